Background: an optimization exercise with open tools, aiming at small area. Do not read the settings as production practice.
RTL that was checked went through simulation tests only; none was proved equivalent to the original.
Runs are listed by start time; runs that overlapped did not see each other's results, and the first one shown may already differ from the original design.
Some runs may be left out. An edit can pass the tests and still lose a function that they never use.
Only the layout flow was run in runs 7 to 9, 14 and 15; the RTL was not checked for function there.

$ cat flow/config.mk
export PLATFORM = sky130hd
export DESIGN_NAME = processing_element
export DESIGN_NICKNAME = processing_element
export VERILOG_FILES = /design/flow/design.v
export SDC_FILE = /design/flow/constraint.sdc
export NUM_CORES = 4
export LEC_CHECK = 0
export CAP_MARGIN = 20
export CORE_MARGIN = 2
export CORE_UTILIZATION = 40
export SLEW_MARGIN = 20
$ cat flow/constraint.sdc
create_clock -name core_clock -period 8.0 [get_ports {clk}]
set_input_delay 1.6000 -clock core_clock [delete_from_list [all_inputs] [get_ports {clk}]]
set_output_delay 1.6000 -clock core_clock [all_outputs]
set_load 0.01 [all_outputs]
$ cat flow/design.v
module processing_element (
    input clk, reset,
    input [15:0] in_a, in_b,
    output reg [15:0] out_a, out_b,
    output reg [31:0] acc
);
    always @(posedge clk or posedge reset) begin
        if (reset) begin
            acc <= 32'b0; out_a <= 16'b0; out_b <= 16'b0;
        end else begin
            acc <= acc + (in_a * in_b);
            out_a <= in_a; out_b <= in_b;
        end
    end
endmodule
$ cat flow/run.sh
#!/bin/bash
# synth_recipe.tcl (not shown) runs the flow's synth.tcl, then flattens the netlist and writes it again
# the make line also repeats each setting of config.mk as NAME=value (left out here)
make -C /OpenROAD-flow-scripts/flow DESIGN_CONFIG=/design/flow/config.mk WORK_HOME=/design/flow/orfs CLKGATE_MAP_FILE= SYNTH_SCRIPT=/design/flow/synth_recipe.tcl finish
==> summary.txt, run 1 <==
* Slew margin rel. at 0.387
* ANT cells at 0
* Period utilization at 0.931
* Synth Flop Type: dfrtp_1
* Slowest cell on the critical path: clkdlybuf4s50_1
* Clk pin slew, worst setup/hold paths at ~60 ps
* Min cycle time layout at between 7000 and 8000 ps
* Post-route clock skew at 9.56 ps
* Syn Std Cell Area at 0.0112 sq mm
* Status: finished clean
* CTS buffer count at 9
* Yosys cell types at 50
* Fin nets at 1671
* Total track usage at 0.204
* Std cell rows at 61
* Initial Utilization at 0.406
* Sum Neg Setup Slack at 0 ps
* WS Path Type: in2reg
* Register area share after synthesis at 0.143
* Proportion of layout cells with a drive suffix above 1 at 0.0509
* DR iter-0 viols at 478
* Setup crit end kind: flip-flop
* Mapped Cells at 1209
* Worst-margin pin slew at 920 ps
* CP cell instances: clkdlybuf4s50_1, buf_4, nand2_1, fa_1, fa_1, inv_1, fa_1, inv_1, fa_1, fa_1, fa_1, inv_1, ha_1, a21oi_1, o21ai_0, a221o_2, a2111oi_0, a311oi_1
* Cts hold-fix bufs at 0
* Drt first pass iters at 7
* Post-CTS Resized at 0
* Post-route ant nets at 0
* Crit-path most repeated cell: fa_1
* CP Launch Type: primary input
* F_max at 134 MHz
* Die Span X at 172 microns
* Count of pins over their slew limit at 0
* Worst-Skew Late Latency at 350 ps
* P&R area growth vs syn at 16.5%
* Max incr delay on CP at 860 ps
* Layout fillers at 2656
* Hold Path Depth at 1
* Asr flop ratio synth at 1.00
* Core area at 0.0277 sq mm
* First-pass GRT wire length at 46300 microns
* Routed wire length at 27500 microns
* Clk buf depth at 2
* H-Tree Depth at 3
* CTS tree: yes
* Final routed wire length divided by cell count at 16.2 microns
* Pin count of the biggest net entering global routing at 65
* Hold Vio Cnt, Final at 0
* DP Wirelength at 23200 microns
* CP arrival at 7660 ps
* Die area at between 0.02 and 0.03 sq mm
* Vias in the first global route at 8557
* Clk root buf: clkbuf_16
* Unrepaired setup endpoints after global routing: no
* Initial antenna violation count at 0
* Max Cap Violations at 0
* Port buffer count at between 90 and 100
* Worst Path Required at approximately 8200 ps
* Worst min path class: reg2reg
* Synthesized area per cell at roughly 9.3 sq um
* Remaining global-route overflow at 0
* DRC viols at 0
* Vias per cell at 4.71
* Post-CTS setup buffers at 0
* Setup-failing EPs final at 0
* GP Congestion at 0.847
* Worst Path Max Fanout at 15
* Clock sink total at 64
* Yosys reg bits at 64
* EDFF count, synth at 0
* FF-to-FF path depth at 15
* Yosys warnings at 1
* Routed vias at 7991
* Die H at 172 microns
* I/O pin count at 98
kinds of logic after synthesis:
| kind of cell | Yosys count | synth area share |
|---|---|---|
| xor+xnor | 27 | 0.0210 |
| buf+inv | 368 | 0.125 |
| fa+ha+maj | 324 | 0.511 |
| simple gates | 332 | 0.144 |
| flops | 64 | 0.143 |
| compound gates | 93 | 0.0558 |
| mux | 1 | 0.000891 |
cells in the mapped netlist, types with 2 or more instances:
master     instances  share of area
nand2b_1           2         0.0011
nor2b_1            2         0.0011
o211ai_2           2         0.0022
o21ai_1            4         0.0018
nand2_1          172          0.057
buf_2              3         0.0013
xnor2_1           14          0.011
nor3_1             5         0.0022
and2_1           117          0.065
dfrtp_1           64           0.14
a211oi_1           3         0.0020
a311oi_1           3         0.0023
fa_1             225           0.40
a21o_2             2         0.0016
a2111oi_0          2         0.0016
o21ai_0           17         0.0076
a21oi_2            2         0.0016
inv_1            326           0.11
nor4_1             2         0.0011
o31ai_1            2         0.0013
o22ai_1            2         0.0011
ha_1              99           0.11
nand4_1            5         0.0028
a21o_1             4         0.0027
and4_1             4         0.0031
a21oi_1           32          0.014
a2111oi_2          2         0.0027
nand3_1            5         0.0022
xor2_1            13          0.010
buf_6              2         0.0020
nor2_1            14         0.0047
a31oi_1            2         0.0011
o211ai_1           3         0.0020
clkbuf_1          37          0.012
layer usage:
layer / GRT usage / share of wire / wire [microns] / up-vias
met3: 0.0251 / 0.040 / 1110 / 22
met4: 0.0402 / 0.011 / 310 / 0
li1: - / - / - / 3757
met2: 0.321 / 0.46 / 12600 / 179
met5: 0 / 0 / 0 / -
met1: 0.304 / 0.49 / 13400 / 4033
final timing paths:
check,startpoint,end,slack [ps]
max in group asynchronous,reset,out_a[8]$_DFF_PP0_,5540
setup / recovery,in_b[6],acc[21]$_DFF_PP0_,550
min in group asynchronous,reset,acc[10]$_DFF_PP0_,1840
hold / removal,acc[0]$_DFF_PP0_,acc[0]$_DFF_PP0_,540
hold reg to reg,acc[0]$_DFF_PP0_,acc[0]$_DFF_PP0_,540
setup reg to reg,acc[9]$_DFF_PP0_,acc[28]$_DFF_PP0_,3460
worst max-delay path, delay by kind of cell:
family | cells | cell delay, ps
and+or+nand+nor | 1 | 70
buffers and inverters | 5 | 1230
adders and majority gates | 7 | 3340
AOI/OAI and AO/OA | 5 | 1400
state kept, by name (all words and copies together), names as in the netlist:
name   cells
acc       32
out_b     16
out_a     16
placed cells by master, fill, tap and decap left out, types with 17 or more instances in the layout:
| cell | Yosys | layout |
|---|---|---|
| inv_1 | 326 | 325 |
| fa_1 | 225 | 225 |
| nand2_1 | 172 | 172 |
| and2_1 | 117 | 117 |
| ha_1 | 99 | 99 |
| clkdlybuf4s50_1 | 0 | 97 |
| dfrtp_1 | 64 | 64 |
| buf_4 | 0 | 38 |
| a21oi_1 | 32 | 32 |
| o21ai_0 | 17 | 17 |
metrics by stage:
| stage | utilization | cells | cell area [sq um] | worst slack, ps | hold WS, ps |
|---|---|---|---|---|---|
| 2_1_floorplan | - | 1209 | 11200 | 1320 | 545 |
| 3_3_place_gp | 0.462 | 1680 | 12800 | 213 | 492 |
| 3_5_place_dp | 0.462 | 1680 | 12800 | 237 | 530 |
| 4_1_cts | 0.473 | 1695 | 13100 | 573 | 541 |
| 5_1_grt | 0.473 | 1695 | 13100 | 243 | 556 |
| 6_report | 0.473 | 1695 | 13100 | 552 | 537 |
area by class of cell:
| class | instances | area [sq um] | share of cell area |
|---|---|---|---|
| clock inverters | 4 | 70.1 | 0.00535 |
| flip-flops and latches | 64 | 1600 | 0.122 |
| clock buffers | 11 | 233 | 0.0178 |
| well taps | 378 | 473 | 0.0361 |
| inverters | 326 | 1220 | 0.0935 |
| multi-input cells | 777 | 8240 | 0.629 |
| repair buffers | 135 | 1260 | 0.0959 |
Power of run 1 is left out: the tool's default activity adds up to more than one toggle a clock period on the data nets, which glitch-free logic cannot reach.
==> run 2, diff against run 1 <==
==> flow/design.v (replaced) <==
module processing_element (
    input clk, reset,
    input [15:0] in_a, in_b,
    output reg [15:0] out_a, out_b,
    output reg [31:0] acc
);
  wire [15:0] na, nb;
  pe_inv16 u_ia (.a(in_a), .y(na));
  pe_inv16 u_ib (.a(in_b), .y(nb));
  wire pp_0_0 = ~(na[0] | nb[0]);
  wire pp_0_1 = ~(na[0] | nb[1]);
  wire pp_0_2 = ~(na[0] | nb[2]);
  wire pp_0_3 = ~(na[0] | nb[3]);
  wire pp_0_4 = ~(na[0] | nb[4]);
  wire pp_0_5 = ~(na[0] | nb[5]);
  wire pp_0_6 = ~(na[0] | nb[6]);
  wire pp_0_7 = ~(na[0] | nb[7]);
  wire pp_0_8 = ~(na[0] | nb[8]);
  wire pp_0_9 = ~(na[0] | nb[9]);
  wire pp_0_10 = ~(na[0] | nb[10]);
  wire pp_0_11 = ~(na[0] | nb[11]);
  wire pp_0_12 = ~(na[0] | nb[12]);
  wire pp_0_13 = ~(na[0] | nb[13]);
  wire pp_0_14 = ~(na[0] | nb[14]);
  wire pp_0_15 = ~(na[0] | nb[15]);
  wire pp_1_0 = ~(na[1] | nb[0]);
  wire pp_1_1 = ~(na[1] | nb[1]);
  wire pp_1_2 = ~(na[1] | nb[2]);
  wire pp_1_3 = ~(na[1] | nb[3]);
  wire pp_1_4 = ~(na[1] | nb[4]);
  wire pp_1_5 = ~(na[1] | nb[5]);
  wire pp_1_6 = ~(na[1] | nb[6]);
  wire pp_1_7 = ~(na[1] | nb[7]);
  wire pp_1_8 = ~(na[1] | nb[8]);
  wire pp_1_9 = ~(na[1] | nb[9]);
  wire pp_1_10 = ~(na[1] | nb[10]);
  wire pp_1_11 = ~(na[1] | nb[11]);
  wire pp_1_12 = ~(na[1] | nb[12]);
  wire pp_1_13 = ~(na[1] | nb[13]);
  wire pp_1_14 = ~(na[1] | nb[14]);
  wire pp_1_15 = ~(na[1] | nb[15]);
  wire pp_2_0 = ~(na[2] | nb[0]);
  wire pp_2_1 = ~(na[2] | nb[1]);
  wire pp_2_2 = ~(na[2] | nb[2]);
  wire pp_2_3 = ~(na[2] | nb[3]);
  wire pp_2_4 = ~(na[2] | nb[4]);
  wire pp_2_5 = ~(na[2] | nb[5]);
  wire pp_2_6 = ~(na[2] | nb[6]);
  wire pp_2_7 = ~(na[2] | nb[7]);
  wire pp_2_8 = ~(na[2] | nb[8]);
  wire pp_2_9 = ~(na[2] | nb[9]);
  wire pp_2_10 = ~(na[2] | nb[10]);
  wire pp_2_11 = ~(na[2] | nb[11]);
  wire pp_2_12 = ~(na[2] | nb[12]);
  wire pp_2_13 = ~(na[2] | nb[13]);
  wire pp_2_14 = ~(na[2] | nb[14]);
  wire pp_2_15 = ~(na[2] | nb[15]);
  wire pp_3_0 = ~(na[3] | nb[0]);
  wire pp_3_1 = ~(na[3] | nb[1]);
  wire pp_3_2 = ~(na[3] | nb[2]);
  wire pp_3_3 = ~(na[3] | nb[3]);
  wire pp_3_4 = ~(na[3] | nb[4]);
  wire pp_3_5 = ~(na[3] | nb[5]);
  wire pp_3_6 = ~(na[3] | nb[6]);
  wire pp_3_7 = ~(na[3] | nb[7]);
  wire pp_3_8 = ~(na[3] | nb[8]);
  wire pp_3_9 = ~(na[3] | nb[9]);
  wire pp_3_10 = ~(na[3] | nb[10]);
  wire pp_3_11 = ~(na[3] | nb[11]);
  wire pp_3_12 = ~(na[3] | nb[12]);
  wire pp_3_13 = ~(na[3] | nb[13]);
  wire pp_3_14 = ~(na[3] | nb[14]);
  wire pp_3_15 = ~(na[3] | nb[15]);
  wire pp_4_0 = ~(na[4] | nb[0]);
  wire pp_4_1 = ~(na[4] | nb[1]);
  wire pp_4_2 = ~(na[4] | nb[2]);
  wire pp_4_3 = ~(na[4] | nb[3]);
  wire pp_4_4 = ~(na[4] | nb[4]);
  wire pp_4_5 = ~(na[4] | nb[5]);
  wire pp_4_6 = ~(na[4] | nb[6]);
  wire pp_4_7 = ~(na[4] | nb[7]);
  wire pp_4_8 = ~(na[4] | nb[8]);
  wire pp_4_9 = ~(na[4] | nb[9]);
  wire pp_4_10 = ~(na[4] | nb[10]);
  wire pp_4_11 = ~(na[4] | nb[11]);
  wire pp_4_12 = ~(na[4] | nb[12]);
  wire pp_4_13 = ~(na[4] | nb[13]);
  wire pp_4_14 = ~(na[4] | nb[14]);
  wire pp_4_15 = ~(na[4] | nb[15]);
  wire pp_5_0 = ~(na[5] | nb[0]);
  wire pp_5_1 = ~(na[5] | nb[1]);
  wire pp_5_2 = ~(na[5] | nb[2]);
  wire pp_5_3 = ~(na[5] | nb[3]);
  wire pp_5_4 = ~(na[5] | nb[4]);
  wire pp_5_5 = ~(na[5] | nb[5]);
  wire pp_5_6 = ~(na[5] | nb[6]);
  wire pp_5_7 = ~(na[5] | nb[7]);
  wire pp_5_8 = ~(na[5] | nb[8]);
  wire pp_5_9 = ~(na[5] | nb[9]);
  wire pp_5_10 = ~(na[5] | nb[10]);
  wire pp_5_11 = ~(na[5] | nb[11]);
  wire pp_5_12 = ~(na[5] | nb[12]);
  wire pp_5_13 = ~(na[5] | nb[13]);
  wire pp_5_14 = ~(na[5] | nb[14]);
  wire pp_5_15 = ~(na[5] | nb[15]);
  wire pp_6_0 = ~(na[6] | nb[0]);
  wire pp_6_1 = ~(na[6] | nb[1]);
  wire pp_6_2 = ~(na[6] | nb[2]);
  wire pp_6_3 = ~(na[6] | nb[3]);
  wire pp_6_4 = ~(na[6] | nb[4]);
  wire pp_6_5 = ~(na[6] | nb[5]);
  wire pp_6_6 = ~(na[6] | nb[6]);
  wire pp_6_7 = ~(na[6] | nb[7]);
  wire pp_6_8 = ~(na[6] | nb[8]);
  wire pp_6_9 = ~(na[6] | nb[9]);
  wire pp_6_10 = ~(na[6] | nb[10]);
  wire pp_6_11 = ~(na[6] | nb[11]);
  wire pp_6_12 = ~(na[6] | nb[12]);
  wire pp_6_13 = ~(na[6] | nb[13]);
  wire pp_6_14 = ~(na[6] | nb[14]);
  wire pp_6_15 = ~(na[6] | nb[15]);
  wire pp_7_0 = ~(na[7] | nb[0]);
  wire pp_7_1 = ~(na[7] | nb[1]);
  wire pp_7_2 = ~(na[7] | nb[2]);
  wire pp_7_3 = ~(na[7] | nb[3]);
  wire pp_7_4 = ~(na[7] | nb[4]);
  wire pp_7_5 = ~(na[7] | nb[5]);
  wire pp_7_6 = ~(na[7] | nb[6]);
  wire pp_7_7 = ~(na[7] | nb[7]);
  wire pp_7_8 = ~(na[7] | nb[8]);
  wire pp_7_9 = ~(na[7] | nb[9]);
  wire pp_7_10 = ~(na[7] | nb[10]);
  wire pp_7_11 = ~(na[7] | nb[11]);
  wire pp_7_12 = ~(na[7] | nb[12]);
  wire pp_7_13 = ~(na[7] | nb[13]);
  wire pp_7_14 = ~(na[7] | nb[14]);
  wire pp_7_15 = ~(na[7] | nb[15]);
  wire pp_8_0 = ~(na[8] | nb[0]);
  wire pp_8_1 = ~(na[8] | nb[1]);
  wire pp_8_2 = ~(na[8] | nb[2]);
  wire pp_8_3 = ~(na[8] | nb[3]);
  wire pp_8_4 = ~(na[8] | nb[4]);
  wire pp_8_5 = ~(na[8] | nb[5]);
  wire pp_8_6 = ~(na[8] | nb[6]);
  wire pp_8_7 = ~(na[8] | nb[7]);
  wire pp_8_8 = ~(na[8] | nb[8]);
  wire pp_8_9 = ~(na[8] | nb[9]);
  wire pp_8_10 = ~(na[8] | nb[10]);
  wire pp_8_11 = ~(na[8] | nb[11]);
  wire pp_8_12 = ~(na[8] | nb[12]);
  wire pp_8_13 = ~(na[8] | nb[13]);
  wire pp_8_14 = ~(na[8] | nb[14]);
  wire pp_8_15 = ~(na[8] | nb[15]);
  wire pp_9_0 = ~(na[9] | nb[0]);
  wire pp_9_1 = ~(na[9] | nb[1]);
  wire pp_9_2 = ~(na[9] | nb[2]);
  wire pp_9_3 = ~(na[9] | nb[3]);
  wire pp_9_4 = ~(na[9] | nb[4]);
  wire pp_9_5 = ~(na[9] | nb[5]);
  wire pp_9_6 = ~(na[9] | nb[6]);
  wire pp_9_7 = ~(na[9] | nb[7]);
  wire pp_9_8 = ~(na[9] | nb[8]);
  wire pp_9_9 = ~(na[9] | nb[9]);
  wire pp_9_10 = ~(na[9] | nb[10]);
  wire pp_9_11 = ~(na[9] | nb[11]);
  wire pp_9_12 = ~(na[9] | nb[12]);
  wire pp_9_13 = ~(na[9] | nb[13]);
  wire pp_9_14 = ~(na[9] | nb[14]);
  wire pp_9_15 = ~(na[9] | nb[15]);
  wire pp_10_0 = ~(na[10] | nb[0]);
  wire pp_10_1 = ~(na[10] | nb[1]);
  wire pp_10_2 = ~(na[10] | nb[2]);
  wire pp_10_3 = ~(na[10] | nb[3]);
  wire pp_10_4 = ~(na[10] | nb[4]);
  wire pp_10_5 = ~(na[10] | nb[5]);
  wire pp_10_6 = ~(na[10] | nb[6]);
  wire pp_10_7 = ~(na[10] | nb[7]);
  wire pp_10_8 = ~(na[10] | nb[8]);
  wire pp_10_9 = ~(na[10] | nb[9]);
  wire pp_10_10 = ~(na[10] | nb[10]);
  wire pp_10_11 = ~(na[10] | nb[11]);
  wire pp_10_12 = ~(na[10] | nb[12]);
  wire pp_10_13 = ~(na[10] | nb[13]);
  wire pp_10_14 = ~(na[10] | nb[14]);
  wire pp_10_15 = ~(na[10] | nb[15]);
  wire pp_11_0 = ~(na[11] | nb[0]);
  wire pp_11_1 = ~(na[11] | nb[1]);
  wire pp_11_2 = ~(na[11] | nb[2]);
  wire pp_11_3 = ~(na[11] | nb[3]);
  wire pp_11_4 = ~(na[11] | nb[4]);
  wire pp_11_5 = ~(na[11] | nb[5]);
  wire pp_11_6 = ~(na[11] | nb[6]);
  wire pp_11_7 = ~(na[11] | nb[7]);
  wire pp_11_8 = ~(na[11] | nb[8]);
  wire pp_11_9 = ~(na[11] | nb[9]);
  wire pp_11_10 = ~(na[11] | nb[10]);
  wire pp_11_11 = ~(na[11] | nb[11]);
  wire pp_11_12 = ~(na[11] | nb[12]);
  wire pp_11_13 = ~(na[11] | nb[13]);
  wire pp_11_14 = ~(na[11] | nb[14]);
  wire pp_11_15 = ~(na[11] | nb[15]);
  wire pp_12_0 = ~(na[12] | nb[0]);
  wire pp_12_1 = ~(na[12] | nb[1]);
  wire pp_12_2 = ~(na[12] | nb[2]);
  wire pp_12_3 = ~(na[12] | nb[3]);
  wire pp_12_4 = ~(na[12] | nb[4]);
  wire pp_12_5 = ~(na[12] | nb[5]);
  wire pp_12_6 = ~(na[12] | nb[6]);
  wire pp_12_7 = ~(na[12] | nb[7]);
  wire pp_12_8 = ~(na[12] | nb[8]);
  wire pp_12_9 = ~(na[12] | nb[9]);
  wire pp_12_10 = ~(na[12] | nb[10]);
  wire pp_12_11 = ~(na[12] | nb[11]);
  wire pp_12_12 = ~(na[12] | nb[12]);
  wire pp_12_13 = ~(na[12] | nb[13]);
  wire pp_12_14 = ~(na[12] | nb[14]);
  wire pp_12_15 = ~(na[12] | nb[15]);
  wire pp_13_0 = ~(na[13] | nb[0]);
  wire pp_13_1 = ~(na[13] | nb[1]);
  wire pp_13_2 = ~(na[13] | nb[2]);
  wire pp_13_3 = ~(na[13] | nb[3]);
  wire pp_13_4 = ~(na[13] | nb[4]);
  wire pp_13_5 = ~(na[13] | nb[5]);
  wire pp_13_6 = ~(na[13] | nb[6]);
  wire pp_13_7 = ~(na[13] | nb[7]);
  wire pp_13_8 = ~(na[13] | nb[8]);
  wire pp_13_9 = ~(na[13] | nb[9]);
  wire pp_13_10 = ~(na[13] | nb[10]);
  wire pp_13_11 = ~(na[13] | nb[11]);
  wire pp_13_12 = ~(na[13] | nb[12]);
  wire pp_13_13 = ~(na[13] | nb[13]);
  wire pp_13_14 = ~(na[13] | nb[14]);
  wire pp_13_15 = ~(na[13] | nb[15]);
  wire pp_14_0 = ~(na[14] | nb[0]);
  wire pp_14_1 = ~(na[14] | nb[1]);
  wire pp_14_2 = ~(na[14] | nb[2]);
  wire pp_14_3 = ~(na[14] | nb[3]);
  wire pp_14_4 = ~(na[14] | nb[4]);
  wire pp_14_5 = ~(na[14] | nb[5]);
  wire pp_14_6 = ~(na[14] | nb[6]);
  wire pp_14_7 = ~(na[14] | nb[7]);
  wire pp_14_8 = ~(na[14] | nb[8]);
  wire pp_14_9 = ~(na[14] | nb[9]);
  wire pp_14_10 = ~(na[14] | nb[10]);
  wire pp_14_11 = ~(na[14] | nb[11]);
  wire pp_14_12 = ~(na[14] | nb[12]);
  wire pp_14_13 = ~(na[14] | nb[13]);
  wire pp_14_14 = ~(na[14] | nb[14]);
  wire pp_14_15 = ~(na[14] | nb[15]);
  wire pp_15_0 = ~(na[15] | nb[0]);
  wire pp_15_1 = ~(na[15] | nb[1]);
  wire pp_15_2 = ~(na[15] | nb[2]);
  wire pp_15_3 = ~(na[15] | nb[3]);
  wire pp_15_4 = ~(na[15] | nb[4]);
  wire pp_15_5 = ~(na[15] | nb[5]);
  wire pp_15_6 = ~(na[15] | nb[6]);
  wire pp_15_7 = ~(na[15] | nb[7]);
  wire pp_15_8 = ~(na[15] | nb[8]);
  wire pp_15_9 = ~(na[15] | nb[9]);
  wire pp_15_10 = ~(na[15] | nb[10]);
  wire pp_15_11 = ~(na[15] | nb[11]);
  wire pp_15_12 = ~(na[15] | nb[12]);
  wire pp_15_13 = ~(na[15] | nb[13]);
  wire pp_15_14 = ~(na[15] | nb[14]);
  wire pp_15_15 = ~(na[15] | nb[15]);
  wire s1, c2;
  pe_ha u_s1 (.a(acc[12]), .b(pp_0_12), .s(s1), .co(c2));
  wire s3, c4;
  pe_fa u_s3 (.a(acc[13]), .b(pp_0_13), .c(pp_1_12), .s(s3), .co(c4));
  wire s5, c6;
  pe_ha u_s5 (.a(pp_2_11), .b(pp_3_10), .s(s5), .co(c6));
  wire s7, c8;
  pe_fa u_s7 (.a(acc[14]), .b(pp_0_14), .c(pp_1_13), .s(s7), .co(c8));
  wire s9, c10;
  pe_fa u_s9 (.a(pp_2_12), .b(pp_3_11), .c(pp_4_10), .s(s9), .co(c10));
  wire s11, c12;
  pe_ha u_s11 (.a(pp_5_9), .b(pp_6_8), .s(s11), .co(c12));
  wire s13, c14;
  pe_fa u_s13 (.a(acc[15]), .b(pp_0_15), .c(pp_1_14), .s(s13), .co(c14));
  wire s15, c16;
  pe_fa u_s15 (.a(pp_2_13), .b(pp_3_12), .c(pp_4_11), .s(s15), .co(c16));
  wire s17, c18;
  pe_fa u_s17 (.a(pp_5_10), .b(pp_6_9), .c(pp_7_8), .s(s17), .co(c18));
  wire s19, c20;
  pe_ha u_s19 (.a(pp_8_7), .b(pp_9_6), .s(s19), .co(c20));
  wire s21, c22;
  pe_fa u_s21 (.a(acc[16]), .b(pp_1_15), .c(pp_2_14), .s(s21), .co(c22));
  wire s23, c24;
  pe_fa u_s23 (.a(pp_3_13), .b(pp_4_12), .c(pp_5_11), .s(s23), .co(c24));
  wire s25, c26;
  pe_fa u_s25 (.a(pp_6_10), .b(pp_7_9), .c(pp_8_8), .s(s25), .co(c26));
  wire s27, c28;
  pe_ha u_s27 (.a(pp_9_7), .b(pp_10_6), .s(s27), .co(c28));
  wire s29, c30;
  pe_fa u_s29 (.a(acc[17]), .b(pp_2_15), .c(pp_3_14), .s(s29), .co(c30));
  wire s31, c32;
  pe_fa u_s31 (.a(pp_4_13), .b(pp_5_12), .c(pp_6_11), .s(s31), .co(c32));
  wire s33, c34;
  pe_fa u_s33 (.a(pp_7_10), .b(pp_8_9), .c(pp_9_8), .s(s33), .co(c34));
  wire s35, c36;
  pe_fa u_s35 (.a(acc[18]), .b(pp_3_15), .c(pp_4_14), .s(s35), .co(c36));
  wire s37, c38;
  pe_fa u_s37 (.a(pp_5_13), .b(pp_6_12), .c(pp_7_11), .s(s37), .co(c38));
  wire s39, c40;
  pe_fa u_s39 (.a(acc[19]), .b(pp_4_15), .c(pp_5_14), .s(s39), .co(c40));
  wire s41, c42;
  pe_ha u_s41 (.a(acc[8]), .b(pp_0_8), .s(s41), .co(c42));
  wire s43, c44;
  pe_fa u_s43 (.a(acc[9]), .b(pp_0_9), .c(pp_1_8), .s(s43), .co(c44));
  wire s45, c46;
  pe_ha u_s45 (.a(pp_2_7), .b(pp_3_6), .s(s45), .co(c46));
  wire s47, c48;
  pe_fa u_s47 (.a(acc[10]), .b(pp_0_10), .c(pp_1_9), .s(s47), .co(c48));
  wire s49, c50;
  pe_fa u_s49 (.a(pp_2_8), .b(pp_3_7), .c(pp_4_6), .s(s49), .co(c50));
  wire s51, c52;
  pe_ha u_s51 (.a(pp_5_5), .b(pp_6_4), .s(s51), .co(c52));
  wire s53, c54;
  pe_fa u_s53 (.a(acc[11]), .b(pp_0_11), .c(pp_1_10), .s(s53), .co(c54));
  wire s55, c56;
  pe_fa u_s55 (.a(pp_2_9), .b(pp_3_8), .c(pp_4_7), .s(s55), .co(c56));
  wire s57, c58;
  pe_fa u_s57 (.a(pp_5_6), .b(pp_6_5), .c(pp_7_4), .s(s57), .co(c58));
  wire s59, c60;
  pe_ha u_s59 (.a(pp_8_3), .b(pp_9_2), .s(s59), .co(c60));
  wire s61, c62;
  pe_fa u_s61 (.a(pp_1_11), .b(pp_2_10), .c(pp_3_9), .s(s61), .co(c62));
  wire s63, c64;
  pe_fa u_s63 (.a(pp_4_8), .b(pp_5_7), .c(pp_6_6), .s(s63), .co(c64));
  wire s65, c66;
  pe_fa u_s65 (.a(pp_7_5), .b(pp_8_4), .c(pp_9_3), .s(s65), .co(c66));
  wire s67, c68;
  pe_fa u_s67 (.a(pp_10_2), .b(pp_11_1), .c(pp_12_0), .s(s67), .co(c68));
  wire s69, c70;
  pe_fa u_s69 (.a(pp_4_9), .b(pp_5_8), .c(pp_6_7), .s(s69), .co(c70));
  wire s71, c72;
  pe_fa u_s71 (.a(pp_7_6), .b(pp_8_5), .c(pp_9_4), .s(s71), .co(c72));
  wire s73, c74;
  pe_fa u_s73 (.a(pp_10_3), .b(pp_11_2), .c(pp_12_1), .s(s73), .co(c74));
  wire s75, c76;
  pe_fa u_s75 (.a(pp_13_0), .b(c2), .c(s5), .s(s75), .co(c76));
  wire s77, c78;
  pe_fa u_s77 (.a(pp_7_7), .b(pp_8_6), .c(pp_9_5), .s(s77), .co(c78));
  wire s79, c80;
  pe_fa u_s79 (.a(pp_10_4), .b(pp_11_3), .c(pp_12_2), .s(s79), .co(c80));
  wire s81, c82;
  pe_fa u_s81 (.a(pp_13_1), .b(pp_14_0), .c(c6), .s(s81), .co(c82));
  wire s83, c84;
  pe_fa u_s83 (.a(s11), .b(c4), .c(c70), .s(s83), .co(c84));
  wire s85, c86;
  pe_fa u_s85 (.a(pp_10_5), .b(pp_11_4), .c(pp_12_3), .s(s85), .co(c86));
  wire s87, c88;
  pe_fa u_s87 (.a(pp_13_2), .b(pp_14_1), .c(pp_15_0), .s(s87), .co(c88));
  wire s89, c90;
  pe_fa u_s89 (.a(c12), .b(s19), .c(c8), .s(s89), .co(c90));
  wire s91, c92;
  pe_fa u_s91 (.a(c10), .b(c78), .c(c80), .s(s91), .co(c92));
  wire s93, c94;
  pe_fa u_s93 (.a(pp_11_5), .b(pp_12_4), .c(pp_13_3), .s(s93), .co(c94));
  wire s95, c96;
  pe_fa u_s95 (.a(pp_14_2), .b(pp_15_1), .c(c20), .s(s95), .co(c96));
  wire s97, c98;
  pe_fa u_s97 (.a(s27), .b(c14), .c(c16), .s(s97), .co(c98));
  wire s99, c100;
  pe_fa u_s99 (.a(c18), .b(c86), .c(c88), .s(s99), .co(c100));
  wire s101, c102;
  pe_fa u_s101 (.a(pp_10_7), .b(pp_11_6), .c(pp_12_5), .s(s101), .co(c102));
  wire s103, c104;
  pe_fa u_s103 (.a(pp_13_4), .b(pp_14_3), .c(pp_15_2), .s(s103), .co(c104));
  wire s105, c106;
  pe_fa u_s105 (.a(c28), .b(c22), .c(c24), .s(s105), .co(c106));
  wire s107, c108;
  pe_fa u_s107 (.a(c26), .b(c94), .c(s29), .s(s107), .co(c108));
  wire s109, c110;
  pe_fa u_s109 (.a(pp_8_10), .b(pp_9_9), .c(pp_10_8), .s(s109), .co(c110));
  wire s111, c112;
  pe_fa u_s111 (.a(pp_11_7), .b(pp_12_6), .c(pp_13_5), .s(s111), .co(c112));
  wire s113, c114;
  pe_fa u_s113 (.a(pp_14_4), .b(pp_15_3), .c(c30), .s(s113), .co(c114));
  wire s115, c116;
  pe_fa u_s115 (.a(c32), .b(c34), .c(c102), .s(s115), .co(c116));
  wire s117, c118;
  pe_fa u_s117 (.a(pp_6_13), .b(pp_7_12), .c(pp_8_11), .s(s117), .co(c118));
  wire s119, c120;
  pe_fa u_s119 (.a(pp_9_10), .b(pp_10_9), .c(pp_11_8), .s(s119), .co(c120));
  wire s121, c122;
  pe_fa u_s121 (.a(pp_12_7), .b(pp_13_6), .c(pp_14_5), .s(s121), .co(c122));
  wire s123, c124;
  pe_fa u_s123 (.a(pp_15_4), .b(c36), .c(c38), .s(s123), .co(c124));
  wire s125, c126;
  pe_fa u_s125 (.a(acc[20]), .b(pp_5_15), .c(pp_6_14), .s(s125), .co(c126));
  wire s127, c128;
  pe_fa u_s127 (.a(pp_7_13), .b(pp_8_12), .c(pp_9_11), .s(s127), .co(c128));
  wire s129, c130;
  pe_fa u_s129 (.a(pp_10_10), .b(pp_11_9), .c(pp_12_8), .s(s129), .co(c130));
  wire s131, c132;
  pe_fa u_s131 (.a(pp_13_7), .b(pp_14_6), .c(pp_15_5), .s(s131), .co(c132));
  wire s133, c134;
  pe_fa u_s133 (.a(acc[21]), .b(pp_6_15), .c(pp_7_14), .s(s133), .co(c134));
  wire s135, c136;
  pe_fa u_s135 (.a(pp_8_13), .b(pp_9_12), .c(pp_10_11), .s(s135), .co(c136));
  wire s137, c138;
  pe_fa u_s137 (.a(pp_11_10), .b(pp_12_9), .c(pp_13_8), .s(s137), .co(c138));
  wire s139, c140;
  pe_fa u_s139 (.a(acc[22]), .b(pp_7_15), .c(pp_8_14), .s(s139), .co(c140));
  wire s141, c142;
  pe_fa u_s141 (.a(pp_9_13), .b(pp_10_12), .c(pp_11_11), .s(s141), .co(c142));
  wire s143, c144;
  pe_fa u_s143 (.a(acc[23]), .b(pp_8_15), .c(pp_9_14), .s(s143), .co(c144));
  wire s145, c146;
  pe_ha u_s145 (.a(acc[5]), .b(pp_0_5), .s(s145), .co(c146));
  wire s147, c148;
  pe_fa u_s147 (.a(acc[6]), .b(pp_0_6), .c(pp_1_5), .s(s147), .co(c148));
  wire s149, c150;
  pe_ha u_s149 (.a(pp_2_4), .b(pp_3_3), .s(s149), .co(c150));
  wire s151, c152;
  pe_fa u_s151 (.a(acc[7]), .b(pp_0_7), .c(pp_1_6), .s(s151), .co(c152));
  wire s153, c154;
  pe_fa u_s153 (.a(pp_2_5), .b(pp_3_4), .c(pp_4_3), .s(s153), .co(c154));
  wire s155, c156;
  pe_ha u_s155 (.a(pp_5_2), .b(pp_6_1), .s(s155), .co(c156));
  wire s157, c158;
  pe_fa u_s157 (.a(pp_1_7), .b(pp_2_6), .c(pp_3_5), .s(s157), .co(c158));
  wire s159, c160;
  pe_fa u_s159 (.a(pp_4_4), .b(pp_5_3), .c(pp_6_2), .s(s159), .co(c160));
  wire s161, c162;
  pe_fa u_s161 (.a(pp_7_1), .b(pp_8_0), .c(c156), .s(s161), .co(c162));
  wire s163, c164;
  pe_fa u_s163 (.a(pp_4_5), .b(pp_5_4), .c(pp_6_3), .s(s163), .co(c164));
  wire s165, c166;
  pe_fa u_s165 (.a(pp_7_2), .b(pp_8_1), .c(pp_9_0), .s(s165), .co(c166));
  wire s167, c168;
  pe_fa u_s167 (.a(c42), .b(s45), .c(c158), .s(s167), .co(c168));
  wire s169, c170;
  pe_fa u_s169 (.a(pp_7_3), .b(pp_8_2), .c(pp_9_1), .s(s169), .co(c170));
  wire s171, c172;
  pe_fa u_s171 (.a(pp_10_0), .b(c46), .c(s51), .s(s171), .co(c172));
  wire s173, c174;
  pe_fa u_s173 (.a(c44), .b(c164), .c(c166), .s(s173), .co(c174));
  wire s175, c176;
  pe_fa u_s175 (.a(pp_10_1), .b(pp_11_0), .c(c52), .s(s175), .co(c176));
  wire s177, c178;
  pe_fa u_s177 (.a(s59), .b(c48), .c(c50), .s(s177), .co(c178));
  wire s179, c180;
  pe_fa u_s179 (.a(c170), .b(s53), .c(s55), .s(s179), .co(c180));
  wire s181, c182;
  pe_fa u_s181 (.a(c60), .b(s1), .c(c54), .s(s181), .co(c182));
  wire s183, c184;
  pe_fa u_s183 (.a(c56), .b(c58), .c(s61), .s(s183), .co(c184));
  wire s185, c186;
  pe_fa u_s185 (.a(s63), .b(s65), .c(s67), .s(s185), .co(c186));
  wire s187, c188;
  pe_fa u_s187 (.a(c62), .b(c64), .c(c66), .s(s187), .co(c188));
  wire s189, c190;
  pe_fa u_s189 (.a(c68), .b(s3), .c(s69), .s(s189), .co(c190));
  wire s191, c192;
  pe_fa u_s191 (.a(s71), .b(s73), .c(s75), .s(s191), .co(c192));
  wire s193, c194;
  pe_fa u_s193 (.a(c72), .b(c74), .c(s7), .s(s193), .co(c194));
  wire s195, c196;
  pe_fa u_s195 (.a(s9), .b(s77), .c(s79), .s(s195), .co(c196));
  wire s197, c198;
  pe_fa u_s197 (.a(s81), .b(c76), .c(c188), .s(s197), .co(c198));
  wire s199, c200;
  pe_fa u_s199 (.a(s13), .b(s15), .c(s17), .s(s199), .co(c200));
  wire s201, c202;
  pe_fa u_s201 (.a(s85), .b(s87), .c(c82), .s(s201), .co(c202));
  wire s203, c204;
  pe_fa u_s203 (.a(c84), .b(c194), .c(c196), .s(s203), .co(c204));
  wire s205, c206;
  pe_fa u_s205 (.a(s21), .b(s23), .c(s25), .s(s205), .co(c206));
  wire s207, c208;
  pe_fa u_s207 (.a(s93), .b(s95), .c(c90), .s(s207), .co(c208));
  wire s209, c210;
  pe_fa u_s209 (.a(c92), .b(c200), .c(s97), .s(s209), .co(c210));
  wire s211, c212;
  pe_fa u_s211 (.a(s31), .b(s33), .c(s101), .s(s211), .co(c212));
  wire s213, c214;
  pe_fa u_s213 (.a(s103), .b(c96), .c(c98), .s(s213), .co(c214));
  wire s215, c216;
  pe_fa u_s215 (.a(c100), .b(c206), .c(s105), .s(s215), .co(c216));
  wire s217, c218;
  pe_fa u_s217 (.a(c104), .b(s35), .c(s37), .s(s217), .co(c218));
  wire s219, c220;
  pe_fa u_s219 (.a(s109), .b(s111), .c(c106), .s(s219), .co(c220));
  wire s221, c222;
  pe_fa u_s221 (.a(c108), .b(c212), .c(s113), .s(s221), .co(c222));
  wire s223, c224;
  pe_fa u_s223 (.a(c110), .b(c112), .c(s39), .s(s223), .co(c224));
  wire s225, c226;
  pe_fa u_s225 (.a(s117), .b(s119), .c(s121), .s(s225), .co(c226));
  wire s227, c228;
  pe_fa u_s227 (.a(c114), .b(c116), .c(c218), .s(s227), .co(c228));
  wire s229, c230;
  pe_fa u_s229 (.a(c40), .b(c118), .c(c120), .s(s229), .co(c230));
  wire s231, c232;
  pe_fa u_s231 (.a(c122), .b(s125), .c(s127), .s(s231), .co(c232));
  wire s233, c234;
  pe_fa u_s233 (.a(s129), .b(s131), .c(c124), .s(s233), .co(c234));
  wire s235, c236;
  pe_fa u_s235 (.a(pp_14_7), .b(pp_15_6), .c(c126), .s(s235), .co(c236));
  wire s237, c238;
  pe_fa u_s237 (.a(c128), .b(c130), .c(c132), .s(s237), .co(c238));
  wire s239, c240;
  pe_fa u_s239 (.a(s133), .b(s135), .c(s137), .s(s239), .co(c240));
  wire s241, c242;
  pe_fa u_s241 (.a(pp_12_10), .b(pp_13_9), .c(pp_14_8), .s(s241), .co(c242));
  wire s243, c244;
  pe_fa u_s243 (.a(pp_15_7), .b(c134), .c(c136), .s(s243), .co(c244));
  wire s245, c246;
  pe_fa u_s245 (.a(c138), .b(s139), .c(s141), .s(s245), .co(c246));
  wire s247, c248;
  pe_fa u_s247 (.a(pp_10_13), .b(pp_11_12), .c(pp_12_11), .s(s247), .co(c248));
  wire s249, c250;
  pe_fa u_s249 (.a(pp_13_10), .b(pp_14_9), .c(pp_15_8), .s(s249), .co(c250));
  wire s251, c252;
  pe_fa u_s251 (.a(c140), .b(c142), .c(c242), .s(s251), .co(c252));
  wire s253, c254;
  pe_fa u_s253 (.a(acc[24]), .b(pp_9_15), .c(pp_10_14), .s(s253), .co(c254));
  wire s255, c256;
  pe_fa u_s255 (.a(pp_11_13), .b(pp_12_12), .c(pp_13_11), .s(s255), .co(c256));
  wire s257, c258;
  pe_fa u_s257 (.a(pp_14_10), .b(pp_15_9), .c(c144), .s(s257), .co(c258));
  wire s259, c260;
  pe_fa u_s259 (.a(acc[25]), .b(pp_10_15), .c(pp_11_14), .s(s259), .co(c260));
  wire s261, c262;
  pe_fa u_s261 (.a(pp_12_13), .b(pp_13_12), .c(pp_14_11), .s(s261), .co(c262));
  wire s263, c264;
  pe_fa u_s263 (.a(acc[26]), .b(pp_11_15), .c(pp_12_14), .s(s263), .co(c264));
  wire s265, c266;
  pe_ha u_s265 (.a(acc[3]), .b(pp_0_3), .s(s265), .co(c266));
  wire s267, c268;
  pe_fa u_s267 (.a(acc[4]), .b(pp_0_4), .c(pp_1_3), .s(s267), .co(c268));
  wire s269, c270;
  pe_ha u_s269 (.a(pp_2_2), .b(pp_3_1), .s(s269), .co(c270));
  wire s271, c272;
  pe_fa u_s271 (.a(pp_1_4), .b(pp_2_3), .c(pp_3_2), .s(s271), .co(c272));
  wire s273, c274;
  pe_fa u_s273 (.a(pp_4_1), .b(pp_5_0), .c(c270), .s(s273), .co(c274));
  wire s275, c276;
  pe_fa u_s275 (.a(pp_4_2), .b(pp_5_1), .c(pp_6_0), .s(s275), .co(c276));
  wire s277, c278;
  pe_fa u_s277 (.a(c146), .b(s149), .c(c272), .s(s277), .co(c278));
  wire s279, c280;
  pe_fa u_s279 (.a(pp_7_0), .b(c150), .c(s155), .s(s279), .co(c280));
  wire s281, c282;
  pe_fa u_s281 (.a(c148), .b(c276), .c(s151), .s(s281), .co(c282));
  wire s283, c284;
  pe_fa u_s283 (.a(s41), .b(c152), .c(c154), .s(s283), .co(c284));
  wire s285, c286;
  pe_fa u_s285 (.a(s157), .b(s159), .c(s161), .s(s285), .co(c286));
  wire s287, c288;
  pe_fa u_s287 (.a(c160), .b(s43), .c(s163), .s(s287), .co(c288));
  wire s289, c290;
  pe_fa u_s289 (.a(s165), .b(c162), .c(c284), .s(s289), .co(c290));
  wire s291, c292;
  pe_fa u_s291 (.a(s47), .b(s49), .c(s169), .s(s291), .co(c292));
  wire s293, c294;
  pe_fa u_s293 (.a(s171), .b(c168), .c(c288), .s(s293), .co(c294));
  wire s295, c296;
  pe_fa u_s295 (.a(s57), .b(s175), .c(c172), .s(s295), .co(c296));
  wire s297, c298;
  pe_fa u_s297 (.a(c174), .b(c292), .c(s177), .s(s297), .co(c298));
  wire s299, c300;
  pe_fa u_s299 (.a(c176), .b(c178), .c(c180), .s(s299), .co(c300));
  wire s301, c302;
  pe_fa u_s301 (.a(s181), .b(s183), .c(s185), .s(s301), .co(c302));
  wire s303, c304;
  pe_fa u_s303 (.a(c182), .b(c184), .c(c186), .s(s303), .co(c304));
  wire s305, c306;
  pe_fa u_s305 (.a(s187), .b(s189), .c(s191), .s(s305), .co(c306));
  wire s307, c308;
  pe_fa u_s307 (.a(c190), .b(s83), .c(s193), .s(s307), .co(c308));
  wire s309, c310;
  pe_fa u_s309 (.a(s195), .b(c192), .c(s197), .s(s309), .co(c310));
  wire s311, c312;
  pe_fa u_s311 (.a(s89), .b(s91), .c(s199), .s(s311), .co(c312));
  wire s313, c314;
  pe_fa u_s313 (.a(s201), .b(c198), .c(c308), .s(s313), .co(c314));
  wire s315, c316;
  pe_fa u_s315 (.a(s99), .b(s205), .c(c202), .s(s315), .co(c316));
  wire s317, c318;
  pe_fa u_s317 (.a(c204), .b(s207), .c(c312), .s(s317), .co(c318));
  wire s319, c320;
  pe_fa u_s319 (.a(s107), .b(s211), .c(c208), .s(s319), .co(c320));
  wire s321, c322;
  pe_fa u_s321 (.a(s213), .b(c210), .c(s215), .s(s321), .co(c322));
  wire s323, c324;
  pe_fa u_s323 (.a(s115), .b(s217), .c(c214), .s(s323), .co(c324));
  wire s325, c326;
  pe_fa u_s325 (.a(s219), .b(c216), .c(s221), .s(s325), .co(c326));
  wire s327, c328;
  pe_fa u_s327 (.a(s123), .b(s223), .c(s225), .s(s327), .co(c328));
  wire s329, c330;
  pe_fa u_s329 (.a(c220), .b(c222), .c(s227), .s(s329), .co(c330));
  wire s331, c332;
  pe_fa u_s331 (.a(c224), .b(c226), .c(s229), .s(s331), .co(c332));
  wire s333, c334;
  pe_fa u_s333 (.a(s231), .b(c228), .c(s233), .s(s333), .co(c334));
  wire s335, c336;
  pe_fa u_s335 (.a(c230), .b(c232), .c(s235), .s(s335), .co(c336));
  wire s337, c338;
  pe_fa u_s337 (.a(s237), .b(s239), .c(c234), .s(s337), .co(c338));
  wire s339, c340;
  pe_fa u_s339 (.a(s241), .b(c236), .c(c238), .s(s339), .co(c340));
  wire s341, c342;
  pe_fa u_s341 (.a(c240), .b(s243), .c(s245), .s(s341), .co(c342));
  wire s343, c344;
  pe_fa u_s343 (.a(s143), .b(s247), .c(s249), .s(s343), .co(c344));
  wire s345, c346;
  pe_fa u_s345 (.a(c244), .b(c246), .c(s251), .s(s345), .co(c346));
  wire s347, c348;
  pe_fa u_s347 (.a(c248), .b(c250), .c(s253), .s(s347), .co(c348));
  wire s349, c350;
  pe_fa u_s349 (.a(s255), .b(c252), .c(c344), .s(s349), .co(c350));
  wire s351, c352;
  pe_fa u_s351 (.a(pp_15_10), .b(c254), .c(c256), .s(s351), .co(c352));
  wire s353, c354;
  pe_fa u_s353 (.a(s259), .b(s261), .c(c258), .s(s353), .co(c354));
  wire s355, c356;
  pe_fa u_s355 (.a(pp_13_13), .b(pp_14_12), .c(pp_15_11), .s(s355), .co(c356));
  wire s357, c358;
  pe_fa u_s357 (.a(c260), .b(c262), .c(s263), .s(s357), .co(c358));
  wire s359, c360;
  pe_fa u_s359 (.a(acc[27]), .b(pp_12_15), .c(pp_13_14), .s(s359), .co(c360));
  wire s361, c362;
  pe_fa u_s361 (.a(pp_14_13), .b(pp_15_12), .c(c264), .s(s361), .co(c362));
  wire s363, c364;
  pe_fa u_s363 (.a(acc[28]), .b(pp_13_15), .c(pp_14_14), .s(s363), .co(c364));
  wire s365, c366;
  pe_ha u_s365 (.a(acc[2]), .b(pp_0_2), .s(s365), .co(c366));
  wire s367, c368;
  pe_fa u_s367 (.a(pp_1_2), .b(pp_2_1), .c(pp_3_0), .s(s367), .co(c368));
  wire s369, c370;
  pe_fa u_s369 (.a(pp_4_0), .b(c266), .c(s269), .s(s369), .co(c370));
  wire s371, c372;
  pe_fa u_s371 (.a(s145), .b(c268), .c(s271), .s(s371), .co(c372));
  wire s373, c374;
  pe_fa u_s373 (.a(s147), .b(s275), .c(c274), .s(s373), .co(c374));
  wire s375, c376;
  pe_fa u_s375 (.a(s153), .b(s279), .c(c278), .s(s375), .co(c376));
  wire s377, c378;
  pe_fa u_s377 (.a(c280), .b(c282), .c(s283), .s(s377), .co(c378));
  wire s379, c380;
  pe_fa u_s379 (.a(s167), .b(s287), .c(c286), .s(s379), .co(c380));
  wire s381, c382;
  pe_fa u_s381 (.a(s173), .b(s291), .c(c290), .s(s381), .co(c382));
  wire s383, c384;
  pe_fa u_s383 (.a(s179), .b(s295), .c(c294), .s(s383), .co(c384));
  wire s385, c386;
  pe_fa u_s385 (.a(c296), .b(c298), .c(s299), .s(s385), .co(c386));
  wire s387, c388;
  pe_fa u_s387 (.a(c300), .b(c302), .c(s303), .s(s387), .co(c388));
  wire s389, c390;
  pe_fa u_s389 (.a(c304), .b(s307), .c(c306), .s(s389), .co(c390));
  wire s391, c392;
  pe_fa u_s391 (.a(s203), .b(s311), .c(c310), .s(s391), .co(c392));
  wire s393, c394;
  pe_fa u_s393 (.a(s209), .b(s315), .c(c314), .s(s393), .co(c394));
  wire s395, c396;
  pe_fa u_s395 (.a(c316), .b(s319), .c(c318), .s(s395), .co(c396));
  wire s397, c398;
  pe_fa u_s397 (.a(c320), .b(s323), .c(c322), .s(s397), .co(c398));
  wire s399, c400;
  pe_fa u_s399 (.a(s327), .b(c324), .c(c326), .s(s399), .co(c400));
  wire s401, c402;
  pe_fa u_s401 (.a(c328), .b(s331), .c(c330), .s(s401), .co(c402));
  wire s403, c404;
  pe_fa u_s403 (.a(c332), .b(s335), .c(c334), .s(s403), .co(c404));
  wire s405, c406;
  pe_fa u_s405 (.a(s339), .b(c336), .c(s341), .s(s405), .co(c406));
  wire s407, c408;
  pe_fa u_s407 (.a(s343), .b(c340), .c(c342), .s(s407), .co(c408));
  wire s409, c410;
  pe_fa u_s409 (.a(s257), .b(s347), .c(c346), .s(s409), .co(c410));
  wire s411, c412;
  pe_fa u_s411 (.a(c348), .b(s351), .c(c350), .s(s411), .co(c412));
  wire s413, c414;
  pe_fa u_s413 (.a(s355), .b(c352), .c(s357), .s(s413), .co(c414));
  wire s415, c416;
  pe_fa u_s415 (.a(c356), .b(s359), .c(c358), .s(s415), .co(c416));
  wire s417, c418;
  pe_fa u_s417 (.a(pp_15_13), .b(c360), .c(s363), .s(s417), .co(c418));
  wire s419, c420;
  pe_fa u_s419 (.a(acc[29]), .b(pp_14_15), .c(pp_15_14), .s(s419), .co(c420));
  wire s421, c422;
  pe_ha u_s421 (.a(acc[1]), .b(pp_0_1), .s(s421), .co(c422));
  wire s423, c424;
  pe_fa u_s423 (.a(pp_1_1), .b(pp_2_0), .c(c422), .s(s423), .co(c424));
  wire s425, c426;
  pe_fa u_s425 (.a(c366), .b(s265), .c(s367), .s(s425), .co(c426));
  wire s427, c428;
  pe_fa u_s427 (.a(c368), .b(s267), .c(s369), .s(s427), .co(c428));
  wire s429, c430;
  pe_fa u_s429 (.a(s273), .b(c370), .c(s371), .s(s429), .co(c430));
  wire s431, c432;
  pe_fa u_s431 (.a(c372), .b(s277), .c(s373), .s(s431), .co(c432));
  wire s433, c434;
  pe_fa u_s433 (.a(s281), .b(c374), .c(s375), .s(s433), .co(c434));
  wire s435, c436;
  pe_fa u_s435 (.a(s285), .b(c376), .c(s377), .s(s435), .co(c436));
  wire s437, c438;
  pe_fa u_s437 (.a(s289), .b(c378), .c(s379), .s(s437), .co(c438));
  wire s439, c440;
  pe_fa u_s439 (.a(s293), .b(c380), .c(s381), .s(s439), .co(c440));
  wire s441, c442;
  pe_fa u_s441 (.a(s297), .b(c382), .c(s383), .s(s441), .co(c442));
  wire s443, c444;
  pe_fa u_s443 (.a(s301), .b(c384), .c(s385), .s(s443), .co(c444));
  wire s445, c446;
  pe_fa u_s445 (.a(s305), .b(c386), .c(s387), .s(s445), .co(c446));
  wire s447, c448;
  pe_fa u_s447 (.a(s309), .b(c388), .c(s389), .s(s447), .co(c448));
  wire s449, c450;
  pe_fa u_s449 (.a(s313), .b(c390), .c(s391), .s(s449), .co(c450));
  wire s451, c452;
  pe_fa u_s451 (.a(s317), .b(c392), .c(s393), .s(s451), .co(c452));
  wire s453, c454;
  pe_fa u_s453 (.a(s321), .b(c394), .c(s395), .s(s453), .co(c454));
  wire s455, c456;
  pe_fa u_s455 (.a(s325), .b(c396), .c(s397), .s(s455), .co(c456));
  wire s457, c458;
  pe_fa u_s457 (.a(s329), .b(c398), .c(s399), .s(s457), .co(c458));
  wire s459, c460;
  pe_fa u_s459 (.a(s333), .b(c400), .c(s401), .s(s459), .co(c460));
  wire s461, c462;
  pe_fa u_s461 (.a(s337), .b(s403), .c(c402), .s(s461), .co(c462));
  wire s463, c464;
  pe_fa u_s463 (.a(c338), .b(s405), .c(c404), .s(s463), .co(c464));
  wire s465, c466;
  pe_fa u_s465 (.a(s345), .b(c406), .c(s407), .s(s465), .co(c466));
  wire s467, c468;
  pe_fa u_s467 (.a(s349), .b(c408), .c(s409), .s(s467), .co(c468));
  wire s469, c470;
  pe_fa u_s469 (.a(s353), .b(c410), .c(s411), .s(s469), .co(c470));
  wire s471, c472;
  pe_fa u_s471 (.a(c354), .b(s413), .c(c412), .s(s471), .co(c472));
  wire s473, c474;
  pe_fa u_s473 (.a(s361), .b(c414), .c(s415), .s(s473), .co(c474));
  wire s475, c476;
  pe_fa u_s475 (.a(c362), .b(s417), .c(c416), .s(s475), .co(c476));
  wire s477, c478;
  pe_fa u_s477 (.a(c364), .b(s419), .c(c418), .s(s477), .co(c478));
  wire s479, c480;
  pe_fa u_s479 (.a(acc[30]), .b(pp_15_15), .c(c420), .s(s479), .co(c480));
  wire s481;
  assign s481 = acc[31] ^ c480;
  wire s482, c483;
  pe_ha u_s482 (.a(pp_0_0), .b(acc[0]), .s(s482), .co(c483));
  wire s484, c485;
  pe_fa u_s484 (.a(pp_1_0), .b(s421), .c(c483), .s(s484), .co(c485));
  wire s486, c487;
  pe_fa u_s486 (.a(s365), .b(s423), .c(c485), .s(s486), .co(c487));
  wire s488, c489;
  pe_fa u_s488 (.a(c424), .b(s425), .c(c487), .s(s488), .co(c489));
  wire s490, c491;
  pe_fa u_s490 (.a(c426), .b(s427), .c(c489), .s(s490), .co(c491));
  wire s492, c493;
  pe_fa u_s492 (.a(c428), .b(s429), .c(c491), .s(s492), .co(c493));
  wire s494, c495;
  pe_fa u_s494 (.a(c430), .b(s431), .c(c493), .s(s494), .co(c495));
  wire g496 = c495;
  wire p497 = 1'b0;
  wire g498 = c432 & s433;
  wire p499 = c432 ^ s433;
  wire g500 = c434 & s435;
  wire p501 = c434 ^ s435;
  wire g502 = c436 & s437;
  wire p503 = c436 ^ s437;
  wire g504 = c438 & s439;
  wire p505 = c438 ^ s439;
  wire g506 = c440 & s441;
  wire p507 = c440 ^ s441;
  wire g508 = c442 & s443;
  wire p509 = c442 ^ s443;
  wire g510 = c444 & s445;
  wire p511 = c444 ^ s445;
  wire g512 = c446 & s447;
  wire p513 = c446 ^ s447;
  wire g514 = c448 & s449;
  wire p515 = c448 ^ s449;
  wire g516 = c450 & s451;
  wire p517 = c450 ^ s451;
  wire g518 = c452 & s453;
  wire p519 = c452 ^ s453;
  wire g520 = c454 & s455;
  wire p521 = c454 ^ s455;
  wire g522 = c456 & s457;
  wire p523 = c456 ^ s457;
  wire g524 = c458 & s459;
  wire p525 = c458 ^ s459;
  wire g526 = c460 & s461;
  wire p527 = c460 ^ s461;
  wire g528 = c462 & s463;
  wire p529 = c462 ^ s463;
  wire g530 = c464 & s465;
  wire p531 = c464 ^ s465;
  wire g532 = c466 & s467;
  wire p533 = c466 ^ s467;
  wire g534 = c468 & s469;
  wire p535 = c468 ^ s469;
  wire g536 = c470 & s471;
  wire p537 = c470 ^ s471;
  wire g538 = c472 & s473;
  wire p539 = c472 ^ s473;
  wire g540 = c474 & s475;
  wire p541 = c474 ^ s475;
  wire g542 = c476 & s477;
  wire p543 = c476 ^ s477;
  wire g544 = c478 & s479;
  wire p545 = c478 ^ s479;
  wire G546 = g498 | (p499 & g496);
  wire G547 = g502 | (p503 & g500);
  wire P548 = p503 & p501;
  wire G549 = g506 | (p507 & g504);
  wire P550 = p507 & p505;
  wire G551 = g510 | (p511 & g508);
  wire P552 = p511 & p509;
  wire G553 = g514 | (p515 & g512);
  wire P554 = p515 & p513;
  wire G555 = g518 | (p519 & g516);
  wire P556 = p519 & p517;
  wire G557 = g522 | (p523 & g520);
  wire P558 = p523 & p521;
  wire G559 = g526 | (p527 & g524);
  wire P560 = p527 & p525;
  wire G561 = g530 | (p531 & g528);
  wire P562 = p531 & p529;
  wire G563 = g534 | (p535 & g532);
  wire P564 = p535 & p533;
  wire G565 = g538 | (p539 & g536);
  wire P566 = p539 & p537;
  wire G567 = g542 | (p543 & g540);
  wire P568 = p543 & p541;
  wire G569 = G547 | (P548 & G546);
  wire G570 = G551 | (P552 & G549);
  wire P571 = P552 & P550;
  wire G572 = G555 | (P556 & G553);
  wire P573 = P556 & P554;
  wire G574 = G559 | (P560 & G557);
  wire P575 = P560 & P558;
  wire G576 = G563 | (P564 & G561);
  wire P577 = P564 & P562;
  wire G578 = G567 | (P568 & G565);
  wire P579 = P568 & P566;
  wire G580 = G570 | (P571 & G569);
  wire G581 = G574 | (P575 & G572);
  wire P582 = P575 & P573;
  wire G583 = G578 | (P579 & G576);
  wire P584 = P579 & P577;
  wire G585 = G581 | (P582 & G580);
  wire G586 = G583 | (P584 & G585);
  wire G587 = G572 | (P573 & G580);
  wire G588 = G576 | (P577 & G585);
  wire G589 = G549 | (P550 & G569);
  wire G590 = G553 | (P554 & G580);
  wire G591 = G557 | (P558 & G587);
  wire G592 = G561 | (P562 & G585);
  wire G593 = G565 | (P566 & G588);
  wire G594 = g500 | (p501 & G546);
  wire G595 = g504 | (p505 & G569);
  wire G596 = g508 | (p509 & G589);
  wire G597 = g512 | (p513 & G580);
  wire G598 = g516 | (p517 & G590);
  wire G599 = g520 | (p521 & G587);
  wire G600 = g524 | (p525 & G591);
  wire G601 = g528 | (p529 & G585);
  wire G602 = g532 | (p533 & G592);
  wire G603 = g536 | (p537 & G588);
  wire G604 = g540 | (p541 & G593);
  wire G605 = g544 | (p545 & G586);
  wire o606 = p499 ^ g496;
  wire o607 = p501 ^ G546;
  wire o608 = p503 ^ G594;
  wire o609 = p505 ^ G569;
  wire o610 = p507 ^ G595;
  wire o611 = p509 ^ G589;
  wire o612 = p511 ^ G596;
  wire o613 = p513 ^ G580;
  wire o614 = p515 ^ G597;
  wire o615 = p517 ^ G590;
  wire o616 = p519 ^ G598;
  wire o617 = p521 ^ G587;
  wire o618 = p523 ^ G599;
  wire o619 = p525 ^ G591;
  wire o620 = p527 ^ G600;
  wire o621 = p529 ^ G585;
  wire o622 = p531 ^ G601;
  wire o623 = p533 ^ G592;
  wire o624 = p535 ^ G602;
  wire o625 = p537 ^ G588;
  wire o626 = p539 ^ G603;
  wire o627 = p541 ^ G593;
  wire o628 = p543 ^ G604;
  wire o629 = p545 ^ G586;
  wire o630 = s481 ^ G605;
  wire [31:0] nxt;
  assign nxt[0] = s482;
  assign nxt[1] = s484;
  assign nxt[2] = s486;
  assign nxt[3] = s488;
  assign nxt[4] = s490;
  assign nxt[5] = s492;
  assign nxt[6] = s494;
  assign nxt[7] = o606;
  assign nxt[8] = o607;
  assign nxt[9] = o608;
  assign nxt[10] = o609;
  assign nxt[11] = o610;
  assign nxt[12] = o611;
  assign nxt[13] = o612;
  assign nxt[14] = o613;
  assign nxt[15] = o614;
  assign nxt[16] = o615;
  assign nxt[17] = o616;
  assign nxt[18] = o617;
  assign nxt[19] = o618;
  assign nxt[20] = o619;
  assign nxt[21] = o620;
  assign nxt[22] = o621;
  assign nxt[23] = o622;
  assign nxt[24] = o623;
  assign nxt[25] = o624;
  assign nxt[26] = o625;
  assign nxt[27] = o626;
  assign nxt[28] = o627;
  assign nxt[29] = o628;
  assign nxt[30] = o629;
  assign nxt[31] = o630;
  always @(posedge clk or posedge reset) begin
    if (reset) begin
      acc <= 32'b0; out_a <= 16'b0; out_b <= 16'b0;
    end else begin
      acc <= nxt;
      out_a <= in_a; out_b <= in_b;
    end
  end
endmodule
module pe_fa (input a, b, c, output s, co);
  assign s = a ^ b ^ c;
  assign co = (a & b) | (a & c) | (b & c);
endmodule
module pe_ha (input a, b, output s, co);
  assign s = a ^ b;
  assign co = a & b;
endmodule
module pe_inv16 (input [15:0] a, output [15:0] y);
  assign y = ~a;
endmodule
--- a/flow/config.mk
+++ b/flow/config.mk
@@ -11 +11,2 @@
 export SLEW_MARGIN = 20
+export SYNTH_HIERARCHICAL = 1
==> summary.txt, run 2 <==
* Family with the most delay on the worst path: adder cells
* Initial Utilization at 0.405
* Routed wire length at 23800 microns
* Die area at 0.0231 sq mm
* Post-CTS setup buffers at 0
* CTS tree: yes
* Min Hold Slack at 498 ps
* Total track usage at 0.223
* CP Launch Type: primary input
* FF+latch area at 0.00160 sq mm
* Clk root buf: clkbuf_16
* Worst-Skew Late Latency at 360 ps
* Worst Path Max Fanout at 16
* Max Cap Violations at 0
* Mux contribution to synthesized area at 0
* CP cell instances: clkdlybuf4s50_1, inv_1, nor2_1, fa_1, fa_1, fa_1, fa_1, fa_1, fa_1, fa_1, a211oi_2, o211a_1, and4bb_1, a211oi_2, a311oi_2, fa_1, xnor2_1
* Setup crit end kind: flip-flop
* Mapped Cells at 774
* Clock sink total at 64
* Yosys reg bits at 64
* Sum Neg Setup Slack at 0 ps
* Post-CTS Resized at 0
* Crit-path most repeated cell: fa_1
* Count of pins over their slew limit at 0
* Cts hold-fix bufs at 0
* Asr flop ratio synth at 1.00
* DP Wirelength at 19100 microns
* WS Path Type: in2reg
* Max incr delay on CP at about 520 ps
* Syn Std Cell Area at 0.00875 sq mm
* Min cycle time layout at between 7000 and 8000 ps
* Core area at 0.0216 sq mm
* Synthesized area per cell at 11.3 sq um
* Worst min path class: reg2reg
* Adder-Cell Fraction of Synth Area at 0.611
* Count leader, synth: nor2_1
* Post-synth top area cell: fa_1
* Die H at ~150 microns
* F_max at ~140 MHz
* Fin nets at 1173
* Vias in the first global route at 6929
* Simple-gate share of the synthesized area at 0.120
* CTS buffer count at 9
* Synth Flop Type: dfrtp_1
* Proportion of layout cells with a drive suffix above 1 at 0.0708
* Buf+Inv Stages, Crit Path at 2
* Routed vias at 5835
* DR iter-0 viols at 314
* ANT cells at 0
* Synth top cells by count: 261 x nor2_1, 243 x fa_1, 64 x dfrtp_1
* DRC viols at 0
* Layout fillers at 1994
* Largest family of logic cells by synthesized area: adder cells
* Clk pin slew, worst setup/hold paths at 60 ps
* Slew margin rel. at 0.430
* Unrepaired setup endpoints after global routing: no
* Remaining global-route overflow at 0
* Drt first pass iters at 6
* Initial antenna violation count at 0
* Hold Vio Cnt, Final at 0
* Biggest register: acc
* Number of flip-flops in the largest register at 32
* Post-route clock skew at 7.86 ps
* EDFF count, synth at 0
* Register area share after synthesis at 0.183
* Setup-failing EPs final at 0
* Pin count of the biggest net entering global routing at 65
* Die Span X at 152 microns
* Yosys warnings at 7
* Period utilization at 0.911
* H-Tree Depth at 3
* P&R area growth vs syn at 19.2%
* Synth Area in Compound Gates at 0.0243
* Yosys cell types at 29
* Port buffer count at 97
* I/O pin count at 98
* Worst-margin pin slew at 855 ps
* Worst Path Required at 8240 ps
* Clk buf depth at 2
* Final routed wire length divided by cell count at between 20 and 25 microns
* CP arrival at 7530 ps
* Most frequent cells in the layout: 261 x nor2_1, 243 x fa_1, 97 x clkdlybuf4s50_1
* Ranking of synthesized cells by area: fa_1 56%, dfrtp_1 18%, nor2_1 11%
* Most common cell after layout, fill and taps aside: nor2_1
* Vias per cell at 5.11
* Largest registers: acc: 32 flops, out_a: 16 flops, out_b: 16 flops
* First-pass GRT wire length at 39200 microns
* Status: finished clean
* Std cell rows at 54
* Multi-input gate area at 0.00673 sq mm
* Top-area cell type share of the netlist area at 0.556
* Post-route ant nets at 0
* GP Congestion at 0.862
* Slowest cell on the critical path: fa_1
* Post-Synth XOR/XNOR Area at 0.0130
run 2: changes by cell type after synthesis, sizes merged, moves of 17 or more:
cell,previous run,this run
clkbuf,37,57
fa,225,243
inv,326,48
a21oi,34,11
ha,99,39
o21ai,22,5
nor2,14,261
nand2,173,7
and2,117,1
run 2: routing by layer:
layer,track usage,part of all wire,vias to the layer above
li1,-,-,2481
met1,0.284,0.39,3091
met2,0.384,0.52,206
met3,0.0416,0.054,57
met4,0.0806,0.035,0
met5,0,0,-
run 2: metrics by stage:
step,std cells,util,cell area [sq um],worst slack (ps)
global route,1142,0.483,10400,466
global placement,1126,0.468,10100,326
floorplan,774,-,8750,1270
finish,1142,0.483,10400,715
detailed placement,1126,0.468,10100,341
CTS,1142,0.483,10400,698
run 2: kinds of logic (layout without fill, tap and decap cells):
kind of cell / count (synthesis) / in the layout
and+or+nand+nor: 275 / 275
buffers and inverters: 112 / 200
xor gates and xnor gates: 13 / 13
DFF: 64 / 64
AOI/OAI and AO/OA: 28 / 28
adders and majority gates: 282 / 282
run 2: cell type report:
type | instances | share of cell area
clock buffers | 10 | 0.0229
clock inverters | 6 | 0.00647
inverters | 48 | 0.0173
multi-input cells | 598 | 0.645
flip-flops and latches | 64 | 0.153
well taps | 280 | 0.0336
repair buffers | 136 | 0.121
run 2: worst register-to-register path, cell delays in order (launching register included):
cell	delay [ps]
dfrtp_1	400
ha_1	320
fa_1	420
fa_1	410
fa_1	400
fa_1	400
fa_1	400
fa_1	410
fa_1	440
a211oi_2	290
o211a_1	330
and4bb_1	240
a211oi_2	310
a311oi_2	180
fa_1	400
xnor2_1	140
run 2: worst paths after layout:
check / cells after the start / end / startpoint / slack [ps]
setup / recovery: 17 / acc[31]$_DFF_PP0_ / in_a[3] / 720
hold / removal: 1 / acc[0]$_DFF_PP0_ / acc[0]$_DFF_PP0_ / 500
setup reg to reg: 15 / acc[31]$_DFF_PP0_ / acc[1]$_DFF_PP0_ / 2400
hold reg to reg: 1 / acc[0]$_DFF_PP0_ / acc[0]$_DFF_PP0_ / 500
max in group asynchronous: 3 / out_b[14]$_DFF_PP0_ / reset / 5630
min in group asynchronous: 3 / out_b[3]$_DFF_PP0_ / reset / 1820
run 2: modules after synthesis, one instance, submodules excluded:
module,flip-flops and latches,times used,area [sq um],cells inside
pe_fa,0,230,20.0,1
processing_element,64,1,3820,495
pe_ha,0,17,12.5,1
pe_inv16,0,2,60.1,16
Power of run 2 is left out for the same reason.
==> run 3, diff against run 2 <==
==> flow/flow/run.sh (new file) <==
#!/bin/bash
# Standard ORFS layout, with smaller port buffers and no CTS dummy loads.
set -euo pipefail
export BUFFER_PORTS_ARGS="-buffer_cell sky130_fd_sc_hd__buf_1"
export CTS_ARGS="-sink_clustering_enable -repair_clock_nets -dont_use_dummy_load"
bash standard.sh > flow_make.log 2>&1
==> flow/standard.sh (new file) <==
#!/bin/bash
# synth_recipe.tcl (not shown) runs the flow's synth.tcl, then flattens the netlist and writes it again
# the make line also repeats each setting of config.mk as NAME=value (left out here)
make -C /OpenROAD-flow-scripts/flow DESIGN_CONFIG=/design/flow/config.mk WORK_HOME=/design/flow/orfs CLKGATE_MAP_FILE= SYNTH_SCRIPT=/design/flow/synth_recipe.tcl "${@:-finish}"
--- a/flow/config.mk
+++ b/flow/config.mk
@@ -7,6 +7,6 @@
 export LEC_CHECK = 0
-export CAP_MARGIN = 20
+export CAP_MARGIN = 0
 export CORE_MARGIN = 2
 export CORE_UTILIZATION = 40
-export SLEW_MARGIN = 20
+export SLEW_MARGIN = 0
 export SYNTH_HIERARCHICAL = 1
removed: flow/run.sh
==> summary.txt, run 3 <==
* Status: finished clean
* Initial antenna violation count at 0
* Hold Vio Cnt, Final at 0
* Clk root buf: clkbuf_16
* CP arrival at approximately 7000 ps
* F_max at 144 MHz
* Clock sink total at 64
* Std cell rows at 54
* Yosys warnings at 7
* Vias per cell at 5.18
* Setup-failing EPs final at 0
* Min Hold Slack at 510 ps
* P&R area growth vs syn at 10.5%
* Remaining global-route overflow at 0
* Post-route clock skew at between 15 and 20 ps
* Count of pins over their slew limit at 0
* Yosys cell types at 29
* Mapped Cells at 774
* Total track usage at 0.216
* H-Tree Depth at 3
* CP Launch Type: primary input
* Proportion of layout cells with a drive suffix above 1 at 0.0521
* I/O pin count at 98
* Yosys reg bits at 64
* Worst min path class: reg2reg
* Setup crit end kind: flip-flop
* CTS buffer count at 9
* GP Congestion at 0.843
* Number of flip-flops in the largest register at 32
* Unrepaired setup endpoints after global routing: no
* Routed vias at 5826
* FF+latch area at 0.00160 sq mm
* Asr flop ratio synth at 1.00
* Pin count of the biggest net entering global routing at 65
* Clk pin slew, worst setup/hold paths at 60 ps
* Worst Path Required at roughly 8000 ps
* Synth top cells by count: 261 x nor2_1, 243 x fa_1, 64 x dfrtp_1
* CP startpoint: in_b[1]
* Routed wire length at 23200 microns
* Syn Std Cell Area at 0.00875 sq mm
* Ranking of synthesized cells by area: fa_1 56%, dfrtp_1 18%, nor2_1 11%
* Die area at 0.0231 sq mm
* Worst-margin pin slew at 854 ps
* Fin nets at about 1.2k
* Register area share after synthesis at 0.183
* Post-route ant nets at 0
* Layout fillers at just over 2k
* Worst min-delay path startpoint: acc[0]$_DFF_PP0_
* DR iter-0 viols at 336
* Count leader, synth: nor2_1
* Drt first pass iters at 6
* EDFF count, synth at 0
* Synth Flop Type: dfrtp_1
* First-pass GRT wire length at 38000 microns
* Sum Neg Setup Slack at 0 ps
* ANT cells at 0
* Most frequent cells in the layout: 261 x nor2_1, 243 x fa_1, 97 x buf_1
* Worst Path Max Fanout at 16
* Worst-Skew Late Latency at 350 ps
* Synthesized area per cell at ~11 sq um
* Die Span X at ~150 microns
* Most common cell after layout, fill and taps aside: nor2_1
* Cts hold-fix bufs at 0
* DP Wirelength at between 15000 and 20000 microns
* Max Cap Violations at 0
* Port buffer count at 97
* DRC viols at 0
* Post-CTS setup buffers at 0
* Final routed wire length divided by cell count at 20.6 microns
* Post-synth top area cell: fa_1
* Period utilization at 0.871
* Clk buf depth at 2
* Slew margin rel. at 0.430
* CTS tree: yes
* Top-area cell type share of the netlist area at 0.556
* Core area at 0.0216 sq mm
* Biggest register: acc
* RR Startpoint: acc[1]$_DFF_PP0_
* Largest registers: acc: 32 flops, out_a: 16 flops, out_b: 16 flops
* Die H at ~150 microns
* Vias in the first global route at 6808
* Min cycle time layout at 6970 ps
* Post-CTS Resized at 0
* Multi-input gate area at 0.00673 sq mm
* WS Path Type: in2reg
* Initial Utilization at 0.405
==> run 3: cell types whose count changed in the layout (fill, tap and decap cells not counted), sizes merged <==
cell / change
clkbuf: -1
inv: -1
bufinv: -1
clkinv: -2
clkinvlp: -2
clkdlybuf4s50: -97
buf: +87
==> run 3: stage by stage <==
stage | util | area [sq um] | setup slack (ps) | cells
floorplan | - | 8750 | 1270 | 774
global placement | 0.437 | 9450 | 701 | 1116
detailed placement | 0.437 | 9450 | 707 | 1116
CTS | 0.447 | 9670 | 1030 | 1125
global route | 0.447 | 9670 | 759 | 1125
finish | 0.447 | 9670 | 1030 | 1125
==> run 3: critical path, cell delays in order <==
cell and delay, ps:
buf_1 100, inv_1 440, nor2_1 90, ha_1 320, fa_1 430, fa_1 420
fa_1 420, fa_1 400, fa_1 400, fa_1 390, fa_1 450, a211oi_2 240
o211a_1 340, and4bb_1 240, a211oi_2 230, a311oi_2 150, fa_1 390, xnor2_1 130
==> run 3: modules after synthesis (local to each module, per instance) <==
module,cell area (sq um),flip-flops and latches,copies in the design,cells inside
processing_element,3820,64,1,495
pe_ha,12.5,0,17,1
pe_fa,20.0,0,230,1
pe_inv16,60.1,0,2,16
==> run 3: cell type report <==
type / count / area share
Sequential cell: 64 / 0.166
Clock buffer: 9 / 0.0233
Multi-Input combinational cell: 598 / 0.696
Tap cell: 280 / 0.0362
Inverter: 48 / 0.0186
Timing Repair Buffer: 126 / 0.0602
==> run 3: logic make-up after synthesis <==
family | Yosys count | synth area share
compound gates | 28 | 0.0243
xor+xnor | 13 | 0.0130
fa+ha+maj | 282 | 0.611
buf+inv | 112 | 0.0480
flops | 64 | 0.183
simple gates | 275 | 0.120
==> run 3: path summary, 6_finish.rpt <==
path	end	slack, ps	cells after the start
max reg2reg	acc[31]$_DFF_PP0_	2470	15
min	acc[0]$_DFF_PP0_	510	1
max	acc[31]$_DFF_PP0_	1030	18
min in group asynchronous	acc[8]$_DFF_PP0_	1490	3
max in group asynchronous	acc[25]$_DFF_PP0_	5950	3
min reg2reg	acc[0]$_DFF_PP0_	510	1
==> run 3: metal layers <==
layer  global-route usage  part of all wire
met1                0.277              0.39
met5                    0                 0
met4               0.0912             0.046
met3               0.0365             0.064
met2                0.366              0.50
Power of run 3 is left out for the same reason.
==> run 4, diff against run 3 <==
--- a/flow/config.mk
+++ b/flow/config.mk
@@ -10,2 +10,4 @@
 export CORE_UTILIZATION = 40
+export CTS_BUF_LIST = sky130_fd_sc_hd__clkbuf_2
+export GPL_TIMING_DRIVEN = 0
 export SLEW_MARGIN = 0
==> summary.txt, run 4 <==
* ANT cells at 0
* CP Launch Type: primary input
* Routed wire length at 23900 microns
* CTS tree: yes
* Worst-Skew Late Latency at 340 ps
* Yosys cell types at 29
* Worst-margin pin slew at 831 ps
* Post-route clock skew at 3.78 ps
* Clk buf depth at 2
* EDFF count, synth at 0
* Crit-path most repeated cell: fa_1
* Proportion of layout cells with a drive suffix above 1 at 0.0170
* Core area at approximately 0.022 sq mm
* First-pass GRT wire length at 39400 microns
* Routed vias at 5955
* Total track usage at 0.224
* Syn Std Cell Area at 0.00875 sq mm
* WS Path Type: in2reg
* Setup-failing EPs final at 0
* Final cell count without fillers at 1160
* Initial antenna violation count at 0
* Most frequent cells in the layout: 261 x nor2_1, 243 x fa_1, 104 x buf_1
* Yosys reg bits at 64
* P&R area growth vs syn at 10.8%
* Die area at 0.0231 sq mm
* Min cycle time layout at roughly 7500 ps
* Ranking of synthesized cells by area: fa_1 56%, dfrtp_1 18%, nor2_1 11%
* Post-route ant nets at 0
* Die H at 152 microns
* Post-CTS Resized at 0
* CP arrival at 7760 ps
* Period utilization at 0.941
* Fin nets at 1198
* Synth Flop Type: dfrtp_1
* Top-area cell type share of the netlist area at 0.556
* CP cell instances: buf_1, inv_1, clkbuf_1, clkbuf_1, nor2_1, ha_1, fa_1, fa_1, fa_1, fa_1, fa_1, fa_1, fa_1, a211oi_2, o211a_1, and4bb_1, a211oi_2, a311oi_2, fa_1, xnor2_1
* H-Tree Depth at 3
* Post-synth top area cell: fa_1
* Largest registers: acc: 32 flops, out_a: 16 flops, out_b: 16 flops
* Remaining global-route overflow at 0
* Yosys warnings at 7
* Synth top cells by count: 261 x nor2_1, 243 x fa_1, 64 x dfrtp_1
* Hold Vio Cnt, Final at 0
* CTS buffer count at 9
* DR iter-0 viols at 397
* Clk root buf: clkbuf_16
* Slew margin rel. at 0.446
* Number of flip-flops in the largest register at 32
* GP Congestion at 0.916
* Final Util at 0.448
* Clock sink total at 64
* Sum Neg Setup Slack at 0 ps
* Most common cell after layout, fill and taps aside: nor2_1
* Unrepaired setup endpoints after global routing: no
* Final routed wire length divided by cell count at 20.6 microns
* Mapped Cells at about 770
* F_max at roughly 130 MHz
* Pin count of the biggest net entering global routing at 65
* Slowest cell on the critical path: clkbuf_1
* Worst Path Required at 8230 ps
* Synthesized area per cell at 11.3 sq um
* DP Wirelength at 19300 microns
* Count leader, synth: nor2_1
* Status: finished clean
* DRC viols at 0
* I/O pin count at 98
* Initial Utilization at 0.405
* Vias in the first global route at 7000
* Post-CTS setup buffers at 0
* Worst min path class: reg2reg
* Count of pins over their slew limit at 0
* Asr flop ratio synth at 1.00
* Vias per cell at around 5.1
* Clk pin slew, worst setup/hold paths at 50 ps
* Die Span X at 152 microns
* Drt first pass iters at 7
* Std cell rows at 54
* Biggest register: acc
* Max incr delay on CP at 460 ps
* Cts hold-fix bufs at 0
* Worst Path Max Fanout at 10
* Max Cap Violations at 0
* Register area share after synthesis at 0.183
* Setup crit end kind: flip-flop
* Placed Instances at 1151
* Port buffer count at just under 100
[run 4: cell types whose count changed in the layout (fill, tap and decap cells not counted), sizes merged]
| cell | delta |
|---|---|
| buf | -22 |
| clkbuf | +57 |
[run 4: area by class of cell]
| cell class | count | area (sq um) |
|---|---|---|
| Fill cell | 2040 | 11900 |
| Buffer | 64 | 240 |
| Sequential cell | 64 | 1600 |
| Tap cell | 280 | 350 |
| Inverter | 48 | 183 |
| Timing Repair Buffer | 97 | 364 |
| Clock buffer | 9 | 225 |
| Multi-Input combinational cell | 598 | 6730 |
[run 4: worst paths after layout]
| kind | from | end | depth (start not counted) | slack [ps] |
|---|---|---|---|---|
| max | in_b[1] | acc[31]$_DFF_PP0_ | 20 | 470 |
| max reg2reg | acc[1]$_DFF_PP0_ | acc[31]$_DFF_PP0_ | 15 | 2280 |
| min in group asynchronous | reset | acc[4]$_DFF_PP0_ | 2 | 1420 |
| min reg2reg | acc[0]$_DFF_PP0_ | acc[0]$_DFF_PP0_ | 1 | 520 |
| max in group asynchronous | reset | acc[22]$_DFF_PP0_ | 2 | 6040 |
| min | acc[0]$_DFF_PP0_ | acc[0]$_DFF_PP0_ | 1 | 520 |
[run 4: kinds of logic after synthesis]
logic type | count (synthesis) | synth area share
buf+inv | 112 | 0.0480
flops | 64 | 0.183
simple gates | 275 | 0.120
compound gates | 28 | 0.0243
fa+ha+maj | 282 | 0.611
xor+xnor | 13 | 0.0130
[run 4: Yosys stat by module, one instance, submodules excluded]
module / area, sq um / copies in the design / cells inside / flip-flops and latches
processing_element: 3820 / 1 / 495 / 64
pe_inv16: 60.1 / 2 / 16 / 0
pe_ha: 12.5 / 17 / 1 / 0
pe_fa: 20.0 / 230 / 1 / 0
[run 4: routing by layer]
metal | part of all wire | up-vias | GRT usage
met3 | 0.054 | 43 | 0.0376
met1 | 0.41 | 3171 | 0.297
met5 | 0 | - | 0
met4 | 0.031 | 0 | 0.0743
met2 | 0.51 | 222 | 0.379
li1 | - | 2519 | -
[run 4: critical path: cells and delay by family]
kind / cells / cell delay [ps]
XOR/XNOR: 1 / 140
buffers and inverters: 4 / 890
AO/OA/AOI/OAI: 4 / 1150
adder cells (fa/ha/maj): 9 / 3650
AND/OR/NAND/NOR: 2 / 340
[run 4: stage by stage]
step	setup WS [ps]	hold WS, ps	area [sq um]
5_1_grt	170	543	9700
2_1_floorplan	1270	532	8750
4_1_cts	487	517	9700
6_report	469	517	9700
3_5_place_dp	184	505	9470
3_3_place_gp	193	478	9470
Power of run 4 is left out for the same reason.
==> run 5, diff against run 4 <==
--- a/flow/config.mk
+++ b/flow/config.mk
@@ -10,3 +10,3 @@
 export CORE_UTILIZATION = 40
-export CTS_BUF_LIST = sky130_fd_sc_hd__clkbuf_2
+export CTS_BUF_LIST = sky130_fd_sc_hd__clkbuf_4
 export GPL_TIMING_DRIVEN = 0
==> summary.txt, run 5 <==
* DP Wirelength at 19300 microns
* Count of pins over their slew limit at 0
* Port buffer count at 97
* Post-CTS setup buffers at 0
* Die H at 152 microns
* Post-route ant nets at 0
* CP arrival at around 7800 ps
* Die area at 0.0231 sq mm
* Min-Delay Endpoint: acc[0]$_DFF_PP0_
* DR iter-0 viols at approximately 400
* Clk pin slew, worst setup/hold paths at 50 ps
* Max Cap Violations at 0
* Clk root buf: clkbuf_16
* Hold Path Depth at 1
* Mapped Cells at 774
* First-pass GRT wire length at 39400 microns
* Post-CTS Resized at 0
* Yosys cell types at 29
* Worst-margin pin slew at 831 ps
* Initial antenna violation count at 0
* Post-route clock skew at ~3.8 ps
* Worst min-delay path startpoint: acc[0]$_DFF_PP0_
* Biggest register: acc
* Cts hold-fix bufs at 0
* Top-area cell type share of the netlist area at 0.556
* Final routed wire length divided by cell count at 20.6 microns
* Remaining global-route overflow at 0
* Layout fillers at 2040
* CP Launch Type: primary input
* Yosys reg bits at 64
* Hold Vio Cnt, Final at 0
* EDFF count, synth at 0
* Yosys warnings at 7
* WS Path Type: in2reg
* ANT cells at 0
* Internal reg-to-reg setup slack at 2280 ps
* Min cycle time layout at 7530 ps
* Slew margin rel. at 0.446
* Most common cell after layout, fill and taps aside: nor2_1
* Total track usage at 0.224
* Worst Path Required at 8230 ps
* Routed wire length at between 20000 and 25000 microns
* Asr flop ratio synth at 1.00
* CTS tree: yes
* Initial Utilization at 0.405
* Unrepaired setup endpoints after global routing: no
* Most frequent cells in the layout: 261 x nor2_1, 243 x fa_1, 104 x buf_1
* Worst Path Max Fanout at 10
* Die Span X at 152 microns
* Period utilization at 0.941
* Number of flip-flops in the largest register at 32
* Synthesized area per cell at 11.3 sq um
* Syn Std Cell Area at 0.00875 sq mm
* CTS buffer count at 9
* Post-synth top area cell: fa_1
* Vias per cell at between 5 and 6
* Ranking of synthesized cells by area: fa_1 56%, dfrtp_1 18%, nor2_1 11%
* P&R area growth vs syn at 10.8%
* Status: finished clean
* Clock sink total at 64
* Worst min path class: reg2reg
* Synth top cells by count: 261 x nor2_1, 243 x fa_1, 64 x dfrtp_1
* Core area at 0.0216 sq mm
* Count leader, synth: nor2_1
* Clk buf depth at 2
* FF-to-FF path depth at 15
* Setup crit end kind: flip-flop
* GP Congestion at roughly 0.92
* Fin nets at between 1k and 1.5k
* Std cell rows at 54
* Setup-failing EPs final at 0
* Pin count of the biggest net entering global routing at 65
* F_max at 133 MHz
* Vias in the first global route at 7000
* RR Startpoint: acc[1]$_DFF_PP0_
* H-Tree Depth at 3
* Sum Neg Setup Slack at 0 ps
* Proportion of layout cells with a drive suffix above 1 at 0.0170
* Synth Flop Type: dfrtp_1
* Largest registers: acc: 32 flops, out_a: 16 flops, out_b: 16 flops
* Worst-Skew Late Latency at 340 ps
* Drt first pass iters at 7
* Routed vias at between 5k and 6k
* I/O pin count at 98
* Reg-to-reg endpoint: acc[31]$_DFF_PP0_
* Register area share after synthesis at 0.183
* DRC viols at 0
-- run 5: cell counts in the layout (fill, tap and decap cells not counted) --
Identical to the previous run, type by type.
-- run 5: per-layer routing --
layer	vias up	GRT usage	wire, microns
li1	2519	-	-
met1	3171	0.297	9760
met2	222	0.379	12100
met3	43	0.0376	1290
met4	0	0.0743	739
met5	-	0	0
-- run 5: cell families after synthesis --
kind of cell | Yosys count | share of synthesized area
adders and majority gates | 282 | 0.611
and+or+nand+nor | 275 | 0.120
buffers and inverters | 112 | 0.0480
DFF | 64 | 0.183
AOI/OAI and AO/OA | 28 | 0.0243
xor gates and xnor gates | 13 | 0.0130
-- run 5: through the flow --
step                setup slack (ps)  cell area [sq um]  hold WS (ps)  utilization  cells
floorplan                       1270               8750           532            -    774
global placement                 193               9470           478        0.438   1151
detailed placement               184               9470           505        0.438   1151
CTS                              487               9700           517        0.448   1160
global route                     170               9700           543        0.448   1160
finish                           469               9700           517        0.448   1160
-- run 5: Yosys stat by module (local to each module, per instance) --
module / cells inside / times used / flip-flops and latches
pe_inv16: 16 / 2 / 0
pe_ha: 1 / 17 / 0
processing_element: 495 / 1 / 64
pe_fa: 1 / 230 / 0
-- run 5: layout make-up --
cell class | instances | area (sq um) | area share
clock buffers | 9 | 225 | 0.0232
flip-flops and latches | 64 | 1600 | 0.165
plain buffers | 64 | 240 | 0.0248
multi-input cells | 598 | 6730 | 0.694
well taps | 280 | 350 | 0.0361
repair buffers | 97 | 364 | 0.0375
inverters | 48 | 183 | 0.0188
-- run 5: worst max path at each step --
| stage | slack (ps) | cells past startpoint | to | startpoint |
|---|---|---|---|---|
| 2_1_floorplan | 1270 | 19 | acc[31]$_DFF_PP0_ | in_a[0] |
| 3_3_place_gp | 190 | 20 | acc[31]$_DFF_PP0_ | in_b[1] |
| 3_5_place_dp | 180 | 20 | acc[31]$_DFF_PP0_ | in_b[1] |
| 4_1_cts | 490 | 20 | acc[31]$_DFF_PP0_ | in_b[1] |
| 5_1_grt | 170 | 20 | acc[31]$_DFF_PP0_ | in_b[1] |
| 6_report | 470 | 20 | acc[31]$_DFF_PP0_ | in_b[1] |
-- run 5: critical path, cell delays in order --
cell and delay [ps]:
buf_1 90, inv_1 50, clkbuf_1 290, clkbuf_1 460, nor2_1 100, ha_1 320, fa_1 430, fa_1 410
fa_1 430, fa_1 400, fa_1 400, fa_1 410, fa_1 440, a211oi_2 290, o211a_1 330, and4bb_1 240
a211oi_2 350, a311oi_2 180, fa_1 410, xnor2_1 140
Power of run 5 is left out for the same reason.
==> run 6, diff against run 5 <==
==> flow/flow/run.sh (replaced) <==
#!/bin/bash
# Standard ORFS layout, with smaller port buffers, synthesis buffers removed
# at floorplan, and a clock tree of small buffers without dummy loads.
set -euo pipefail
export BUFFER_PORTS_ARGS="-buffer_cell sky130_fd_sc_hd__buf_1"
export REMOVE_ABC_BUFFERS=1
export CTS_ARGS="-sink_clustering_enable -repair_clock_nets -dont_use_dummy_load -buf_list sky130_fd_sc_hd__clkbuf_8"
bash standard.sh > flow_make.log 2>&1
--- a/flow/config.mk
+++ b/flow/config.mk
@@ -10,3 +10,2 @@
 export CORE_UTILIZATION = 40
-export CTS_BUF_LIST = sky130_fd_sc_hd__clkbuf_4
 export GPL_TIMING_DRIVEN = 0
==> summary.txt, run 6 <==
* Status: finished clean
* CTS buffer count at 9
* FF-to-FF path depth at 15
* Mapped Cells at 774
* Total track usage at 0.212
* Proportion of layout cells with a drive suffix above 1 at 0.0184
* Worst min path class: reg2reg
* Final routed wire length divided by cell count at 20.3 microns
* CTS tree: yes
* CP Launch Type: primary input
* Setup-failing EPs final at 0
* Die Span X at 152 microns
* Pin count of the biggest net entering global routing at 65
* Remaining global-route overflow at 0
* Min-Delay Endpoint: acc[0]$_DFF_PP0_
* DP Wirelength at 17000 microns
* Register area share after synthesis at 0.183
* CP arrival at between 7000 and 8000 ps
* WS Path Type: in2reg
* Most common cell after layout, fill and taps aside: nor2_1
* F_max at 140 MHz
* Slew margin rel. at 0.448
* Count of pins over their slew limit at 0
* P&R area growth vs syn at 6.86%
* Clk buf depth at 2
* Vias in the first global route at 6813
* Synth top cells by count: 261 x nor2_1, 243 x fa_1, 64 x dfrtp_1
* Yosys reg bits at 64
* Syn Std Cell Area at about 0.0088 sq mm
* Post-route clock skew at 24.1 ps
* EDFF count, synth at 0
* Vias per cell at 5.17
* Drt first pass iters at 5
* Unrepaired setup endpoints after global routing: no
* Ranking of synthesized cells by area: fa_1 56%, dfrtp_1 18%, nor2_1 11%
* Routed wire length at 22200 microns
* I/O pin count at roughly 100
* Count leader, synth: nor2_1
* H-Tree Depth at 3
* Worst Path Max Fanout at 16
* Worst min-delay path startpoint: acc[0]$_DFF_PP0_
* Clk pin slew, worst setup/hold paths at about 80 ps
* Top-area cell type share of the netlist area at 0.556
* DRC viols at 0
* Std cell rows at 54
* Post-synth top area cell: fa_1
* Initial Utilization at 0.405
* Biggest register: acc
* Hold Vio Cnt, Final at 0
* Sum Neg Setup Slack at 0 ps
* Synthesized area per cell at 11.3 sq um
* Internal reg-to-reg setup slack at 2390 ps
* Worst-Skew Late Latency at 370 ps
* Post-CTS Resized at 0
* Clock sink total at between 60 and 70
* Hold Path Depth at 1
* Core area at 0.0216 sq mm
* Period utilization at 0.892
* Routed vias at 5669
* Number of flip-flops in the largest register at 32
* Max Cap Violations at 0
* Die area at 0.0231 sq mm
* Setup crit end kind: flip-flop
* Min cycle time layout at 7140 ps
* Worst Path Required at between 8000 and 9000 ps
* Layout fillers at 2081
* Die H at 152 microns
* Largest registers: acc: 32 flops, out_a: 16 flops, out_b: 16 flops
* DR iter-0 viols at 312
* Asr flop ratio synth at 1.00
* Cts hold-fix bufs at 0
* Reg-to-reg endpoint: acc[31]$_DFF_PP0_
* Yosys cell types at 29
* Most frequent cells in the layout: 261 x nor2_1, 243 x fa_1, 97 x buf_1
* Clk root buf: clkbuf_8
* RR Startpoint: acc[1]$_DFF_PP0_
* Initial antenna violation count at 0
* Worst-margin pin slew at between 800 and 900 ps
* Yosys warnings at 7
* Fin nets at approximately 1.1k
* Synth Flop Type: dfrtp_1
* GP Congestion at ~0.81
* ANT cells at 0
* Post-route ant nets at 0
* First-pass GRT wire length at about 37000 microns
* Port buffer count at 97
* Post-CTS setup buffers at 0
==> run 6: how the worst max path moves through the flow <==
stage / end / from / slack, ps
after floorplan: acc[31]$_DFF_PP0_ / in_a[0] / 1530
final: acc[31]$_DFF_PP0_ / in_a[0] / 860
after global routing: acc[31]$_DFF_PP0_ / in_a[0] / 590
after CTS: acc[31]$_DFF_PP0_ / in_a[0] / 850
after detailed placement: acc[31]$_DFF_PP0_ / in_a[0] / 480
after global placement: acc[31]$_DFF_PP0_ / in_a[0] / 500
==> run 6: cell type report <==
cell class | instances | area [sq um] | area share
flip-flops and latches | 64 | 1600 | 0.171
inverters | 48 | 183 | 0.0195
clock buffers | 9 | 124 | 0.0132
multi-input cells | 598 | 6730 | 0.720
repair buffers | 97 | 364 | 0.0389
well taps | 280 | 350 | 0.0374
==> run 6: modules after synthesis, one instance, submodules excluded <==
module | times used | area, sq um | cells inside
pe_inv16 | 2 | 60.1 | 16
pe_fa | 230 | 20.0 | 1
pe_ha | 17 | 12.5 | 1
processing_element | 1 | 3820 | 495
==> run 6: cells by family after synthesis <==
kind of cell	synth area share
adder cells (fa/ha/maj)	0.611
AND/OR/NAND/NOR	0.120
buffers and inverters	0.0480
flip-flops	0.183
AO/OA/AOI/OAI	0.0243
XOR/XNOR	0.0130
==> run 6: through the flow <==
step | hold slack, ps | cells | util | setup WS [ps] | area (sq um)
finish | 504 | 1096 | 0.433 | 860 | 9360
global route | 517 | 1096 | 0.433 | 592 | 9360
CTS | 507 | 1096 | 0.433 | 851 | 9360
detailed placement | 488 | 1087 | 0.427 | 478 | 9230
global placement | 480 | 1087 | 0.427 | 495 | 9230
floorplan | 532 | 710 | - | 1530 | 8510
==> run 6: per-layer routing <==
metal / wire [microns] / share of wire / up-vias / GRT usage
met5: 0 / 0 / - / 0
met4: 782 / 0.035 / 0 / 0.0863
met3: 1190 / 0.053 / 53 / 0.0405
met2: 11100 / 0.50 / 198 / 0.357
met1: 9160 / 0.41 / 3028 / 0.270
li1: - / - / 2390 / -
==> run 6: critical path, cell delays in order <==
cell      delay [ps]
buf_1             80
inv_1            490
nor2_1           120
ha_1             320
fa_1             440
fa_1             410
fa_1             390
fa_1             390
fa_1             390
fa_1             420
fa_1             450
a211oi_2         300
o211a_1          280
and4bb_1         220
a211oi_2         350
a311oi_2         180
fa_1             410
xnor2_1          140
Power of run 6 is left out for the same reason.
==> run 7, diff against run 6 <==
--- a/flow/design.v
+++ b/flow/design.v
@@ -761,10 +761,10 @@
   pe_fa u_s494 (.a(c430), .b(s431), .c(c493), .s(s494), .co(c495));
-  wire g496 = c495;
-  wire p497 = 1'b0;
-  wire g498 = c432 & s433;
-  wire p499 = c432 ^ s433;
-  wire g500 = c434 & s435;
-  wire p501 = c434 ^ s435;
-  wire g502 = c436 & s437;
-  wire p503 = c436 ^ s437;
+  wire s496, c497;
+  pe_fa u_s496 (.a(c432), .b(s433), .c(c495), .s(s496), .co(c497));
+  wire s498, c499;
+  pe_fa u_s498 (.a(c434), .b(s435), .c(c497), .s(s498), .co(c499));
+  wire s500, c501;
+  pe_fa u_s500 (.a(c436), .b(s437), .c(c499), .s(s500), .co(c501));
+  wire g502 = c501;
+  wire p503 = 1'b0;
   wire g504 = c438 & s439;
@@ -811,87 +811,75 @@
   wire p545 = c478 ^ s479;
-  wire G546 = g498 | (p499 & g496);
-  wire G547 = g502 | (p503 & g500);
-  wire P548 = p503 & p501;
-  wire G549 = g506 | (p507 & g504);
-  wire P550 = p507 & p505;
-  wire G551 = g510 | (p511 & g508);
-  wire P552 = p511 & p509;
-  wire G553 = g514 | (p515 & g512);
-  wire P554 = p515 & p513;
-  wire G555 = g518 | (p519 & g516);
-  wire P556 = p519 & p517;
-  wire G557 = g522 | (p523 & g520);
-  wire P558 = p523 & p521;
-  wire G559 = g526 | (p527 & g524);
-  wire P560 = p527 & p525;
-  wire G561 = g530 | (p531 & g528);
-  wire P562 = p531 & p529;
-  wire G563 = g534 | (p535 & g532);
-  wire P564 = p535 & p533;
-  wire G565 = g538 | (p539 & g536);
-  wire P566 = p539 & p537;
-  wire G567 = g542 | (p543 & g540);
-  wire P568 = p543 & p541;
-  wire G569 = G547 | (P548 & G546);
-  wire G570 = G551 | (P552 & G549);
-  wire P571 = P552 & P550;
-  wire G572 = G555 | (P556 & G553);
-  wire P573 = P556 & P554;
-  wire G574 = G559 | (P560 & G557);
-  wire P575 = P560 & P558;
-  wire G576 = G563 | (P564 & G561);
-  wire P577 = P564 & P562;
-  wire G578 = G567 | (P568 & G565);
-  wire P579 = P568 & P566;
-  wire G580 = G570 | (P571 & G569);
-  wire G581 = G574 | (P575 & G572);
-  wire P582 = P575 & P573;
-  wire G583 = G578 | (P579 & G576);
-  wire P584 = P579 & P577;
-  wire G585 = G581 | (P582 & G580);
-  wire G586 = G583 | (P584 & G585);
-  wire G587 = G572 | (P573 & G580);
-  wire G588 = G576 | (P577 & G585);
-  wire G589 = G549 | (P550 & G569);
-  wire G590 = G553 | (P554 & G580);
-  wire G591 = G557 | (P558 & G587);
-  wire G592 = G561 | (P562 & G585);
-  wire G593 = G565 | (P566 & G588);
-  wire G594 = g500 | (p501 & G546);
-  wire G595 = g504 | (p505 & G569);
-  wire G596 = g508 | (p509 & G589);
-  wire G597 = g512 | (p513 & G580);
-  wire G598 = g516 | (p517 & G590);
-  wire G599 = g520 | (p521 & G587);
-  wire G600 = g524 | (p525 & G591);
-  wire G601 = g528 | (p529 & G585);
-  wire G602 = g532 | (p533 & G592);
-  wire G603 = g536 | (p537 & G588);
-  wire G604 = g540 | (p541 & G593);
-  wire G605 = g544 | (p545 & G586);
-  wire o606 = p499 ^ g496;
-  wire o607 = p501 ^ G546;
-  wire o608 = p503 ^ G594;
-  wire o609 = p505 ^ G569;
-  wire o610 = p507 ^ G595;
-  wire o611 = p509 ^ G589;
-  wire o612 = p511 ^ G596;
-  wire o613 = p513 ^ G580;
-  wire o614 = p515 ^ G597;
-  wire o615 = p517 ^ G590;
-  wire o616 = p519 ^ G598;
-  wire o617 = p521 ^ G587;
-  wire o618 = p523 ^ G599;
-  wire o619 = p525 ^ G591;
-  wire o620 = p527 ^ G600;
-  wire o621 = p529 ^ G585;
-  wire o622 = p531 ^ G601;
-  wire o623 = p533 ^ G592;
-  wire o624 = p535 ^ G602;
-  wire o625 = p537 ^ G588;
-  wire o626 = p539 ^ G603;
-  wire o627 = p541 ^ G593;
-  wire o628 = p543 ^ G604;
-  wire o629 = p545 ^ G586;
-  wire o630 = s481 ^ G605;
+  wire G546 = g504 | (p505 & g502);
+  wire G547 = g508 | (p509 & g506);
+  wire P548 = p509 & p507;
+  wire G549 = g512 | (p513 & g510);
+  wire P550 = p513 & p511;
+  wire G551 = g516 | (p517 & g514);
+  wire P552 = p517 & p515;
+  wire G553 = g520 | (p521 & g518);
+  wire P554 = p521 & p519;
+  wire G555 = g524 | (p525 & g522);
+  wire P556 = p525 & p523;
+  wire G557 = g528 | (p529 & g526);
+  wire P558 = p529 & p527;
+  wire G559 = g532 | (p533 & g530);
+  wire P560 = p533 & p531;
+  wire G561 = g536 | (p537 & g534);
+  wire P562 = p537 & p535;
+  wire G563 = g540 | (p541 & g538);
+  wire P564 = p541 & p539;
+  wire G565 = g544 | (p545 & g542);
+  wire P566 = p545 & p543;
+  wire G567 = G547 | (P548 & G546);
+  wire G568 = G551 | (P552 & G549);
+  wire P569 = P552 & P550;
+  wire G570 = G555 | (P556 & G553);
+  wire P571 = P556 & P554;
+  wire G572 = G559 | (P560 & G557);
+  wire P573 = P560 & P558;
+  wire G574 = G563 | (P564 & G561);
+  wire P575 = P564 & P562;
+  wire G576 = G568 | (P569 & G567);
+  wire G577 = G572 | (P573 & G570);
+  wire P578 = P573 & P571;
+  wire G579 = G577 | (P578 & G576);
+  wire G580 = G570 | (P571 & G576);
+  wire G581 = G574 | (P575 & G579);
+  wire G582 = G549 | (P550 & G567);
+  wire G583 = G553 | (P554 & G576);
+  wire G584 = G557 | (P558 & G580);
+  wire G585 = G561 | (P562 & G579);
+  wire G586 = G565 | (P566 & G581);
+  wire G587 = g506 | (p507 & G546);
+  wire G588 = g510 | (p511 & G567);
+  wire G589 = g514 | (p515 & G582);
+  wire G590 = g518 | (p519 & G576);
+  wire G591 = g522 | (p523 & G583);
+  wire G592 = g526 | (p527 & G580);
+  wire G593 = g530 | (p531 & G584);
+  wire G594 = g534 | (p535 & G579);
+  wire G595 = g538 | (p539 & G585);
+  wire G596 = g542 | (p543 & G581);
+  wire o597 = p505 ^ g502;
+  wire o598 = p507 ^ G546;
+  wire o599 = p509 ^ G587;
+  wire o600 = p511 ^ G567;
+  wire o601 = p513 ^ G588;
+  wire o602 = p515 ^ G582;
+  wire o603 = p517 ^ G589;
+  wire o604 = p519 ^ G576;
+  wire o605 = p521 ^ G590;
+  wire o606 = p523 ^ G583;
+  wire o607 = p525 ^ G591;
+  wire o608 = p527 ^ G580;
+  wire o609 = p529 ^ G592;
+  wire o610 = p531 ^ G584;
+  wire o611 = p533 ^ G593;
+  wire o612 = p535 ^ G579;
+  wire o613 = p537 ^ G594;
+  wire o614 = p539 ^ G585;
+  wire o615 = p541 ^ G595;
+  wire o616 = p543 ^ G581;
+  wire o617 = p545 ^ G596;
+  wire o618 = s481 ^ G586;
   wire [31:0] nxt;
@@ -904,27 +892,27 @@
   assign nxt[6] = s494;
-  assign nxt[7] = o606;
-  assign nxt[8] = o607;
-  assign nxt[9] = o608;
-  assign nxt[10] = o609;
-  assign nxt[11] = o610;
-  assign nxt[12] = o611;
-  assign nxt[13] = o612;
-  assign nxt[14] = o613;
-  assign nxt[15] = o614;
-  assign nxt[16] = o615;
-  assign nxt[17] = o616;
-  assign nxt[18] = o617;
-  assign nxt[19] = o618;
-  assign nxt[20] = o619;
-  assign nxt[21] = o620;
-  assign nxt[22] = o621;
-  assign nxt[23] = o622;
-  assign nxt[24] = o623;
-  assign nxt[25] = o624;
-  assign nxt[26] = o625;
-  assign nxt[27] = o626;
-  assign nxt[28] = o627;
-  assign nxt[29] = o628;
-  assign nxt[30] = o629;
-  assign nxt[31] = o630;
+  assign nxt[7] = s496;
+  assign nxt[8] = s498;
+  assign nxt[9] = s500;
+  assign nxt[10] = o597;
+  assign nxt[11] = o598;
+  assign nxt[12] = o599;
+  assign nxt[13] = o600;
+  assign nxt[14] = o601;
+  assign nxt[15] = o602;
+  assign nxt[16] = o603;
+  assign nxt[17] = o604;
+  assign nxt[18] = o605;
+  assign nxt[19] = o606;
+  assign nxt[20] = o607;
+  assign nxt[21] = o608;
+  assign nxt[22] = o609;
+  assign nxt[23] = o610;
+  assign nxt[24] = o611;
+  assign nxt[25] = o612;
+  assign nxt[26] = o613;
+  assign nxt[27] = o614;
+  assign nxt[28] = o615;
+  assign nxt[29] = o616;
+  assign nxt[30] = o617;
+  assign nxt[31] = o618;
   always @(posedge clk or posedge reset) begin
==> summary.txt, run 7 <==
* ANT cells at 0
* Worst-Skew Late Latency at 360 ps
* Die area at about 0.023 sq mm
* Period utilization at 0.969
* Layout fillers at 2032
* Final Cell Area at 0.00958 sq mm
* Fin nets at 1156
* H-Tree Depth at 3
* Count of pins over their slew limit at 0
* CP arrival at 8000 ps
* Setup-failing EPs final at 0
* GP Congestion at 0.834
* Worst Path Max Fanout at 6
* Buf+Inv Stages, Crit Path at 3
* Total track usage at 0.225
* Cts hold-fix bufs at 0
* Unrepaired setup endpoints after global routing: no
* Status: finished clean
* CTS tree: yes
* Worst setup margin at 252 ps
* Hold Vio Cnt, Final at 0
* Place WS at -673 ps
* Worst min path class: reg2reg
* Number of flip-flops in the largest register at 32
* Routed wire length at 23100 microns
* DP Area at slightly above 0.009 sq mm
* P&R area growth vs syn at 9.84%
* Final Util at 0.443
* CP cell instances: buf_1, clkinvlp_4, nor2_2, fa_1, fa_1, fa_1, fa_1, fa_1, fa_1, fa_2, fa_1, fa_2, fa_2, a211oi_4, o211ai_2, a41o_4, a21o_1, inv_1, o21ai_1, fa_1, xor2_1
* Die Span X at roughly 150 microns
* Most common cell after layout, fill and taps aside: nor2_1
* First-pass GRT wire length at 37900 microns
* Min cycle time layout at 7750 ps
* Post-route ant nets at 0
* F_max at 129 MHz
* CP Launch Type: primary input
* Clk buf depth at 2
* Synth top cells by count: 259 x nor2_1, 244 x fa_1, 64 x clkbuf_1, 64 x dfrtp_1, 47 x inv_1
* Initial Utilization at 0.403
* Initial antenna violation count at 0
* Most frequent cells in the layout: 258 x nor2_1, 240 x fa_1, 96 x buf_1
* Drt first pass iters at 5
* Post-synth top area cell: fa_1
* Routed vias at 5875
* Std cell rows at 54
* WS Path Type: in2reg
* Crit-path most repeated cell: fa_1
* EDFF count, synth at 0
* Biggest register: acc
* Vias in the first global route at 6794
* Setup crit end kind: flip-flop
* Register area share after synthesis at 0.184
* Max incr delay on CP at about 470 ps
* DP Wirelength at 16600 microns
* Slew margin rel. at 0.446
* Yosys warnings at 7
* Yosys cell types at 27
* Clk pin slew, worst setup/hold paths at 70 ps
* DR iter-0 viols at 315
* Sum Neg Setup Slack at 0 ps
* Max Cap Violations at 0
* Top-area cell type share of the netlist area at 0.560
* Mapped Cells at 772
* Yosys reg bits at 64
* Worst Path Required at just over 8000 ps
* Proportion of layout cells with a drive suffix above 1 at 0.0667
* Vias per cell at 5.25
* Post-route clock skew at 11.8 ps
* Pin count of the biggest net entering global routing at 65
* Syn Std Cell Area at 0.00872 sq mm
* Remaining global-route overflow at 0
* Clock sink total at 64
* DRC viols at 0
* Synthesized area per cell at 11.3 sq um
* Ranking of synthesized cells by area: fa_1 56%, dfrtp_1 18%, nor2_1 11%
* Family with the most delay on the worst path: adder cells
* Synth Flop Type: dfrtp_1
* I/O pin count at around 100
* Port buffer count at between 90 and 100
* Asr flop ratio synth at 1.00
* Slowest cell on the critical path: fa_1
* Core area at 0.0216 sq mm
* Worst-margin pin slew at 830 ps
* Final routed wire length divided by cell count at approximately 21 microns
* Die H at 152 microns
* Largest registers: acc: 32 flops, out_a: 16 flops, out_b: 16 flops
* Count leader, synth: nor2_1
* CTS buffer count at 9
* Clk root buf: clkbuf_8
[run 7: cells by family (layout without fill, tap and decap cells)]
kind of cell	count (synthesis)	in the layout	share of synthesized area
buffers and inverters	111	178	0.0478
xor gates and xnor gates	11	11	0.0110
and+or+nand+nor	274	274	0.120
adders and majority gates	281	281	0.613
DFF	64	64	0.184
AOI/OAI and AO/OA	31	31	0.0245
[run 7: layer usage]
| layer | part of all wire | track usage | up-vias | routed length (microns) |
|---|---|---|---|---|
| met4 | 0.030 | 0.0667 | 0 | 683 |
| met2 | 0.51 | 0.389 | 241 | 11800 |
| met3 | 0.064 | 0.0497 | 46 | 1470 |
| met1 | 0.39 | 0.286 | 3152 | 9070 |
| met5 | 0 | 0 | - | 0 |
| li1 | - | - | 2436 | - |
[run 7: final timing paths]
path | from | end | slack (ps) | cells after the start
max in group asynchronous | reset | acc[21]$_DFF_PP0_ | 6070 | 2
setup / recovery | in_b[0] | acc[28]$_DFF_PP0_ | 250 | 21
setup reg to reg | acc[1]$_DFF_PP0_ | acc[28]$_DFF_PP0_ | 1450 | 19
hold reg to reg | acc[0]$_DFF_PP0_ | acc[0]$_DFF_PP0_ | 500 | 1
min in group asynchronous | reset | acc[2]$_DFF_PP0_ | 1390 | 2
hold / removal | acc[0]$_DFF_PP0_ | acc[0]$_DFF_PP0_ | 500 | 1
[run 7: final cells by class]
cell class                 instances  area, sq um  share of cell area
sequential                        64         1600               0.167
clock buffer                       9          124              0.0129
inverter                          47          216              0.0226
multi-input combinational        597         6740               0.703
tap                              280          350              0.0366
timing repair buffer             122          553              0.0577
[run 7: repair_timing]
item | 4_1_cts | 5_1_grt
setup buffers | 20 | 5
endpoints found under the setup margin | 7 | 7
gates resized for setup | 8 | 12
pin swaps | 0 | 2
[run 7: through the flow]
step,hold slack (ps),std cells
global placement,480,1085
global route,540,1119
detailed placement,484,1085
finish,497,1119
floorplan,532,708
CTS,503,1114
[run 7: modules after synthesis (local to each module, per instance)]
module	times used	cells inside	flops+latches
processing_element	1	490	64
pe_inv16	2	16	0
pe_fa	233	1	0
pe_ha	17	1	0
Power of run 7 is left out for the same reason.
==> run 8, diff against run 7 <==
--- a/flow/design.v
+++ b/flow/design.v
@@ -767,10 +767,10 @@
   pe_fa u_s500 (.a(c436), .b(s437), .c(c499), .s(s500), .co(c501));
-  wire g502 = c501;
-  wire p503 = 1'b0;
-  wire g504 = c438 & s439;
-  wire p505 = c438 ^ s439;
-  wire g506 = c440 & s441;
-  wire p507 = c440 ^ s441;
-  wire g508 = c442 & s443;
-  wire p509 = c442 ^ s443;
+  wire s502, c503;
+  pe_fa u_s502 (.a(c438), .b(s439), .c(c501), .s(s502), .co(c503));
+  wire s504, c505;
+  pe_fa u_s504 (.a(c440), .b(s441), .c(c503), .s(s504), .co(c505));
+  wire s506, c507;
+  pe_fa u_s506 (.a(c442), .b(s443), .c(c505), .s(s506), .co(c507));
+  wire g508 = c507;
+  wire p509 = 1'b0;
   wire g510 = c444 & s445;
@@ -811,75 +811,63 @@
   wire p545 = c478 ^ s479;
-  wire G546 = g504 | (p505 & g502);
-  wire G547 = g508 | (p509 & g506);
-  wire P548 = p509 & p507;
-  wire G549 = g512 | (p513 & g510);
-  wire P550 = p513 & p511;
-  wire G551 = g516 | (p517 & g514);
-  wire P552 = p517 & p515;
-  wire G553 = g520 | (p521 & g518);
-  wire P554 = p521 & p519;
-  wire G555 = g524 | (p525 & g522);
-  wire P556 = p525 & p523;
-  wire G557 = g528 | (p529 & g526);
-  wire P558 = p529 & p527;
-  wire G559 = g532 | (p533 & g530);
-  wire P560 = p533 & p531;
-  wire G561 = g536 | (p537 & g534);
-  wire P562 = p537 & p535;
-  wire G563 = g540 | (p541 & g538);
-  wire P564 = p541 & p539;
-  wire G565 = g544 | (p545 & g542);
-  wire P566 = p545 & p543;
-  wire G567 = G547 | (P548 & G546);
-  wire G568 = G551 | (P552 & G549);
-  wire P569 = P552 & P550;
-  wire G570 = G555 | (P556 & G553);
-  wire P571 = P556 & P554;
-  wire G572 = G559 | (P560 & G557);
-  wire P573 = P560 & P558;
-  wire G574 = G563 | (P564 & G561);
-  wire P575 = P564 & P562;
-  wire G576 = G568 | (P569 & G567);
-  wire G577 = G572 | (P573 & G570);
-  wire P578 = P573 & P571;
-  wire G579 = G577 | (P578 & G576);
-  wire G580 = G570 | (P571 & G576);
-  wire G581 = G574 | (P575 & G579);
-  wire G582 = G549 | (P550 & G567);
-  wire G583 = G553 | (P554 & G576);
-  wire G584 = G557 | (P558 & G580);
-  wire G585 = G561 | (P562 & G579);
-  wire G586 = G565 | (P566 & G581);
-  wire G587 = g506 | (p507 & G546);
-  wire G588 = g510 | (p511 & G567);
-  wire G589 = g514 | (p515 & G582);
-  wire G590 = g518 | (p519 & G576);
-  wire G591 = g522 | (p523 & G583);
-  wire G592 = g526 | (p527 & G580);
-  wire G593 = g530 | (p531 & G584);
-  wire G594 = g534 | (p535 & G579);
-  wire G595 = g538 | (p539 & G585);
-  wire G596 = g542 | (p543 & G581);
-  wire o597 = p505 ^ g502;
-  wire o598 = p507 ^ G546;
-  wire o599 = p509 ^ G587;
-  wire o600 = p511 ^ G567;
-  wire o601 = p513 ^ G588;
-  wire o602 = p515 ^ G582;
-  wire o603 = p517 ^ G589;
-  wire o604 = p519 ^ G576;
-  wire o605 = p521 ^ G590;
-  wire o606 = p523 ^ G583;
-  wire o607 = p525 ^ G591;
-  wire o608 = p527 ^ G580;
-  wire o609 = p529 ^ G592;
-  wire o610 = p531 ^ G584;
-  wire o611 = p533 ^ G593;
-  wire o612 = p535 ^ G579;
-  wire o613 = p537 ^ G594;
-  wire o614 = p539 ^ G585;
-  wire o615 = p541 ^ G595;
-  wire o616 = p543 ^ G581;
-  wire o617 = p545 ^ G596;
-  wire o618 = s481 ^ G586;
+  wire G546 = g510 | (p511 & g508);
+  wire G547 = g514 | (p515 & g512);
+  wire P548 = p515 & p513;
+  wire G549 = g518 | (p519 & g516);
+  wire P550 = p519 & p517;
+  wire G551 = g522 | (p523 & g520);
+  wire P552 = p523 & p521;
+  wire G553 = g526 | (p527 & g524);
+  wire P554 = p527 & p525;
+  wire G555 = g530 | (p531 & g528);
+  wire P556 = p531 & p529;
+  wire G557 = g534 | (p535 & g532);
+  wire P558 = p535 & p533;
+  wire G559 = g538 | (p539 & g536);
+  wire P560 = p539 & p537;
+  wire G561 = g542 | (p543 & g540);
+  wire P562 = p543 & p541;
+  wire G563 = G547 | (P548 & G546);
+  wire G564 = G551 | (P552 & G549);
+  wire P565 = P552 & P550;
+  wire G566 = G555 | (P556 & G553);
+  wire P567 = P556 & P554;
+  wire G568 = G559 | (P560 & G557);
+  wire P569 = P560 & P558;
+  wire G570 = G564 | (P565 & G563);
+  wire G571 = G568 | (P569 & G566);
+  wire P572 = P569 & P567;
+  wire G573 = G571 | (P572 & G570);
+  wire G574 = G566 | (P567 & G570);
+  wire G575 = G549 | (P550 & G563);
+  wire G576 = G553 | (P554 & G570);
+  wire G577 = G557 | (P558 & G574);
+  wire G578 = G561 | (P562 & G573);
+  wire G579 = g512 | (p513 & G546);
+  wire G580 = g516 | (p517 & G563);
+  wire G581 = g520 | (p521 & G575);
+  wire G582 = g524 | (p525 & G570);
+  wire G583 = g528 | (p529 & G576);
+  wire G584 = g532 | (p533 & G574);
+  wire G585 = g536 | (p537 & G577);
+  wire G586 = g540 | (p541 & G573);
+  wire G587 = g544 | (p545 & G578);
+  wire o588 = p511 ^ g508;
+  wire o589 = p513 ^ G546;
+  wire o590 = p515 ^ G579;
+  wire o591 = p517 ^ G563;
+  wire o592 = p519 ^ G580;
+  wire o593 = p521 ^ G575;
+  wire o594 = p523 ^ G581;
+  wire o595 = p525 ^ G570;
+  wire o596 = p527 ^ G582;
+  wire o597 = p529 ^ G576;
+  wire o598 = p531 ^ G583;
+  wire o599 = p533 ^ G574;
+  wire o600 = p535 ^ G584;
+  wire o601 = p537 ^ G577;
+  wire o602 = p539 ^ G585;
+  wire o603 = p541 ^ G573;
+  wire o604 = p543 ^ G586;
+  wire o605 = p545 ^ G578;
+  wire o606 = s481 ^ G587;
   wire [31:0] nxt;
@@ -895,24 +883,24 @@
   assign nxt[9] = s500;
-  assign nxt[10] = o597;
-  assign nxt[11] = o598;
-  assign nxt[12] = o599;
-  assign nxt[13] = o600;
-  assign nxt[14] = o601;
-  assign nxt[15] = o602;
-  assign nxt[16] = o603;
-  assign nxt[17] = o604;
-  assign nxt[18] = o605;
-  assign nxt[19] = o606;
-  assign nxt[20] = o607;
-  assign nxt[21] = o608;
-  assign nxt[22] = o609;
-  assign nxt[23] = o610;
-  assign nxt[24] = o611;
-  assign nxt[25] = o612;
-  assign nxt[26] = o613;
-  assign nxt[27] = o614;
-  assign nxt[28] = o615;
-  assign nxt[29] = o616;
-  assign nxt[30] = o617;
-  assign nxt[31] = o618;
+  assign nxt[10] = s502;
+  assign nxt[11] = s504;
+  assign nxt[12] = s506;
+  assign nxt[13] = o588;
+  assign nxt[14] = o589;
+  assign nxt[15] = o590;
+  assign nxt[16] = o591;
+  assign nxt[17] = o592;
+  assign nxt[18] = o593;
+  assign nxt[19] = o594;
+  assign nxt[20] = o595;
+  assign nxt[21] = o596;
+  assign nxt[22] = o597;
+  assign nxt[23] = o598;
+  assign nxt[24] = o599;
+  assign nxt[25] = o600;
+  assign nxt[26] = o601;
+  assign nxt[27] = o602;
+  assign nxt[28] = o603;
+  assign nxt[29] = o604;
+  assign nxt[30] = o605;
+  assign nxt[31] = o606;
   always @(posedge clk or posedge reset) begin
==> summary.txt, run 8 <==
* Synthesized area per cell at 11.4 sq um
* DP Area at 0.00906 sq mm
* Std cell rows at 53
* Count leader, synth: nor2_1
* RR Startpoint: acc[1]$_DFF_PP0_
* Pin count of the biggest net entering global routing at 65
* Final Cell Area at 0.00963 sq mm
* Crit-path most repeated cell: fa_2
* Max incr delay on CP at 540 ps
* Core area at 0.0210 sq mm
* Die H at 151 microns
* Post-Synth XOR/XNOR Area at 0.0102
* DRC viols at 0
* CTS tree: yes
* Period utilization at 0.988
* Die Span X at approximately 150 microns
* Clk buf depth at 2
* H-Tree Depth at 3
* Worst min-delay path startpoint: acc[0]$_DFF_PP0_
* Worst-Skew Late Latency at 370 ps
* Count of pins over their slew limit at 0
* Post-route clock skew at around 15 ps
* Worst-margin pin slew at between 800 and 900 ps
* Yosys reg bits at 64
* Asr flop ratio synth at 1.00
* Die area at ~0.023 sq mm
* Initial Utilization at 0.409
* Routed vias at between 5k and 6k
* Total track usage at 0.217
* Top-area cell type share of the netlist area at 0.573
* Ranking of synthesized cells by area: fa_1 57%, dfrtp_1 19%, nor2_1 11%
* Most frequent cells in the layout: 250 x nor2_1, 228 x fa_1, 90 x buf_1
* Place WS at -1490 ps
* Synth Flop Type: dfrtp_1
* Post-synth top area cell: fa_1
* Routed wire length at 22500 microns
* Initial antenna violation count at 0
* Yosys cell types at 20
* Slew margin rel. at 0.442
* Worst Path Required at 8300 ps
* Largest registers: acc: 32 flops, out_a: 16 flops, out_b: 16 flops
* Max Cap Violations at 0
* GP Congestion at 0.816
* CP arrival at 8210 ps
* Syn Std Cell Area at 0.00859 sq mm
* Clock sink total at 64
* Worst min path class: reg2reg
* CTS buffer count at 9
* DP Wirelength at roughly 16000 microns
* Internal reg-to-reg setup slack at 1220 ps
* Final routed wire length divided by cell count at 20.5 microns
* Clk root buf: clkbuf_8
* Largest family of logic cells by synthesized area: adder cells
* Register area share after synthesis at 0.186
* Synth top cells by count: 258 x nor2_1, 246 x fa_1, 64 x clkbuf_1, 64 x dfrtp_1, 46 x inv_1
* Synth Area in Compound Gates at 0.0157
* Adder-Cell Fraction of Synth Area at 0.621
* Worst setup margin at 92.6 ps
* Most common cell after layout, fill and taps aside: nor2_1
* CP startpoint: in_b[1]
* Proportion of layout cells with a drive suffix above 1 at 0.109
* Slowest cell on the critical path: fa_2
* Unrepaired setup endpoints after global routing: yes
* EDFF count, synth at 0
* Simple-gate share of the synthesized area at 0.119
* Min Hold Slack at 511 ps
* CP Launch Type: primary input
* I/O pin count at 98
* Number of flip-flops in the largest register at 32
* Clk pin slew, worst setup/hold paths at 70 ps
* WS Path Type: in2reg
* Port buffer count at slightly below 100
* FF-to-FF path depth at 19
* Cts hold-fix bufs at 0
* F_max at 126 MHz
* Fin nets at 1135
* Min cycle time layout at 7910 ps
* Vias in the first global route at 6469
* Yosys warnings at 7
* Mapped Cells at about 750
* First-pass GRT wire length at approximately 36000 microns
* Remaining global-route overflow at 0
* Vias per cell at 5.24
* Setup crit end kind: flip-flop
* Setup-failing EPs final at 0
* Post-route ant nets at 0
* ANT cells at 0
* Worst Path Max Fanout at 4
* Status: finished clean
* Hold Vio Cnt, Final at 0
* DR iter-0 viols at approximately 330
* CP cell instances: buf_8, clkinvlp_4, buf_6, nor2_4, ha_4, fa_1, fa_1, fa_2, fa_2, fa_2, fa_2, fa_2, fa_2, fa_2, fa_2, fa_2, fa_2, a211oi_4, o211ai_4, a31oi_2, a32oi_1, fa_2
* P&R area growth vs syn at 12.1%
* Drt first pass iters at 5
* Biggest register: acc
* Mux contribution to synthesized area at 0
* Hold Path Depth at 1
run 8: metal layers:
layer,GRT usage,part of all wire,vias up
met5,0,0,-
met3,0.0433,0.070,42
met2,0.347,0.49,234
met1,0.299,0.41,3110
met4,0.0766,0.025,0
li1,-,-,2357
run 8: area by class of cell:
| cell class | count | area, sq um |
|---|---|---|
| clock buffers | 9 | 124 |
| fillers | 1994 | 11400 |
| inverters | 46 | 216 |
| multi-input cells | 579 | 6730 |
| flip-flops and latches | 64 | 1600 |
| well taps | 275 | 344 |
| repair buffers | 122 | 616 |
run 8: critical path: cells and delay by family:
kind            cells  cell delay, ps
compound gates      4             860
fa+ha+maj          14            5250
buf+inv             3             390
simple gates        1              90
run 8: timing repair:
action                                  CTS  global route
resized for setup                        52            21
pin swaps                                15             9
setup buffers                            23             2
endpoints found under the setup margin   18            11
gates cloned                              0             0
endpoints found under the hold margin     0             0
run 8: per-module statistics from Yosys, one instance, submodules excluded:
module | cells | cell area (sq um) | flip-flops and latches | copies in the design
pe_fa | 1 | 20.0 | 0 | 236
pe_ha | 1 | 12.5 | 0 | 17
pe_inv16 | 16 | 60.1 | 0 | 2
processing_element | 468 | 3540 | 64 | 1
run 8: path summary, 6_finish.rpt:
kind,end
hold reg to reg,acc[0]$_DFF_PP0_
hold / removal,acc[0]$_DFF_PP0_
max in group asynchronous,acc[25]$_DFF_PP0_
setup reg to reg,acc[30]$_DFF_PP0_
min in group asynchronous,acc[2]$_DFF_PP0_
setup / recovery,acc[30]$_DFF_PP0_
run 8: through the flow:
step	TNS (ps)	cells	util
floorplan	-5140	689	-
global placement	-20340	1061	0.431
detailed placement	-20710	1061	0.431
CTS	0	1093	0.453
global route	-329	1095	0.458
finish	0	1095	0.458
run 8: logic make-up (layout without fill, tap and decap cells):
kind of cell             after synthesis  after routing
adder cells (fa/ha/maj)              279            279
AND/OR/NAND/NOR                      269            269
buffers and inverters                110            177
flip-flops                            64             64
AO/OA/AOI/OAI                         21             21
XOR/XNOR                              10             10
Power of run 8 is left out for the same reason.
==> run 9, diff against run 8 <==
--- a/flow/design.v
+++ b/flow/design.v
@@ -468,3 +468,3 @@
   wire s203, c204;
-  pe_fa u_s203 (.a(c84), .b(c194), .c(c196), .s(s203), .co(c204));
+  pe_fa u_s203 (.a(c84), .b(s89), .c(s91), .s(s203), .co(c204));
   wire s205, c206;
@@ -474,3 +474,3 @@
   wire s209, c210;
-  pe_fa u_s209 (.a(c92), .b(c200), .c(s97), .s(s209), .co(c210));
+  pe_fa u_s209 (.a(c92), .b(s97), .c(s99), .s(s209), .co(c210));
   wire s211, c212;
@@ -480,3 +480,3 @@
   wire s215, c216;
-  pe_fa u_s215 (.a(c100), .b(c206), .c(s105), .s(s215), .co(c216));
+  pe_fa u_s215 (.a(c100), .b(s105), .c(c206), .s(s215), .co(c216));
   wire s217, c218;
@@ -486,3 +486,3 @@
   wire s221, c222;
-  pe_fa u_s221 (.a(c108), .b(c212), .c(s113), .s(s221), .co(c222));
+  pe_fa u_s221 (.a(c108), .b(s113), .c(s115), .s(s221), .co(c222));
   wire s223, c224;
@@ -492,3 +492,3 @@
   wire s227, c228;
-  pe_fa u_s227 (.a(c114), .b(c116), .c(c218), .s(s227), .co(c228));
+  pe_fa u_s227 (.a(c114), .b(c116), .c(s123), .s(s227), .co(c228));
   wire s229, c230;
@@ -558,3 +558,3 @@
   wire s293, c294;
-  pe_fa u_s293 (.a(s171), .b(c168), .c(c288), .s(s293), .co(c294));
+  pe_fa u_s293 (.a(s171), .b(c168), .c(s173), .s(s293), .co(c294));
   wire s295, c296;
@@ -562,3 +562,3 @@
   wire s297, c298;
-  pe_fa u_s297 (.a(c174), .b(c292), .c(s177), .s(s297), .co(c298));
+  pe_fa u_s297 (.a(c174), .b(s177), .c(c292), .s(s297), .co(c298));
   wire s299, c300;
@@ -572,3 +572,3 @@
   wire s307, c308;
-  pe_fa u_s307 (.a(c190), .b(s83), .c(s193), .s(s307), .co(c308));
+  pe_fa u_s307 (.a(s83), .b(c190), .c(s193), .s(s307), .co(c308));
   wire s309, c310;
@@ -576,9 +576,9 @@
   wire s311, c312;
-  pe_fa u_s311 (.a(s89), .b(s91), .c(s199), .s(s311), .co(c312));
+  pe_fa u_s311 (.a(c194), .b(c196), .c(s199), .s(s311), .co(c312));
   wire s313, c314;
-  pe_fa u_s313 (.a(s201), .b(c198), .c(c308), .s(s313), .co(c314));
+  pe_fa u_s313 (.a(s201), .b(c198), .c(s203), .s(s313), .co(c314));
   wire s315, c316;
-  pe_fa u_s315 (.a(s99), .b(s205), .c(c202), .s(s315), .co(c316));
+  pe_fa u_s315 (.a(c200), .b(s205), .c(c202), .s(s315), .co(c316));
   wire s317, c318;
-  pe_fa u_s317 (.a(c204), .b(s207), .c(c312), .s(s317), .co(c318));
+  pe_fa u_s317 (.a(c204), .b(s207), .c(s209), .s(s317), .co(c318));
   wire s319, c320;
@@ -586,9 +586,9 @@
   wire s321, c322;
-  pe_fa u_s321 (.a(s213), .b(c210), .c(s215), .s(s321), .co(c322));
+  pe_fa u_s321 (.a(c210), .b(s213), .c(s215), .s(s321), .co(c322));
   wire s323, c324;
-  pe_fa u_s323 (.a(s115), .b(s217), .c(c214), .s(s323), .co(c324));
+  pe_fa u_s323 (.a(c212), .b(s217), .c(c214), .s(s323), .co(c324));
   wire s325, c326;
-  pe_fa u_s325 (.a(s219), .b(c216), .c(s221), .s(s325), .co(c326));
+  pe_fa u_s325 (.a(c216), .b(s219), .c(s221), .s(s325), .co(c326));
   wire s327, c328;
-  pe_fa u_s327 (.a(s123), .b(s223), .c(s225), .s(s327), .co(c328));
+  pe_fa u_s327 (.a(c218), .b(s223), .c(s225), .s(s327), .co(c328));
   wire s329, c330;
@@ -614,3 +614,3 @@
   wire s349, c350;
-  pe_fa u_s349 (.a(s255), .b(c252), .c(c344), .s(s349), .co(c350));
+  pe_fa u_s349 (.a(s255), .b(c252), .c(s257), .s(s349), .co(c350));
   wire s351, c352;
@@ -646,3 +646,3 @@
   wire s381, c382;
-  pe_fa u_s381 (.a(s173), .b(s291), .c(c290), .s(s381), .co(c382));
+  pe_fa u_s381 (.a(c288), .b(s291), .c(c290), .s(s381), .co(c382));
   wire s383, c384;
@@ -656,5 +656,5 @@
   wire s391, c392;
-  pe_fa u_s391 (.a(s203), .b(s311), .c(c310), .s(s391), .co(c392));
+  pe_fa u_s391 (.a(c308), .b(s311), .c(c310), .s(s391), .co(c392));
   wire s393, c394;
-  pe_fa u_s393 (.a(s209), .b(s315), .c(c314), .s(s393), .co(c394));
+  pe_fa u_s393 (.a(c312), .b(s315), .c(c314), .s(s393), .co(c394));
   wire s395, c396;
@@ -670,3 +670,3 @@
   wire s405, c406;
-  pe_fa u_s405 (.a(s339), .b(c336), .c(s341), .s(s405), .co(c406));
+  pe_fa u_s405 (.a(c336), .b(s339), .c(s341), .s(s405), .co(c406));
   wire s407, c408;
@@ -674,3 +674,3 @@
   wire s409, c410;
-  pe_fa u_s409 (.a(s257), .b(s347), .c(c346), .s(s409), .co(c410));
+  pe_fa u_s409 (.a(c344), .b(s347), .c(c346), .s(s409), .co(c410));
   wire s411, c412;
@@ -696,3 +696,3 @@
   wire s431, c432;
-  pe_fa u_s431 (.a(c372), .b(s277), .c(s373), .s(s431), .co(c432));
+  pe_fa u_s431 (.a(s277), .b(c372), .c(s373), .s(s431), .co(c432));
   wire s433, c434;
@@ -726,3 +726,3 @@
   wire s461, c462;
-  pe_fa u_s461 (.a(s337), .b(s403), .c(c402), .s(s461), .co(c462));
+  pe_fa u_s461 (.a(s337), .b(c402), .c(s403), .s(s461), .co(c462));
   wire s463, c464;
@@ -767,107 +767,156 @@
   pe_fa u_s500 (.a(c436), .b(s437), .c(c499), .s(s500), .co(c501));
-  wire s502, c503;
-  pe_fa u_s502 (.a(c438), .b(s439), .c(c501), .s(s502), .co(c503));
-  wire s504, c505;
-  pe_fa u_s504 (.a(c440), .b(s441), .c(c503), .s(s504), .co(c505));
-  wire s506, c507;
-  pe_fa u_s506 (.a(c442), .b(s443), .c(c505), .s(s506), .co(c507));
-  wire g508 = c507;
-  wire p509 = 1'b0;
-  wire g510 = c444 & s445;
-  wire p511 = c444 ^ s445;
-  wire g512 = c446 & s447;
-  wire p513 = c446 ^ s447;
-  wire g514 = c448 & s449;
-  wire p515 = c448 ^ s449;
-  wire g516 = c450 & s451;
-  wire p517 = c450 ^ s451;
-  wire g518 = c452 & s453;
-  wire p519 = c452 ^ s453;
-  wire g520 = c454 & s455;
-  wire p521 = c454 ^ s455;
-  wire g522 = c456 & s457;
-  wire p523 = c456 ^ s457;
-  wire g524 = c458 & s459;
-  wire p525 = c458 ^ s459;
-  wire g526 = c460 & s461;
-  wire p527 = c460 ^ s461;
-  wire g528 = c462 & s463;
-  wire p529 = c462 ^ s463;
-  wire g530 = c464 & s465;
-  wire p531 = c464 ^ s465;
-  wire g532 = c466 & s467;
-  wire p533 = c466 ^ s467;
-  wire g534 = c468 & s469;
-  wire p535 = c468 ^ s469;
-  wire g536 = c470 & s471;
-  wire p537 = c470 ^ s471;
-  wire g538 = c472 & s473;
-  wire p539 = c472 ^ s473;
-  wire g540 = c474 & s475;
-  wire p541 = c474 ^ s475;
-  wire g542 = c476 & s477;
-  wire p543 = c476 ^ s477;
-  wire g544 = c478 & s479;
-  wire p545 = c478 ^ s479;
-  wire G546 = g510 | (p511 & g508);
-  wire G547 = g514 | (p515 & g512);
-  wire P548 = p515 & p513;
-  wire G549 = g518 | (p519 & g516);
-  wire P550 = p519 & p517;
-  wire G551 = g522 | (p523 & g520);
-  wire P552 = p523 & p521;
-  wire G553 = g526 | (p527 & g524);
-  wire P554 = p527 & p525;
-  wire G555 = g530 | (p531 & g528);
-  wire P556 = p531 & p529;
-  wire G557 = g534 | (p535 & g532);
-  wire P558 = p535 & p533;
-  wire G559 = g538 | (p539 & g536);
-  wire P560 = p539 & p537;
-  wire G561 = g542 | (p543 & g540);
-  wire P562 = p543 & p541;
-  wire G563 = G547 | (P548 & G546);
-  wire G564 = G551 | (P552 & G549);
-  wire P565 = P552 & P550;
-  wire G566 = G555 | (P556 & G553);
-  wire P567 = P556 & P554;
-  wire G568 = G559 | (P560 & G557);
-  wire P569 = P560 & P558;
-  wire G570 = G564 | (P565 & G563);
-  wire G571 = G568 | (P569 & G566);
-  wire P572 = P569 & P567;
-  wire G573 = G571 | (P572 & G570);
-  wire G574 = G566 | (P567 & G570);
-  wire G575 = G549 | (P550 & G563);
-  wire G576 = G553 | (P554 & G570);
-  wire G577 = G557 | (P558 & G574);
-  wire G578 = G561 | (P562 & G573);
-  wire G579 = g512 | (p513 & G546);
-  wire G580 = g516 | (p517 & G563);
-  wire G581 = g520 | (p521 & G575);
-  wire G582 = g524 | (p525 & G570);
-  wire G583 = g528 | (p529 & G576);
-  wire G584 = g532 | (p533 & G574);
-  wire G585 = g536 | (p537 & G577);
-  wire G586 = g540 | (p541 & G573);
-  wire G587 = g544 | (p545 & G578);
-  wire o588 = p511 ^ g508;
-  wire o589 = p513 ^ G546;
-  wire o590 = p515 ^ G579;
-  wire o591 = p517 ^ G563;
-  wire o592 = p519 ^ G580;
-  wire o593 = p521 ^ G575;
-  wire o594 = p523 ^ G581;
-  wire o595 = p525 ^ G570;
-  wire o596 = p527 ^ G582;
-  wire o597 = p529 ^ G576;
-  wire o598 = p531 ^ G583;
-  wire o599 = p533 ^ G574;
-  wire o600 = p535 ^ G584;
-  wire o601 = p537 ^ G577;
-  wire o602 = p539 ^ G585;
-  wire o603 = p541 ^ G573;
-  wire o604 = p543 ^ G586;
-  wire o605 = p545 ^ G578;
-  wire o606 = s481 ^ G587;
+  wire g502, p503;
+  pe_ha u_p503 (.a(c438), .b(s439), .s(p503), .co(g502));
+  wire g504, p505;
+  pe_ha u_p505 (.a(c440), .b(s441), .s(p505), .co(g504));
+  wire g506, p507;
+  pe_ha u_p507 (.a(c442), .b(s443), .s(p507), .co(g506));
+  wire g508, p509;
+  pe_ha u_p509 (.a(c444), .b(s445), .s(p509), .co(g508));
+  wire g510, p511;
+  pe_ha u_p511 (.a(c446), .b(s447), .s(p511), .co(g510));
+  wire g512, p513;
+  pe_ha u_p513 (.a(c448), .b(s449), .s(p513), .co(g512));
+  wire g514, p515;
+  pe_ha u_p515 (.a(c450), .b(s451), .s(p515), .co(g514));
+  wire g516, p517;
+  pe_ha u_p517 (.a(c452), .b(s453), .s(p517), .co(g516));
+  wire g518, p519;
+  pe_ha u_p519 (.a(c454), .b(s455), .s(p519), .co(g518));
+  wire g520, p521;
+  pe_ha u_p521 (.a(c456), .b(s457), .s(p521), .co(g520));
+  wire g522, p523;
+  pe_ha u_p523 (.a(c458), .b(s459), .s(p523), .co(g522));
+  wire g524, p525;
+  pe_ha u_p525 (.a(c460), .b(s461), .s(p525), .co(g524));
+  wire g526, p527;
+  pe_ha u_p527 (.a(c462), .b(s463), .s(p527), .co(g526));
+  wire g528, p529;
+  pe_ha u_p529 (.a(c464), .b(s465), .s(p529), .co(g528));
+  wire g530, p531;
+  pe_ha u_p531 (.a(c466), .b(s467), .s(p531), .co(g530));
+  wire g532, p533;
+  pe_ha u_p533 (.a(c468), .b(s469), .s(p533), .co(g532));
+  wire g534, p535;
+  pe_ha u_p535 (.a(c470), .b(s471), .s(p535), .co(g534));
+  wire g536, p537;
+  pe_ha u_p537 (.a(c472), .b(s473), .s(p537), .co(g536));
+  wire g538, p539;
+  pe_ha u_p539 (.a(c474), .b(s475), .s(p539), .co(g538));
+  wire g540, p541;
+  pe_ha u_p541 (.a(c476), .b(s477), .s(p541), .co(g540));
+  wire g542, p543;
+  pe_ha u_p543 (.a(c478), .b(s479), .s(p543), .co(g542));
+  wire G544 = g504 | (p505 & g502);
+  wire P545 = p505 & p503;
+  wire G546 = g508 | (p509 & g506);
+  wire P547 = p509 & p507;
+  wire G548 = g512 | (p513 & g510);
+  wire P549 = p513 & p511;
+  wire G550 = g516 | (p517 & g514);
+  wire P551 = p517 & p515;
+  wire G552 = g520 | (p521 & g518);
+  wire P553 = p521 & p519;
+  wire G554 = g524 | (p525 & g522);
+  wire P555 = p525 & p523;
+  wire G556 = g528 | (p529 & g526);
+  wire P557 = p529 & p527;
+  wire G558 = g532 | (p533 & g530);
+  wire P559 = p533 & p531;
+  wire G560 = g536 | (p537 & g534);
+  wire P561 = p537 & p535;
+  wire G562 = g540 | (p541 & g538);
+  wire P563 = p541 & p539;
+  wire G564 = G546 | (P547 & G544);
+  wire P565 = P547 & P545;
+  wire G566 = G550 | (P551 & G548);
+  wire P567 = P551 & P549;
+  wire G568 = G554 | (P555 & G552);
+  wire P569 = P555 & P553;
+  wire G570 = G558 | (P559 & G556);
+  wire P571 = P559 & P557;
+  wire G572 = G562 | (P563 & G560);
+  wire P573 = P563 & P561;
+  wire G574 = G566 | (P567 & G564);
+  wire P575 = P567 & P565;
+  wire G576 = G570 | (P571 & G568);
+  wire P577 = P571 & P569;
+  wire G578 = G576 | (P577 & G574);
+  wire P579 = P577 & P575;
+  wire G580 = G568 | (P569 & G574);
+  wire P581 = P569 & P575;
+  wire G582 = G572 | (P573 & G578);
+  wire P583 = P573 & P579;
+  wire G584 = G548 | (P549 & G564);
+  wire P585 = P549 & P565;
+  wire G586 = G552 | (P553 & G574);
+  wire P587 = P553 & P575;
+  wire G588 = G556 | (P557 & G580);
+  wire P589 = P557 & P581;
+  wire G590 = G560 | (P561 & G578);
+  wire P591 = P561 & P579;
+  wire G592 = g506 | (p507 & G544);
+  wire P593 = p507 & P545;
+  wire G594 = g510 | (p511 & G564);
+  wire P595 = p511 & P565;
+  wire G596 = g514 | (p515 & G584);
+  wire P597 = p515 & P585;
+  wire G598 = g518 | (p519 & G574);
+  wire P599 = p519 & P575;
+  wire G600 = g522 | (p523 & G586);
+  wire P601 = p523 & P587;
+  wire G602 = g526 | (p527 & G580);
+  wire P603 = p527 & P581;
+  wire G604 = g530 | (p531 & G588);
+  wire P605 = p531 & P589;
+  wire G606 = g534 | (p535 & G578);
+  wire P607 = p535 & P579;
+  wire G608 = g538 | (p539 & G590);
+  wire P609 = p539 & P591;
+  wire G610 = g542 | (p543 & G582);
+  wire P611 = p543 & P583;
+  wire G612 = g502 | (p503 & c501);
+  wire G613 = G544 | (P545 & c501);
+  wire G614 = G592 | (P593 & c501);
+  wire G615 = G564 | (P565 & c501);
+  wire G616 = G594 | (P595 & c501);
+  wire G617 = G584 | (P585 & c501);
+  wire G618 = G596 | (P597 & c501);
+  wire G619 = G574 | (P575 & c501);
+  wire G620 = G598 | (P599 & c501);
+  wire G621 = G586 | (P587 & c501);
+  wire G622 = G600 | (P601 & c501);
+  wire G623 = G580 | (P581 & c501);
+  wire G624 = G602 | (P603 & c501);
+  wire G625 = G588 | (P589 & c501);
+  wire G626 = G604 | (P605 & c501);
+  wire G627 = G578 | (P579 & c501);
+  wire G628 = G606 | (P607 & c501);
+  wire G629 = G590 | (P591 & c501);
+  wire G630 = G608 | (P609 & c501);
+  wire G631 = G582 | (P583 & c501);
+  wire G632 = G610 | (P611 & c501);
+  wire o633 = p503 ^ c501;
+  wire o634 = p505 ^ G612;
+  wire o635 = p507 ^ G613;
+  wire o636 = p509 ^ G614;
+  wire o637 = p511 ^ G615;
+  wire o638 = p513 ^ G616;
+  wire o639 = p515 ^ G617;
+  wire o640 = p517 ^ G618;
+  wire o641 = p519 ^ G619;
+  wire o642 = p521 ^ G620;
+  wire o643 = p523 ^ G621;
+  wire o644 = p525 ^ G622;
+  wire o645 = p527 ^ G623;
+  wire o646 = p529 ^ G624;
+  wire o647 = p531 ^ G625;
+  wire o648 = p533 ^ G626;
+  wire o649 = p535 ^ G627;
+  wire o650 = p537 ^ G628;
+  wire o651 = p539 ^ G629;
+  wire o652 = p541 ^ G630;
+  wire o653 = p543 ^ G631;
+  wire s654;
+  assign s654 = s481 ^ G632;
   wire [31:0] nxt;
@@ -883,24 +932,24 @@
   assign nxt[9] = s500;
-  assign nxt[10] = s502;
-  assign nxt[11] = s504;
-  assign nxt[12] = s506;
-  assign nxt[13] = o588;
-  assign nxt[14] = o589;
-  assign nxt[15] = o590;
-  assign nxt[16] = o591;
-  assign nxt[17] = o592;
-  assign nxt[18] = o593;
-  assign nxt[19] = o594;
-  assign nxt[20] = o595;
-  assign nxt[21] = o596;
-  assign nxt[22] = o597;
-  assign nxt[23] = o598;
-  assign nxt[24] = o599;
-  assign nxt[25] = o600;
-  assign nxt[26] = o601;
-  assign nxt[27] = o602;
-  assign nxt[28] = o603;
-  assign nxt[29] = o604;
-  assign nxt[30] = o605;
-  assign nxt[31] = o606;
+  assign nxt[10] = o633;
+  assign nxt[11] = o634;
+  assign nxt[12] = o635;
+  assign nxt[13] = o636;
+  assign nxt[14] = o637;
+  assign nxt[15] = o638;
+  assign nxt[16] = o639;
+  assign nxt[17] = o640;
+  assign nxt[18] = o641;
+  assign nxt[19] = o642;
+  assign nxt[20] = o643;
+  assign nxt[21] = o644;
+  assign nxt[22] = o645;
+  assign nxt[23] = o646;
+  assign nxt[24] = o647;
+  assign nxt[25] = o648;
+  assign nxt[26] = o649;
+  assign nxt[27] = o650;
+  assign nxt[28] = o651;
+  assign nxt[29] = o652;
+  assign nxt[30] = o653;
+  assign nxt[31] = s654;
   always @(posedge clk or posedge reset) begin
==> summary.txt, run 9 <==
* Status: finished clean
* Total track usage at 0.212
* Final cell count without fillers at between 1k and 1.5k
* Pin count of the biggest net entering global routing at 65
* Min cycle time layout at about 7500 ps
* CTS buffer count at 9
* Post-CTS Resized at 0
* Drt first pass iters at 5
* DRC viols at 0
* FF-to-FF path depth at 16
* Proportion of layout cells with a drive suffix above 1 at 0.0300
* Yosys warnings at 7
* First-pass GRT wire length at between 30000 and 40000 microns
* Synth Flop Type: dfrtp_1
* Remaining global-route overflow at 0
* F_max at 132 MHz
* Worst min-delay path startpoint: acc[0]$_DFF_PP0_
* P&R area growth vs syn at 6.84%
* Top Layer Used: met4
* Routed vias at just under 6k
* Met3 wire len at 1410 microns
* DR iter-0 viols at 332
* Min-Delay Endpoint: acc[0]$_DFF_PP0_
* CTS tree: yes
* Clk buf depth at 2
* Worst-Skew Late Latency at 370 ps
* Register area share after synthesis at 0.182
* WS Path Type: in2reg
* Fin nets at 1141
* Hold Vio Cnt, Final at 0
* Clk pin slew, worst setup/hold paths at 70 ps
* Post-route clock skew at 14.7 ps
* DP Wirelength at ~17000 microns
* RR Startpoint: acc[1]$_DFF_PP0_
* Sum Neg Setup Slack at 0 ps
* Layout fillers at 2070
* Placed Instances at 1104
* DR WL met2 at 11500 microns
* Synthesized area per cell at about 11 sq um
* Number of flip-flops in the largest register at 32
* EDFF count, synth at 0
* Met1 WL at 8790 microns
* Initial antenna violation count at 0
* Most frequent cells in the layout: 265 x nor2_1, 233 x fa_1, 97 x buf_1
* Clk root buf: clkbuf_8
* Slew margin rel. at 0.463
* Count of pins over their slew limit at 0
* Biggest register: acc
* Vias in the first global route at 6753
* Worst setup margin at about 450 ps
* Setup-failing EPs final at 0
* Mapped Cells at 791
* Top-area cell type share of the netlist area at 0.531
* Period utilization at 0.944
* Worst-margin pin slew at 806 ps
* Die H at 152 microns
* CP Launch Type: primary input
* Worst Path Required at 8250 ps
* Post-synth top area cell: fa_1
* Asr flop ratio synth at 1.00
* Die Span X at ~150 microns
* Vias per cell at 5.31
* H-Tree Depth at 3
* Initial Utilization at 0.405
* Die area at between 0.02 and 0.025 sq mm
* Unrepaired setup endpoints after global routing: no
* Largest registers: acc: 32 flops, out_a: 16 flops, out_b: 16 flops
* Max Cap Violations at 0
* Final routed wire length divided by cell count at 20.4 microns
* Port buffer count at 97
* Yosys cell types at 42
* Ranking of synthesized cells by area: fa_1 53%, dfrtp_1 18%, nor2_1 11%
* Place WS at 75.6 ps
* Setup crit end kind: flip-flop
* Std cell rows at 54
* Core area at 0.0217 sq mm
* Most common cell after layout, fill and taps aside: nor2_1
* Worst Path Max Fanout at 16
* Clock sink total at 64
* Post-CTS setup buffers at 0
* ANT cells at 0
* Syn Std Cell Area at between 0.008 and 0.009 sq mm
* I/O pin count at 98
* Cts hold-fix bufs at 0
* Reg-to-reg endpoint: acc[30]$_DFF_PP0_
* Synth top cells by count: 265 x nor2_1, 233 x fa_1, 64 x clkbuf_1, 64 x dfrtp_1, 40 x inv_1
* Min Hold Slack at 508 ps
* Hold Path Depth at 1
* GP Congestion at 0.807
* Internal reg-to-reg setup slack at ~2000 ps
* Yosys reg bits at 64
* CP arrival at 7800 ps
* Post-route ant nets at 0
* Count leader, synth: nor2_1
* Worst min path class: reg2reg
* Routed wire length at 22700 microns
## run 9: per-module statistics from Yosys, one instance, submodules excluded
| module | copies in the design | cells inside |
|---|---|---|
| pe_fa | 233 | 1 |
| pe_ha | 38 | 1 |
| pe_inv16 | 2 | 16 |
| processing_element | 1 | 488 |
## run 9: metrics by stage
stage / utilization / cell area, sq um
2_1_floorplan: - / 8540
3_3_place_gp: 0.427 / 9260
3_5_place_dp: 0.427 / 9260
4_1_cts: 0.433 / 9390
5_1_grt: 0.433 / 9390
6_report: 0.433 / 9390
## run 9: layer usage
metal	vias up	track usage
li1	2481	-
met2	240	0.361
met4	0	0.0908
met3	66	0.0401
met1	3118	0.265
met5	-	0
## run 9: layout make-up
type,instances,area [sq um],share of cell area
Multi-Input combinational cell,623,6790,0.724
Sequential cell,64,1600,0.171
Timing Repair Buffer,97,364,0.0388
Tap cell,280,350,0.0373
Inverter,40,153,0.0163
Clock buffer,9,124,0.0132
## run 9: cells by family (layout without fill, tap and decap cells)
family,after synthesis,after routing,synth area share
adders and majority gates,272,272,0.587
xor gates and xnor gates,18,18,0.0179
and+or+nand+nor,290,290,0.130
AOI/OAI and AO/OA,41,41,0.0360
muxes,2,2,0.00228
buffers and inverters,104,146,0.0444
DFF,64,64,0.182
## run 9: worst max path at each step
| stage | slack, ps | endpoint | from |
|---|---|---|---|
| 2_1_floorplan | 1060 | acc[29]$_DFF_PP0_ | in_b[1] |
| 3_3_place_gp | 30 | acc[27]$_DFF_PP0_ | in_a[0] |
| 3_5_place_dp | 80 | acc[27]$_DFF_PP0_ | in_a[0] |
| 4_1_cts | 440 | acc[30]$_DFF_PP0_ | in_a[0] |
| 5_1_grt | 110 | acc[27]$_DFF_PP0_ | in_a[0] |
| 6_report | 450 | acc[30]$_DFF_PP0_ | in_b[2] |
## run 9: worst max-delay path, stage by stage
cell      delay [ps]
buf_1             90
inv_1            550
nor2_1           160
fa_1             590
fa_1             430
fa_1             420
fa_1             390
fa_1             400
fa_1             390
fa_1             430
fa_1             420
fa_1             450
a211oi_2         300
o21ai_1          190
a211o_1          410
nand3_2          160
nand2_2           90
a311oi_1         310
Power of run 9 is left out for the same reason.
==> run 10, diff against run 9 <==
--- a/flow/design.v
+++ b/flow/design.v
@@ -761,8 +761,8 @@
   pe_fa u_s494 (.a(c430), .b(s431), .c(c493), .s(s494), .co(c495));
-  wire s496, c497;
-  pe_fa u_s496 (.a(c432), .b(s433), .c(c495), .s(s496), .co(c497));
-  wire s498, c499;
-  pe_fa u_s498 (.a(c434), .b(s435), .c(c497), .s(s498), .co(c499));
-  wire s500, c501;
-  pe_fa u_s500 (.a(c436), .b(s437), .c(c499), .s(s500), .co(c501));
+  wire g496, p497;
+  pe_ha u_p497 (.a(c432), .b(s433), .s(p497), .co(g496));
+  wire g498, p499;
+  pe_ha u_p499 (.a(c434), .b(s435), .s(p499), .co(g498));
+  wire g500, p501;
+  pe_ha u_p501 (.a(c436), .b(s437), .s(p501), .co(g500));
   wire g502, p503;
@@ -809,114 +809,134 @@
   pe_ha u_p543 (.a(c478), .b(s479), .s(p543), .co(g542));
-  wire G544 = g504 | (p505 & g502);
-  wire P545 = p505 & p503;
-  wire G546 = g508 | (p509 & g506);
-  wire P547 = p509 & p507;
-  wire G548 = g512 | (p513 & g510);
-  wire P549 = p513 & p511;
-  wire G550 = g516 | (p517 & g514);
-  wire P551 = p517 & p515;
-  wire G552 = g520 | (p521 & g518);
-  wire P553 = p521 & p519;
-  wire G554 = g524 | (p525 & g522);
-  wire P555 = p525 & p523;
-  wire G556 = g528 | (p529 & g526);
-  wire P557 = p529 & p527;
-  wire G558 = g532 | (p533 & g530);
-  wire P559 = p533 & p531;
-  wire G560 = g536 | (p537 & g534);
-  wire P561 = p537 & p535;
-  wire G562 = g540 | (p541 & g538);
-  wire P563 = p541 & p539;
-  wire G564 = G546 | (P547 & G544);
-  wire P565 = P547 & P545;
-  wire G566 = G550 | (P551 & G548);
-  wire P567 = P551 & P549;
-  wire G568 = G554 | (P555 & G552);
-  wire P569 = P555 & P553;
-  wire G570 = G558 | (P559 & G556);
-  wire P571 = P559 & P557;
-  wire G572 = G562 | (P563 & G560);
-  wire P573 = P563 & P561;
-  wire G574 = G566 | (P567 & G564);
-  wire P575 = P567 & P565;
-  wire G576 = G570 | (P571 & G568);
-  wire P577 = P571 & P569;
-  wire G578 = G576 | (P577 & G574);
-  wire P579 = P577 & P575;
-  wire G580 = G568 | (P569 & G574);
-  wire P581 = P569 & P575;
-  wire G582 = G572 | (P573 & G578);
-  wire P583 = P573 & P579;
-  wire G584 = G548 | (P549 & G564);
-  wire P585 = P549 & P565;
-  wire G586 = G552 | (P553 & G574);
-  wire P587 = P553 & P575;
-  wire G588 = G556 | (P557 & G580);
-  wire P589 = P557 & P581;
-  wire G590 = G560 | (P561 & G578);
-  wire P591 = P561 & P579;
-  wire G592 = g506 | (p507 & G544);
-  wire P593 = p507 & P545;
-  wire G594 = g510 | (p511 & G564);
-  wire P595 = p511 & P565;
-  wire G596 = g514 | (p515 & G584);
-  wire P597 = p515 & P585;
-  wire G598 = g518 | (p519 & G574);
-  wire P599 = p519 & P575;
-  wire G600 = g522 | (p523 & G586);
-  wire P601 = p523 & P587;
-  wire G602 = g526 | (p527 & G580);
-  wire P603 = p527 & P581;
-  wire G604 = g530 | (p531 & G588);
-  wire P605 = p531 & P589;
-  wire G606 = g534 | (p535 & G578);
-  wire P607 = p535 & P579;
-  wire G608 = g538 | (p539 & G590);
-  wire P609 = p539 & P591;
-  wire G610 = g542 | (p543 & G582);
-  wire P611 = p543 & P583;
-  wire G612 = g502 | (p503 & c501);
-  wire G613 = G544 | (P545 & c501);
-  wire G614 = G592 | (P593 & c501);
-  wire G615 = G564 | (P565 & c501);
-  wire G616 = G594 | (P595 & c501);
-  wire G617 = G584 | (P585 & c501);
-  wire G618 = G596 | (P597 & c501);
-  wire G619 = G574 | (P575 & c501);
-  wire G620 = G598 | (P599 & c501);
-  wire G621 = G586 | (P587 & c501);
-  wire G622 = G600 | (P601 & c501);
-  wire G623 = G580 | (P581 & c501);
-  wire G624 = G602 | (P603 & c501);
-  wire G625 = G588 | (P589 & c501);
-  wire G626 = G604 | (P605 & c501);
-  wire G627 = G578 | (P579 & c501);
-  wire G628 = G606 | (P607 & c501);
-  wire G629 = G590 | (P591 & c501);
-  wire G630 = G608 | (P609 & c501);
-  wire G631 = G582 | (P583 & c501);
-  wire G632 = G610 | (P611 & c501);
-  wire o633 = p503 ^ c501;
-  wire o634 = p505 ^ G612;
-  wire o635 = p507 ^ G613;
-  wire o636 = p509 ^ G614;
-  wire o637 = p511 ^ G615;
-  wire o638 = p513 ^ G616;
-  wire o639 = p515 ^ G617;
-  wire o640 = p517 ^ G618;
-  wire o641 = p519 ^ G619;
-  wire o642 = p521 ^ G620;
-  wire o643 = p523 ^ G621;
-  wire o644 = p525 ^ G622;
-  wire o645 = p527 ^ G623;
-  wire o646 = p529 ^ G624;
-  wire o647 = p531 ^ G625;
-  wire o648 = p533 ^ G626;
-  wire o649 = p535 ^ G627;
-  wire o650 = p537 ^ G628;
-  wire o651 = p539 ^ G629;
-  wire o652 = p541 ^ G630;
-  wire o653 = p543 ^ G631;
-  wire s654;
-  assign s654 = s481 ^ G632;
+  wire G544 = g498 | (p499 & g496);
+  wire P545 = p499 & p497;
+  wire G546 = g502 | (p503 & g500);
+  wire P547 = p503 & p501;
+  wire G548 = g506 | (p507 & g504);
+  wire P549 = p507 & p505;
+  wire G550 = g510 | (p511 & g508);
+  wire P551 = p511 & p509;
+  wire G552 = g514 | (p515 & g512);
+  wire P553 = p515 & p513;
+  wire G554 = g518 | (p519 & g516);
+  wire P555 = p519 & p517;
+  wire G556 = g522 | (p523 & g520);
+  wire P557 = p523 & p521;
+  wire G558 = g526 | (p527 & g524);
+  wire P559 = p527 & p525;
+  wire G560 = g530 | (p531 & g528);
+  wire P561 = p531 & p529;
+  wire G562 = g534 | (p535 & g532);
+  wire P563 = p535 & p533;
+  wire G564 = g538 | (p539 & g536);
+  wire P565 = p539 & p537;
+  wire G566 = g542 | (p543 & g540);
+  wire P567 = p543 & p541;
+  wire G568 = G546 | (P547 & G544);
+  wire P569 = P547 & P545;
+  wire G570 = G550 | (P551 & G548);
+  wire P571 = P551 & P549;
+  wire G572 = G554 | (P555 & G552);
+  wire P573 = P555 & P553;
+  wire G574 = G558 | (P559 & G556);
+  wire P575 = P559 & P557;
+  wire G576 = G562 | (P563 & G560);
+  wire P577 = P563 & P561;
+  wire G578 = G566 | (P567 & G564);
+  wire P579 = P567 & P565;
+  wire G580 = G570 | (P571 & G568);
+  wire P581 = P571 & P569;
+  wire G582 = G574 | (P575 & G572);
+  wire P583 = P575 & P573;
+  wire G584 = G578 | (P579 & G576);
+  wire P585 = P579 & P577;
+  wire G586 = G582 | (P583 & G580);
+  wire P587 = P583 & P581;
+  wire G588 = G584 | (P585 & G586);
+  wire P589 = P585 & P587;
+  wire G590 = G572 | (P573 & G580);
+  wire P591 = P573 & P581;
+  wire G592 = G576 | (P577 & G586);
+  wire P593 = P577 & P587;
+  wire G594 = G548 | (P549 & G568);
+  wire P595 = P549 & P569;
+  wire G596 = G552 | (P553 & G580);
+  wire P597 = P553 & P581;
+  wire G598 = G556 | (P557 & G590);
+  wire P599 = P557 & P591;
+  wire G600 = G560 | (P561 & G586);
+  wire P601 = P561 & P587;
+  wire G602 = G564 | (P565 & G592);
+  wire P603 = P565 & P593;
+  wire G604 = g500 | (p501 & G544);
+  wire P605 = p501 & P545;
+  wire G606 = g504 | (p505 & G568);
+  wire P607 = p505 & P569;
+  wire G608 = g508 | (p509 & G594);
+  wire P609 = p509 & P595;
+  wire G610 = g512 | (p513 & G580);
+  wire P611 = p513 & P581;
+  wire G612 = g516 | (p517 & G596);
+  wire P613 = p517 & P597;
+  wire G614 = g520 | (p521 & G590);
+  wire P615 = p521 & P591;
+  wire G616 = g524 | (p525 & G598);
+  wire P617 = p525 & P599;
+  wire G618 = g528 | (p529 & G586);
+  wire P619 = p529 & P587;
+  wire G620 = g532 | (p533 & G600);
+  wire P621 = p533 & P601;
+  wire G622 = g536 | (p537 & G592);
+  wire P623 = p537 & P593;
+  wire G624 = g540 | (p541 & G602);
+  wire P625 = p541 & P603;
+  wire G626 = g496 | (p497 & c495);
+  wire G627 = G544 | (P545 & c495);
+  wire G628 = G604 | (P605 & c495);
+  wire G629 = G568 | (P569 & c495);
+  wire G630 = G606 | (P607 & c495);
+  wire G631 = G594 | (P595 & c495);
+  wire G632 = G608 | (P609 & c495);
+  wire G633 = G580 | (P581 & c495);
+  wire G634 = G610 | (P611 & c495);
+  wire G635 = G596 | (P597 & c495);
+  wire G636 = G612 | (P613 & c495);
+  wire G637 = G590 | (P591 & c495);
+  wire G638 = G614 | (P615 & c495);
+  wire G639 = G598 | (P599 & c495);
+  wire G640 = G616 | (P617 & c495);
+  wire G641 = G586 | (P587 & c495);
+  wire G642 = G618 | (P619 & c495);
+  wire G643 = G600 | (P601 & c495);
+  wire G644 = G620 | (P621 & c495);
+  wire G645 = G592 | (P593 & c495);
+  wire G646 = G622 | (P623 & c495);
+  wire G647 = G602 | (P603 & c495);
+  wire G648 = G624 | (P625 & c495);
+  wire G649 = G588 | (P589 & c495);
+  wire o650 = p497 ^ c495;
+  wire o651 = p499 ^ G626;
+  wire o652 = p501 ^ G627;
+  wire o653 = p503 ^ G628;
+  wire o654 = p505 ^ G629;
+  wire o655 = p507 ^ G630;
+  wire o656 = p509 ^ G631;
+  wire o657 = p511 ^ G632;
+  wire o658 = p513 ^ G633;
+  wire o659 = p515 ^ G634;
+  wire o660 = p517 ^ G635;
+  wire o661 = p519 ^ G636;
+  wire o662 = p521 ^ G637;
+  wire o663 = p523 ^ G638;
+  wire o664 = p525 ^ G639;
+  wire o665 = p527 ^ G640;
+  wire o666 = p529 ^ G641;
+  wire o667 = p531 ^ G642;
+  wire o668 = p533 ^ G643;
+  wire o669 = p535 ^ G644;
+  wire o670 = p537 ^ G645;
+  wire o671 = p539 ^ G646;
+  wire o672 = p541 ^ G647;
+  wire o673 = p543 ^ G648;
+  wire s674;
+  assign s674 = s481 ^ G649;
   wire [31:0] nxt;
@@ -929,27 +949,27 @@
   assign nxt[6] = s494;
-  assign nxt[7] = s496;
-  assign nxt[8] = s498;
-  assign nxt[9] = s500;
-  assign nxt[10] = o633;
-  assign nxt[11] = o634;
-  assign nxt[12] = o635;
-  assign nxt[13] = o636;
-  assign nxt[14] = o637;
-  assign nxt[15] = o638;
-  assign nxt[16] = o639;
-  assign nxt[17] = o640;
-  assign nxt[18] = o641;
-  assign nxt[19] = o642;
-  assign nxt[20] = o643;
-  assign nxt[21] = o644;
-  assign nxt[22] = o645;
-  assign nxt[23] = o646;
-  assign nxt[24] = o647;
-  assign nxt[25] = o648;
-  assign nxt[26] = o649;
-  assign nxt[27] = o650;
-  assign nxt[28] = o651;
-  assign nxt[29] = o652;
-  assign nxt[30] = o653;
-  assign nxt[31] = s654;
+  assign nxt[7] = o650;
+  assign nxt[8] = o651;
+  assign nxt[9] = o652;
+  assign nxt[10] = o653;
+  assign nxt[11] = o654;
+  assign nxt[12] = o655;
+  assign nxt[13] = o656;
+  assign nxt[14] = o657;
+  assign nxt[15] = o658;
+  assign nxt[16] = o659;
+  assign nxt[17] = o660;
+  assign nxt[18] = o661;
+  assign nxt[19] = o662;
+  assign nxt[20] = o663;
+  assign nxt[21] = o664;
+  assign nxt[22] = o665;
+  assign nxt[23] = o666;
+  assign nxt[24] = o667;
+  assign nxt[25] = o668;
+  assign nxt[26] = o669;
+  assign nxt[27] = o670;
+  assign nxt[28] = o671;
+  assign nxt[29] = o672;
+  assign nxt[30] = o673;
+  assign nxt[31] = s674;
   always @(posedge clk or posedge reset) begin
--- a/flow/config.mk
+++ b/flow/config.mk
@@ -7,2 +7,3 @@
 export LEC_CHECK = 0
+export ABC_AREA = 1
 export CAP_MARGIN = 0
==> summary.txt, run 10 <==
* Biggest register: acc
* Drt first pass iters at 4
* Initial antenna violation count at 0
* Clk root buf: clkbuf_8
* Count of pins over their slew limit at 0
* Die Span X at 153 microns
* Min cycle time layout at about 6500 ps
* Register area share after synthesis at 0.180
* Worst Path Required at 8240 ps
* Internal reg-to-reg setup slack at ~3100 ps
* Setup-failing EPs final at 0
* First-pass GRT wire length at 37400 microns
* Yosys reg bits at 64
* Routed vias at between 6k and 7k
* Core area at around 0.022 sq mm
* Reg-to-reg endpoint: acc[30]$_DFF_PP0_
* Clock sink total at 64
* Largest registers: acc: 32 flops, out_a: 16 flops, out_b: 16 flops
* EDFF count, synth at 0
* Setup crit end kind: flip-flop
* CP arrival at roughly 6800 ps
* Slew margin rel. at 0.443
* CTS tree: yes
* Routed wire length at 22600 microns
* RR Startpoint: acc[15]$_DFF_PP0_
* DP Area at 0.00937 sq mm
* Vias in the first global route at 6601
* Final routed wire length divided by cell count at slightly below 20 microns
* Worst-margin pin slew at 834 ps
* Pin count of the biggest net entering global routing at 65
* Top-area cell type share of the netlist area at 0.518
* Die area at 0.0234 sq mm
* Vias per cell at between 5 and 6
* Yosys cell types at 28
* CP Launch Type: primary input
* Worst-Skew Late Latency at between 300 and 400 ps
* Clk pin slew, worst setup/hold paths at 70 ps
* Post-synth top area cell: fa_1
* Worst min path class: reg2reg
* Remaining global-route overflow at 0
* Synth top cells by count: 264 x nor2_1, 230 x fa_1, 64 x clkbuf_1, 64 x dfrtp_1, 56 x inv_1
* DP Wirelength at roughly 17000 microns
* Ranking of synthesized cells by area: fa_1 52%, dfrtp_1 18%, nor2_1 11%
* Status: finished clean
* Unrepaired setup endpoints after global routing: no
* Post-CTS setup buffers at 0
* Sum Neg Setup Slack at 0 ps
* Period utilization at 0.817
* Initial Utilization at 0.407
* Asr flop ratio synth at 1.00
* DRC viols at 0
* P&R area growth vs syn at 6.75%
* Mapped Cells at 840
* FF-to-FF path depth at 19
* Most common cell after layout, fill and taps aside: nor2_1
* Critical path endpoint: acc[30]$_DFF_PP0_
* WS Path Type: in2reg
* Hold Path Depth at 1
* Yosys warnings at 7
* CTS buffer count at 9
* CP startpoint: in_a[10]
* Proportion of layout cells with a drive suffix above 1 at 0.0363
* Post-route ant nets at 0
* ANT cells at 0
* Synth Flop Type: dfrtp_1
* DR iter-0 viols at between 300 and 400
* F_max at approximately 150 MHz
* Fin nets at 1190
* GP Congestion at 0.806
* Die H at ~150 microns
* Post-route clock skew at about 18 ps
* Most frequent cells in the layout: 264 x nor2_1, 230 x fa_1, 97 x buf_1
* Cts hold-fix bufs at 0
* Clk buf depth at 2
* Std cell rows at 54
* Worst Path Max Fanout at 16
* Post-CTS Resized at 0
* Count leader, synth: nor2_1
* Number of flip-flops in the largest register at 32
* H-Tree Depth at 3
* Port buffer count at just under 100
* Total track usage at 0.212
* Hold Vio Cnt, Final at 0
* Final Cell Area at ~0.0095 sq mm
* I/O pin count at 98
* Syn Std Cell Area at 0.00889 sq mm
* Max Cap Violations at 0
* Synthesized area per cell at 10.6 sq um
-- run 10: changes by cell type in the layout (fill, tap and decap cells not counted), sizes merged, moves of 3 or more --
cell,before,now
a211o,4,0
a21oi,13,19
nand2,9,54
o21bai,4,1
nand3,1,9
xnor2,13,10
fa,233,230
nor2,265,268
ha,39,42
nor3,4,1
xor2,5,13
o21ai,7,1
inv,40,57
-- run 10: worst min path at each step --
stage	from	endpoint	slack [ps]
final	acc[0]$_DFF_PP0_	acc[0]$_DFF_PP0_	510
after global routing	acc[0]$_DFF_PP0_	acc[0]$_DFF_PP0_	530
after CTS	acc[0]$_DFF_PP0_	acc[0]$_DFF_PP0_	520
after detailed placement	acc[0]$_DFF_PP0_	acc[0]$_DFF_PP0_	500
after global placement	acc[0]$_DFF_PP0_	acc[0]$_DFF_PP0_	480
after floorplan	acc[0]$_DFF_PP0_	acc[0]$_DFF_PP0_	530
-- run 10: final cells by class --
| class | count | area (sq um) |
|---|---|---|
| Inverter | 57 | 216 |
| Timing Repair Buffer | 97 | 364 |
| Clock buffer | 9 | 124 |
| Multi-Input combinational cell | 655 | 6840 |
| Fill cell | 2128 | 12300 |
| Sequential cell | 64 | 1600 |
| Tap cell | 280 | 350 |
-- run 10: cells by family after synthesis --
logic type,synth area share
buffers and inverters,0.0511
adder cells (fa/ha/maj),0.577
XOR/XNOR,0.0227
flip-flops,0.180
AO/OA/AOI/OAI,0.0173
AND/OR/NAND/NOR,0.152
-- run 10: layer usage --
| layer | up-vias | track usage | part of all wire |
|---|---|---|---|
| met5 | - | 0 | 0 |
| met4 | 0 | 0.0776 | 0.033 |
| met3 | 49 | 0.0505 | 0.070 |
| met2 | 253 | 0.349 | 0.50 |
| met1 | 3200 | 0.274 | 0.39 |
| li1 | 2571 | - | - |
-- run 10: metrics by stage --
| step | util | hold slack, ps | instances | setup WS (ps) |
|---|---|---|---|---|
| 3_3_place_gp | 0.429 | 485 | 1153 | 1120 |
| 5_1_grt | 0.435 | 532 | 1162 | 1230 |
| 3_5_place_dp | 0.429 | 502 | 1153 | 1110 |
| 6_report | 0.435 | 510 | 1162 | 1460 |
| 4_1_cts | 0.435 | 518 | 1162 | 1500 |
| 2_1_floorplan | - | 532 | 776 | 1930 |
-- run 10: critical path, cell delays in order --
cell and delay (ps):
buf_1 80, inv_1 600, nor2_1 140, fa_1 480, fa_1 550, fa_1 430, fa_1 410, fa_1 510
fa_1 410, ha_1 330, nand2_1 140, inv_1 60, nand2_1 60, nand2_1 90, a21oi_2 230, nand3_2 160
nand2_2 100, nand2_4 60, nand2_2 50, nand2_2 60, a21oi_1 140, nor2_1 60
-- run 10: modules after synthesis (local to each module, per instance) --
module | cell area, sq um | flip-flops and latches
pe_ha | 12.5 | 0
processing_element | 3650 | 64
pe_fa | 20.0 | 0
pe_inv16 | 60.1 | 0
Power of run 10 is left out for the same reason.
==> run 11, diff against run 10 <==
--- a/flow/flow/run.sh
+++ b/flow/flow/run.sh
@@ -6,3 +6,3 @@
 export REMOVE_ABC_BUFFERS=1
-export CTS_ARGS="-sink_clustering_enable -repair_clock_nets -dont_use_dummy_load -buf_list sky130_fd_sc_hd__clkbuf_8"
+export CTS_ARGS="-sink_clustering_enable -repair_clock_nets -dont_use_dummy_load -root_buf sky130_fd_sc_hd__clkbuf_8 -buf_list sky130_fd_sc_hd__clkbuf_4 -sink_clustering_size 6"
 bash standard.sh > flow_make.log 2>&1
--- a/flow/config.mk
+++ b/flow/config.mk
@@ -7,3 +7,2 @@
 export LEC_CHECK = 0
-export ABC_AREA = 1
 export CAP_MARGIN = 0
==> summary.txt, run 11 <==
* Count of pins over their slew limit at 0
* Worst Path Max Fanout at 16
* Buf+Inv Stages, Crit Path at 2
* Max incr delay on CP at 570 ps
* H-Tree Depth at 3
* Clk buf depth at 2
* Asr flop ratio synth at 1.00
* Post-route clock skew at 15.8 ps
* FF-to-FF path depth at 14
* WS Path Type: in2reg
* Post-CTS setup buffers at 0
* Die H at 151 microns
* Worst-margin pin slew at between 800 and 900 ps
* Ranking of synthesized cells by area: fa_1 53%, dfrtp_1 18%, nor2_1 12%
* Setup-failing EPs final at 0
* CTS tree: yes
* FF+latch area at 0.00160 sq mm
* Biggest register: acc
* Remaining global-route overflow at 0
* Number of flip-flops in the largest register at 32
* Register area share after synthesis at 0.184
* GP Congestion at 0.823
* DP Wirelength at around 17000 microns
* Synthesized area per cell at approximately 11 sq um
* Initial antenna violation count at 0
* Slew margin rel. at 0.451
* Clk root buf: clkbuf_8
* Slowest cell on the critical path: inv_1
* Vias in the first global route at 6564
* RR Startpoint: acc[14]$_DFF_PP0_
* Crit-path most repeated cell: fa_1
* CP arrival at 7390 ps
* Post-CTS Resized at 0
* Reg-to-reg endpoint: acc[24]$_DFF_PP0_
* Count leader, synth: nor2_1
* Std cell rows at 53
* Final routed wire length divided by cell count at 20.2 microns
* Largest registers: acc: 32 flops, out_a: 16 flops, out_b: 16 flops
* Core area at 0.0212 sq mm
* Worst-Skew Late Latency at between 300 and 400 ps
* First-pass GRT wire length at around 36000 microns
* Unrepaired setup endpoints after global routing: no
* I/O pin count at 98
* Min cycle time layout at a little over 7000 ps
* Max Cap Violations at 0
* Most common cell after layout, fill and taps aside: nor2_1
* Cts hold-fix bufs at 0
* Routed wire length at 22400 microns
* Syn Std Cell Area at 0.00870 sq mm
* EDFF count, synth at 0
* Pin count of the biggest net entering global routing at 65
* F_max at 140 MHz
* Met2 Usage GRT at 0.369
* Yosys warnings at 7
* Fin nets at 1146
* Top-area cell type share of the netlist area at 0.529
* DR iter-0 viols at 293
* Initial Utilization at 0.411
* Setup crit end kind: flip-flop
* CP cell instances: buf_1, inv_1, nor2_1, fa_1, fa_1, fa_1, fa_1, fa_1, fa_1, ha_1, a211oi_1, nor2_1, o31ai_1, nand2_1, a41oi_1, nor2b_1, o31a_1
* Die Span X at 151 microns
* Port buffer count at 97
* Most frequent cells in the layout: 279 x nor2_1, 230 x fa_1, 97 x buf_1
* Worst min path class: reg2reg
* Busiest layer in global routing: met2
* Period utilization at 0.893
* Vias per cell at between 5 and 6
* Family with the most delay on the worst path: adder cells
* Worst Path Required at 8250 ps
* Clk pin slew, worst setup/hold paths at around 80 ps
* Layout fillers at roughly 2.0k
* Sum Neg Setup Slack at 0 ps
* Hold Vio Cnt, Final at 0
* ANT cells at 0
* P&R area growth vs syn at 6.83%
* Yosys reg bits at between 60 and 70
* Yosys cell types at 30
* Total track usage at 0.219
* Clock sink total at 64
* Final Cell Area at 0.00929 sq mm
* Proportion of layout cells with a drive suffix above 1 at 0.0191
* Status: finished clean
* Mapped Cells at 796
* Met3 Use GR at 0.0401
* CTS buffer count at 9
* DP Area at 0.00917 sq mm
* Internal reg-to-reg setup slack at roughly 2500 ps
* Die area at ~0.023 sq mm
* Drt first pass iters at 5
* CP startpoint: in_b[7]
* Met1 usage at 0.281
* Post-synth top area cell: fa_1
* Routed vias at around 5.9k
* Synth top cells by count: 279 x nor2_1, 230 x fa_1, 64 x clkbuf_1, 64 x dfrtp_1, 42 x ha_1
* Critical path endpoint: acc[24]$_DFF_PP0_
* Min Hold Slack at 526 ps
* Critical path depth in cells at 17
* DRC viols at 0
* CP Launch Type: primary input
* Post-route ant nets at 0
* Multi-input gate area at between 0.006 and 0.007 sq mm
* Synth Flop Type: dfrtp_1
run 11: worst register-to-register path, stage by stage (launching register included):
cell      delay, ps
dfrtp_1         460
fa_1            470
fa_1            520
fa_1            430
fa_1            400
fa_1            510
fa_1            440
ha_1            350
a211oi_1        250
nor2_1           90
o31ai_1         550
nand2_1         240
a41oi_1         390
nor2b_1          80
o31a_1          240
run 11: layer usage:
layer,share of wire,routed length [microns]
met1,0.40,8890
met2,0.50,11300
met3,0.070,1570
met4,0.032,714
met5,0,0
run 11: area by class of cell:
| cell class | instances | area share |
|---|---|---|
| Tap cell | 275 | 0.0370 |
| Clock buffer | 9 | 0.0133 |
| Multi-Input combinational cell | 633 | 0.724 |
| Inverter | 35 | 0.0144 |
| Timing Repair Buffer | 97 | 0.0392 |
| Sequential cell | 64 | 0.172 |
run 11: logic make-up (layout without fill, tap and decap cells):
kind of cell               Yosys count  after routing  synth area share
adders and majority gates          272            272             0.590
buffers and inverters               99            141            0.0427
xor gates and xnor gates            15             15            0.0151
and+or+nand+nor                    308            308             0.139
AOI/OAI and AO/OA                   38             38            0.0295
DFF                                 64             64             0.184
run 11: how the worst min path moves through the flow:
stage,slack [ps],end,depth (start not counted),from
floorplan,530,acc[0]$_DFF_PP0_,1,acc[0]$_DFF_PP0_
global placement,500,acc[0]$_DFF_PP0_,1,acc[0]$_DFF_PP0_
detailed placement,510,acc[0]$_DFF_PP0_,1,acc[0]$_DFF_PP0_
CTS,530,acc[0]$_DFF_PP0_,1,acc[0]$_DFF_PP0_
global route,540,acc[0]$_DFF_PP0_,1,acc[0]$_DFF_PP0_
finish,530,acc[0]$_DFF_PP0_,1,acc[0]$_DFF_PP0_
run 11: per-module statistics from Yosys (local to each module, per instance):
module / cell area, sq um / flip-flops and latches / times used
pe_ha: 12.5 / 0 / 41
pe_inv16: 60.1 / 0 / 2
processing_element: 3460 / 64 / 1
pe_fa: 20.0 / 0 / 230
run 11: stage by stage:
stage / worst slack, ps / utilization / cells
detailed placement: 511 / 0.433 / 1104
global placement: 511 / 0.433 / 1104
finish: 857 / 0.439 / 1113
global route: 581 / 0.439 / 1113
floorplan: 1520 / - / 732
CTS: 868 / 0.439 / 1113
Power of run 11 is left out for the same reason.
==> run 12, diff against run 11 <==
==> flow/flow/run.sh (replaced) <==
#!/bin/bash
# Standard ORFS layout, with smaller port buffers, synthesis buffers removed
# at floorplan, and a clock tree of small buffers without dummy loads.
set -euo pipefail
export BUFFER_PORTS_ARGS="-buffer_cell sky130_fd_sc_hd__buf_1"
export REMOVE_ABC_BUFFERS=1
export CTS_ARGS="-sink_clustering_enable -repair_clock_nets -dont_use_dummy_load -buf_list sky130_fd_sc_hd__clkbuf_8"
bash standard.sh > flow_make.log 2>&1
==> summary.txt, run 12 <==
* Syn Std Cell Area at about 0.0087 sq mm
* Slew margin rel. at 0.451
* DP Area at 0.00917 sq mm
* Core area at 0.0212 sq mm
* Post-synth top area cell: fa_1
* Worst Path Max Fanout at 16
* Port buffer count at 97
* Final routed wire length divided by cell count at 20.2 microns
* Fin nets at 1146
* Hold Vio Cnt, Final at 0
* Clk pin slew, worst setup/hold paths at approximately 80 ps
* WS Path Type: in2reg
* Drt first pass iters at 5
* Number of flip-flops in the largest register at 32
* H-Tree Depth at 3
* Min cycle time layout at roughly 7100 ps
* Clk root buf: clkbuf_8
* Sum Neg Setup Slack at 0 ps
* Unrepaired setup endpoints after global routing: no
* Worst-Skew Late Latency at 380 ps
* Slowest cell on the critical path: inv_1
* Synth Flop Type: dfrtp_1
* Status: finished clean
* CP cell instances: buf_1, inv_1, nor2_1, fa_1, fa_1, fa_1, fa_1, fa_1, fa_1, ha_1, a211oi_1, nor2_1, o31ai_1, nand2_1, a41oi_1, nor2b_1, o31a_1
* Internal reg-to-reg setup slack at between 2000 and 2500 ps
* EDFF count, synth at 0
* F_max at 140 MHz
* P&R area growth vs syn at 6.83%
* I/O pin count at 98
* Max incr delay on CP at roughly 570 ps
* Die H at 151 microns
* Routed vias at 5873
* Post-CTS setup buffers at 0
* Yosys cell types at 30
* CTS buffer count at 9
* Reg-to-reg endpoint: acc[24]$_DFF_PP0_
* Synth top cells by count: 279 x nor2_1, 230 x fa_1, 64 x clkbuf_1, 64 x dfrtp_1, 42 x ha_1
* Yosys reg bits at 64
* Count leader, synth: nor2_1
* Worst min path class: reg2reg
* Ranking of synthesized cells by area: fa_1 53%, dfrtp_1 18%, nor2_1 12%
* Cts hold-fix bufs at 0
* Worst Path Required at 8250 ps
* Hold Path Depth at 1
* Critical path endpoint: acc[24]$_DFF_PP0_
* Initial Utilization at 0.411
* Proportion of layout cells with a drive suffix above 1 at 0.0191
* Most frequent cells in the layout: 279 x nor2_1, 230 x fa_1, 97 x buf_1
* Clock sink total at 64
* Total track usage at 0.219
* Crit-path most repeated cell: fa_1
* Register area share after synthesis at 0.184
* Initial antenna violation count at 0
* Asr flop ratio synth at 1.00
* Count of pins over their slew limit at 0
* CP Launch Type: primary input
* Setup crit end kind: flip-flop
* CP startpoint: in_b[7]
* Setup-failing EPs final at 0
* Period utilization at 0.893
* Vias in the first global route at around 6.6k
* Post-route clock skew at 15.8 ps
* Top-area cell type share of the netlist area at 0.529
* FF-to-FF path depth at 14
* Most common cell after layout, fill and taps aside: nor2_1
* Max Cap Violations at 0
* Routed wire length at between 20000 and 25000 microns
* ANT cells at 0
* Final Cell Area at 0.00929 sq mm
* DR iter-0 viols at 293
* Largest registers: acc: 32 flops, out_a: 16 flops, out_b: 16 flops
* GP Congestion at 0.823
* Yosys warnings at 7
* Clk buf depth at 2
* Layout fillers at 2014
* CTS tree: yes
* CP arrival at 7390 ps
* Mapped Cells at 796
* Die area at around 0.023 sq mm
* Vias per cell at ~5.3
* Std cell rows at 53
* Remaining global-route overflow at 0
* Biggest register: acc
* Synthesized area per cell at approximately 11 sq um
* DP Wirelength at 16500 microns
* DRC viols at 0
* Die Span X at about 150 microns
* RR Startpoint: acc[14]$_DFF_PP0_
* First-pass GRT wire length at about 36000 microns
* Worst-margin pin slew at 824 ps
* Pin count of the biggest net entering global routing at 65
* Post-CTS Resized at 0
* Post-route ant nets at 0
==> run 12: cell counts in the layout (fill, tap and decap cells not counted) <==
No cell type changed its count.
==> run 12: cell families (layout without fill, tap and decap cells) <==
logic type,count (synthesis),count (layout),share of synthesized area
flip-flops,64,64,0.184
AO/OA/AOI/OAI,38,38,0.0295
buffers and inverters,99,141,0.0427
XOR/XNOR,15,15,0.0151
adder cells (fa/ha/maj),272,272,0.590
AND/OR/NAND/NOR,308,308,0.139
==> run 12: worst min path at each step <==
stage	from	to	slack [ps]
after floorplan	acc[0]$_DFF_PP0_	acc[0]$_DFF_PP0_	530
after global placement	acc[0]$_DFF_PP0_	acc[0]$_DFF_PP0_	500
after detailed placement	acc[0]$_DFF_PP0_	acc[0]$_DFF_PP0_	510
after CTS	acc[0]$_DFF_PP0_	acc[0]$_DFF_PP0_	530
after global routing	acc[0]$_DFF_PP0_	acc[0]$_DFF_PP0_	540
final	acc[0]$_DFF_PP0_	acc[0]$_DFF_PP0_	530
==> run 12: final cells by class <==
cell class / instances / area [sq um] / area share
clock buffer: 9 / 124 / 0.0133
inverter: 35 / 134 / 0.0144
multi-input combinational: 633 / 6720 / 0.724
sequential: 64 / 1600 / 0.172
tap: 275 / 344 / 0.0370
timing repair buffer: 97 / 364 / 0.0392
==> run 12: metrics by stage <==
stage / instances / util / setup slack [ps] / hold slack (ps)
6_report: 1113 / 0.439 / 857 / 526
5_1_grt: 1113 / 0.439 / 581 / 542
4_1_cts: 1113 / 0.439 / 868 / 528
3_5_place_dp: 1104 / 0.433 / 511 / 510
3_3_place_gp: 1104 / 0.433 / 511 / 497
2_1_floorplan: 732 / - / 1520 / 532
==> run 12: layer usage <==
| layer | up-vias | GRT usage | part of all wire |
|---|---|---|---|
| li1 | 2503 | - | - |
| met1 | 3072 | 0.281 | 0.40 |
| met2 | 254 | 0.369 | 0.50 |
| met3 | 44 | 0.0401 | 0.070 |
| met4 | 0 | 0.0836 | 0.032 |
| met5 | - | 0 | 0 |
==> run 12: worst max-delay path: cells and delay by family <==
kind                       cells  cell delay, ps
AOI/OAI and AO/OA              4            1420
adders and majority gates      7            3140
buffers and inverters          2             650
and+or+nand+nor                4             570
==> run 12: Yosys stat by module (local to each module, per instance) <==
| module | area (sq um) | cells inside | times used |
|---|---|---|---|
| processing_element | 3460 | 493 | 1 |
| pe_inv16 | 60.1 | 16 | 2 |
| pe_ha | 12.5 | 1 | 41 |
| pe_fa | 20.0 | 1 | 230 |
Power of run 12 is left out for the same reason.
==> run 13, diff against run 12 <==
--- a/flow/flow/run.sh
+++ b/flow/flow/run.sh
@@ -6,3 +6,3 @@
 export REMOVE_ABC_BUFFERS=1
-export CTS_ARGS="-sink_clustering_enable -repair_clock_nets -dont_use_dummy_load -buf_list sky130_fd_sc_hd__clkbuf_8"
+export CTS_ARGS="-sink_clustering_enable -repair_clock_nets -dont_use_dummy_load -root_buf sky130_fd_sc_hd__clkbuf_16 -buf_list sky130_fd_sc_hd__clkbuf_16 -sink_clustering_size 64 -sink_clustering_max_diameter 400 -balance_levels"
 bash standard.sh > flow_make.log 2>&1
==> summary.txt, run 13 <==
* Status: finished clean
* I/O pin count at 98
* Core area at 0.0212 sq mm
* Setup-failing EPs final at 0
* Most frequent cells in the layout: 279 x nor2_1, 230 x fa_1, 97 x buf_1
* Layout fillers at 2005
* Worst min path class: reg2reg
* Number of flip-flops in the largest register at 32
* Crit-path most repeated cell: fa_1
* Yosys cell types at 30
* Post-route clock skew at ~11 ps
* Unrepaired setup endpoints after global routing: no
* Period utilization at 0.901
* Synthesized area per cell at between 10 and 15 sq um
* Post-Synth XOR/XNOR Area at 0.0151
* Max incr delay on CP at 580 ps
* Post-synth top area cell: fa_1
* Largest registers: acc: 32 flops, out_a: 16 flops, out_b: 16 flops
* GP Congestion at 0.823
* Port buffer count at 97
* Clk root buf: clkbuf_16
* DP Wirelength at 16500 microns
* Cts hold-fix bufs at 0
* Sum Neg Setup Slack at 0 ps
* Yosys warnings at 7
* Worst-margin pin slew at 829 ps
* Internal reg-to-reg setup slack at 2450 ps
* Largest family of logic cells by synthesized area: adder cells
* Min cycle time layout at roughly 7200 ps
* Routed wire length at between 20000 and 25000 microns
* CP arrival at 7430 ps
* Post-CTS setup buffers at 0
* WS Path Type: in2reg
* Yosys reg bits at 64
* Synth top cells by count: 279 x nor2_1, 230 x fa_1, 64 x clkbuf_1, 64 x dfrtp_1, 42 x ha_1
* Synth Area in Compound Gates at 0.0295
* Setup crit end kind: flip-flop
* Worst-Skew Late Latency at 350 ps
* Mux contribution to synthesized area at 0
* Hold Vio Cnt, Final at 0
* Post-CTS Resized at 0
* Vias per cell at around 5.3
* Total track usage at 0.219
* F_max at 139 MHz
* Clk pin slew, worst setup/hold paths at 60 ps
* Multi-input gate area at 0.00672 sq mm
* Most common cell after layout, fill and taps aside: nor2_1
* Buf+Inv Stages, Crit Path at 2
* ANT cells at 0
* Die Span X at about 150 microns
* Count of pins over their slew limit at 0
* Simple-gate share of the synthesized area at 0.139
* Fin nets at 1146
* Asr flop ratio synth at 1.00
* Std cell rows at 53
* Initial antenna violation count at 0
* CP cell instances: buf_1, inv_1, nor2_1, fa_1, fa_1, fa_1, fa_1, fa_1, fa_1, ha_1, a211oi_1, nor2_1, o31ai_1, nand2_1, a41oi_1, nor2b_1, o31a_1
* Count leader, synth: nor2_1
* Worst Path Required at slightly above 8000 ps
* Top-area cell type share of the netlist area at 0.529
* CP Launch Type: primary input
* Slowest cell on the critical path: inv_1
* P&R area growth vs syn at 8.00%
* Max Cap Violations at 0
* Proportion of layout cells with a drive suffix above 1 at 0.0191
* Remaining global-route overflow at 0
* Family with the most delay on the worst path: adder cells
* Post-route ant nets at 0
* FF+latch area at roughly 0.0016 sq mm
* Drt first pass iters at 5
* Clock sink total at 64
* Worst Path Max Fanout at 16
* Adder-Cell Fraction of Synth Area at 0.590
* Register area share after synthesis at 0.184
* CTS buffer count at 9
* Synth Flop Type: dfrtp_1
* Routed vias at 5882
* EDFF count, synth at 0
* H-Tree Depth at 3
* Biggest register: acc
* DRC viols at 0
* Initial Utilization at 0.411
* Die H at about 150 microns
* DR iter-0 viols at about 330
* Mapped Cells at 796
* First-pass GRT wire length at 36500 microns
* Syn Std Cell Area at 0.00870 sq mm
* Vias in the first global route at ~6.6k
* Clk buf depth at 2
* CTS tree: yes
* Die area at about 0.023 sq mm
* Final routed wire length divided by cell count at 20.2 microns
* Pin count of the biggest net entering global routing at 65
* Ranking of synthesized cells by area: fa_1 53%, dfrtp_1 18%, nor2_1 12%
* Slew margin rel. at 0.448
==> run 13: cell counts after synthesis <==
No cell type changed its count.
==> run 13: layout make-up <==
class	instances	share of cell area
repair buffers	97	0.0388
flip-flops and latches	64	0.171
inverters	35	0.0143
clock buffers	9	0.0240
well taps	275	0.0366
multi-input cells	633	0.716
==> run 13: final timing paths <==
path / start / endpoint / depth (start not counted)
max: in_b[7] / acc[24]$_DFF_PP0_ / 17
min: acc[0]$_DFF_PP0_ / acc[0]$_DFF_PP0_ / 1
max reg2reg: acc[14]$_DFF_PP0_ / acc[24]$_DFF_PP0_ / 14
min reg2reg: acc[0]$_DFF_PP0_ / acc[0]$_DFF_PP0_ / 1
max in group asynchronous: reset / acc[27]$_DFF_PP0_ / 2
min in group asynchronous: reset / acc[2]$_DFF_PP0_ / 2
==> run 13: cell families (layout without fill, tap and decap cells) <==
logic type	Yosys count	after routing
compound gates	38	38
xor+xnor	15	15
fa+ha+maj	272	272
buf+inv	99	141
flops	64	64
simple gates	308	308
==> run 13: per-module statistics from Yosys, one instance, submodules excluded <==
module | cell area, sq um | cells | times used | flip-flops and latches
pe_ha | 12.5 | 1 | 41 | 0
processing_element | 3460 | 493 | 1 | 64
pe_fa | 20.0 | 1 | 230 | 0
pe_inv16 | 60.1 | 16 | 2 | 0
==> run 13: metrics by stage <==
stage / hold slack (ps) / std cells / util / setup WS (ps) / area, sq um
after floorplan: 532 / 732 / - / 1520 / 8460
after global placement: 497 / 1104 / 0.433 / 511 / 9160
after detailed placement: 510 / 1104 / 0.433 / 511 / 9170
after CTS: 523 / 1113 / 0.444 / 834 / 9390
after global routing: 536 / 1113 / 0.444 / 546 / 9390
final: 521 / 1113 / 0.444 / 792 / 9390
==> run 13: layer usage <==
metal / vias to the layer above / wire length (microns) / GRT usage
met5: - / 0 / 0
met4: 0 / 631 / 0.0822
met3: 42 / 1470 / 0.0404
met2: 260 / 11400 / 0.373
met1: 3075 / 9000 / 0.279
li1: 2505 / - / -
Power of run 13 is left out for the same reason.
==> run 14, diff against run 13 <==
--- a/flow/design.v
+++ b/flow/design.v
@@ -809,134 +809,188 @@
   pe_ha u_p543 (.a(c478), .b(s479), .s(p543), .co(g542));
-  wire G544 = g498 | (p499 & g496);
-  wire P545 = p499 & p497;
-  wire G546 = g502 | (p503 & g500);
-  wire P547 = p503 & p501;
-  wire G548 = g506 | (p507 & g504);
-  wire P549 = p507 & p505;
-  wire G550 = g510 | (p511 & g508);
-  wire P551 = p511 & p509;
-  wire G552 = g514 | (p515 & g512);
-  wire P553 = p515 & p513;
-  wire G554 = g518 | (p519 & g516);
-  wire P555 = p519 & p517;
-  wire G556 = g522 | (p523 & g520);
-  wire P557 = p523 & p521;
-  wire G558 = g526 | (p527 & g524);
-  wire P559 = p527 & p525;
-  wire G560 = g530 | (p531 & g528);
-  wire P561 = p531 & p529;
-  wire G562 = g534 | (p535 & g532);
-  wire P563 = p535 & p533;
-  wire G564 = g538 | (p539 & g536);
-  wire P565 = p539 & p537;
-  wire G566 = g542 | (p543 & g540);
-  wire P567 = p543 & p541;
-  wire G568 = G546 | (P547 & G544);
-  wire P569 = P547 & P545;
-  wire G570 = G550 | (P551 & G548);
-  wire P571 = P551 & P549;
-  wire G572 = G554 | (P555 & G552);
-  wire P573 = P555 & P553;
-  wire G574 = G558 | (P559 & G556);
-  wire P575 = P559 & P557;
-  wire G576 = G562 | (P563 & G560);
-  wire P577 = P563 & P561;
-  wire G578 = G566 | (P567 & G564);
-  wire P579 = P567 & P565;
-  wire G580 = G570 | (P571 & G568);
-  wire P581 = P571 & P569;
-  wire G582 = G574 | (P575 & G572);
-  wire P583 = P575 & P573;
-  wire G584 = G578 | (P579 & G576);
-  wire P585 = P579 & P577;
-  wire G586 = G582 | (P583 & G580);
-  wire P587 = P583 & P581;
-  wire G588 = G584 | (P585 & G586);
-  wire P589 = P585 & P587;
-  wire G590 = G572 | (P573 & G580);
-  wire P591 = P573 & P581;
-  wire G592 = G576 | (P577 & G586);
-  wire P593 = P577 & P587;
-  wire G594 = G548 | (P549 & G568);
-  wire P595 = P549 & P569;
-  wire G596 = G552 | (P553 & G580);
-  wire P597 = P553 & P581;
-  wire G598 = G556 | (P557 & G590);
-  wire P599 = P557 & P591;
-  wire G600 = G560 | (P561 & G586);
-  wire P601 = P561 & P587;
-  wire G602 = G564 | (P565 & G592);
-  wire P603 = P565 & P593;
-  wire G604 = g500 | (p501 & G544);
-  wire P605 = p501 & P545;
-  wire G606 = g504 | (p505 & G568);
-  wire P607 = p505 & P569;
-  wire G608 = g508 | (p509 & G594);
-  wire P609 = p509 & P595;
-  wire G610 = g512 | (p513 & G580);
-  wire P611 = p513 & P581;
-  wire G612 = g516 | (p517 & G596);
-  wire P613 = p517 & P597;
-  wire G614 = g520 | (p521 & G590);
-  wire P615 = p521 & P591;
-  wire G616 = g524 | (p525 & G598);
-  wire P617 = p525 & P599;
-  wire G618 = g528 | (p529 & G586);
-  wire P619 = p529 & P587;
-  wire G620 = g532 | (p533 & G600);
-  wire P621 = p533 & P601;
-  wire G622 = g536 | (p537 & G592);
-  wire P623 = p537 & P593;
-  wire G624 = g540 | (p541 & G602);
-  wire P625 = p541 & P603;
-  wire G626 = g496 | (p497 & c495);
-  wire G627 = G544 | (P545 & c495);
-  wire G628 = G604 | (P605 & c495);
-  wire G629 = G568 | (P569 & c495);
-  wire G630 = G606 | (P607 & c495);
-  wire G631 = G594 | (P595 & c495);
-  wire G632 = G608 | (P609 & c495);
-  wire G633 = G580 | (P581 & c495);
-  wire G634 = G610 | (P611 & c495);
-  wire G635 = G596 | (P597 & c495);
-  wire G636 = G612 | (P613 & c495);
-  wire G637 = G590 | (P591 & c495);
-  wire G638 = G614 | (P615 & c495);
-  wire G639 = G598 | (P599 & c495);
-  wire G640 = G616 | (P617 & c495);
-  wire G641 = G586 | (P587 & c495);
-  wire G642 = G618 | (P619 & c495);
-  wire G643 = G600 | (P601 & c495);
-  wire G644 = G620 | (P621 & c495);
-  wire G645 = G592 | (P593 & c495);
-  wire G646 = G622 | (P623 & c495);
-  wire G647 = G602 | (P603 & c495);
-  wire G648 = G624 | (P625 & c495);
-  wire G649 = G588 | (P589 & c495);
-  wire o650 = p497 ^ c495;
-  wire o651 = p499 ^ G626;
-  wire o652 = p501 ^ G627;
-  wire o653 = p503 ^ G628;
-  wire o654 = p505 ^ G629;
-  wire o655 = p507 ^ G630;
-  wire o656 = p509 ^ G631;
-  wire o657 = p511 ^ G632;
-  wire o658 = p513 ^ G633;
-  wire o659 = p515 ^ G634;
-  wire o660 = p517 ^ G635;
-  wire o661 = p519 ^ G636;
-  wire o662 = p521 ^ G637;
-  wire o663 = p523 ^ G638;
-  wire o664 = p525 ^ G639;
-  wire o665 = p527 ^ G640;
-  wire o666 = p529 ^ G641;
-  wire o667 = p531 ^ G642;
-  wire o668 = p533 ^ G643;
-  wire o669 = p535 ^ G644;
-  wire o670 = p537 ^ G645;
-  wire o671 = p539 ^ G646;
-  wire o672 = p541 ^ G647;
-  wire o673 = p543 ^ G648;
-  wire s674;
-  assign s674 = s481 ^ G649;
+  wire n544;
+  pe_aoi21 u_n544 (.a1(p497), .a2(c495), .b1(g496), .y(n544));
+  wire n545;
+  pe_aoi21 u_n545 (.a1(p501), .a2(g498), .b1(g500), .y(n545));
+  wire n546;
+  pe_nand2 u_n546 (.a(p501), .b(p499), .y(n546));
+  wire n547;
+  pe_aoi21 u_n547 (.a1(p505), .a2(g502), .b1(g504), .y(n547));
+  wire n548;
+  pe_nand2 u_n548 (.a(p505), .b(p503), .y(n548));
+  wire n549;
+  pe_aoi21 u_n549 (.a1(p509), .a2(g506), .b1(g508), .y(n549));
+  wire n550;
+  pe_nand2 u_n550 (.a(p509), .b(p507), .y(n550));
+  wire n551;
+  pe_aoi21 u_n551 (.a1(p513), .a2(g510), .b1(g512), .y(n551));
+  wire n552;
+  pe_nand2 u_n552 (.a(p513), .b(p511), .y(n552));
+  wire n553;
+  pe_aoi21 u_n553 (.a1(p517), .a2(g514), .b1(g516), .y(n553));
+  wire n554;
+  pe_nand2 u_n554 (.a(p517), .b(p515), .y(n554));
+  wire n555;
+  pe_aoi21 u_n555 (.a1(p521), .a2(g518), .b1(g520), .y(n555));
+  wire n556;
+  pe_nand2 u_n556 (.a(p521), .b(p519), .y(n556));
+  wire n557;
+  pe_aoi21 u_n557 (.a1(p525), .a2(g522), .b1(g524), .y(n557));
+  wire n558;
+  pe_nand2 u_n558 (.a(p525), .b(p523), .y(n558));
+  wire n559;
+  pe_aoi21 u_n559 (.a1(p529), .a2(g526), .b1(g528), .y(n559));
+  wire n560;
+  pe_nand2 u_n560 (.a(p529), .b(p527), .y(n560));
+  wire n561;
+  pe_aoi21 u_n561 (.a1(p533), .a2(g530), .b1(g532), .y(n561));
+  wire n562;
+  pe_nand2 u_n562 (.a(p533), .b(p531), .y(n562));
+  wire n563;
+  pe_aoi21 u_n563 (.a1(p537), .a2(g534), .b1(g536), .y(n563));
+  wire n564;
+  pe_nand2 u_n564 (.a(p537), .b(p535), .y(n564));
+  wire n565;
+  pe_aoi21 u_n565 (.a1(p541), .a2(g538), .b1(g540), .y(n565));
+  wire n566;
+  pe_nand2 u_n566 (.a(p541), .b(p539), .y(n566));
+  wire n567;
+  pe_oai21 u_n567 (.a1(n546), .a2(n544), .b1(n545), .y(n567));
+  wire n568;
+  pe_oai21 u_n568 (.a1(n550), .a2(n547), .b1(n549), .y(n568));
+  wire n569;
+  pe_nor2 u_n569 (.a(n550), .b(n548), .y(n569));
+  wire n570;
+  pe_oai21 u_n570 (.a1(n554), .a2(n551), .b1(n553), .y(n570));
+  wire n571;
+  pe_nor2 u_n571 (.a(n554), .b(n552), .y(n571));
+  wire n572;
+  pe_oai21 u_n572 (.a1(n558), .a2(n555), .b1(n557), .y(n572));
+  wire n573;
+  pe_nor2 u_n573 (.a(n558), .b(n556), .y(n573));
+  wire n574;
+  pe_oai21 u_n574 (.a1(n562), .a2(n559), .b1(n561), .y(n574));
+  wire n575;
+  pe_nor2 u_n575 (.a(n562), .b(n560), .y(n575));
+  wire n576;
+  pe_oai21 u_n576 (.a1(n566), .a2(n563), .b1(n565), .y(n576));
+  wire n577;
+  pe_nor2 u_n577 (.a(n566), .b(n564), .y(n577));
+  wire n578;
+  pe_aoi21 u_n578 (.a1(n569), .a2(n567), .b1(n568), .y(n578));
+  wire n579;
+  pe_aoi21 u_n579 (.a1(n573), .a2(n570), .b1(n572), .y(n579));
+  wire n580;
+  pe_nand2 u_n580 (.a(n573), .b(n571), .y(n580));
+  wire n581;
+  pe_aoi21 u_n581 (.a1(n577), .a2(n574), .b1(n576), .y(n581));
+  wire n582;
+  pe_nand2 u_n582 (.a(n577), .b(n575), .y(n582));
+  wire n583;
+  pe_oai21 u_n583 (.a1(n580), .a2(n578), .b1(n579), .y(n583));
+  wire n584;
+  pe_inv u_n584 (.a(n583), .y(n584));
+  wire n585;
+  pe_oai21 u_n585 (.a1(n582), .a2(n584), .b1(n581), .y(n585));
+  wire n586;
+  pe_inv u_n586 (.a(n578), .y(n586));
+  wire n587;
+  pe_aoi21 u_n587 (.a1(n571), .a2(n586), .b1(n570), .y(n587));
+  wire n588;
+  pe_aoi21 u_n588 (.a1(n575), .a2(n583), .b1(n574), .y(n588));
+  wire n589;
+  pe_inv u_n589 (.a(n567), .y(n589));
+  wire n590;
+  pe_oai21 u_n590 (.a1(n548), .a2(n589), .b1(n547), .y(n590));
+  wire n591;
+  pe_oai21 u_n591 (.a1(n552), .a2(n578), .b1(n551), .y(n591));
+  wire n592;
+  pe_oai21 u_n592 (.a1(n556), .a2(n587), .b1(n555), .y(n592));
+  wire n593;
+  pe_inv u_n593 (.a(n583), .y(n593));
+  wire n594;
+  pe_oai21 u_n594 (.a1(n560), .a2(n593), .b1(n559), .y(n594));
+  wire n595;
+  pe_oai21 u_n595 (.a1(n564), .a2(n588), .b1(n563), .y(n595));
+  wire n596;
+  pe_inv u_n596 (.a(n544), .y(n596));
+  wire n597;
+  pe_aoi21 u_n597 (.a1(p499), .a2(n596), .b1(g498), .y(n597));
+  wire n598;
+  pe_aoi21 u_n598 (.a1(p503), .a2(n567), .b1(g502), .y(n598));
+  wire n599;
+  pe_aoi21 u_n599 (.a1(p507), .a2(n590), .b1(g506), .y(n599));
+  wire n600;
+  pe_inv u_n600 (.a(n578), .y(n600));
+  wire n601;
+  pe_aoi21 u_n601 (.a1(p511), .a2(n600), .b1(g510), .y(n601));
+  wire n602;
+  pe_aoi21 u_n602 (.a1(p515), .a2(n591), .b1(g514), .y(n602));
+  wire n603;
+  pe_inv u_n603 (.a(n587), .y(n603));
+  wire n604;
+  pe_aoi21 u_n604 (.a1(p519), .a2(n603), .b1(g518), .y(n604));
+  wire n605;
+  pe_aoi21 u_n605 (.a1(p523), .a2(n592), .b1(g522), .y(n605));
+  wire n606;
+  pe_aoi21 u_n606 (.a1(p527), .a2(n583), .b1(g526), .y(n606));
+  wire n607;
+  pe_aoi21 u_n607 (.a1(p531), .a2(n594), .b1(g530), .y(n607));
+  wire n608;
+  pe_inv u_n608 (.a(n588), .y(n608));
+  wire n609;
+  pe_aoi21 u_n609 (.a1(p535), .a2(n608), .b1(g534), .y(n609));
+  wire n610;
+  pe_aoi21 u_n610 (.a1(p539), .a2(n595), .b1(g538), .y(n610));
+  wire n611;
+  pe_aoi21 u_n611 (.a1(p543), .a2(n585), .b1(g542), .y(n611));
+  wire n612;
+  pe_xor2 u_n612 (.a(p497), .b(c495), .y(n612));
+  wire n613;
+  pe_xnor2 u_n613 (.a(p499), .b(n544), .y(n613));
+  wire n614;
+  pe_xnor2 u_n614 (.a(p501), .b(n597), .y(n614));
+  wire n615;
+  pe_xor2 u_n615 (.a(p503), .b(n567), .y(n615));
+  wire n616;
+  pe_xnor2 u_n616 (.a(p505), .b(n598), .y(n616));
+  wire n617;
+  pe_xor2 u_n617 (.a(p507), .b(n590), .y(n617));
+  wire n618;
+  pe_xnor2 u_n618 (.a(p509), .b(n599), .y(n618));
+  wire n619;
+  pe_xnor2 u_n619 (.a(p511), .b(n578), .y(n619));
+  wire n620;
+  pe_xnor2 u_n620 (.a(p513), .b(n601), .y(n620));
+  wire n621;
+  pe_xor2 u_n621 (.a(p515), .b(n591), .y(n621));
+  wire n622;
+  pe_xnor2 u_n622 (.a(p517), .b(n602), .y(n622));
+  wire n623;
+  pe_xnor2 u_n623 (.a(p519), .b(n587), .y(n623));
+  wire n624;
+  pe_xnor2 u_n624 (.a(p521), .b(n604), .y(n624));
+  wire n625;
+  pe_xor2 u_n625 (.a(p523), .b(n592), .y(n625));
+  wire n626;
+  pe_xnor2 u_n626 (.a(p525), .b(n605), .y(n626));
+  wire n627;
+  pe_xor2 u_n627 (.a(p527), .b(n583), .y(n627));
+  wire n628;
+  pe_xnor2 u_n628 (.a(p529), .b(n606), .y(n628));
+  wire n629;
+  pe_xor2 u_n629 (.a(p531), .b(n594), .y(n629));
+  wire n630;
+  pe_xnor2 u_n630 (.a(p533), .b(n607), .y(n630));
+  wire n631;
+  pe_xnor2 u_n631 (.a(p535), .b(n588), .y(n631));
+  wire n632;
+  pe_xnor2 u_n632 (.a(p537), .b(n609), .y(n632));
+  wire n633;
+  pe_xor2 u_n633 (.a(p539), .b(n595), .y(n633));
+  wire n634;
+  pe_xnor2 u_n634 (.a(p541), .b(n610), .y(n634));
+  wire n635;
+  pe_xor2 u_n635 (.a(p543), .b(n585), .y(n635));
+  wire n636;
+  pe_xnor2 u_n636 (.a(s481), .b(n611), .y(n636));
   wire [31:0] nxt;
@@ -949,27 +1003,27 @@
   assign nxt[6] = s494;
-  assign nxt[7] = o650;
-  assign nxt[8] = o651;
-  assign nxt[9] = o652;
-  assign nxt[10] = o653;
-  assign nxt[11] = o654;
-  assign nxt[12] = o655;
-  assign nxt[13] = o656;
-  assign nxt[14] = o657;
-  assign nxt[15] = o658;
-  assign nxt[16] = o659;
-  assign nxt[17] = o660;
-  assign nxt[18] = o661;
-  assign nxt[19] = o662;
-  assign nxt[20] = o663;
-  assign nxt[21] = o664;
-  assign nxt[22] = o665;
-  assign nxt[23] = o666;
-  assign nxt[24] = o667;
-  assign nxt[25] = o668;
-  assign nxt[26] = o669;
-  assign nxt[27] = o670;
-  assign nxt[28] = o671;
-  assign nxt[29] = o672;
-  assign nxt[30] = o673;
-  assign nxt[31] = s674;
+  assign nxt[7] = n612;
+  assign nxt[8] = n613;
+  assign nxt[9] = n614;
+  assign nxt[10] = n615;
+  assign nxt[11] = n616;
+  assign nxt[12] = n617;
+  assign nxt[13] = n618;
+  assign nxt[14] = n619;
+  assign nxt[15] = n620;
+  assign nxt[16] = n621;
+  assign nxt[17] = n622;
+  assign nxt[18] = n623;
+  assign nxt[19] = n624;
+  assign nxt[20] = n625;
+  assign nxt[21] = n626;
+  assign nxt[22] = n627;
+  assign nxt[23] = n628;
+  assign nxt[24] = n629;
+  assign nxt[25] = n630;
+  assign nxt[26] = n631;
+  assign nxt[27] = n632;
+  assign nxt[28] = n633;
+  assign nxt[29] = n634;
+  assign nxt[30] = n635;
+  assign nxt[31] = n636;
   always @(posedge clk or posedge reset) begin
@@ -994 +1048,22 @@
 endmodule
+module pe_inv (input a, output y);
+  assign y = ~a;
+endmodule
+module pe_aoi21 (input a1, a2, b1, output y);
+  assign y = ~((a1 & a2) | b1);
+endmodule
+module pe_oai21 (input a1, a2, b1, output y);
+  assign y = ~((a1 | a2) & b1);
+endmodule
+module pe_nand2 (input a, b, output y);
+  assign y = ~(a & b);
+endmodule
+module pe_nor2 (input a, b, output y);
+  assign y = ~(a | b);
+endmodule
+module pe_xor2 (input a, b, output y);
+  assign y = a ^ b;
+endmodule
+module pe_xnor2 (input a, b, output y);
+  assign y = ~(a ^ b);
+endmodule
==> flow/flow/run.sh (replaced) <==
#!/bin/bash
# Standard ORFS layout, with smaller port buffers, synthesis buffers removed
# at floorplan, and a clock tree of small buffers without dummy loads.
set -euo pipefail
export BUFFER_PORTS_ARGS="-buffer_cell sky130_fd_sc_hd__buf_1"
export REMOVE_ABC_BUFFERS=1
export CTS_ARGS="-sink_clustering_enable -repair_clock_nets -dont_use_dummy_load -buf_list sky130_fd_sc_hd__clkbuf_8"
bash standard.sh > flow_make.log 2>&1
==> summary.txt, run 14 <==
* Status: finished clean
* Fin nets at 1131
* Die H at 155 microns
* F_max at 143 MHz
* Synth Area in Compound Gates at 0.0348
* Total track usage at 0.203
* Post-CTS setup buffers at 0
* Post-route clock skew at 16.7 ps
* FF-to-FF path depth at 15
* Count leader, synth: nor2_1
* Worst Path Max Fanout at 16
* EDFF count, synth at 0
* Max Cap Violations at 0
* Yosys warnings at 7
* Post-CTS Resized at 0
* ANT cells at 0
* CP arrival at 7300 ps
* Setup-failing EPs final at 0
* Slew margin rel. at 0.438
* Clk pin slew, worst setup/hold paths at 80 ps
* Count of pins over their slew limit at 0
* CP Launch Type: primary input
* Cts hold-fix bufs at 0
* Most frequent cells in the layout: 253 x nor2_1, 230 x fa_1, 97 x buf_1
* Worst Path Required at 8290 ps
* Syn Std Cell Area at 0.00917 sq mm
* Mapped Cells at 782
* Period utilization at 0.877
* Pin count of the biggest net entering global routing at 65
* I/O pin count at 98
* Proportion of layout cells with a drive suffix above 1 at 0.0570
* Routed vias at 5747
* Clock sink total at 64
* Synth top cells by count: 253 x nor2_1, 230 x fa_1, 64 x dfrtp_1
* Die Span X at 155 microns
* Post-synth top area cell: fa_1
* Routed wire length at 22200 microns
* First-pass GRT wire length at 36500 microns
* Most common cell after layout, fill and taps aside: nor2_1
* Min cycle time layout at 7020 ps
* Layout fillers at 2196
* Yosys reg bits at between 60 and 70
* Post-Synth XOR/XNOR Area at 0.0248
* Ranking of synthesized cells by area: fa_1 50%, dfrtp_1 17%, nor2_1 10%
* CTS tree: yes
* Vias per cell at 5.18
* GP Congestion at 0.804
* Setup crit end kind: flip-flop
* Biggest register: acc
* Worst min-delay path startpoint: acc[0]$_DFF_PP0_
* Initial antenna violation count at 0
* Internal reg-to-reg setup slack at 2670 ps
* Hold Path Depth at 1
* Die area at between 0.02 and 0.025 sq mm
* P&R area growth vs syn at 1.61%
* Worst-margin pin slew at between 800 and 900 ps
* Synthesized area per cell at 11.7 sq um
* Drt first pass iters at 5
* Worst min path class: reg2reg
* Initial Utilization at 0.406
* Sum Neg Setup Slack at 0 ps
* CTS buffer count at 9
* Largest family of logic cells by synthesized area: adder cells
* WS Path Type: in2reg
* Hold Vio Cnt, Final at 0
* Clk buf depth at 2
* Register area share after synthesis at 0.175
* Core area at 0.0226 sq mm
* DRC viols at 0
* RR Startpoint: acc[15]$_DFF_PP0_
* Yosys cell types at 15
* Post-route ant nets at 0
* Largest registers: acc: 32 flops, out_a: 16 flops, out_b: 16 flops
* Std cell rows at 55
* Vias in the first global route at ~6.6k
* Min-Delay Endpoint: acc[0]$_DFF_PP0_
* Clk root buf: clkbuf_8
* DR iter-0 viols at ~210
* Worst-Skew Late Latency at 370 ps
* Mux contribution to synthesized area at 0
* Adder-Cell Fraction of Synth Area at 0.558
* Synth Flop Type: dfrtp_1
* Unrepaired setup endpoints after global routing: no
* Final routed wire length divided by cell count at 20.0 microns
* Reg-to-reg endpoint: acc[29]$_DFF_PP0_
* DP Wirelength at 16500 microns
* Top-area cell type share of the netlist area at 0.502
* Simple-gate share of the synthesized area at 0.114
* H-Tree Depth at 3
* Remaining global-route overflow at 0
* Number of flip-flops in the largest register at 32
* Asr flop ratio synth at 1.00
* Port buffer count at 97
==> run 14: cell count changes in the layout (fill, tap and decap cells not counted), sizes merged, moves of 4 or more <==
cell	previous run	this run
nor2	279	261
a21oi	12	29
nor3	11	0
o21a	7	0
o21ai	6	13
xor2	3	10
inv	35	41
nand2	8	13
a21o	4	0
xnor2	12	16
==> run 14: modules after synthesis, one instance, submodules excluded, a selection <==
module | flip-flops and latches | area, sq um | copies in the design
pe_nand2 | 0 | 3.75 | 13
pe_fa | 0 | 20.0 | 230
pe_xnor2 | 0 | 8.76 | 16
pe_xor2 | 0 | 8.76 | 9
processing_element | 64 | 3290 | 1
pe_inv | 0 | 3.75 | 8
pe_nor2 | 0 | 3.75 | 5
pe_oai21 | 0 | 5.00 | 13
pe_aoi21 | 0 | 8.76 | 29
==> run 14: cell type report <==
cell class	instances	area (sq um)	share of cell area
Clock buffer	9	124	0.0133
Timing Repair Buffer	97	364	0.0391
Sequential cell	64	1600	0.172
Tap cell	285	357	0.0383
Inverter	41	156	0.0168
Multi-Input combinational cell	613	6710	0.721
==> run 14: kinds of logic after synthesis <==
kind of cell	count (synthesis)
compound gates	42
buf+inv	105
xor+xnor	26
fa+ha+maj	271
flops	64
simple gates	274
==> run 14: stage by stage <==
step,instance area (sq um),utilization,cells,hold WS (ps),setup WS (ps)
6_report,9320,0.413,1109,514,984
5_1_grt,9320,0.413,1109,539,709
4_1_cts,9320,0.413,1109,509,1020
3_3_place_gp,9190,0.407,1100,480,650
3_5_place_dp,9190,0.407,1100,489,642
2_1_floorplan,8470,-,718,532,1700
==> run 14: worst max path at each step <==
stage / slack (ps) / end / cells past startpoint / start
2_1_floorplan: 1700 / acc[29]$_DFF_PP0_ / 17 / in_b[13]
5_1_grt: 710 / acc[29]$_DFF_PP0_ / 18 / in_b[12]
3_5_place_dp: 640 / acc[29]$_DFF_PP0_ / 18 / in_b[11]
4_1_cts: 1020 / acc[29]$_DFF_PP0_ / 18 / in_b[11]
3_3_place_gp: 650 / acc[29]$_DFF_PP0_ / 18 / in_b[11]
6_report: 980 / acc[29]$_DFF_PP0_ / 18 / in_b[7]
==> run 14: critical path: stages <==
cell and delay [ps]:
buf_1 140, inv_1 570, nor2_1 160, fa_1 480
fa_1 550, fa_1 430, fa_1 420, fa_1 510
fa_1 410, ha_1 370, nand2_1 90, nor2_1 230
nand2_1 80, o21ai_1 560, a21oi_2 170, o21ai_1 260
a21oi_2 90, xnor2_1 170
==> run 14: routing by layer <==
layer	track usage	share of wire
met5	0	0
met2	0.349	0.51
met1	0.266	0.41
met4	0.0668	0.026
met3	0.0284	0.050
Power of run 14 is left out for the same reason.
==> run 15, diff against run 14 <==
--- a/flow/flow/run.sh
+++ b/flow/flow/run.sh
@@ -6,2 +6,3 @@
 export REMOVE_ABC_BUFFERS=1
+export RECOVER_POWER=100
 export CTS_ARGS="-sink_clustering_enable -repair_clock_nets -dont_use_dummy_load -buf_list sky130_fd_sc_hd__clkbuf_8"
==> summary.txt, run 15 <==
* Worst Path Max Fanout at 16
* Port buffer count at 97
* Post-route clock skew at 17.9 ps
* Clk buf depth at 2
* Unrepaired setup endpoints after global routing: no
* Slew margin rel. at -0.947
* Post-CTS setup buffers at 0
* DRC viols at 0
* Post-synth top area cell: fa_1
* Status: finished with violations
* ANT cells at 0
* Worst-Skew Late Latency at 370 ps
* Cts hold-fix bufs at 0
* I/O pin count at 98
* Buf+Inv Stages, Crit Path at 2
* Drt first pass iters at 4
* Synth Flop Type: dfrtp_1
* DR iter-0 viols at between 200 and 250
* Yosys cell types at 15
* Vias per cell at between 5 and 6
* Setup crit end kind: flip-flop
* Most frequent cells in the layout: 254 x nor2_1, 230 x fa_1, 97 x buf_1
* Sum Neg Setup Slack at 0 ps
* Max incr delay on CP at between 600 and 700 ps
* Routed vias at 5732
* Syn Std Cell Area at 0.00917 sq mm
* Post-CTS Resized at 0
* Count of pins over their slew limit at 65
* Period utilization at 0.907
* Vias in the first global route at 6574
* F_max at 138 MHz
* P&R area growth vs syn at 1.24%
* Clk root buf: clkbuf_8
* Worst-margin pin slew at 2900 ps
* Hold Path Depth at 1
* EDFF count, synth at 0
* GP Congestion at 0.804
* Worst min path class: reg2reg
* Asr flop ratio synth at 1.00
* Clock sink total at 64
* Min cycle time layout at 7260 ps
* FF-to-FF path depth at 15
* Die H at 155 microns
* Synth top cells by count: 253 x nor2_1, 230 x fa_1, 64 x dfrtp_1
* Critical path depth in cells at 17
* Layout Check Fails: capacitance limit, slew limit
* Mapped Cells at 782
* Layout fillers at ~2.2k
* Core area at 0.0226 sq mm
* Initial antenna violation count at 0
* Total track usage at 0.203
* Hold Vio Cnt, Final at 0
* H-Tree Depth at 3
* CP arrival at 7540 ps
* Clk pin slew, worst setup/hold paths at 80 ps
* First-pass GRT wire length at 36500 microns
* Fin nets at 1131
* Yosys warnings at 7
* CP cell instances: buf_1, inv_1, nor2_1, fa_1, fa_1, fa_1, fa_1, fa_1, fa_1, a21oi_1, o21ai_0, a21oi_1, o21ai_1, a21oi_1, o21ai_1, a21oi_2, xnor2_1
* Die Span X at 155 microns
* Remaining global-route overflow at 0
* Top-area cell type share of the netlist area at 0.502
* Die area at 0.0241 sq mm
* Synthesized area per cell at 11.7 sq um
* Largest registers: acc: 32 flops, out_a: 16 flops, out_b: 16 flops
* Ranking of synthesized cells by area: fa_1 50%, dfrtp_1 17%, nor2_1 10%
* Proportion of layout cells with a drive suffix above 1 at 0.0461
* WS Path Type: in2reg
* Family with the most delay on the worst path: adder cells
* Most common cell after layout, fill and taps aside: nor2_1
* Setup-failing EPs final at 0
* Std cell rows at 55
* CP Launch Type: primary input
* Final routed wire length divided by cell count at between 15 and 20 microns
* CTS buffer count at 9
* Initial Utilization at 0.406
* CTS tree: yes
* Routed wire length at 22100 microns
* Number of flip-flops in the largest register at 32
* Post-route ant nets at 0
* Crit-path most repeated cell: fa_1
* Count leader, synth: nor2_1
* Register area share after synthesis at 0.175
* Pin count of the biggest net entering global routing at 65
* Max Cap Violations at 1
* DP Wirelength at between 15000 and 20000 microns
* Worst Path Required at 8280 ps
* Slowest cell on the critical path: a21oi_1
* Yosys reg bits at 64
* Biggest register: acc
[run 15: cell counts after synthesis]
No cell type changed its count.
[run 15: stage by stage]
stage	util	setup slack [ps]	instances	hold slack (ps)	area, sq um
2_1_floorplan	-	1700	718	532	8470
3_3_place_gp	0.407	650	1100	480	9190
3_5_place_dp	0.407	642	1100	489	9190
4_1_cts	0.413	1020	1109	509	9320
5_1_grt	0.411	366	1109	539	9280
6_report	0.411	743	1109	508	9280
[run 15: routing by layer]
metal	global-route usage	part of all wire	vias up
met5	0	0	-
met4	0.0668	0.028	0
met3	0.0284	0.052	42
met2	0.349	0.51	184
met1	0.266	0.41	3086
li1	-	-	2420
[run 15: cell type report]
class                      instances  area, sq um  area share
multi-input combinational        613         6680       0.720
sequential                        64         1600       0.173
tap                              285          357      0.0384
timing repair buffer              97          364      0.0392
inverter                          41          155      0.0167
clock buffer                       9          124      0.0133
[run 15: final timing paths]
| path | startpoint | end | slack (ps) |
|---|---|---|---|
| setup / recovery | in_b[2] | acc[29]$_DFF_PP0_ | 740 |
| hold / removal | acc[0]$_DFF_PP0_ | acc[0]$_DFF_PP0_ | 510 |
| setup reg to reg | acc[1]$_DFF_PP0_ | acc[29]$_DFF_PP0_ | 2270 |
| hold reg to reg | acc[0]$_DFF_PP0_ | acc[0]$_DFF_PP0_ | 510 |
| max in group asynchronous | reset | acc[25]$_DFF_PP0_ | 4670 |
| min in group asynchronous | reset | out_b[12]$_DFF_PP0_ | 2040 |
[run 15: modules after synthesis (local to each module, per instance), excerpt]
module | times used | area [sq um] | cells
pe_nor2 | 5 | 3.75 | 1
processing_element | 1 | 3290 | 386
pe_oai21 | 13 | 5.00 | 1
pe_xnor2 | 16 | 8.76 | 1
pe_inv16 | 2 | 60.1 | 16
pe_fa | 230 | 20.0 | 1
pe_aoi21 | 29 | 8.76 | 1
pe_xor2 | 9 | 8.76 | 1
pe_ha | 41 | 12.5 | 1
pe_inv | 8 | 3.75 | 1
[run 15: kinds of logic (layout without fill, tap and decap cells)]
logic type | Yosys count | after routing | share of synthesized area
AND/OR/NAND/NOR | 274 | 274 | 0.114
buffers and inverters | 105 | 147 | 0.0931
adder cells (fa/ha/maj) | 271 | 271 | 0.558
flip-flops | 64 | 64 | 0.175
AO/OA/AOI/OAI | 42 | 42 | 0.0348
XOR/XNOR | 26 | 26 | 0.0248
Power of run 15 is left out for the same reason.
==> run 16, diff against run 15 <==
==> flow/design.v: back to that of run 10 <==
==> summary.txt, run 16 <==
* Status: finished with violations
* Layout Check Fails: capacitance limit, slew limit
* H-Tree Depth at 3
* Final routed wire length divided by cell count at 20.2 microns
* Unrepaired setup endpoints after global routing: no
* Sum Neg Setup Slack at 0 ps
* Mux contribution to synthesized area at 0
* Asr flop ratio synth at 1.00
* EDFF count, synth at 0
* Synth Area in Compound Gates at 0.0295
* Vias per cell at about 5.3
* Synth top cells by count: 279 x nor2_1, 230 x fa_1, 64 x clkbuf_1, 64 x dfrtp_1, 42 x ha_1
* DP Wirelength at 16500 microns
* Yosys cell types at 30
* FF+latch area at 0.00160 sq mm
* Min cycle time layout at roughly 7200 ps
* Clk pin slew, worst setup/hold paths at 80 ps
* Clock sink total at 64
* DP Area at 0.00917 sq mm
* Register area share after synthesis at 0.184
* Die area at around 0.023 sq mm
* Total track usage at 0.219
* Post-synth top area cell: fa_1
* Setup crit end kind: flip-flop
* Most common cell after layout, fill and taps aside: nor2_1
* Post-Synth XOR/XNOR Area at 0.0151
* Routed vias at 5879
* Adder-Cell Fraction of Synth Area at 0.590
* Setup-failing EPs final at 0
* WS Path Type: in2reg
* Worst Path Max Fanout at 16
* Biggest register: acc
* P&R area growth vs syn at 6.60%
* Remaining global-route overflow at 0
* Period utilization at 0.894
* GP Congestion at 0.823
* Largest registers: acc: 32 flops, out_a: 16 flops, out_b: 16 flops
* Layout fillers at 2016
* Vias in the first global route at 6564
* Drt first pass iters at 4
* Ranking of synthesized cells by area: fa_1 53%, dfrtp_1 18%, nor2_1 12%
* Port buffer count at 97
* ANT cells at 0
* Post-CTS setup buffers at 0
* Hold Vio Cnt, Final at 0
* Fin nets at 1146
* Mapped Cells at 796
* CP arrival at 7440 ps
* Post-CTS Resized at 0
* Worst min path class: reg2reg
* Most frequent cells in the layout: 279 x nor2_1, 230 x fa_1, 97 x buf_1
* Initial Utilization at 0.411
* F_max at 140 MHz
* Count leader, synth: nor2_1
* Std cell rows at 53
* Worst-margin pin slew at ~2900 ps
* Die Span X at 151 microns
* Slew margin rel. at -0.968
* Cts hold-fix bufs at 0
* CP Launch Type: primary input
* CTS tree: yes
* Post-route ant nets at 0
* Yosys warnings at 7
* DR iter-0 viols at between 200 and 300
* Syn Std Cell Area at 0.00870 sq mm
* Clk buf depth at 2
* Yosys reg bits at 64
* Worst Path Required at 8280 ps
* Number of flip-flops in the largest register at 32
* Final Cell Area at 0.00927 sq mm
* Synth Flop Type: dfrtp_1
* Initial antenna violation count at 0
* First-pass GRT wire length at roughly 36000 microns
* Max Cap Violations at 1
* Simple-gate share of the synthesized area at 0.139
* CTS buffer count at 9
* Post-route clock skew at 16.0 ps
* Clk root buf: clkbuf_8
* Proportion of layout cells with a drive suffix above 1 at 0.0143
* Multi-input gate area at 0.00670 sq mm
* Synthesized area per cell at 10.9 sq um
* Pin count of the biggest net entering global routing at 65
* Routed wire length at approximately 22000 microns
* Core area at approximately 0.021 sq mm
* Worst-Skew Late Latency at 380 ps
* DRC viols at 0
* Internal reg-to-reg setup slack at about 2500 ps
* Top-area cell type share of the netlist area at 0.529
* Count of pins over their slew limit at 65
* Die H at 151 microns
* Largest family of logic cells by synthesized area: adder cells
* I/O pin count at 98
==> run 16: layer usage <==
layer  global-route usage  part of all wire  vias to the layer above
met1                0.281              0.40                     3095
li1                     -                 -                     2504
met3               0.0401             0.064                       45
met2                0.369              0.50                      235
met5                    0                 0                        -
met4               0.0836             0.031                        0
==> run 16: through the flow <==
step | utilization | hold WS (ps) | worst slack [ps] | instances
finish | 0.438 | 526 | 848 | 1113
global route | 0.438 | 542 | 449 | 1113
CTS | 0.439 | 528 | 868 | 1113
detailed placement | 0.433 | 510 | 511 | 1104
global placement | 0.433 | 497 | 511 | 1104
floorplan | - | 532 | 1520 | 732
==> run 16: cell type report <==
| cell class | instances | share of cell area |
|---|---|---|
| clock buffer | 9 | 0.0134 |
| inverter | 35 | 0.0143 |
| multi-input combinational | 633 | 0.723 |
| timing repair buffer | 97 | 0.0393 |
| tap | 275 | 0.0371 |
| sequential | 64 | 0.173 |
==> run 16: per-module statistics from Yosys (local to each module, per instance) <==
module,cells,copies in the design,area (sq um),flip-flops and latches
pe_fa,1,230,20.0,0
processing_element,493,1,3460,64
pe_ha,1,41,12.5,0
pe_inv16,16,2,60.1,0
==> run 16: final timing paths <==
path                                   startpoint                 to  depth (start not counted)
worst max-delay path                      in_b[5]  acc[31]$_DFF_PP0_                         18
worst min-delay path             acc[0]$_DFF_PP0_   acc[0]$_DFF_PP0_                          1
worst max register to register  acc[14]$_DFF_PP0_  acc[29]$_DFF_PP0_                         15
worst min register to register   acc[0]$_DFF_PP0_   acc[0]$_DFF_PP0_                          1
max in group asynchronous                   reset  acc[22]$_DFF_PP0_                          2
min in group asynchronous                   reset   acc[2]$_DFF_PP0_                          2
==> run 16: cells by family (layout without fill, tap and decap cells) <==
group                    after synthesis  in the layout
AO/OA/AOI/OAI                         38             38
XOR/XNOR                              15             15
adder cells (fa/ha/maj)              272            272
buffers and inverters                 99            141
flip-flops                            64             64
AND/OR/NAND/NOR                      308            308
==> run 16: worst max-delay path, stage by stage <==
cell	delay (ps)
buf_1	90
inv_1	550
nor2_1	160
fa_1	470
fa_1	570
fa_1	440
fa_1	390
fa_1	530
fa_1	420
ha_1	340
nand4_1	170
nor4_1	360
o31ai_1	210
a21oi_1	290
nor2_1	140
o31a_1	350
a21oi_1	180
xnor2_1	140
Power of run 16 is left out for the same reason.
==> run 17, diff against run 16 <==
--- a/flow/flow/run.sh
+++ b/flow/flow/run.sh
@@ -6,4 +6,3 @@
 export REMOVE_ABC_BUFFERS=1
-export RECOVER_POWER=100
-export CTS_ARGS="-sink_clustering_enable -repair_clock_nets -dont_use_dummy_load -buf_list sky130_fd_sc_hd__clkbuf_8"
+export CTS_ARGS="-sink_clustering_enable -repair_clock_nets -dont_use_dummy_load -buf_list sky130_fd_sc_hd__clkbuf_4 -sink_clustering_size 8 -sink_clustering_max_diameter 60"
 bash standard.sh > flow_make.log 2>&1
==> summary.txt, run 17 <==
* Clk root buf: clkbuf_4
* DRC viols at 0
* Clock sink total at 64
* Placed Instances at ~1.1k
* P&R area growth vs syn at 6.22%
* I/O pin count at 98
* Drt first pass iters at 5
* DP Wirelength at 16500 microns
* Vias per cell at between 5 and 6
* Yosys warnings at 7
* Min cycle time layout at a little over 7000 ps
* Clk pin slew, worst setup/hold paths at between 100 and 150 ps
* Most common cell after layout, fill and taps aside: nor2_1
* Clk buf depth at 2
* Die area at around 0.023 sq mm
* Adder-Cell Fraction of Synth Area at 0.590
* Met3 Use GR at 0.0407
* Post-synth top area cell: fa_1
* Slew margin rel. at 0.443
* Synthesized area per cell at 10.9 sq um
* RR Startpoint: acc[14]$_DFF_PP0_
* Internal reg-to-reg setup slack at 2440 ps
* Die Span X at 151 microns
* Worst min-delay path startpoint: acc[0]$_DFF_PP0_
* FF-to-FF path depth at 14
* Hold Vio Cnt, Final at 0
* Worst setup margin at 859 ps
* Hold Path Depth at 1
* Post-route clock skew at between 20 and 30 ps
* Worst min path class: reg2reg
* Initial Utilization at 0.411
* Asr flop ratio synth at 1.00
* First-pass GRT wire length at 36500 microns
* Synth Area in Compound Gates at 0.0295
* Min-Delay Endpoint: acc[0]$_DFF_PP0_
* Ranking of synthesized cells by area: fa_1 53%, dfrtp_1 18%, nor2_1 12%
* Std cell rows at 53
* Post-CTS Resized at 0
* Register area share after synthesis at 0.184
* Final routed wire length divided by cell count at between 20 and 25 microns
* Count of pins over their slew limit at 0
* Reg-to-reg endpoint: acc[24]$_DFF_PP0_
* Core area at around 0.021 sq mm
* Routed vias at just under 6k
* Met1 usage at 0.280
* Synth top cells by count: 279 x nor2_1, 230 x fa_1, 64 x clkbuf_1, 64 x dfrtp_1, 42 x ha_1
* Mapped Cells at ~800
* Unrepaired setup endpoints after global routing: no
* Setup-failing EPs final at 0
* Most frequent cells in the layout: 279 x nor2_1, 230 x fa_1, 97 x buf_1
* Worst-margin pin slew at 835 ps
* Sum Neg Setup Slack at 0 ps
* Place WS at just over 500 ps
* Post-Synth XOR/XNOR Area at 0.0151
* Yosys cell types at 30
* Vias in the first global route at 6565
* Syn Std Cell Area at between 0.008 and 0.009 sq mm
* CTS tree: yes
* F_max at 140 MHz
* Period utilization at 0.893
* Cts hold-fix bufs at 0
* Met2 Usage GRT at 0.370
* Busiest layer in global routing: met2
* Top-area cell type share of the netlist area at 0.529
* Largest registers: acc: 32 flops, out_a: 16 flops, out_b: 16 flops
* Remaining global-route overflow at 0
* Post-route ant nets at 0
* Status: finished clean
* Worst Path Max Fanout at 16
* DR iter-0 viols at 348
* Worst Path Required at 8330 ps
* Largest family of logic cells by synthesized area: adder cells
* Mux contribution to synthesized area at 0
* Setup crit end kind: flip-flop
* CTS buffer count at 9
* Total track usage at 0.219
* Post-CTS setup buffers at 0
* CP Launch Type: primary input
* Worst-Skew Late Latency at approximately 460 ps
* Simple-gate share of the synthesized area at 0.139
* Die H at around 150 microns
* Count leader, synth: nor2_1
* Biggest register: acc
* H-Tree Depth at 3
* Routed wire length at 22400 microns
* Proportion of layout cells with a drive suffix above 1 at 0.0191
* Port buffer count at 97
* CP arrival at around 7500 ps
* Max Cap Violations at 0
* Final cell count without fillers at 1114
* Initial antenna violation count at 1
* GP Congestion at between 0.8 and 0.9
* WS Path Type: in2reg
* EDFF count, synth at 0
* Number of flip-flops in the largest register at 32
* Yosys reg bits at 64
* Synth Flop Type: dfrtp_1
* Fin nets at ~1.1k
* Pin count of the biggest net entering global routing at 65
-- run 17: changes by cell type in the layout (fill, tap and decap cells not counted), sizes merged --
cell / change
clkinvlp: -1
diode: +1
inv: +1
-- run 17: per-stage QoR --
step	util	hold WS, ps	cell area, sq um
floorplan	-	532	8460
global placement	0.433	497	9160
detailed placement	0.433	510	9170
CTS	0.437	539	9230
global route	0.437	553	9240
finish	0.437	537	9240
-- run 17: worst max-delay path, stage by stage --
cell	delay (ps)
buf_1	80
inv_1	610
nor2_1	170
fa_1	480
fa_1	530
fa_1	430
fa_1	400
fa_1	510
fa_1	440
ha_1	350
a211oi_1	250
nor2_1	90
o31ai_1	560
nand2_1	240
a41oi_1	390
nor2b_1	80
o31a_1	240
-- run 17: routing by layer --
metal / wire length [microns] / part of all wire
met5: 0 / 0
met3: 1540 / 0.069
met1: 8930 / 0.40
met2: 11200 / 0.50
met4: 729 / 0.033
-- run 17: logic make-up after synthesis --
| family | count (synthesis) |
|---|---|
| XOR/XNOR | 15 |
| AND/OR/NAND/NOR | 308 |
| AO/OA/AOI/OAI | 38 |
| adder cells (fa/ha/maj) | 272 |
| flip-flops | 64 |
| buffers and inverters | 99 |
-- run 17: area by class of cell --
type                    instances  area [sq um]
inverters                      35           134
well taps                     275           344
repair buffers                 97           364
clock buffers                   9          67.6
diodes                          1          2.50
flip-flops and latches         64          1600
multi-input cells             633          6720
fillers                      2018         11900
-- run 17: how the worst max path moves through the flow --
stage                   from                 to  slack [ps]  depth (start not counted)
floorplan           in_b[12]  acc[24]$_DFF_PP0_        1520                         16
CTS                 in_b[11]  acc[24]$_DFF_PP0_         960                         17
global route         in_b[7]  acc[28]$_DFF_PP0_         670                         18
finish               in_b[7]  acc[24]$_DFF_PP0_         860                         17
global placement    in_b[12]  acc[24]$_DFF_PP0_         510                         17
detailed placement  in_b[11]  acc[24]$_DFF_PP0_         510                         17
-- run 17: modules after synthesis, one instance, submodules excluded --
module / flip-flops and latches / times used
processing_element: 64 / 1
pe_inv16: 0 / 2
pe_ha: 0 / 41
pe_fa: 0 / 230
Power of run 17 is left out for the same reason.

## port drivers added, routing unchanged
In the flow no input, the clock included, has a driving cell. The finished layouts below were timed again as built, in two steps. Step 1 assumes that a clkbuf_16 drives the clock port and a buf_2 every other input. Step 2 moves the port delays by t, midway between the first and last clock arrival at a register: inputs arrive t later, outputs are due t later. That takes back most of the time a late clock gives input paths. Three values: no drivers, after step 1, after step 2; two values: the first two.
| run | t, ns | setup slack, ns | clock arrival spread, ns |
|---|---|---|---|
| run 1 | 0.389 | 0.552 / 0.572 / 0.183 | 0.010 / 0.010 |
| run 2 | 0.395 | 0.715 / 0.726 / 0.331 | 0.012 / 0.011 |
| run 3 | 0.385 | 1.034 / 1.055 / 0.670 | 0.019 / 0.019 |
| run 4 | 0.388 | 0.469 / 0.494 / 0.106 | 0.004 / 0.004 |
| run 5 | 0.388 | 0.469 / 0.494 / 0.106 | 0.004 / 0.004 |
| run 6 | 0.401 | 0.860 / 0.875 / 0.474 | 0.024 / 0.024 |
| run 7 | 0.395 | 0.252 / 0.256 / -0.139 | 0.012 / 0.012 |
| run 8 | 0.405 | 0.093 / 0.082 / -0.323 | 0.016 / 0.015 |
| run 9 | 0.407 | 0.452 / 0.463 / 0.056 | 0.020 / 0.020 |
| run 10 | 0.408 | 1.464 / 1.487 / 1.079 | 0.023 / 0.023 |
| run 11 | 0.410 | 0.857 / 0.875 / 0.465 | 0.016 / 0.016 |
| run 12 | 0.410 | 0.857 / 0.875 / 0.465 | 0.016 / 0.016 |
| run 13 | 0.385 | 0.792 / 0.813 / 0.428 | 0.012 / 0.012 |
| run 14 | 0.404 | 0.984 / 1.004 / 0.600 | 0.018 / 0.018 |
| run 15 | 0.401 | 0.743 / 0.756 / 0.355 | 0.018 / 0.018 |
| run 16 | 0.408 | 0.848 / 0.867 / 0.458 | 0.017 / 0.017 |
| run 17 | 0.486 | 0.859 / 0.877 / 0.391 | 0.025 / 0.025 |
Met with ideal ports but missed after step 2: setup timing in run 7 and run 8. For run 17, which loses most, drivers alone change the setup slack by +0.018 ns; drivers and shift together by -0.468 ns.
